This is an optimization exercise on Yosys and OpenROAD, whose aim is small area, not a production implementation. Where RTL was checked, it was by simulation tests only, not by an equivalence proof against the original. The runs stand in the order in which they began. Some may have run side by side, so a run need not build on the results above it, and the first need not be the original design. The series may have gaps, and a smaller design here may also do less where the tests do not look. No functional check of the RTL was part of runs 8 and 9. The flow treats the clock pin as an ideal source, which a real chip does not have.

**flow/config.mk**
```make
export PLATFORM = sky130hd
export DESIGN_NAME = Finale
export DESIGN_NICKNAME = Finale
export VERILOG_FILES = /design/flow/design.v
export SDC_FILE = /design/flow/constraint.sdc
export NUM_CORES = 4
export LEC_CHECK = 0
export CAP_MARGIN = 20
export CORE_MARGIN = 2
export CORE_UTILIZATION = 40
export SLEW_MARGIN = 20
```
**flow/constraint.sdc**
```tcl
create_clock -name core_clock -period 12.0 [get_ports {CLOCK_50}]
set_input_delay 2.4000 -clock core_clock [delete_from_list [all_inputs] [get_ports {CLOCK_50}]]
set_output_delay 2.4000 -clock core_clock [all_outputs]
set_load 0.01 [all_outputs]
```
**flow/design.v**
```verilog
module Finale
	(	CLOCK_50,						 
		resetn,							 
		SW_colour,						 
		ps2_key_data,					 
		ps2_key_pressed,				 
		vga_x,							 
		vga_y,
		vga_colour,
		vga_plot,
		HEX0, HEX1, HEX2, HEX3, HEX4, HEX5
	);
	input			CLOCK_50;				 
	input			resetn;
	input	[2:0]	SW_colour;
	input	[7:0]	ps2_key_data;
	input			ps2_key_pressed;
	output	[7:0]	vga_x;
	output	[6:0]	vga_y;
	output	[2:0]	vga_colour;
	output			vga_plot;
	output [6:0]HEX0, HEX1, HEX2, HEX3, HEX4, HEX5;
	reg [7:0] last_data_received;
	wire [2:0] colour, colourset;
	wire [7:0] x;
	wire [6:0] y;
	wire writeEn;
	assign colourset = SW_colour;
	assign vga_x = x;
	assign vga_y = y;
	assign vga_colour = colour;
	assign vga_plot = writeEn;
	wire [9:0] count;
	wire [13:0] clear_count;
	wire [9:0]seg_count;
	wire donebox, boxpos1, boxpos2, boxpos3, boxpos4, plot, countEn, clear_en, doneshift, shift_en, check_en, correct, colourred, donecheck, donegame, checkgame, colourgreen, seg_en, doneseg, segpos1,segpos2,segpos3,segpos4,segpos5,segpos6,segpos7, restart0, randorestart, restart1;
	wire count_en, clearred_en;
	wire timer_en;
	wire [6:0] deltax;
	wire [14:0]progress_count;
	wire doneprogress, progress_en, progresspos;
	wire [14:0]redcount;
	wire clearred;
	wire [29:0]animate_count;
	wire animate_en;
	wire increment_en;
	wire [11:0]score;
	wire [26:0]q;
	wire [11:0]counterout;
	wire enable;
	wire inputkey1, inputkey2, inputkey3, inputkey4;
	assign inputkey1 = 1'b0;
	assign inputkey2 = 1'b0;
	assign inputkey3 = 1'b0;
	assign inputkey4 = ~resetn;
	assign writeEn = plot;
	reg gamemode;
	always @(posedge CLOCK_50) begin
	if (resetn == 0) begin
		last_data_received <= 8'h00;
	end
	else if (ps2_key_pressed == 1'b1)
		last_data_received <= ps2_key_data;
	if (resetn == 0)
		gamemode<=0;
	else if (ps2_key_data == 8'h05)
		gamemode<=0;
	else if (ps2_key_data == 8'h06)
		gamemode<=1;
	end
	datapath dp(CLOCK_50, resetn, x, y, count_en, count, clear_en, clear_count, colourset, colour, donebox, boxpos1, boxpos2, boxpos3, boxpos4, shift_en, doneshift, correct, check_en, colourred, inputkey1, inputkey2, inputkey3, inputkey4, donecheck, checkgame, colourgreen, donegame, seg_en, segpos1,segpos2,segpos3,segpos4,segpos5,segpos6,segpos7, deltax, doneseg, seg_count, restart0, randorestart, last_data_received, progress_count, doneprogress, progress_en, progresspos, redcount, clearred_en, animate_count, animate_en, gamemode, increment_en, score, restart1);  
   control con(CLOCK_50, resetn, plot, count_en, count, clear_en, clear_count, inputkey1, inputkey2, inputkey3, inputkey4, donebox, boxpos1, boxpos2, boxpos3, boxpos4, shift_en, check_en, colourred, doneshift, correct, donecheck, timer_en, donegame, checkgame, colourgreen, counterout, doneseg, seg_count, seg_en, segpos1,segpos2,segpos3,segpos4,segpos5,segpos6,segpos7,deltax, restart0, randorestart, last_data_received, ps2_key_pressed, progress_count, doneprogress, progress_en, progresspos, redcount, clearred_en, animate_count, animate_en, gamemode, increment_en, restart1, score);  
	counterRateDivider dcount(CLOCK_50,resetn,q,gamemode);
	assign enable = (q == 0)?1:0;
	countern ucount(CLOCK_50, resetn, enable, counterout,~restart0, ~restart1, timer_en, gamemode, last_data_received);
	seg7 display0(counterout[3:0], HEX0);
	seg7 display1(counterout[7:4], HEX1);
	seg7 display2(counterout[11:8], HEX2);
	seg7 display3(score[3:0], HEX3);
	seg7 display4(score[7:4], HEX4);
	seg7 display5(score[11:8], HEX5);
endmodule
module counterRateDivider(clock, resetn, q, gamemode);
	input clock, resetn;
	output reg [26:0] q;
	input gamemode;
	always @(posedge clock)
		begin
			if (resetn == 0)
				q <= 0;
			else if (q == 0 && gamemode == 0)
				q <= 27'd2047;
			else if (q == 0 && gamemode == 1)
				q <= 27'd23999;
			else
				q <= q - 1;
		end
endmodule
module countern(clock, resetn, enable, q, reset0, reset1, timer_en, gamemode, key);
	parameter n=12;
	input clock, resetn, enable, reset0, reset1, timer_en, gamemode;
	input [7:0]key;
	output reg [n-1:0] q;
	always @(posedge clock)
		begin
			if (resetn == 0) begin
				q <= 0;
			end
			else begin
			if (!reset0 && gamemode == 0) begin
				q[3:0] <= 4'b1001;
				q[7:4] <= 4'b1001;
				q[11:8] <= 4'b1001;
			end
			if (key == 8'h06) begin
				q[3:0] <= 4'b0000;
				q[7:4] <= 4'b0011;
				q[11:8] <= 4'b0000;
			end
			else if (!reset1 && gamemode == 1) begin
				q[3:0] <= 4'b0000;
				q[7:4] <= 4'b0011;
				q[11:8] <= 4'b0000;
			end
			else if (enable && timer_en) begin
				q <= q - 1;
				if (q[3:0] == 4'b0) begin
					q[3:0] <=4'b1001;
					q[7:4] <= q[7:4] - 1;
					if(q[7:4]==4'b0) begin
						q[7:4]<=4'b1001;
						q[11:8]<= q[11:8] - 1;
						if(q[11:8]==4'b0) begin
							q[11:8]<=4'b0000;
							q[7:4]<=4'b0000;
							q[3:0]<=4'b0000;
						end
					end
				end
			end
			end
		end
endmodule
module datapath(
   input clk,
   input resetn,
   output reg [7:0] data_x,  
	output reg [6:0] data_y,
   input count_en,
   output reg [9:0] count,
	input clear_en,
	output reg [13:0]clear_count,
	input [2:0]colourset, 
	output reg [2:0]colour,
	output reg donebox,
	input boxpos1, boxpos2, boxpos3, boxpos4,
	input shift_en,
	output reg doneshift,
	output reg correct,
	input check_en, colourred,
	input inputkey1, inputkey2, inputkey3, inputkey4,
	output reg donecheck,
	input checkgame, colourgreen,
	output reg donegame,
	input seg_en, segpos1,segpos2,segpos3,segpos4,segpos5,segpos6,segpos7,
	input [6:0]deltax,
	output reg doneseg,
	output reg [9:0]seg_count,
	input restart, randorestart,
	input [7:0]ps2_key_data,
	output reg [14:0]progress_count, 
	output reg doneprogress,
	input progress_en, progresspos,
	output reg [14:0]redcount,
	input clearred_en,
	output reg [29:0]animate_count, 
	input animate_en,
	input gamemode,
	input increment_en,
	output reg [11:0] score,
	input restart1
   );
	reg [7:0]x;
	reg [6:0]y;
	reg [121:0] queue;
	reg [7:0] progpos;
	always @ (posedge clk)begin
		if(resetn==0 || restart1 || ps2_key_data == 8'h06 || ps2_key_data == 8'h05)begin
			score <= 0;
		end
		else if(increment_en && gamemode==1)begin
			score <= score + 1'b1;
		end
		else if (score[3:0]>4'b1001) begin
				score[3:0] <=4'b0;
				score[7:4] <= score[7:4] + 1;
				if(score[7:4]==4'b1001) begin
					score[7:4]<=4'b0;
					score[11:8]<= score[11:8] + 1;
					if(score[11:8]==4'b1001) begin
						score[11:8]<=4'b1001;
						score[7:4]<=4'b1001;
						score[3:0]<=4'b1001;
					end
				end
		end
	end
	always @ (negedge clk) begin
		if(resetn==0 || restart) begin
			queue<=122'b11010010110001011000111101001010011101001000100011010010010101100010110110000001110011010110001001001110110001000101110011;
			doneshift <= 0;
		end
		else if(shift_en == 1 && gamemode == 0) begin
			queue<= {1'b0, queue[121:1]};
			doneshift <= 1;
		end
		else if(shift_en == 1 && gamemode == 1) begin
			queue<= {queue[0], queue[121:1]};
			doneshift <= 1;
		end
		else if(randorestart) begin
			queue<= {queue[0], queue[121:1]};
		end
	end
	 always@(posedge clk) begin
		if(!resetn || restart) begin
			x<= 0;
			y<=0;
			progpos<=0;
			donebox<=1'b0;
			doneseg<=1'b0;
			doneprogress<=1'b0;
		end
		else if (boxpos1) begin
			y<=7'b1011001;
			if (queue[1:0] == 2'b00)
				x<=8'b00010010;
			else if (queue[1:0] == 2'b01)
				x<=8'b00110001;
			else if (queue[1:0] == 2'b10)
				x<=8'b01010001;
			else if (queue[1:0] == 2'b11)
				x<=8'b01110000;
			donebox<=1'b1;
		end
		else if (boxpos2) begin
			y<=7'b0111011;
			if (queue[3:2] == 2'b00)
				x<=8'b00010010;
			else if (queue[3:2] == 2'b01)
				x<=8'b00110001;
			else if (queue[3:2] == 2'b10)
				x<=8'b01010001;
			else if (queue[3:2] == 2'b11)
				x<=8'b01110000;
			donebox<=1'b1;
		end
		else if (boxpos3) begin
			y<=7'b0011101;
			if (queue[5:4] == 2'b00)
				x<=8'b00010010;
			else if (queue[5:4] == 2'b01)
				x<=8'b00110001;
			else if (queue[5:4] == 2'b10)
				x<=8'b01010001;
			else if (queue[5:4] == 2'b11)
				x<=8'b01110000;
			donebox<=1'b1;
		end
		else if (boxpos4) begin
			y<=7'b0;
			if (queue[7:6] == 2'b00)
				x<=8'b00010010;
			else if (queue[7:6] == 2'b01)
				x<=8'b00110001;
			else if (queue[7:6] == 2'b10)
				x<=8'b01010001;
			else if (queue[7:6] == 2'b11)
				x<=8'b01110000;
			donebox<=1'b1;
		end
		else if (segpos1 && seg_en==0) begin
			x<=8'd25 + deltax;
			y<=7'd30;
			doneseg<=1'b1;
		end
		else if (segpos2 && seg_en==0) begin
			x<=8'd46 + deltax;
			y<=7'd30;
			doneseg<=1'b1;
		end
		else if (segpos3 && seg_en==0) begin
			x<=8'd46 + deltax;
			y<=7'd60;
			doneseg<=1'b1;
		end
		else if (segpos4 && seg_en==0) begin
			x<=8'd25 + deltax;
			y<=7'd81;
			doneseg<=1'b1;
		end
		else if (segpos5 && seg_en==0) begin
			x<=8'd25 + deltax;
			y<=7'd60;
			doneseg<=1'b1;
		end
		else if (segpos6 && seg_en==0) begin
			x<=8'd25 + deltax;
			y<=7'd30;
			doneseg<=1'b1;
		end
		else if (segpos7 && seg_en==0) begin
			x<=8'd25 + deltax;
			y<=7'd55;
			doneseg<=1'b1;
		end
		else if (progresspos == 1) begin
			x<=0;
			y<=7'd119 - progpos;
			progpos <= progpos + 2'd2;
			doneprogress<=1'b1;
		end
		else if (clear_en) begin
			x <= 8'b00010001;
		end
	 end
	 always @(posedge clk)begin
		if(!resetn || restart) begin
			correct<= 0;
			donecheck<=0;
		end
		else if(check_en)begin
			if (queue[1:0] == 2'b00 && ps2_key_data == 8'h15) begin
				correct <= 1'b1;
				donecheck <= 1'b1;
				end
			else if (queue[1:0] == 2'b01 && ps2_key_data == 8'h1d) begin
				correct <= 1'b1;
				donecheck <= 1'b1;
				end
			else if (queue[1:0] == 2'b10 && ps2_key_data == 8'h24) begin
				correct <= 1'b1;
				donecheck <= 1'b1;
				end
			else if (queue[1:0] == 2'b11 && ps2_key_data == 8'h2d) begin
				correct <= 1'b1;
				donecheck <= 1'b1;
				end
			else begin
				correct <= 1'b0;
				donecheck <= 1'b1;
			end
		end
	 end
	 always @(posedge clk) begin
		if(count_en) begin
			count <= count + 1;
		end
		else begin
			count <=0;
		end
	end
	always @(posedge clk) begin
		if(clear_en) begin
			clear_count <= clear_count + 1;
		end
		else
			clear_count <= 0;
	end
	always @(posedge clk) begin
		if(clearred_en) begin
			redcount <= redcount + 1;
		end
		else
			redcount <= 0;
	end
	always @(posedge clk) begin
		if(seg_en) begin
			seg_count <= seg_count + 1;
		end
		else begin
			seg_count <=0;
		end
	end
	always @(posedge clk) begin
		if(progress_en) begin
			progress_count <= progress_count + 1;
		end
		else begin
			progress_count <=0;
		end
	end
	always @(posedge clk) begin
		if(animate_en) begin
			animate_count <= animate_count + 1;
		end
		else begin
			animate_count <=0;
		end
	end
	 always @(*) begin
			if(!resetn || restart) begin
				data_x<=8'b00000000;
				data_y<=7'b0000000;
			end
			else if(count_en) begin
				data_x <= x + {3'b0,count[4:0]};
				data_y <= y + {2'b0, count[9:5]};
			end
			else if(seg_en) begin
				if(segpos2 || segpos3 || segpos5 || segpos6) begin
					data_x <= x + {3'b0, seg_count[9:5]};
					data_y <= y + {2'b0, seg_count[4:0]};
				end
				else begin
					data_x <= x + {3'b0, seg_count[4:0]};
					data_y <= y + {2'b0, seg_count[9:5]};
				end
			end
			else if(progress_en)begin
				data_x <= x + progress_count[7:0];
				data_y <= y + progress_count[14:8];
			end
			else if(clear_en) begin
				data_x <= x + {1'b0, clear_count[6:0]};
				data_y <= clear_count[13:7];
			end
			else if(clearred_en) begin
				data_x <= x + redcount[7:0];
				data_y <= y + redcount[14:8];
			end
			else begin
				data_x <= 8'b0;
				data_y <= 7'b0;
			end
		end
		always @(negedge clk) begin
			if(!resetn || restart) begin
				donegame <= 1'b0;
			end
			else if(checkgame) begin
				if(queue==100'b0)
					donegame<=1'b1;
				else
					donegame<=1'b0;
			end
		end
		always @(*) begin
			if (colourgreen) 
				colour<=3'b010;
			else if(clear_en)
				colour<=3'b111;
			else if (colourred)
				colour<=3'b100;
			else if (count_en || seg_en)
				colour<=colourset;
			else
				colour<=3'b000;
		end
endmodule
module control(
    input clk,
    input resetn,
    output reg plot,
    output reg count_en,
	 input [9:0]count,
    output reg clear_en,
	 input [13:0]clear_count,
    input inputkey1, inputkey2, inputkey3, inputkey4, donebox,
	 output reg boxpos1, boxpos2, boxpos3, boxpos4,
	 output reg shift_en, check_en, colourred,
	 input doneshift, correct, donecheck,
	 output reg timer_en,
	 input donegame,
	 output reg checkgame, colourgreen,
	 input [11:0]counterout,
	 input doneseg,
	 input [9:0]seg_count,
	 output reg seg_en, segpos1,segpos2,segpos3,segpos4,segpos5,segpos6,segpos7,
	 output reg [6:0] deltax,
	 output reg restart0, randorestart,
	 input [7:0]ps2_key_data,
	 input ps2_key_pressed,
	 input [14:0]progress_count,
	 input doneprogress,
	 output reg progress_en,
	 output reg progresspos,
	 input [14:0]redcount,
	 output reg clearred_en,
	 input [29:0]animate_count,
	 output reg animate_en,
	 input gamemode,
	 output reg increment_en,
	 output reg restart1,
	 input [11:0]score
    );
    reg [6:0] current_state, next_state; 
    localparam  
					 START	= 7'd0,
					 UNSTART = 7'd1,
					 CLEAR   = 7'd2,
					 BOXPOS1	= 7'd3,
					 DRAW1   = 7'd4,
					 BOXPOS2	= 7'd5,
					 DRAW2   = 7'd6,
					 BOXPOS3	= 7'd7,
					 DRAW3   = 7'd8,
					 BOXPOS4	= 7'd9,
					 DRAW4   = 7'd10,
                WAIT    = 7'd11,
					 UNWAIT  = 7'd12,
					 CHECK	= 7'd13,
					 DONECHECK = 7'd14,
					 INCORRECTPOS = 7'd15,
					 DRAWRED	=	7'd16,
					 GAMEOVER = 7'd17,
					 GREENSCREEN = 7'd18,
					 STOP		=	7'd19,
				    UNSTOP	= 	7'd20,
					 SHIFT1  = 7'd21,
					 SHIFT2  = 7'd22,
					 SEGPOS1_1 = 7'd23,
					 SEGDRAW1_1 = 7'd24,
					 SEGPOS2_1 = 7'd25,
					 SEGDRAW2_1 = 7'd26,
					 SEGPOS3_1 = 7'd27,
					 SEGDRAW3_1 = 7'd28,
					 SEGPOS4_1 = 7'd29,
					 SEGDRAW4_1 = 7'd30,
					 SEGPOS5_1 = 7'd31,
					 SEGDRAW5_1 = 7'd32,
					 SEGPOS6_1 = 7'd33,
					 SEGDRAW6_1 = 7'd34,
					 SEGPOS7_1 = 7'd35,
					 SEGDRAW7_1 = 7'd36,
					 SEGPOS1_2 = 7'd37,
					 SEGDRAW1_2 = 7'd38,
					 SEGPOS2_2 = 7'd39,
					 SEGDRAW2_2 = 7'd40,
					 SEGPOS3_2 = 7'd41,
					 SEGDRAW3_2 = 7'd42,
					 SEGPOS4_2 = 7'd43,
					 SEGDRAW4_2 = 7'd44,
					 SEGPOS5_2 = 7'd45,
					 SEGDRAW5_2 = 7'd46,
					 SEGPOS6_2 = 7'd47,
					 SEGDRAW6_2 = 7'd48,
					 SEGPOS7_2 = 7'd49,
					 SEGDRAW7_2 = 7'd50,
					 SEGPOS1_3 = 7'd51,
					 SEGDRAW1_3 = 7'd52,
					 SEGPOS2_3 = 7'd53,
					 SEGDRAW2_3 = 7'd54,
					 SEGPOS3_3 = 7'd55,
					 SEGDRAW3_3 = 7'd56,
					 SEGPOS4_3 = 7'd57,
					 SEGDRAW4_3 = 7'd58,
					 SEGPOS5_3 = 7'd59,
					 SEGDRAW5_3 = 7'd60,
					 SEGPOS6_3 = 7'd61,
					 SEGDRAW6_3 = 7'd62,
					 SEGPOS7_3 = 7'd63,
					 SEGDRAW7_3 = 7'd64,
					 KEYWAIT = 7'd65,
					 RANDOM = 7'd66,
					 PROGRESSPOS = 7'd67,
					 PROGRESSDRAW = 7'd68,
					 CLEARRED = 7'd69,
					 ANIMATE1 = 7'd70,
					 ANIMATE2 = 7'd71,
					 ANIMATE3 = 7'd72,
					 ANIMATE4 = 7'd73, 
					 ANIMATE5 = 7'd74,
					 ANIMATE6 = 7'd75,
					 ANIMATE7 = 7'd76,
					 ANIMATE8 = 7'd77,
					 ANIMATE9 = 7'd78,
					 ANIMATE10 = 7'd79,
					 ANIMATE11 = 7'd80,
					 ANIMATE12 = 7'd81,
					 ANIMATE13 = 7'd82,
					 ANIMATE14 = 7'd83,
					 ANIMATE15 = 7'd84,
					 ANIMATE16 = 7'd85,
					 ANIMATE17 = 7'd86,
					 ANIMATE18 = 7'd87,
					 ANIMATE19 = 7'd88,
					 ANIMATE20 = 7'd89,
					 ANIMATE21 = 7'd90,
					 TIMERCHECK1 = 7'd91,
					 TIMERCHECK2 = 7'd92,
					 STOP1 = 7'd93;
    always@(*)
    begin: state_table 
            case (current_state)
				START: 
					next_state = (ps2_key_pressed==1) ? UNSTART : START;
				UNSTART: 
					next_state = (ps2_key_pressed==0) ? PROGRESSPOS : UNSTART;
				PROGRESSPOS:
					next_state = doneprogress ? PROGRESSDRAW : PROGRESSPOS;
				PROGRESSDRAW:
					next_state = (progress_count > 15'b000001010100000) ? CLEAR : PROGRESSDRAW;
				CLEAR: 
					next_state = (clear_count > 14'b11110001111111) ? BOXPOS1 : CLEAR;
				BOXPOS1:
					next_state = donebox ? DRAW1 : BOXPOS1;
				DRAW1: 
					next_state = (count > 10'b1111011110) ? BOXPOS2 : DRAW1;
				BOXPOS2:
					next_state = donebox ? DRAW2 : BOXPOS2;
				DRAW2: 
					next_state = (count > 10'b1111011110) ? BOXPOS3 : DRAW2;
				BOXPOS3:
					next_state = donebox ? DRAW3 : BOXPOS3;
				DRAW3: 
					next_state = (count > 10'b1111011110) ? BOXPOS4 : DRAW3;
				BOXPOS4:
					next_state = donebox ? DRAW4 : BOXPOS4;
				DRAW4: 
					next_state = (count > 10'b1111011110) ? WAIT : DRAW4;
				WAIT: 
					next_state = (ps2_key_pressed==1) ? UNWAIT : WAIT;
				UNWAIT:
						next_state = (ps2_key_pressed==0) ? CHECK : UNWAIT;
				CHECK: 
					next_state =  donecheck ? DONECHECK : CHECK;
				DONECHECK:
					if (gamemode==0)
						next_state = correct ? GAMEOVER : INCORRECTPOS;
					else 
						next_state = correct ? TIMERCHECK1 : INCORRECTPOS;
				GAMEOVER:
					next_state = donegame ? GREENSCREEN : KEYWAIT;
				TIMERCHECK1:
					next_state = (counterout <= 12'b0) ? GREENSCREEN : KEYWAIT;
				GREENSCREEN:
					next_state = (clear_count > 14'b11110001111111) ? ANIMATE1 : GREENSCREEN;
				ANIMATE1:
					next_state = (animate_count > 30'd255) ? SEGPOS1_1 : ANIMATE1;
				SEGPOS1_1:
					if (~doneseg)
						next_state = SEGPOS1_1;
					else if (gamemode==0&&(counterout[11:8]==4'd0 || counterout[11:8]==4'd2 || counterout[11:8]==4'd3 || counterout[11:8]==4'd5 || counterout[11:8]==4'd6 || counterout[11:8]==4'd7 || counterout[11:8]==4'd8 || counterout[11:8]==4'd9))
						next_state = SEGDRAW1_1;
                    else if (gamemode==1&&(score[11:8]==4'd0 || score[11:8]==4'd2 || score[11:8]==4'd3 || score[11:8]==4'd5 || score[11:8]==4'd6 || score[11:8]==4'd7 || score[11:8]==4'd8 || score[11:8]==4'd9))
						next_state = SEGDRAW1_1;
					else
						next_state = SEGPOS2_1;
				SEGDRAW1_1:
					next_state = (seg_count > 10'b0101011110) ? ANIMATE2 : SEGDRAW1_1;
				ANIMATE2:
					next_state = (animate_count > 30'd255) ? SEGPOS2_1 : ANIMATE2;
				SEGPOS2_1:
					if (~doneseg)
						next_state = SEGPOS2_1;
					else if (gamemode==0&&(counterout[11:8]==4'd0 || counterout[11:8]==4'd1 || counterout[11:8]==4'd2 || counterout[11:8]==4'd3 || counterout[11:8]==4'd4 || counterout[11:8]==4'd7 || counterout[11:8]==4'd8 || counterout[11:8]==4'd9))
						next_state = SEGDRAW2_1;
                    else if (gamemode==1&&(score[11:8]==4'd0 || score[11:8]==4'd1 || score[11:8]==4'd2 || score[11:8]==4'd3 || score[11:8]==4'd4 || score[11:8]==4'd7 || score[11:8]==4'd8 || score[11:8]==4'd9))
						next_state = SEGDRAW2_1;
					else
						next_state = SEGPOS3_1;				
				SEGDRAW2_1:
					next_state = (seg_count > 10'b0101011110) ? ANIMATE3 : SEGDRAW2_1;
				ANIMATE3:
					next_state = (animate_count > 30'd255) ? SEGPOS3_1 : ANIMATE3;
				SEGPOS3_1:
					if (~doneseg)
						next_state = SEGPOS3_1;
					else if (gamemode==0&&(counterout[11:8]==4'd0 || counterout[11:8]==4'd1 || counterout[11:8]==4'd3 || counterout[11:8]==4'd4 || counterout[11:8]==4'd5 || counterout[11:8]==4'd6 || counterout[11:8]==4'd7 || counterout[11:8]==4'd8 || counterout[11:8]==4'd9))
						next_state = SEGDRAW3_1;
                    else if (gamemode==1&&(score[11:8]==4'd0 || score[11:8]==4'd1 || score[11:8]==4'd3 || score[11:8]==4'd4 || score[11:8]==4'd5 || score[11:8]==4'd6 || score[11:8]==4'd7 || score[11:8]==4'd8 || score[11:8]==4'd9))
						next_state = SEGDRAW3_1;
					else
						next_state = SEGPOS4_1;				
				SEGDRAW3_1:
					next_state = (seg_count > 10'b0101011110) ? ANIMATE4 : SEGDRAW3_1;
				ANIMATE4:
					next_state = (animate_count > 30'd255) ? SEGPOS4_1 : ANIMATE4;
				SEGPOS4_1:
					if (~doneseg)
						next_state = SEGPOS4_1;
					else if (gamemode==0&&(counterout[11:8]==4'd0 || counterout[11:8]==4'd2 || counterout[11:8]==4'd3 || counterout[11:8]==4'd5 || counterout[11:8]==4'd6 || counterout[11:8]==4'd8))
						next_state = SEGDRAW4_1;
                    else if (gamemode==1&&(score[11:8]==4'd0 || score[11:8]==4'd2 || score[11:8]==4'd3 || score[11:8]==4'd5 || score[11:8]==4'd6 || score[11:8]==4'd8))
						next_state = SEGDRAW4_1;
					else
						next_state = SEGPOS5_1;
				SEGDRAW4_1:
					next_state = (seg_count > 10'b0101011110) ? ANIMATE5 : SEGDRAW4_1;
				ANIMATE5:
					next_state = (animate_count > 30'd255) ? SEGPOS5_1 : ANIMATE5;
				SEGPOS5_1:
					if (~doneseg)
						next_state = SEGPOS5_1;
					else if (gamemode==0&&(counterout[11:8]==4'd0 || counterout[11:8]==4'd2 || counterout[11:8]==4'd6 || counterout[11:8]==4'd8))
						next_state = SEGDRAW5_1;
                    else if (gamemode==1&&(score[11:8]==4'd0 || score[11:8]==4'd2 || score[11:8]==4'd6 || score[11:8]==4'd8))
						next_state = SEGDRAW5_1;
					else
						next_state = SEGPOS6_1;
				SEGDRAW5_1:
					next_state = (seg_count > 10'b0101011110) ? ANIMATE6 : SEGDRAW5_1;
				ANIMATE6:
					next_state = (animate_count > 30'd255) ? SEGPOS6_1 : ANIMATE6;
				SEGPOS6_1:
					if (~doneseg)
						next_state = SEGPOS6_1;
					else if (gamemode==0&&(counterout[11:8]==4'd0 || counterout[11:8]==4'd4 || counterout[11:8]==4'd5 || counterout[11:8]==4'd6 || counterout[11:8]==4'd8 || counterout[11:8]==4'd9))
						next_state = SEGDRAW6_1;
                    else if (gamemode==1&&(score[11:8]==4'd0 || score[11:8]==4'd4 || score[11:8]==4'd5 || score[11:8]==4'd6 || score[11:8]==4'd8 || score[11:8]==4'd9))
						next_state = SEGDRAW6_1;
					else
						next_state = SEGPOS7_1;	
				SEGDRAW6_1:
					next_state = (seg_count > 10'b0101011110) ? ANIMATE7 : SEGDRAW6_1;
				ANIMATE7:
					next_state = (animate_count > 30'd255) ? SEGPOS7_1 : ANIMATE7;
				SEGPOS7_1:
					if (~doneseg)
						next_state = SEGPOS7_1;
					else if (gamemode==0&&(counterout[11:8]==4'd2 || counterout[11:8]==4'd3 || counterout[11:8]==4'd4 || counterout[11:8]==4'd5 || counterout[11:8]==4'd6 || counterout[11:8]==4'd8 || counterout[11:8]==4'd9))
						next_state = SEGDRAW7_1;
                    else if (gamemode==1&&(score[11:8]==4'd2 || score[11:8]==4'd3 || score[11:8]==4'd4 || score[11:8]==4'd5 || score[11:8]==4'd6 || score[11:8]==4'd8 || score[11:8]==4'd9))
						next_state = SEGDRAW7_1;
					else
						next_state = ANIMATE8;	
				SEGDRAW7_1:
					next_state = (seg_count > 10'b0101011110) ? ANIMATE8 : SEGDRAW7_1;
				ANIMATE8:
					next_state = (animate_count > 30'd255) ? SEGPOS1_2 : ANIMATE8;
				SEGPOS1_2:
					if (~doneseg)
						next_state = SEGPOS1_2;
					else if (gamemode==0&&(counterout[7:4]==4'd0 || counterout[7:4]==4'd2 || counterout[7:4]==4'd3 || counterout[7:4]==4'd5 || counterout[7:4]==4'd6 || counterout[7:4]==4'd7 || counterout[7:4]==4'd8 || counterout[7:4]==4'd9))
						next_state = SEGDRAW1_2;
                    else if (gamemode==1&&(score[7:4]==4'd0 || score[7:4]==4'd2 || score[7:4]==4'd3 || score[7:4]==4'd5 || score[7:4]==4'd6 || score[7:4]==4'd7 || score[7:4]==4'd8 || score[7:4]==4'd9))
						next_state = SEGDRAW1_2;
					else
						next_state = SEGPOS2_2;				
				SEGDRAW1_2:
					next_state = (seg_count > 10'b0101011110) ? ANIMATE9 : SEGDRAW1_2;
				ANIMATE9:
					next_state = (animate_count > 30'd255) ? SEGPOS2_2 : ANIMATE9;
				SEGPOS2_2:
					if (~doneseg)
						next_state = SEGPOS2_2;
					else if (gamemode==0&&(counterout[7:4]==4'd0 || counterout[7:4]==4'd1 || counterout[7:4]==4'd2 || counterout[7:4]==4'd3 || counterout[7:4]==4'd4 || counterout[7:4]==4'd7 || counterout[7:4]==4'd8 || counterout[7:4]==4'd9))
						next_state = SEGDRAW2_2;
                    else if (gamemode==1&&(score[7:4]==4'd0 || score[7:4]==4'd1 || score[7:4]==4'd2 || score[7:4]==4'd3 || score[7:4]==4'd4 || score[7:4]==4'd7 || score[7:4]==4'd8 || score[7:4]==4'd9))
						next_state = SEGDRAW2_2;
					else
						next_state = SEGPOS3_2;				
				SEGDRAW2_2:
					next_state = (seg_count > 10'b0101011110) ? ANIMATE10 : SEGDRAW2_2;
				ANIMATE10:
					next_state = (animate_count > 30'd255) ? SEGPOS3_2 : ANIMATE10;
				SEGPOS3_2:
					if (~doneseg)
						next_state = SEGPOS3_2;
					else if (gamemode==0&&(counterout[7:4]==4'd0 || counterout[7:4]==4'd1 || counterout[7:4]==4'd3 || counterout[7:4]==4'd4 || counterout[7:4]==4'd5 || counterout[7:4]==4'd6 || counterout[7:4]==4'd7 || counterout[7:4]==4'd8 || counterout[7:4]==4'd9))
						next_state = SEGDRAW3_2;
                    else if (gamemode==1&&(score[7:4]==4'd0 || score[7:4]==4'd1 || score[7:4]==4'd3 || score[7:4]==4'd4 || score[7:4]==4'd5 || score[7:4]==4'd6 || score[7:4]==4'd7 || score[7:4]==4'd8 || score[7:4]==4'd9))
						next_state = SEGDRAW3_2;
					else
						next_state = SEGPOS4_2;				
				SEGDRAW3_2:
					next_state = (seg_count > 10'b0101011110) ? ANIMATE11 : SEGDRAW3_2;
				ANIMATE11:
					next_state = (animate_count > 30'd255) ? SEGPOS4_2 : ANIMATE11;
				SEGPOS4_2:
					if (~doneseg)
						next_state = SEGPOS4_2;
					else if (gamemode==0&&(counterout[7:4]==4'd0 || counterout[7:4]==4'd2 || counterout[7:4]==4'd3 || counterout[7:4]==4'd5 || counterout[7:4]==4'd6 || counterout[7:4]==4'd8))
						next_state = SEGDRAW4_2;
                    else if (gamemode==1&&(score[7:4]==4'd0 || score[7:4]==4'd2 || score[7:4]==4'd3 || score[7:4]==4'd5 || score[7:4]==4'd6 || score[7:4]==4'd8))
						next_state = SEGDRAW4_2;
					else
						next_state = SEGPOS5_2;
				SEGDRAW4_2:
					next_state = (seg_count > 10'b0101011110) ? ANIMATE12 : SEGDRAW4_2;
				ANIMATE12:
					next_state = (animate_count > 30'd255) ? SEGPOS5_2 : ANIMATE12;
				SEGPOS5_2:
					if (~doneseg)
						next_state = SEGPOS5_2;
					else if (gamemode==0&&(counterout[7:4]==4'd0 || counterout[7:4]==4'd2 || counterout[7:4]==4'd6 || counterout[7:4]==4'd8))
						next_state = SEGDRAW5_2;
                    else if (gamemode==1&&(score[7:4]==4'd0 || score[7:4]==4'd2 || score[7:4]==4'd6 || score[7:4]==4'd8))
						next_state = SEGDRAW5_2;
					else
						next_state = SEGPOS6_2;
				SEGDRAW5_2:
					next_state = (seg_count > 10'b0101011110) ? ANIMATE13 : SEGDRAW5_2;
				ANIMATE13:
					next_state = (animate_count > 30'd255) ? SEGPOS6_2 : ANIMATE13;
				SEGPOS6_2:
					if (~doneseg)
						next_state = SEGPOS6_2;
					else if (gamemode==0&&(counterout[7:4]==4'd0 || counterout[7:4]==4'd4 || counterout[7:4]==4'd5 || counterout[7:4]==4'd6 || counterout[7:4]==4'd8 || counterout[7:4]==4'd9))
						next_state = SEGDRAW6_2;
                    else if (gamemode==1&&(score[7:4]==4'd0 || score[7:4]==4'd4 || score[7:4]==4'd5 || score[7:4]==4'd6 || score[7:4]==4'd8 || score[7:4]==4'd9))
						next_state = SEGDRAW6_2;
					else
						next_state = SEGPOS7_2;	
				SEGDRAW6_2:
					next_state = (seg_count > 10'b0101011110) ? ANIMATE14 : SEGDRAW6_2;
				ANIMATE14:
					next_state = (animate_count > 30'd255) ? SEGPOS7_2 : ANIMATE14;
				SEGPOS7_2:
					if (~doneseg)
						next_state = SEGPOS7_2;
					else if (gamemode==0&&(counterout[7:4]==4'd2 || counterout[7:4]==4'd3 || counterout[7:4]==4'd4 || counterout[7:4]==4'd5 || counterout[7:4]==4'd6 || counterout[7:4]==4'd8 || counterout[7:4]==4'd9))
						next_state = SEGDRAW7_2;
                    else if (gamemode==1&&(score[7:4]==4'd2 || score[7:4]==4'd3 || score[7:4]==4'd4 || score[7:4]==4'd5 || score[7:4]==4'd6 || score[7:4]==4'd8 || score[7:4]==4'd9))
						next_state = SEGDRAW7_2;
					else
						next_state = ANIMATE15;	
				SEGDRAW7_2:
					next_state = (seg_count > 10'b0101011110) ? ANIMATE15 : SEGDRAW7_2;
				ANIMATE15:
					next_state = (animate_count > 30'd255) ? SEGPOS1_3 : ANIMATE15;
				SEGPOS1_3:
					if (~doneseg)
						next_state = SEGPOS1_3;
					else if (gamemode==0&&(counterout[3:0]==4'd0 || counterout[3:0]==4'd2 || counterout[3:0]==4'd3 || counterout[3:0]==4'd5 || counterout[3:0]==4'd6 || counterout[3:0]==4'd7 || counterout[3:0]==4'd8 || counterout[3:0]==4'd9))
						next_state = SEGDRAW1_3;
                    else if (gamemode==1&&(score[3:0]==4'd0 || score[3:0]==4'd2 || score[3:0]==4'd3 || score[3:0]==4'd5 || score[3:0]==4'd6 || score[3:0]==4'd7 || score[3:0]==4'd8 || score[3:0]==4'd9))
						next_state = SEGDRAW1_3;
					else
						next_state = SEGPOS2_3;	
				SEGDRAW1_3:
					next_state = (seg_count > 10'b0101011110) ? ANIMATE16 : SEGDRAW1_3;
				ANIMATE16:
					next_state = (animate_count > 30'd255) ? SEGPOS2_3 : ANIMATE16;
				SEGPOS2_3:
					if (~doneseg)
						next_state = SEGPOS2_3;
					else if (gamemode==0&&(counterout[3:0]==4'd0 || counterout[3:0]==4'd1 || counterout[3:0]==4'd2 || counterout[3:0]==4'd3 || counterout[3:0]==4'd4 || counterout[3:0]==4'd7 || counterout[3:0]==4'd8 || counterout[3:0]==4'd9))
						next_state = SEGDRAW2_3;
                    else if (gamemode==1&&(score[3:0]==4'd0 || score[3:0]==4'd1 || score[3:0]==4'd2 || score[3:0]==4'd3 || score[3:0]==4'd4 || score[3:0]==4'd7 || score[3:0]==4'd8 || score[3:0]==4'd9))
						next_state = SEGDRAW2_3;
					else
						next_state = SEGPOS3_3;				
				SEGDRAW2_3:
					next_state = (seg_count > 10'b0101011110) ? ANIMATE17 : SEGDRAW2_3;
				ANIMATE17:
					next_state = (animate_count > 30'd255) ? SEGPOS3_3 : ANIMATE17;
				SEGPOS3_3:
					if (~doneseg)
						next_state = SEGPOS3_3;
					else if (gamemode==0&&(counterout[3:0]==4'd0 || counterout[3:0]==4'd1 || counterout[3:0]==4'd3 || counterout[3:0]==4'd4 || counterout[3:0]==4'd5 || counterout[3:0]==4'd6 || counterout[3:0]==4'd7 || counterout[3:0]==4'd8 || counterout[3:0]==4'd9))
						next_state = SEGDRAW3_3;
                    else if (gamemode==1&&(score[3:0]==4'd0 || score[3:0]==4'd1 || score[3:0]==4'd3 || score[3:0]==4'd4 || score[3:0]==4'd5 || score[3:0]==4'd6 || score[3:0]==4'd7 || score[3:0]==4'd8 || score[3:0]==4'd9))
						next_state = SEGDRAW3_3;
					else
						next_state = SEGPOS4_3;				
				SEGDRAW3_3:
					next_state = (seg_count > 10'b0101011110) ? ANIMATE18 : SEGDRAW3_3;
				ANIMATE18:
					next_state = (animate_count > 30'd255) ? SEGPOS4_3 : ANIMATE18;
				SEGPOS4_3:
					if (~doneseg)
						next_state = SEGPOS4_3;
					else if (gamemode==0&&(counterout[3:0]==4'd0 || counterout[3:0]==4'd2 || counterout[3:0]==4'd3 || counterout[3:0]==4'd5 || counterout[3:0]==4'd6 || counterout[3:0]==4'd8))
						next_state = SEGDRAW4_3;
                    else if (gamemode==1&&(score[3:0]==4'd0 || score[3:0]==4'd2 || score[3:0]==4'd3 || score[3:0]==4'd5 || score[3:0]==4'd6 || score[3:0]==4'd8))
						next_state = SEGDRAW4_3;
					else
						next_state = SEGPOS5_3;
				SEGDRAW4_3:
					next_state = (seg_count > 10'b0101011110) ? ANIMATE19 : SEGDRAW4_3;
				ANIMATE19:
					next_state = (animate_count > 30'd255) ? SEGPOS5_3 : ANIMATE19;
				SEGPOS5_3:
					if (~doneseg)
						next_state = SEGPOS5_3;
					else if (gamemode==0&&(counterout[3:0]==4'd0 || counterout[3:0]==4'd2 || counterout[3:0]==4'd6 || counterout[3:0]==4'd8))
						next_state = SEGDRAW5_3;
                    else if (gamemode==1&&(score[3:0]==4'd0 || score[3:0]==4'd2 || score[3:0]==4'd6 || score[3:0]==4'd8))
						next_state = SEGDRAW5_3;
					else
						next_state = SEGPOS6_3;
				SEGDRAW5_3:
					next_state = (seg_count > 10'b0101011110) ? ANIMATE20 : SEGDRAW5_3;
				ANIMATE20:
					next_state = (animate_count > 30'd255) ? SEGPOS6_3 : ANIMATE20;
				SEGPOS6_3:
					if (~doneseg)
						next_state = SEGPOS6_3;
					else if (gamemode==0&&(counterout[3:0]==4'd0 || counterout[3:0]==4'd4 || counterout[3:0]==4'd5 || counterout[3:0]==4'd6 || counterout[3:0]==4'd8 || counterout[3:0]==4'd9))
						next_state = SEGDRAW6_3;
                    else if (gamemode==1&&(score[3:0]==4'd0 || score[3:0]==4'd4 || score[3:0]==4'd5 || score[3:0]==4'd6 || score[3:0]==4'd8 || score[3:0]==4'd9))
					    next_state = SEGDRAW6_3;
					else
						next_state = SEGPOS7_3;	
				SEGDRAW6_3:
					next_state = (seg_count > 10'b0101011110) ? ANIMATE21 : SEGDRAW6_3;
				ANIMATE21:
					next_state = (animate_count > 30'd255) ? SEGPOS7_3 : ANIMATE21;
				SEGPOS7_3:
					if (~doneseg)
						next_state = SEGPOS7_3;
					else if (gamemode==0&&(counterout[3:0]==4'd2 || counterout[3:0]==4'd3 || counterout[3:0]==4'd4 || counterout[3:0]==4'd5 || counterout[3:0]==4'd6 || counterout[3:0]==4'd8 || counterout[3:0]==4'd9))
						next_state = SEGDRAW7_3;
                    else if (gamemode==1&&(score[3:0]==4'd2 || score[3:0]==4'd3 || score[3:0]==4'd4 || score[3:0]==4'd5 || score[3:0]==4'd6 || score[3:0]==4'd8 || score[3:0]==4'd9))
						next_state = SEGDRAW7_3;
					else
						if (gamemode==0)
							next_state = STOP;
						else
							next_state = STOP1;
				SEGDRAW7_3:
					if (gamemode == 0)
						next_state = (seg_count > 10'b0101011110) ? STOP : SEGDRAW7_3;
					else 
						next_state = (seg_count > 10'b0101011110) ? STOP1 : SEGDRAW7_3;
				STOP1:
					next_state = (ps2_key_data==8'h12 || ps2_key_data==8'h05 || ps2_key_data==8'h06) ? START : STOP1;
				KEYWAIT:
					next_state =  (ps2_key_pressed==1) ? SHIFT1 : KEYWAIT;
				INCORRECTPOS:
				if (gamemode==0)
					next_state = donebox ? DRAWRED : INCORRECTPOS;
				else
					next_state = donebox ? TIMERCHECK2 : INCORRECTPOS;
				TIMERCHECK2:
					next_state = (counterout <= 12'b0) ? GREENSCREEN : DRAWRED;
				DRAWRED:
					next_state = (count > 10'b1111011110) ? STOP : DRAWRED;
				STOP: 
					next_state =  RANDOM;
				RANDOM:
					next_state = (ps2_key_data==8'h12) ? UNSTOP : RANDOM;
				UNSTOP: 
					next_state = (ps2_key_pressed==0) ? CLEARRED : UNSTOP;
				CLEARRED:
					next_state = (redcount > 15'b111100010100000) ? CLEAR : CLEARRED;
				SHIFT1:
					next_state = doneshift ? SHIFT2: SHIFT1;
				SHIFT2:
					next_state = doneshift ? START: SHIFT2;
            default:     next_state = START;
        endcase
    end 
    always @(*)
    begin: enable_signals
        count_en = 1'b0;
		  clear_en = 1'b0;
        boxpos1 = 1'b0;
		  boxpos2 = 1'b0;
		  boxpos3 = 1'b0;
		  boxpos4 = 1'b0;
		  plot = 1'b0;
		  shift_en = 1'b0;
		  check_en = 1'b0;
		  colourred = 1'b0;
		  colourgreen=1'b0;
		  checkgame=1'b0;
		  timer_en=1'b1;
		  segpos1 = 1'b0;
		  segpos2 = 1'b0;
		  segpos3 = 1'b0;
		  segpos4 = 1'b0;
		  segpos5 = 1'b0;
		  segpos6 = 1'b0;
		  segpos7 = 1'b0;
		  seg_en = 1'b0;
		  deltax = 7'b0;
		  restart0= 1'b0;
		  restart1=1'b0;
		  randorestart = 1'b0;
		  progress_en = 1'b0;
		  progresspos = 1'b0;
		  clearred_en = 1'b0;
		  animate_en = 1'b0;
		  increment_en = 1'b0;
        case (current_state)
				START: begin
					if(gamemode==0)begin
						timer_en=1'b0;
					end
				end
				UNSTART: begin
					if(gamemode==0)begin
						timer_en=1'b0;
					end
				end
				PROGRESSPOS: begin
					progresspos = 1'b1;
				end
				PROGRESSDRAW: begin
					progress_en = 1'b1;
					plot=1'b1;
					if(gamemode == 0)
						colourgreen = 1'b1;
					else
						colourred = 1'b1;
				end
            CLEAR: begin
					 clear_en = 1'b1;
					 plot = 1'b1;
            end
				BOXPOS1: begin
					 boxpos1=1'b1;
				end
				DRAW1: begin
					 count_en = 1'b1;
					 plot = 1'b1;
				end
				BOXPOS2: begin
					 boxpos2=1'b1;
				end
				DRAW2: begin
					 count_en = 1'b1;
					 plot = 1'b1;
				end
				BOXPOS3: begin
					 boxpos3=1'b1;
				end
				DRAW3: begin
					 count_en = 1'b1;
					 plot = 1'b1;
				end
				BOXPOS4: begin
					 boxpos4=1'b1;
				end
				DRAW4: begin
					 count_en = 1'b1;
					 plot = 1'b1;
				end
				WAIT: begin
				end
				CHECK: begin
					check_en = 1'b1;
				end
				DONECHECK: begin
				end
				GAMEOVER: begin
					checkgame = 1'b1;
				end
				GREENSCREEN: begin
					clear_en=1'b1;
					plot = 1'b1;
					colourgreen = 1'b1;
					timer_en=1'b0;
				end
				SEGPOS1_1: begin
					segpos1 = 1'b1;
					timer_en=1'b0;
				end
				SEGDRAW1_1: begin
					seg_en = 1'b1;
					plot = 1'b1;
					segpos1 = 1'b1;
					timer_en=1'b0;
				end
				SEGPOS2_1: begin
					segpos2 = 1'b1;
					timer_en=1'b0;
				end
				SEGDRAW2_1: begin
					seg_en = 1'b1;
					plot = 1'b1;
					segpos2 = 1'b1;
					timer_en=1'b0;
				end
				SEGPOS3_1: begin
					segpos3 = 1'b1;
					timer_en=1'b0;
				end
				SEGDRAW3_1: begin
					seg_en = 1'b1;
					plot = 1'b1;
					segpos3 = 1'b1;
					timer_en=1'b0;
				end
				SEGPOS4_1: begin
					segpos4 = 1'b1;
					timer_en=1'b0;
				end
				SEGDRAW4_1: begin
					seg_en = 1'b1;
					plot = 1'b1;
					segpos4 = 1'b1;
					timer_en=1'b0;
				end
				SEGPOS5_1: begin
					segpos5 = 1'b1;
					timer_en=1'b0;
				end
				SEGDRAW5_1: begin
					seg_en = 1'b1;
					plot = 1'b1;
					segpos5 = 1'b1;
					timer_en=1'b0;
				end
				SEGPOS6_1: begin
					segpos6 = 1'b1;
					timer_en=1'b0;
				end
				SEGDRAW6_1: begin
					seg_en = 1'b1;
					plot = 1'b1;
					segpos6 = 1'b1;
					timer_en=1'b0;
				end
				SEGPOS7_1: begin
					segpos7 = 1'b1;
					timer_en=1'b0;
				end
				SEGDRAW7_1: begin
					seg_en = 1'b1;
					plot = 1'b1;
					segpos7 = 1'b1;
					timer_en=1'b0;
				end
				SEGPOS1_2: begin
					segpos1 = 1'b1;
					deltax = 7'd40;
					timer_en=1'b0;
				end
				SEGDRAW1_2: begin
					seg_en = 1'b1;
					plot = 1'b1;
					segpos1 = 1'b1;
					timer_en=1'b0;
				end
				SEGPOS2_2: begin
					segpos2 = 1'b1;
					deltax = 7'd40;
					timer_en=1'b0;
				end
				SEGDRAW2_2: begin
					seg_en = 1'b1;
					plot = 1'b1;
					segpos2 = 1'b1;
					timer_en=1'b0;
				end
				SEGPOS3_2: begin
					segpos3 = 1'b1;
					deltax = 7'd40;
					timer_en=1'b0;
				end
				SEGDRAW3_2: begin
					seg_en = 1'b1;
					plot = 1'b1;
					segpos3 = 1'b1;
					timer_en=1'b0;
				end
				SEGPOS4_2: begin
					segpos4 = 1'b1;
					deltax = 7'd40;
					timer_en=1'b0;
				end
				SEGDRAW4_2: begin
					seg_en = 1'b1;
					plot = 1'b1;
					segpos4 = 1'b1;
					timer_en=1'b0;
				end
				SEGPOS5_2: begin
					segpos5 = 1'b1;
					deltax = 7'd40;
					timer_en=1'b0;
				end
				SEGDRAW5_2: begin
					seg_en = 1'b1;
					plot = 1'b1;
					segpos5 = 1'b1;
					timer_en=1'b0;
				end
				SEGPOS6_2: begin
					segpos6 = 1'b1;
					deltax = 7'd40;
					timer_en=1'b0;
				end
				SEGDRAW6_2: begin
					seg_en = 1'b1;
					plot = 1'b1;
					segpos6 = 1'b1;
					timer_en=1'b0;
				end
				SEGPOS7_2: begin
					segpos7 = 1'b1;
					deltax = 7'd40;
					timer_en=1'b0;
				end
				SEGDRAW7_2: begin
					seg_en = 1'b1;
					plot = 1'b1;
					segpos7 = 1'b1;
					timer_en=1'b0;
				end
				SEGPOS1_3: begin
					segpos1 = 1'b1;
					deltax = 7'd80;
					timer_en=1'b0;
				end
				SEGDRAW1_3: begin
					seg_en = 1'b1;
					plot = 1'b1;
					segpos1 = 1'b1;
					timer_en=1'b0;
				end
				SEGPOS2_3: begin
					segpos2 = 1'b1;
					deltax = 7'd80;
					timer_en=1'b0;
				end
				SEGDRAW2_3: begin
					seg_en = 1'b1;
					plot = 1'b1;
					segpos2 = 1'b1;
					timer_en=1'b0;
				end
				SEGPOS3_3: begin
					segpos3 = 1'b1;
					deltax = 7'd80;
					timer_en=1'b0;
				end
				SEGDRAW3_3: begin
					seg_en = 1'b1;
					plot = 1'b1;
					segpos3 = 1'b1;
					timer_en=1'b0;
				end
				SEGPOS4_3: begin
					segpos4 = 1'b1;
					deltax = 7'd80;
					timer_en=1'b0;
				end
				SEGDRAW4_3: begin
					seg_en = 1'b1;
					plot = 1'b1;
					segpos4 = 1'b1;
					timer_en=1'b0;
				end
				SEGPOS5_3: begin
					segpos5 = 1'b1;
					deltax = 7'd80;
					timer_en=1'b0;
				end
				SEGDRAW5_3: begin
					seg_en = 1'b1;
					plot = 1'b1;
					segpos5 = 1'b1;
					timer_en=1'b0;
				end
				SEGPOS6_3: begin
					segpos6 = 1'b1;
					deltax = 7'd80;
					timer_en=1'b0;
				end
				SEGDRAW6_3: begin
					seg_en = 1'b1;
					plot = 1'b1;
					segpos6 = 1'b1;
					timer_en=1'b0;
				end
				SEGPOS7_3: begin
					segpos7 = 1'b1;
					deltax = 7'd80;
					timer_en=1'b0;
				end
				SEGDRAW7_3: begin
					seg_en = 1'b1;
					plot = 1'b1;
					segpos7 = 1'b1;
					timer_en=1'b0;
				end
				ANIMATE1: begin
					animate_en = 1'b1;
					timer_en = 1'b0;
				end
				ANIMATE2: begin
					animate_en = 1'b1;
					timer_en = 1'b0;
				end
				ANIMATE3: begin
					animate_en = 1'b1;
					timer_en = 1'b0;
				end
				ANIMATE4: begin
					animate_en = 1'b1;
					timer_en = 1'b0;
				end
				ANIMATE5: begin
					animate_en = 1'b1;
					timer_en = 1'b0;
				end
				ANIMATE6: begin
					animate_en = 1'b1;
					timer_en = 1'b0;
				end
				ANIMATE7: begin
					animate_en = 1'b1;
					timer_en = 1'b0;
				end
				ANIMATE8: begin
					animate_en = 1'b1;
					timer_en = 1'b0;
				end
				ANIMATE9: begin
					animate_en = 1'b1;
					timer_en = 1'b0;
				end
				ANIMATE10: begin
					animate_en = 1'b1;
					timer_en = 1'b0;
				end
				ANIMATE11: begin
					animate_en = 1'b1;
					timer_en = 1'b0;
				end
				ANIMATE12: begin
					animate_en = 1'b1;
					timer_en = 1'b0;
				end
				ANIMATE13: begin
					animate_en = 1'b1;
					timer_en = 1'b0;
				end
				ANIMATE14: begin
					animate_en = 1'b1;
					timer_en = 1'b0;
				end
				ANIMATE15: begin
					animate_en = 1'b1;
					timer_en = 1'b0;
				end
				ANIMATE16: begin
					animate_en = 1'b1;
					timer_en = 1'b0;
				end
				ANIMATE17: begin
					animate_en = 1'b1;
					timer_en = 1'b0;
				end
				ANIMATE18: begin
					animate_en = 1'b1;
					timer_en = 1'b0;
				end
				ANIMATE19: begin
					animate_en = 1'b1;
					timer_en = 1'b0;
				end
				ANIMATE20: begin
					animate_en = 1'b1;
					timer_en = 1'b0;
				end
				ANIMATE21: begin
					animate_en = 1'b1;
					timer_en = 1'b0;
				end
				UNWAIT: begin
				end
				INCORRECTPOS: begin
					boxpos1=1'b1;
				end
				DRAWRED: begin
					count_en=1'b1;
					plot = 1'b1;
					colourred = 1'b1;
				end
				STOP: begin
					if(gamemode==0)begin
						restart0=1'b1;
					end
				end
				STOP1: begin
					timer_en=1'b0;
					restart1=1'b1;
				end
				CLEARRED: begin
					plot = 1'b1;
					colourred = 1'b1;
					clearred_en =1'b1;
				end
				RANDOM: begin
					if(gamemode==0)begin
						timer_en = 1'b0;
					end
					randorestart = 1'b1;
				end
				UNSTOP: begin
					timer_en = 1'b0;
					randorestart = 1'b1;
				end
				SHIFT1: begin
					shift_en = 1'b1;
				end
				SHIFT2: begin
					shift_en = 1'b1;
					increment_en = 1'b1;
				end
        endcase
    end
    always@(posedge clk)
    begin: state_FFs
        if(!resetn)
            current_state <= START;
        else
            current_state <= next_state;
    end
endmodule
module seg7(input [3:0]C, output [6:0]HEX);
	assign HEX[0] = ((~C[3] & ~C[2] & ~C[1] & C[0]) | (~C[3] & C[2] & ~C[1]  & ~C[0]) | (C[3] & ~C[2] & C[1] & C[0]) | (C[3] & C[2] & ~C[1] & C[0]));
	assign HEX[1] = ((~C[3] & C[2] & ~C[1] & C[0]) | (~C[3] & C[2] & C[1] & ~C[0]) | (C[3] & ~C[2] & C[1] & C[0]) | (C[3] & C[2] & ~C[1] & ~C[0]) | (C[3] & C[2] & C[1] & ~C[0]) | (C[3] & C[2] & C[1] & C[0]));
	assign HEX[2] = ((~C[3] & ~C[2] & C[1] & ~C[0]) | (C[3] & C[2] & ~C[1] & ~C[0]) | (C[3] & C[2] & C[1] & ~C[0]) | (C[3] & C[2] & C[1] & C[0]));
	assign HEX[3] = ((~C[3] & ~C[2] & ~C[1] & C[0]) | (~C[3] & C[2] & ~C[1] & ~C[0]) | (~C[3] & C[2] & C[1] & C[0]) | (C[3] & ~C[2] & ~C[1] & C[0]) | (C[3] & ~C[2] & C[1] & ~C[0]) | (C[3] & C[2] & C[1] & C[0]));
	assign HEX[4] = ((~C[3] & ~C[2] & ~C[1] & C[0]) | (~C[3] & ~C[2] & C[1] & C[0]) | (~C[3] & C[2] & ~C[1] & ~C[0]) | (~C[3] & C[2] & ~C[1] & C[0]) | (~C[3] & C[2] & C[1] & C[0]) | (C[3] & ~C[2] & ~C[1] & C[0]));
	assign HEX[5] = ((~C[3] & ~C[2] & ~C[1] & C[0]) | (~C[3] & ~C[2] & C[1] & ~C[0]) | (~C[3] & ~C[2] & C[1] & C[0]) | (~C[3] & C[2] & C[1] & C[0]) | (C[3] & C[2] & ~C[1] & C[0]));
	assign HEX[6] = ((~C[3] & ~C[2] & ~C[1] & ~C[0]) | (~C[3] & ~C[2] & ~C[1] & C[0]) | (~C[3] & C[2] & C[1] & C[0]) | (C[3] & C[2] & ~C[1] & ~C[0]));
endmodule
```
**flow/run.sh**
```bash
#!/bin/bash
# synth_recipe.tcl (not shown) runs the flow's synth.tcl, then flattens the netlist and writes it again
# the make line also repeats each setting of config.mk as NAME=value (left out here)
make -C /OpenROAD-flow-scripts/flow DESIGN_CONFIG=/design/flow/config.mk WORK_HOME=/design/flow/orfs CLKGATE_MAP_FILE= SYNTH_SCRIPT=/design/flow/synth_recipe.tcl finish
```
==> metrics.cfg, run 1 <==
[synthesis]
synth_seq_area_share_pct = 29.43
synth_most_common_cell = nand2_1
synth_cell_types = 93
yosysWarnings = 5
ys_ff_latch = 311
synth_top_cells_by_area = dfxtp_1, nand2_1, a21oi_1
synth_flop_cell = dfxtp_1
synthCells = 2891
syn-num-nets = 3006
yosys-top-cells-count = nand2_1, dfxtp_1, nor2_1
synth-edff-count = 0
synthesis.area_um2 = 21150
yosysTopAreaCellShare_pct = 29.43
yosys.area.top_type = dfxtp_1
synthArstFlopShare_pct = 0
synth_area_per_cell_um2 = 7.317

[global_routing]
grtUsageTotal_pct = 27.68
antenna_found_initial = 1
overflow = 0
grt_max_degree = 79
grt_pass1_vias = 21040
grt_pass1_wl_um = 119200

[floorplanning]
placementRows = 84
initial_core_util_pct = 40.34
die_area_um2 = 54740
floorplan.die.width_um = 234.0
core-area_um2 = 52450
die_h_um = 234.0
ios = 75

[clock_network]
cts_buffers = 38
ctsResizeCount = 0
ctsHoldBuffers = 0
htreeDepth = 2
clock-root-buffer = clkbuf_16
clkTransAtPathRegs_ns = 0.06
cts_sinks = 311
clockBufferDepth = 3
tritoncts = yes
post_cts_buffers = 0
clkLatencyLatePin_ns = 0.65

[setup_path]
critical_path.startpoint = resetn
r2r-start = con.current_state[4]$_SDFF_PN0_
cp.required_ns = 6.49
arrival_ns = 4.15
start_kind = input port
crit_path_end_kind = flip-flop
criticalPathCategory = in2reg
critPathMaxFanout = 41
r2r_slack_ns = 2.67

[placement]
dp_hpwl_um = 54370
gp_congestion = 1.042
numPortBuffers = 74

[detailed_routing]
routed_via_density = 6.061
post_drt_wl_per_cell_um = 20.91
first_pass_iters = 7
drt-initial-drc-count = 2440
ant_nets = 0
vias = 22420
drcViolationCount = 0
wirelength_um = 77360

[layout]
multi_input_area_um2 = 13950
fin_nets = 3098
fillCellCount = 5238
drive_gt1_share_pct = 5.781
syn_to_final_growth_pct = 14.81
regArea_um2 = 6232

[timing]
timing.final.hold_violations = 0
rsz0062_at_grt = false
setup_viol = 0
worst_pin_slew_ns = 1.034
fin_setup_tns_ns = 0
fin_worst_skew_ns = 0.07966
slew_headroom_pct = 29.32
finalMaxSlewViolations = 0

[outcome]
status = complete, no violations

[min_path]
hp-start = dp.animate_count[0]$_SDFF_PN0_
hp-class = reg2reg

[run]
drv_cap = 0

==> path summary, 6_finish.rpt <==
path / to / cells after the start
worst min register to register: dp.animate_count[0]$_SDFF_PN0_ / 1
worst max register to register: dp.queue[69]$_SDFFE_NN0P_ / 9
worst min-delay path: dp.animate_count[0]$_SDFF_PN0_ / 1
worst max-delay path: dp.queue[17]$_SDFFE_NN1P_ / 4
==> cells by family (layout without fill, tap and decap cells) <==
logic type      count (synthesis)  count (layout)  share of synthesized area, %
compound gates                740             740                         22.18
xor+xnor                      161             161                         6.666
fa+ha+maj                     101             101                         6.293
buf+inv                       259             378                         4.974
flops                         311             311                         29.43
mux                            24              24                         1.189
other cells                     0               1                             0
simple gates                 1295            1295                         29.27
==> flip-flops by register name, indices dropped and copies added, names as in the netlist, 8 cells and up <==
name,flops
dcount.q,27
dp.animate_count,30
dp.clear_count,14
dp.count,10
dp.progress_count,15
dp.queue,122
dp.redcount,15
dp.score,12
dp.seg_count,10
dp.x,8
last_data_received,8
ucount.q,12
==> cells in the final DEF, fill, tap and decap left out, types with 11 or more instances in the layout <==
cell,Yosys,layout
o2111ai_1,11,11
nor2b_1,49,49
nand4_1,39,39
inv_1,57,181
a31oi_1,41,41
buf_4,7,51
o22ai_1,40,40
a21oi_1,246,245
xor2_1,93,93
clkbuf_16,0,40
nor4_1,61,60
and2_1,15,14
or2_2,11,11
dfxtp_1,311,306
o221ai_1,11,11
nor2_1,300,300
a2111oi_0,11,11
nand2_1,446,445
o21ai_0,149,148
or3_1,25,25
nor3_1,71,68
nand3_1,131,131
a211oi_1,24,24
a32oi_1,12,12
a21boi_0,14,13
clkdlybuf4s50_1,0,74
a311oi_1,13,13
xnor2_1,68,68
a21o_1,28,28
mux2i_1,15,15
nand2b_1,39,39
o31ai_1,11,11
o211ai_1,18,18
a22oi_1,17,17
ha_1,92,92
and3_1,28,28
a221oi_1,11,11
==> layer usage <==
layer  part of all wire, %  vias up  wire [um]  global-route usage [%]
met5                 0.016        -         12                       0
met4                   4.4        2       3423                   12.70
met3                   8.4      218       6487                   6.104
met2                    44     1028      33660                   42.70
met1                    44    10600      33770                   36.80
li1                      -    10570          -                       -
==> area by class of cell <==
class,count,area share (%)
antenna,1,0.01030
multi-input combinational,2321,57.44
sequential,311,25.66
tap,688,3.544
timing repair buffer,125,4.626
clock buffer,47,4.384
clock inverter,144,3.374
inverter,62,0.9582
==> critical path, cell delays in order <==
cell,delay [ns]
clkdlybuf4s50_1,0.48
and2_2,0.69
buf_4,0.43
nand3_1,0.12
==> per-stage QoR <==
| step | setup WS (ns) | cells | util [%] | cell area (um^2) | hold slack, ns |
|---|---|---|---|---|---|
| detailed placement | 1.681 | 3508 | 42.72 | 22400 | 0.4461 |
| finish | 2.349 | 3699 | 46.31 | 24290 | 0.4553 |
| CTS | 2.349 | 3698 | 46.30 | 24280 | 0.4561 |
| global placement | 1.729 | 3508 | 42.72 | 22400 | 0.4286 |
| global route | 2.256 | 3698 | 46.30 | 24280 | 0.4633 |
| floorplan | 2.494 | 2891 | - | 21150 | 0.4176 |
Power of run 1 is not shown: the default activity estimate is doubtful for this run.
==> inputs of run 2 (changes only) <==
==> flow/design.v (replaced) <==
module Finale
	(	CLOCK_50,
		resetn,
		SW_colour,
		ps2_key_data,
		ps2_key_pressed,
		vga_x,
		vga_y,
		vga_colour,
		vga_plot,
		HEX0, HEX1, HEX2, HEX3, HEX4, HEX5
	);
	input			CLOCK_50;
	input			resetn;
	input	[2:0]	SW_colour;
	input	[7:0]	ps2_key_data;
	input			ps2_key_pressed;
	output	[7:0]	vga_x;
	output	[6:0]	vga_y;
	output	[2:0]	vga_colour;
	output			vga_plot;
	output [6:0]HEX0, HEX1, HEX2, HEX3, HEX4, HEX5;
	localparam [121:0] QINIT = 122'b11010010110001011000111101001010011101001000100011010010010101100010110110000001110011010110001001001110110001000101110011;
	localparam [4:0]
		S_START    = 5'd0,
		S_UNSTART  = 5'd1,
		S_PROGPOS  = 5'd2,
		S_PROGDRAW = 5'd3,
		S_CLEAR    = 5'd4,
		S_BOXPOS   = 5'd5,
		S_DRAW     = 5'd6,
		S_WAIT     = 5'd7,
		S_UNWAIT   = 5'd8,
		S_CHECK    = 5'd9,
		S_DONECHK  = 5'd10,
		S_GAMEOVER = 5'd11,
		S_TC1      = 5'd12,
		S_GREEN    = 5'd13,
		S_ANIM     = 5'd14,
		S_SEGPOS   = 5'd15,
		S_SEGDRAW  = 5'd16,
		S_STOP1    = 5'd17,
		S_KEYWAIT  = 5'd18,
		S_INCPOS   = 5'd19,
		S_TC2      = 5'd20,
		S_DRAWRED  = 5'd21,
		S_STOP     = 5'd22,
		S_RANDOM   = 5'd23,
		S_UNSTOP   = 5'd24,
		S_CLEARRED = 5'd25,
		S_SHIFT1   = 5'd26,
		S_SHIFT2   = 5'd27;
	reg [2:0] kc;
	reg gamemode;
	wire gm = gamemode;
	reg [2:0] kin;
	always @(*) begin
		case (ps2_key_data)
			8'h15: kin = 3'd0;
			8'h1d: kin = 3'd1;
			8'h24: kin = 3'd2;
			8'h2d: kin = 3'd3;
			8'h05: kin = 3'd4;
			8'h06: kin = 3'd5;
			8'h12: kin = 3'd6;
			default: kin = 3'd7;
		endcase
	end
	always @(posedge CLOCK_50) begin
		if (!resetn)
			kc <= 3'd7;
		else if (ps2_key_pressed)
			kc <= kin;
		if (!resetn)
			gamemode <= 1'b0;
		else if (kin == 3'd4)
			gamemode <= 1'b0;
		else if (kin == 3'd5)
			gamemode <= 1'b1;
	end
	wire k05 = (kc == 3'd4);
	wire k06 = (kc == 3'd5);
	wire k12 = (kc == 3'd6);
	reg [4:0] st;
	reg [4:0] sd;			 
	wire [2:0] ss = sd[2:0];
	wire [1:0] dd = sd[4:3];
	wire [1:0] bb = sd[1:0];
	reg [14:0] cnt;
	reg [121:0] queue;
	reg [11:0] tmr;
	reg [11:0] score;
	reg [14:0] divq;
	reg [7:0] xr;
	reg [6:0] yr;
	reg [5:0] pp;
	reg donebox, doneseg, doneprog, donecheck, correct;
	wire st_stop = (st == S_STOP);
	wire restart0 = st_stop & ~gm;
	wire restart1 = (st == S_STOP1);
	wire rst_r = ~resetn | restart0;
	wire c990 = &{cnt[9:6], cnt[4:0]};
	wire c350 = &{cnt[8], cnt[6], cnt[4:0]};
	wire c672 = &{cnt[9], cnt[7], cnt[5], cnt[0]};
	wire c15487 = &{cnt[13:10], cnt[7]};
	wire c30880 = &{cnt[14:11], cnt[7], cnt[5], cnt[0]};
	wire c255 = cnt[8];
	reg [3:0] dig;
	always @(*) begin
		case (dd)
			2'd0: dig = gm ? score[11:8] : tmr[11:8];
			2'd1: dig = gm ? score[7:4] : tmr[7:4];
			default: dig = gm ? score[3:0] : tmr[3:0];
		endcase
	end
	reg seg_on;
	always @(*) begin
		case (ss)
			3'd0: seg_on = (dig == 0 || dig == 2 || dig == 3 || dig == 5 || dig == 6 || dig == 7 || dig == 8 || dig == 9);
			3'd1: seg_on = (dig == 0 || dig == 1 || dig == 2 || dig == 3 || dig == 4 || dig == 7 || dig == 8 || dig == 9);
			3'd2: seg_on = (dig == 0 || dig == 1 || dig == 3 || dig == 4 || dig == 5 || dig == 6 || dig == 7 || dig == 8 || dig == 9);
			3'd3: seg_on = (dig == 0 || dig == 2 || dig == 3 || dig == 5 || dig == 6 || dig == 8);
			3'd4: seg_on = (dig == 0 || dig == 2 || dig == 6 || dig == 8);
			3'd5: seg_on = (dig == 0 || dig == 4 || dig == 5 || dig == 6 || dig == 8 || dig == 9);
			default: seg_on = (dig == 2 || dig == 3 || dig == 4 || dig == 5 || dig == 6 || dig == 8 || dig == 9);
		endcase
	end
	wire last_seg = (ss == 3'd6);
	wire last_dig = (dd == 2'd2);
	wire [4:0] sd_next = last_seg ? {dd + 2'd1, 3'd0} : {dd, ss + 3'd1};
	wire tmr_zero = (tmr == 12'd0);
	reg [4:0] nst;
	reg [4:0] nsd;
	always @(*) begin
		nst = st;
		nsd = sd;
		case (st)
			S_START:    if (ps2_key_pressed) nst = S_UNSTART;
			S_UNSTART:  if (!ps2_key_pressed) nst = S_PROGPOS;
			S_PROGPOS:  if (doneprog) nst = S_PROGDRAW;
			S_PROGDRAW: if (c672) nst = S_CLEAR;
			S_CLEAR:    if (c15487) begin nst = S_BOXPOS; nsd = 5'd0; end
			S_BOXPOS:   if (donebox) nst = S_DRAW;
			S_DRAW:     if (c990) begin
							if (bb == 2'd3) nst = S_WAIT;
							else begin nst = S_BOXPOS; nsd = {sd[4:2], bb + 2'd1}; end
						end
			S_WAIT:     if (ps2_key_pressed) nst = S_UNWAIT;
			S_UNWAIT:   if (!ps2_key_pressed) nst = S_CHECK;
			S_CHECK:    if (donecheck) nst = S_DONECHK;
			S_DONECHK:  nst = !correct ? S_INCPOS : (gm ? S_TC1 : S_GAMEOVER);
			S_GAMEOVER: nst = (queue == 122'd0) ? S_GREEN : S_KEYWAIT;
			S_TC1:      nst = tmr_zero ? S_GREEN : S_KEYWAIT;
			S_GREEN:    if (c15487) begin nst = S_ANIM; nsd = 5'd0; end
			S_ANIM:     if (c255) nst = S_SEGPOS;
			S_SEGPOS:   if (doneseg) begin
							if (seg_on) nst = S_SEGDRAW;
							else if (!last_seg) nsd = sd_next;
							else if (!last_dig) begin nst = S_ANIM; nsd = sd_next; end
							else nst = gm ? S_STOP1 : S_STOP;
						end
			S_SEGDRAW:  if (c350) begin
							if (last_seg && last_dig) nst = gm ? S_STOP1 : S_STOP;
							else begin nst = S_ANIM; nsd = sd_next; end
						end
			S_STOP1:    if (k12 || k05 || k06) nst = S_START;
			S_KEYWAIT:  if (ps2_key_pressed) nst = S_SHIFT1;
			S_INCPOS:   if (donebox) nst = gm ? S_TC2 : S_DRAWRED;
			S_TC2:      nst = tmr_zero ? S_GREEN : S_DRAWRED;
			S_DRAWRED:  if (c990) nst = S_STOP;
			S_STOP:     nst = S_RANDOM;
			S_RANDOM:   if (k12) nst = S_UNSTOP;
			S_UNSTOP:   if (!ps2_key_pressed) nst = S_CLEARRED;
			S_CLEARRED: if (c30880) nst = S_CLEAR;
			S_SHIFT1:   nst = S_SHIFT2;
			S_SHIFT2:   nst = S_START;
			default:    nst = S_START;
		endcase
	end
	always @(posedge CLOCK_50) begin
		if (!resetn)
			st <= S_START;
		else
			st <= nst;
		sd <= nsd;
		cnt <= (nst == st) ? cnt + 15'd1 : 15'd0;
	end
	wire shift_en = (st == S_SHIFT1) | (st == S_SHIFT2);
	wire rnd = (st == S_RANDOM) | (st == S_UNSTOP);
	always @(posedge CLOCK_50) begin
		if (rst_r)
			queue <= QINIT;
		else if (shift_en | rnd)
			queue <= {(gm | ~shift_en) & queue[0], queue[121:1]};
	end
	wire boxpos = (st == S_BOXPOS) | (st == S_INCPOS);
	wire [1:0] bsel = (st == S_INCPOS) ? 2'd0 : bb;
	reg [1:0] tcol;
	always @(*) begin
		case (bsel)
			2'd0: tcol = queue[1:0];
			2'd1: tcol = queue[3:2];
			2'd2: tcol = queue[5:4];
			default: tcol = queue[7:6];
		endcase
	end
	reg [7:0] tilex;
	always @(*) begin
		case (tcol)
			2'd0: tilex = 8'd18;
			2'd1: tilex = 8'd49;
			2'd2: tilex = 8'd81;
			default: tilex = 8'd112;
		endcase
	end
	reg [6:0] tiley;
	always @(*) begin
		case (bsel)
			2'd0: tiley = 7'd89;
			2'd1: tiley = 7'd59;
			2'd2: tiley = 7'd29;
			default: tiley = 7'd0;
		endcase
	end
	reg [7:0] segx;
	reg [6:0] segy;
	always @(*) begin
		case (ss)
			3'd0: begin segx = 8'd25; segy = 7'd30; end
			3'd1: begin segx = 8'd46; segy = 7'd30; end
			3'd2: begin segx = 8'd46; segy = 7'd60; end
			3'd3: begin segx = 8'd25; segy = 7'd81; end
			3'd4: begin segx = 8'd25; segy = 7'd60; end
			3'd5: begin segx = 8'd25; segy = 7'd30; end
			default: begin segx = 8'd25; segy = 7'd55; end
		endcase
		case (dd)
			2'd0: segx = segx;
			2'd1: segx = segx + 8'd40;
			default: segx = segx + 8'd80;
		endcase
	end
	always @(posedge CLOCK_50) begin
		if (rst_r) begin
			xr <= 8'd0;
			yr <= 7'd0;
			pp <= 6'd0;
			donebox <= 1'b0;
			doneseg <= 1'b0;
			doneprog <= 1'b0;
		end
		else if (boxpos) begin
			xr <= tilex;
			yr <= tiley;
			donebox <= 1'b1;
		end
		else if (st == S_SEGPOS) begin
			xr <= segx;
			yr <= segy;
			doneseg <= 1'b1;
		end
		else if (st == S_PROGPOS) begin
			xr <= 8'd0;
			yr <= 7'd119 - {pp, 1'b0};
			pp <= pp + 6'd1;
			doneprog <= 1'b1;
		end
		else if (st == S_CLEAR || st == S_GREEN)
			xr <= 8'd17;
	end
	always @(posedge CLOCK_50) begin
		if (rst_r) begin
			correct <= 1'b0;
			donecheck <= 1'b0;
		end
		else if (st == S_CHECK) begin
			correct <= ~kc[2] & (kc[1:0] == queue[1:0]);
			donecheck <= 1'b1;
		end
	end
	always @(posedge CLOCK_50) begin
		if (!resetn || restart1 || k06 || k05)
			score <= 12'd0;
		else if (st == S_SHIFT2 && gm)
			score <= score + 12'd1;
		else if (score[3:0] > 4'd9) begin
			score[3:0] <= 4'd0;
			score[7:4] <= score[7:4] + 4'd1;
			if (score[7:4] == 4'd9) begin
				score[7:4] <= 4'd0;
				score[11:8] <= score[11:8] + 4'd1;
				if (score[11:8] == 4'd9) begin
					score <= 12'h999;
				end
			end
		end
	end
	wire tick = (divq == 15'd0);
	always @(posedge CLOCK_50) begin
		if (!resetn)
			divq <= 15'd0;
		else if (tick)
			divq <= gm ? 15'd23999 : 15'd2047;
		else
			divq <= divq - 15'd1;
	end
	reg timer_en;
	always @(*) begin
		case (st)
			S_START, S_UNSTART, S_RANDOM: timer_en = gm;
			S_GREEN, S_ANIM, S_SEGPOS, S_SEGDRAW, S_STOP1, S_UNSTOP: timer_en = 1'b0;
			default: timer_en = 1'b1;
		endcase
	end
	always @(posedge CLOCK_50) begin
		if (!resetn)
			tmr <= 12'd0;
		else if (k06 || (restart1 && gm))
			tmr <= 12'h030;
		else if (tick && timer_en) begin
			if (tmr[3:0] != 4'd0)
				tmr[3:0] <= tmr[3:0] - 4'd1;
			else if (tmr[7:4] != 4'd0) begin
				tmr[3:0] <= 4'd9;
				tmr[7:4] <= tmr[7:4] - 4'd1;
			end
			else if (tmr[11:8] != 4'd0) begin
				tmr[3:0] <= 4'd9;
				tmr[7:4] <= 4'd9;
				tmr[11:8] <= tmr[11:8] - 4'd1;
			end
			else
				tmr <= 12'd0;
		end
		else if (restart0)
			tmr <= 12'h999;
	end
	wire draw_box = (st == S_DRAW) | (st == S_DRAWRED);
	wire segdraw = (st == S_SEGDRAW);
	wire vert = (ss == 3'd1) | (ss == 3'd2) | (ss == 3'd4) | (ss == 3'd5);
	wire progdraw = (st == S_PROGDRAW);
	wire clr = (st == S_CLEAR) | (st == S_GREEN);
	wire clrred = (st == S_CLEARRED);
	reg [7:0] ax;
	reg [6:0] ay;
	reg usexy;
	always @(*) begin
		ax = 8'd0; ay = 7'd0; usexy = 1'b1;
		if (draw_box || (segdraw && !vert)) begin
			ax = {3'b0, cnt[4:0]}; ay = {2'b0, cnt[9:5]};
		end
		else if (segdraw) begin
			ax = {3'b0, cnt[9:5]}; ay = {2'b0, cnt[4:0]};
		end
		else if (progdraw || clrred) begin
			ax = cnt[7:0]; ay = cnt[14:8];
		end
		else if (clr) begin
			ax = {1'b0, cnt[6:0]}; ay = cnt[13:7]; usexy = 1'b0;
		end
		else usexy = 1'b0;
	end
	wire drawing = draw_box | segdraw | progdraw | clrred | clr;
	wire [7:0] bx = (drawing && resetn) ? xr : 8'd0;
	wire [6:0] by = (usexy && resetn) ? yr : 7'd0;
	wire [7:0] ax2 = resetn ? ax : 8'd0;
	wire [6:0] ay2 = resetn ? ay : 7'd0;
	assign vga_x = bx + ax2;
	assign vga_y = by + ay2;
	assign vga_plot = drawing;
	wire cgreen = (progdraw & ~gm) | (st == S_GREEN);
	wire cred = (progdraw & gm) | (st == S_DRAWRED) | clrred;
	assign vga_colour = cgreen ? 3'b010 : clr ? 3'b111 : cred ? 3'b100 : (draw_box | segdraw) ? SW_colour : 3'b000;
	seg7 display0(tmr[3:0], HEX0);
	seg7 display1(tmr[7:4], HEX1);
	seg7 display2(tmr[11:8], HEX2);
	seg7 display3(score[3:0], HEX3);
	seg7 display4(score[7:4], HEX4);
	seg7 display5(score[11:8], HEX5);
endmodule
module seg7(input [3:0]C, output [6:0]HEX);
	assign HEX[0] = ((~C[3] & ~C[2] & ~C[1] & C[0]) | (~C[3] & C[2] & ~C[1]  & ~C[0]) | (C[3] & ~C[2] & C[1] & C[0]) | (C[3] & C[2] & ~C[1] & C[0]));
	assign HEX[1] = ((~C[3] & C[2] & ~C[1] & C[0]) | (~C[3] & C[2] & C[1] & ~C[0]) | (C[3] & ~C[2] & C[1] & C[0]) | (C[3] & C[2] & ~C[1] & ~C[0]) | (C[3] & C[2] & C[1] & ~C[0]) | (C[3] & C[2] & C[1] & C[0]));
	assign HEX[2] = ((~C[3] & ~C[2] & C[1] & ~C[0]) | (C[3] & C[2] & ~C[1] & ~C[0]) | (C[3] & C[2] & C[1] & ~C[0]) | (C[3] & C[2] & C[1] & C[0]));
	assign HEX[3] = ((~C[3] & ~C[2] & ~C[1] & C[0]) | (~C[3] & C[2] & ~C[1] & ~C[0]) | (~C[3] & C[2] & C[1] & C[0]) | (C[3] & ~C[2] & ~C[1] & C[0]) | (C[3] & ~C[2] & C[1] & ~C[0]) | (C[3] & C[2] & C[1] & C[0]));
	assign HEX[4] = ((~C[3] & ~C[2] & ~C[1] & C[0]) | (~C[3] & ~C[2] & C[1] & C[0]) | (~C[3] & C[2] & ~C[1] & ~C[0]) | (~C[3] & C[2] & ~C[1] & C[0]) | (~C[3] & C[2] & C[1] & C[0]) | (C[3] & ~C[2] & ~C[1] & C[0]));
	assign HEX[5] = ((~C[3] & ~C[2] & ~C[1] & C[0]) | (~C[3] & ~C[2] & C[1] & ~C[0]) | (~C[3] & ~C[2] & C[1] & C[0]) | (~C[3] & C[2] & C[1] & C[0]) | (C[3] & C[2] & ~C[1] & C[0]));
	assign HEX[6] = ((~C[3] & ~C[2] & ~C[1] & ~C[0]) | (~C[3] & ~C[2] & ~C[1] & C[0]) | (~C[3] & C[2] & C[1] & C[0]) | (C[3] & C[2] & ~C[1] & ~C[0]));
endmodule
--- a/flow/config.mk
+++ b/flow/config.mk
@@ -5,6 +5,7 @@
 export SDC_FILE = /design/flow/constraint.sdc
 export NUM_CORES = 4
 export LEC_CHECK = 0
+export ABC_AREA = 1
 export CAP_MARGIN = 20
 export CORE_MARGIN = 2
 export CORE_UTILIZATION = 40
==> metrics.cfg, run 2 <==
[outcome]
status = complete, no violations

[clock_network]
tritoncts = yes
cts_buffers = 25
cts_sinks = 215
clkLatencyLatePin_ns = 0.54
htreeDepth = 1
clkTransAtPathRegs_ns = 0.06
clockBufferDepth = 3
ctsHoldBuffers = 0
ctsResizeCount = 0
clock-root-buffer = clkbuf_16
post_cts_buffers = 0

[setup_path]
criticalPathCategory = in2out
critPathMaxFanout = 27
cp.required_ns = 9.60
arrival_ns = 5.77
r2r_cells = 12
start_kind = input port
crit_path_end_kind = output pin

[synthesis]
synth_seq_area_share_pct = 34.68
synthesis.area_um2 = 12560
synth_cell_types = 54
synth_area_per_cell_um2 = 6.619
synth-edff-count = 5
synthArstFlopShare_pct = 0
yosysTopAreaCellShare_pct = 33.48
yosys-top-cells-count = nand2_1, nor2_1, dfxtp_1
ys_ff_latch = 215
synthCells = 1897
yosysWarnings = 1
syn-num-nets = 1946
synth_flop_cell = dfxtp_1
synth_most_common_cell = nand2_1
synth_top_cells_by_area = dfxtp_1, nand2_1, nor2_1
yosys.area.top_type = dfxtp_1

[floorplanning]
placementRows = 64
ios = 75
die_h_um = 181.2
floorplan.die.width_um = 181.2
core-area_um2 = 30750
initial_core_util_pct = 40.83
die_area_um2 = 32820

[detailed_routing]
first_pass_iters = 7
drcViolationCount = 0
ant_nets = 0
post_drt_wl_per_cell_um = 14.75
vias = 12490
wirelength_um = 34680
routed_via_density = 5.309
drt-initial-drc-count = 992

[placement]
numPortBuffers = 74
gp_congestion = 0.9526
dp_hpwl_um = 25120

[timing]
timing.final.hold_violations = 0
fin_worst_skew_ns = 0.02292
rsz0062_at_grt = false
fmax_ghz = 0.1224
fin_crit_ns = 8.170
finalMaxSlewViolations = 0
fin_setup_tns_ns = 0
setup_viol = 0
slew_headroom_pct = 34.06
min_period_over_period_pct = 68.09
worst_pin_slew_ns = 0.9854

[global_routing]
grt_pass1_wl_um = 57180
grtUsageTotal_pct = 20.59
overflow = 0
grt_max_degree = 103
grt_pass1_vias = 11570
antenna_found_initial = 0

[layout]
fillCellCount = 3174
largest_reg_flops = 122
diodes = 0
final_common_cell = nand2_1
syn_to_final_growth_pct = 15.19
drive_gt1_share_pct = 6.237
fin_nets = 1986
most-common-layout-cells = nand2_1, nor2_1, dfxtp_1
largestRegisters = queue: 122 flops, cnt: 15 flops, divq: 15 flops
largest-register = queue

[run]
drv_cap = 0

[min_path]
min_path_cells = 1
hp-class = reg2reg

[run 2: cell count changes in the layout (fill, tap and decap cells not counted), sizes merged, moves of 40 or more]
cell,delta
a21oi,-166
buf,-44
nor2b,-49
nand2b,-40
nand2,-46
xor2,-68
dfxtp,-101
nor3,-42
ha,-59
xnor2,-61
[run 2: worst paths after layout]
| kind | end | startpoint | slack (ns) |
|---|---|---|---|
| min | divq[0]$_SDFF_PN0_ | divq[0]$_SDFF_PN0_ | 0.43 |
| min reg2reg | divq[0]$_SDFF_PN0_ | divq[0]$_SDFF_PN0_ | 0.43 |
| max | vga_x[7] | resetn | 3.83 |
| max reg2reg | queue[60]$_SDFFE_PP1P_ | st[3]$_SDFF_PN0_ | 8.46 |
[run 2: worst max-delay path: stages]
cell and delay, ns:
clkdlybuf4s50_1 0.45, buf_4 0.27, clkinv_1 0.10, buf_4 0.25, o32ai_1 0.50, ha_1 0.32, nand3_1 0.08, nand2_1 0.08
a21oi_1 0.17, o21bai_1 0.13, nand2_1 0.08, nand2_1 0.05, a21oi_1 0.15, xnor2_1 0.15, clkdlybuf4s50_1 0.58
[run 2: kinds of logic (layout without fill, tap and decap cells)]
group	count (synthesis)	in the layout	synth area share (%)
buffers and inverters	293	352	9.258
xor gates and xnor gates	32	32	2.232
AOI/OAI and AO/OA	339	339	15.53
adders and majority gates	35	35	3.607
DFF	215	215	34.68
and+or+nand+nor	983	983	34.70
[run 2: metrics by stage]
stage	hold WS [ns]	setup WS [ns]	std cells	area, um^2	utilization (%)
after global placement	0.4271	3.891	2306	13540	44.04
after detailed placement	0.4305	3.859	2306	13540	44.04
after CTS	0.4396	3.834	2352	14460	47.03
after floorplan	0.4121	5.280	1897	12560	-
after global routing	0.4558	3.613	2352	14460	47.03
final	0.4346	3.830	2352	14460	47.03
[run 2: metal layers]
metal,share of wire [%],GRT usage (%),wire length [um],vias up
met5,0,0,0,-
met4,2.6,6.049,913,0
met3,5.3,2.802,1843,62
met2,45,33.67,15640,329
met1,47,28.26,16290,5740
li1,-,-,-,6356
[run 2: cell type report]
class	count	area [um^2]	area share [%]
Multi-Input combinational cell	1389	7054	48.78
Sequential cell	215	4354	30.11
Inverter	225	845.8	5.848
Timing Repair Buffer	81	793.3	5.485
Clock buffer	33	705.7	4.879
Tap cell	396	495.5	3.426
Clock inverter	13	214.0	1.479
Power of run 2 is not shown: the default activity estimate is doubtful for this run.
==> inputs of run 3 (changes only) <==
--- a/flow/design.v
+++ b/flow/design.v
@@ -87,18 +87,60 @@
 	wire [1:0] dd = sd[4:3];
 	wire [1:0] bb = sd[1:0];
 	reg [14:0] cnt;
-	reg [121:0] queue;
+	reg fc;					 
 	reg [11:0] tmr;
 	reg [11:0] score;
-	reg [14:0] divq;
-	reg [7:0] xr;
-	reg [6:0] yr;
-	reg [5:0] pp;
+	reg [5:0] ry;			 
+	reg [1:0] tcol;			 
+	reg [1:0] lk;			 
 	reg donebox, doneseg, doneprog, donecheck, correct;
 	wire st_stop = (st == S_STOP);
 	wire restart0 = st_stop & ~gm;
 	wire restart1 = (st == S_STOP1);
 	wire rst_r = ~resetn | restart0;
+	wire shift_en = (st == S_SHIFT1) | (st == S_SHIFT2);
+	wire rnd = (st == S_RANDOM) | (st == S_UNSTOP);
+	wire qop = shift_en | rnd;
+	wire qkill = shift_en & ~gm & ~rst_r;
+	reg [121:0] dead;
+	reg [6:0] p8;
+	reg [7:0] W;
+	wire [7:0] plo;
+	wire [15:0] phi;
+	wire [15:0] khi;
+	genvar g;
+	generate
+		for (g = 0; g < 8; g = g + 1) begin : glo
+			assign plo[g] = (p8[2:0] == g);
+		end
+		for (g = 0; g < 16; g = g + 1) begin : ghi
+			assign phi[g] = (p8[6:3] == g);
+			assign khi[g] = phi[g] & qkill;
+		end
+	endgenerate
+	wire [121:0] E = QINIT & ~dead;
+	reg enew;
+	integer j, k;
+	always @(*) begin
+		enew = 1'b0;
+		for (j = 0; j < 122; j = j + 1)
+			if (QINIT[j]) enew = enew | (E[j] & phi[j >> 3] & plo[j & 7]);
+	end
+	always @(posedge CLOCK_50) begin
+		if (rst_r) begin
+			p8 <= 7'd8;
+			W <= QINIT[7:0];
+		end else if (qop) begin
+			p8 <= (p8 == 7'd121) ? 7'd0 : p8 + 7'd1;
+			W <= {enew, W[7:1]};
+		end
+		for (j = 0; j < 122; j = j + 1)
+			if (QINIT[j]) begin
+				k = (j + 8) % 122;
+				dead[j] <= (~rst_r & dead[j]) | (khi[k >> 3] & plo[k & 7]);
+			end
+	end
+	wire qzero = (E == 122'd0);
 	wire c990 = &{cnt[9:6], cnt[4:0]};
 	wire c350 = &{cnt[8], cnt[6], cnt[4:0]};
 	wire c672 = &{cnt[9], cnt[7], cnt[5], cnt[0]};
@@ -128,7 +170,6 @@
 	wire last_seg = (ss == 3'd6);
 	wire last_dig = (dd == 2'd2);
 	wire [4:0] sd_next = last_seg ? {dd + 2'd1, 3'd0} : {dd, ss + 3'd1};
-	wire tmr_zero = (tmr == 12'd0);
 	reg [4:0] nst;
 	reg [4:0] nsd;
 	always @(*) begin
@@ -149,7 +190,7 @@
 			S_UNWAIT:   if (!ps2_key_pressed) nst = S_CHECK;
 			S_CHECK:    if (donecheck) nst = S_DONECHK;
 			S_DONECHK:  nst = !correct ? S_INCPOS : (gm ? S_TC1 : S_GAMEOVER);
-			S_GAMEOVER: nst = (queue == 122'd0) ? S_GREEN : S_KEYWAIT;
+			S_GAMEOVER: nst = qzero ? S_GREEN : S_KEYWAIT;
 			S_TC1:      nst = tmr_zero ? S_GREEN : S_KEYWAIT;
 			S_GREEN:    if (c15487) begin nst = S_ANIM; nsd = 5'd0; end
 			S_ANIM:     if (c255) nst = S_SEGPOS;
@@ -177,33 +218,54 @@
 			default:    nst = S_START;
 		endcase
 	end
+	wire stay = (nst == st);
 	always @(posedge CLOCK_50) begin
 		if (!resetn)
 			st <= S_START;
 		else
 			st <= nst;
 		sd <= nsd;
-		cnt <= (nst == st) ? cnt + 15'd1 : 15'd0;
-	end
-	wire shift_en = (st == S_SHIFT1) | (st == S_SHIFT2);
-	wire rnd = (st == S_RANDOM) | (st == S_UNSTOP);
-	always @(posedge CLOCK_50) begin
-		if (rst_r)
-			queue <= QINIT;
-		else if (shift_en | rnd)
-			queue <= {(gm | ~shift_en) & queue[0], queue[121:1]};
+		cnt <= stay ? cnt + 15'd1 : 15'd0;
+		fc <= ~stay;
 	end
 	wire boxpos = (st == S_BOXPOS) | (st == S_INCPOS);
 	wire [1:0] bsel = (st == S_INCPOS) ? 2'd0 : bb;
-	reg [1:0] tcol;
+	reg [1:0] wcol;
 	always @(*) begin
 		case (bsel)
-			2'd0: tcol = queue[1:0];
-			2'd1: tcol = queue[3:2];
-			2'd2: tcol = queue[5:4];
-			default: tcol = queue[7:6];
+			2'd0: wcol = W[1:0];
+			2'd1: wcol = W[3:2];
+			2'd2: wcol = W[5:4];
+			default: wcol = W[7:6];
 		endcase
 	end
+	always @(posedge CLOCK_50) begin
+		if (rst_r) begin
+			ry <= 6'd60;
+			lk <= 2'd0;
+			donebox <= 1'b0;
+			doneseg <= 1'b0;
+			doneprog <= 1'b0;
+		end
+		else begin
+			if (boxpos) begin
+				tcol <= wcol;
+				donebox <= 1'b1;
+			end
+			if (st == S_SEGPOS)
+				doneseg <= 1'b1;
+			if (st == S_PROGPOS) begin
+				ry <= ry - 6'd1;
+				doneprog <= 1'b1;
+			end
+			if (st == S_PROGPOS)
+				lk <= 2'd0;
+			else if (st == S_DRAWRED)
+				lk <= 2'd1;
+			else if (st == S_SEGDRAW || st == S_SEGPOS)
+				lk <= 2'd2;
+		end
+	end
 	reg [7:0] tilex;
 	always @(*) begin
 		case (tcol)
@@ -215,7 +277,7 @@
 	end
 	reg [6:0] tiley;
 	always @(*) begin
-		case (bsel)
+		case (bb)
 			2'd0: tiley = 7'd89;
 			2'd1: tiley = 7'd59;
 			2'd2: tiley = 7'd29;
@@ -240,41 +302,15 @@
 			default: segx = segx + 8'd80;
 		endcase
 	end
-	always @(posedge CLOCK_50) begin
-		if (rst_r) begin
-			xr <= 8'd0;
-			yr <= 7'd0;
-			pp <= 6'd0;
-			donebox <= 1'b0;
-			doneseg <= 1'b0;
-			doneprog <= 1'b0;
-		end
-		else if (boxpos) begin
-			xr <= tilex;
-			yr <= tiley;
-			donebox <= 1'b1;
-		end
-		else if (st == S_SEGPOS) begin
-			xr <= segx;
-			yr <= segy;
-			doneseg <= 1'b1;
-		end
-		else if (st == S_PROGPOS) begin
-			xr <= 8'd0;
-			yr <= 7'd119 - {pp, 1'b0};
-			pp <= pp + 6'd1;
-			doneprog <= 1'b1;
-		end
-		else if (st == S_CLEAR || st == S_GREEN)
-			xr <= 8'd17;
-	end
+	wire [7:0] lx = (lk == 2'd1) ? tilex : (lk == 2'd2) ? 8'd105 : 8'd0;
+	wire [6:0] ly = (lk == 2'd1) ? 7'd89 : (lk == 2'd2) ? 7'd55 : 7'd0;
 	always @(posedge CLOCK_50) begin
 		if (rst_r) begin
 			correct <= 1'b0;
 			donecheck <= 1'b0;
 		end
 		else if (st == S_CHECK) begin
-			correct <= ~kc[2] & (kc[1:0] == queue[1:0]);
+			correct <= ~kc[2] & (kc[1:0] == W[1:0]);
 			donecheck <= 1'b1;
 		end
 	end
@@ -295,14 +331,16 @@
 			end
 		end
 	end
-	wire tick = (divq == 15'd0);
+	localparam [14:0] LF_T = 15'h3ab4, LF_R0 = 15'h4fb0, LF_R1 = 15'h5a5a;
+	reg [14:0] lf;
+	wire tick = (lf == LF_T);
 	always @(posedge CLOCK_50) begin
 		if (!resetn)
-			divq <= 15'd0;
+			lf <= LF_T;
 		else if (tick)
-			divq <= gm ? 15'd23999 : 15'd2047;
+			lf <= gm ? LF_R1 : LF_R0;
 		else
-			divq <= divq - 15'd1;
+			lf <= {lf[13:0], lf[14] ^ lf[13]};
 	end
 	reg timer_en;
 	always @(*) begin
@@ -312,30 +350,28 @@
 			default: timer_en = 1'b1;
 		endcase
 	end
+	wire [3:0] t0 = tmr[3:0], t1 = tmr[7:4], t2 = tmr[11:8];
+	wire z0 = (t0 == 4'd0), z1 = (t1 == 4'd0), z2 = (t2 == 4'd0);
+	wire tmr_zero = z0 & z1 & z2;
 	always @(posedge CLOCK_50) begin
 		if (!resetn)
 			tmr <= 12'd0;
 		else if (k06 || (restart1 && gm))
 			tmr <= 12'h030;
 		else if (tick && timer_en) begin
-			if (tmr[3:0] != 4'd0)
-				tmr[3:0] <= tmr[3:0] - 4'd1;
-			else if (tmr[7:4] != 4'd0) begin
-				tmr[3:0] <= 4'd9;
-				tmr[7:4] <= tmr[7:4] - 4'd1;
-			end
-			else if (tmr[11:8] != 4'd0) begin
-				tmr[3:0] <= 4'd9;
-				tmr[7:4] <= 4'd9;
-				tmr[11:8] <= tmr[11:8] - 4'd1;
+			if (!tmr_zero) begin
+				tmr[3:0] <= z0 ? 4'd9 : t0 - 4'd1;
+				if (z0) begin
+					tmr[7:4] <= z1 ? 4'd9 : t1 - 4'd1;
+					if (z1) tmr[11:8] <= t2 - 4'd1;
+				end
 			end
-			else
-				tmr <= 12'd0;
 		end
 		else if (restart0)
 			tmr <= 12'h999;
 	end
-	wire draw_box = (st == S_DRAW) | (st == S_DRAWRED);
+	wire draw_box = (st == S_DRAW);
+	wire draw_red = (st == S_DRAWRED);
 	wire segdraw = (st == S_SEGDRAW);
 	wire vert = (ss == 3'd1) | (ss == 3'd2) | (ss == 3'd4) | (ss == 3'd5);
 	wire progdraw = (st == S_PROGDRAW);
@@ -343,10 +379,11 @@
 	wire clrred = (st == S_CLEARRED);
 	reg [7:0] ax;
 	reg [6:0] ay;
-	reg usexy;
+	reg [7:0] bx;
+	reg [6:0] by;
 	always @(*) begin
-		ax = 8'd0; ay = 7'd0; usexy = 1'b1;
-		if (draw_box || (segdraw && !vert)) begin
+		ax = 8'd0; ay = 7'd0; bx = 8'd0; by = 7'd0;
+		if (draw_box || draw_red || (segdraw && !vert)) begin
 			ax = {3'b0, cnt[4:0]}; ay = {2'b0, cnt[9:5]};
 		end
 		else if (segdraw) begin
@@ -356,21 +393,37 @@
 			ax = cnt[7:0]; ay = cnt[14:8];
 		end
 		else if (clr) begin
-			ax = {1'b0, cnt[6:0]}; ay = cnt[13:7]; usexy = 1'b0;
+			ax = {1'b0, cnt[6:0]}; ay = cnt[13:7];
+		end
+		if (draw_box) begin
+			bx = tilex; by = tiley;
+		end
+		else if (draw_red) begin
+			bx = tilex; by = 7'd89;
+		end
+		else if (segdraw) begin
+			bx = segx; by = segy;
+		end
+		else if (progdraw) begin
+			bx = 8'd0; by = {ry, 1'b1};
+		end
+		else if (clrred) begin
+			bx = lx; by = ly;
+		end
+		else if (clr) begin
+			bx = !fc ? 8'd17 : (st == S_GREEN) ? tilex : lx;
+		end
+		if (!resetn) begin
+			ax = 8'd0; ay = 7'd0; bx = 8'd0; by = 7'd0;
 		end
-		else usexy = 1'b0;
 	end
-	wire drawing = draw_box | segdraw | progdraw | clrred | clr;
-	wire [7:0] bx = (drawing && resetn) ? xr : 8'd0;
-	wire [6:0] by = (usexy && resetn) ? yr : 7'd0;
-	wire [7:0] ax2 = resetn ? ax : 8'd0;
-	wire [6:0] ay2 = resetn ? ay : 7'd0;
-	assign vga_x = bx + ax2;
-	assign vga_y = by + ay2;
+	assign vga_x = bx + ax;
+	assign vga_y = by + ay;
+	wire drawing = draw_box | draw_red | segdraw | progdraw | clrred | clr;
 	assign vga_plot = drawing;
 	wire cgreen = (progdraw & ~gm) | (st == S_GREEN);
-	wire cred = (progdraw & gm) | (st == S_DRAWRED) | clrred;
-	assign vga_colour = cgreen ? 3'b010 : clr ? 3'b111 : cred ? 3'b100 : (draw_box | segdraw) ? SW_colour : 3'b000;
+	wire cred = (progdraw & gm) | draw_red | clrred;
+	assign vga_colour = cgreen ? 3'b010 : clr ? 3'b111 : cred ? 3'b100 : (draw_box | draw_red | segdraw) ? SW_colour : 3'b000;
 	seg7 display0(tmr[3:0], HEX0);
 	seg7 display1(tmr[7:4], HEX1);
 	seg7 display2(tmr[11:8], HEX2);
==> metrics.cfg, run 3 <==
[setup_path]
reg2reg_to = sd[0]$_DFFE_PP_
r2r-start = gamemode$_SDFFE_PP0N_
arrival_ns = 6.13
path_cells = clkdlybuf4s50_1 > inv_1 > buf_4 > o32ai_1 > ha_1 > nand3_1 > nand2_1 > a21oi_1 > o21bai_1 > nand2_1 > nand2_1 > a21oi_1 > xnor2_1 > clkdlybuf4s50_1
path_common_cell = nand2_1
crit_path_end_kind = output pin
slowest_delay_ns = 1.13
cp_slowest_cell = clkdlybuf4s50_1
critPathMaxFanout = 30
crit_family = buffers and inverters
criticalPathCategory = in2out
critical_path.startpoint = resetn
start_kind = input port
cp.required_ns = 9.60
r2r_cells = 13
crit_buf_inv = 4
r2r_slack_ns = 8.44

[timing]
worst_pin_slew_ns = 1.141
min_period_over_period_pct = 71.07
fin_crit_ns = 8.528
timing.final.hold_violations = 0
finalMaxSlewViolations = 0
setup_viol = 0
slew_headroom_pct = 23.32
fmax_ghz = 0.1173
fin_setup_tns_ns = 0
rsz0062_at_grt = false
fin_worst_skew_ns = 0.01846

[synthesis]
synth_seq_area_share_pct = 29.10
syn-num-nets = 1767
synth_flop_cell = dfxtp_1
synth_area_per_cell_um2 = 6.429
yosysTopAreaCellShare_pct = 27.18
synth_top_family_by_area = simple AND/OR/NAND/NOR gates
synthCells = 1707
synth-simple-area-share_pct = 32.37
yosys.area.top_type = dfxtp_1
yosys-top-cells-count = nand2_1, inv_1, nor2_1
synth_most_common_cell = nand2_1
synth_xor_area_share_pct = 1.915
synthesis.area_um2 = 10970
synth-edff-count = 7
synth_top_cells_by_area = dfxtp_1, nand2_1, inv_1
yosys.area_share.adder_pct = 5.381
synth_compound_area_share_pct = 19.72
synthMuxAreaShare_pct = 0
synthArstFlopShare_pct = 0
ys_ff_latch = 156
yosysWarnings = 66
synth_cell_types = 61

[min_path]
hp-class = reg2reg
hp-start = lf[1]$_SDFF_PN0_
min_path_cells = 2
hold_end = lf[2]$_SDFF_PN1_

[clock_network]
clock-root-buffer = clkbuf_16
clkTransAtPathRegs_ns = 0.07
ctsResizeCount = 0
post_cts_buffers = 0
cts_sinks = 156
htreeDepth = 4
tritoncts = yes
clkLatencyLatePin_ns = 0.45
cts_buffers = 17
clockBufferDepth = 2
ctsHoldBuffers = 0

[run]
drv_cap = 0

[detailed_routing]
first_pass_iters = 6
post_drt_wl_per_cell_um = 16.51
vias = 11730
routed_via_density = 5.526
drcViolationCount = 0
drt-initial-drc-count = 1259
wirelength_um = 35040
ant_nets = 0

[layout]
diodes = 0
fin_nets = 1828
syn_to_final_growth_pct = 14.56
final_common_cell = nand2_1
largest_reg_flops = 57
most-common-layout-cells = nand2_1, inv_1, nor2_1
largest-register = dead
drive_gt1_share_pct = 5.952
largestRegisters = dead: 57 flops, cnt: 15 flops, lf: 15 flops

[floorplanning]
placementRows = 60
ios = 75
die_h_um = 169.6
floorplan.die.width_um = 169.6
initial_core_util_pct = 40.72
core-area_um2 = 26950
die_area_um2 = 28780

[global_routing]
overflow = 0
antenna_found_initial = 0
grt_pass1_vias = 10870
grt_pass1_wl_um = 56080
grtUsageTotal_pct = 24.34
grt_max_degree = 42

[placement]
gp_congestion = 0.9779
numPortBuffers = 74
dp_hpwl_um = 27080

[outcome]
status = complete, no violations

## run 3: how the worst max path moves through the flow
| stage | slack [ns] | endpoint | depth (start not counted) |
|---|---|---|---|
| 2_1_floorplan | 4.95 | vga_x[6] | 12 |
| 3_3_place_gp | 3.62 | vga_x[7] | 14 |
| 3_5_place_dp | 3.53 | vga_x[7] | 14 |
| 4_1_cts | 3.51 | vga_x[7] | 14 |
| 5_1_grt | 3.21 | vga_x[7] | 14 |
| 6_report | 3.47 | vga_x[7] | 14 |
## run 3: routing by layer
metal | share of wire (%) | vias up | GRT usage, %
met1 | 46 | 5412 | 33.30
met2 | 44 | 421 | 38.42
met3 | 6.9 | 71 | 4.268
met5 | 0 | - | 0
met4 | 3.0 | 0 | 8.919
li1 | - | 5822 | -
## run 3: cell type report
type,instances,area (um^2)
clock inverter,15,168.9
multi-input combinational,1231,6518
fill,2798,14380
tap,341,426.7
clock buffer,17,425.4
timing repair buffer,79,778.2
inverter,283,1062
sequential,156,3193
## run 3: cell families after synthesis
logic type	after synthesis
simple gates	795
flops	156
xor+xnor	24
fa+ha+maj	46
compound gates	366
buf+inv	320
## run 3: stage by stage
step                      utilization [%]  hold WS (ns)  cells  setup WS, ns  cell area (um^2)
after floorplan                         -        0.4043   1707         4.953             10970
after global placement              44.44        0.4391   2090         3.623             11980
after detailed placement            44.44        0.4378   2090         3.533             11980
after CTS                           46.65        0.4539   2122         3.507             12570
after global routing                46.65        0.4787   2122         3.208             12570
final                               46.65        0.4576   2122         3.472             12570
## run 3: worst min-delay path, stage by stage, from the launching register on
cell     delay [ns]
dfxtp_1        0.31
inv_1          0.06
nand2_1        0.06
Power of run 3 is not shown: the default activity estimate is doubtful for this run.
==> inputs of run 4 (changes only) <==
--- a/flow/config.mk
+++ b/flow/config.mk
@@ -6,7 +6,10 @@
 export NUM_CORES = 4
 export LEC_CHECK = 0
 export ABC_AREA = 1
-export CAP_MARGIN = 20
+export CAP_MARGIN = 0
 export CORE_MARGIN = 2
 export CORE_UTILIZATION = 40
-export SLEW_MARGIN = 20
+export CTS_BUF_LIST = sky130_fd_sc_hd__clkbuf_8
+export CTS_CLUSTER_DIAMETER = 60
+export CTS_CLUSTER_SIZE = 16
+export SLEW_MARGIN = 0
==> metrics.cfg, run 4 <==
[detailed_routing]
drcViolationCount = 0
drt-initial-drc-count = 1223
first_pass_iters = 6
wirelength_um = 34990
ant_nets = 0
post_drt_wl_per_cell_um = 16.49
vias = 11720
routed_via_density = 5.521

[setup_path]
crit_path_end_kind = output pin
r2r_cells = 13
cp_slowest_cell = clkdlybuf4s50_1
r2r_slack_ns = 8.41
arrival_ns = 6.12
critical_path.startpoint = resetn
critPathMaxFanout = 30
cp.required_ns = 9.60
slowest_delay_ns = 1.12
r2r-start = gamemode$_SDFFE_PP0N_
reg2reg_to = sd[0]$_DFFE_PP_
crit_family = buffers and inverters
worst-path-stages = 14
path_common_cell = nand2_1
criticalPathCategory = in2out
crit_buf_inv = 4
path_cells = clkdlybuf4s50_1 > inv_1 > buf_4 > o32ai_1 > ha_1 > nand3_1 > nand2_1 > a21oi_1 > o21bai_1 > nand2_1 > nand2_1 > a21oi_1 > xnor2_1 > clkdlybuf4s50_1
crit_end = vga_x[7]
start_kind = input port

[timing]
min_period_over_period_pct = 71.03
fmax_ghz = 0.1173
whs_ns = 0.4614
timing.final.hold_violations = 0
finalMaxSlewViolations = 0
fin_worst_skew_ns = 0.02708
fin_setup_tns_ns = 0
setup_viol = 0
worst_pin_slew_ns = 1.080
rsz0062_at_grt = false
slew_headroom_pct = 27.44
fin_crit_ns = 8.523

[placement]
numPortBuffers = 74
place_inst = 2090
dp_hpwl_um = 27080
gp_congestion = 0.9779

[min_path]
hp-class = reg2reg

[synthesis]
synthesis.area_um2 = 10970
synth_seq_area_share_pct = 29.10
synth_flop_cell = dfxtp_1
synth_most_common_cell = nand2_1
synth-edff-count = 7
synthArstFlopShare_pct = 0
syn-num-nets = 1767
yosysWarnings = 66
synth_area_per_cell_um2 = 6.429
yosys.area.top_type = dfxtp_1
ys_ff_latch = 156
yosys-top-cells-count = nand2_1, inv_1, nor2_1
synth_cell_types = 61
synth_top_cells_by_area = dfxtp_1, nand2_1, inv_1
yosysTopAreaCellShare_pct = 27.18
synthCells = 1707

[layout]
fin_cells = 2122
syn_to_final_growth_pct = 12.81
drive_gt1_share_pct = 5.952
final_common_cell = nand2_1
fin_nets = 1828
utilization_pct = 45.94
most-common-layout-cells = nand2_1, inv_1, nor2_1
largest_reg_flops = 57
largestRegisters = dead: 57 flops, cnt: 15 flops, lf: 15 flops
regArea_um2 = 3193
fillCellCount = 2818
multi_input_area_um2 = 6518
largest-register = dead
diodes = 0

[clock_network]
tritoncts = yes
cts_sinks = 156
ctsHoldBuffers = 0
clockBufferDepth = 2
clock-root-buffer = clkbuf_8
post_cts_buffers = 0
clkTransAtPathRegs_ns = 0.09
htreeDepth = 4
ctsResizeCount = 0
cts_buffers = 17
clkLatencyLatePin_ns = 0.49

[outcome]
status = complete, no violations

[global_routing]
antenna_found_initial = 0
grt_pass1_vias = 10850
grt_max_degree = 42
overflow = 0
grtUsageTotal_pct = 24.29
grt_pass1_wl_um = 56080

[floorplanning]
placementRows = 60
floorplan.die.width_um = 169.6
ios = 75
core-area_um2 = 26950
initial_core_util_pct = 40.72
die_h_um = 169.6
die_area_um2 = 28780

[run]
drv_cap = 0

-- run 4: cell counts after synthesis --
Identical to the previous run, type by type.
-- run 4: logic make-up (layout without fill, tap and decap cells) --
kind of cell | after synthesis | in the layout | share of synthesized area (%)
and+or+nand+nor | 795 | 795 | 32.37
AOI/OAI and AO/OA | 366 | 366 | 19.72
buffers and inverters | 320 | 394 | 11.52
DFF | 156 | 156 | 29.10
adders and majority gates | 46 | 46 | 5.381
xor gates and xnor gates | 24 | 24 | 1.915
-- run 4: metrics by stage --
step | cell area, um^2 | setup slack, ns
global placement | 11980 | 3.623
global route | 12380 | 3.208
CTS | 12380 | 3.507
detailed placement | 11980 | 3.533
floorplan | 10970 | 4.953
finish | 12380 | 3.477
-- run 4: worst register-to-register path, delay by kind of cell, from the launching register on --
kind	cells	cell delay (ns)
AND/OR/NAND/NOR	10	1.60
AO/OA/AOI/OAI	2	0.27
buffers and inverters	1	0.42
flip-flops	1	1.00
-- run 4: area by class of cell --
cell class / instances / area share, %
flip-flops and latches: 156 / 25.79
well taps: 341 / 3.446
multi-input cells: 1231 / 52.64
repair buffers: 79 / 6.286
clock buffers: 17 / 1.890
clock inverters: 15 / 1.364
inverters: 283 / 8.580
-- run 4: layer usage --
| metal | global-route usage, % | part of all wire (%) | vias up |
|---|---|---|---|
| met5 | 0 | 0 | - |
| met4 | 8.361 | 2.8 | 0 |
| met3 | 3.335 | 6.4 | 71 |
| met2 | 38.69 | 45 | 409 |
| met1 | 33.74 | 46 | 5413 |
| li1 | - | - | 5822 |
-- run 4: worst min path at each step --
stage / start / end / slack [ns] / cells past startpoint
2_1_floorplan: lf[1]$_SDFF_PN0_ / lf[2]$_SDFF_PN1_ / 0.40 / 2
3_3_place_gp: lf[3]$_SDFF_PN0_ / lf[4]$_SDFF_PP1_ / 0.44 / 2
3_5_place_dp: lf[1]$_SDFF_PN0_ / lf[2]$_SDFF_PN1_ / 0.44 / 2
4_1_cts: lf[1]$_SDFF_PN0_ / lf[2]$_SDFF_PN1_ / 0.46 / 2
5_1_grt: lf[1]$_SDFF_PN0_ / lf[2]$_SDFF_PN1_ / 0.49 / 2
6_report: lf[1]$_SDFF_PN0_ / lf[2]$_SDFF_PN1_ / 0.46 / 2
Power of run 4 is not shown: the default activity estimate is doubtful for this run.
==> inputs of run 5 (changes only) <==
--- a/flow/design.v
+++ b/flow/design.v
@@ -86,7 +86,8 @@
 	wire [2:0] ss = sd[2:0];
 	wire [1:0] dd = sd[4:3];
 	wire [1:0] bb = sd[1:0];
-	reg [14:0] cnt;
+	reg [7:0] cx;			 
+	reg [6:0] cy;			 
 	reg fc;					 
 	reg [11:0] tmr;
 	reg [11:0] score;
@@ -141,12 +142,12 @@
 			end
 	end
 	wire qzero = (E == 122'd0);
-	wire c990 = &{cnt[9:6], cnt[4:0]};
-	wire c350 = &{cnt[8], cnt[6], cnt[4:0]};
-	wire c672 = &{cnt[9], cnt[7], cnt[5], cnt[0]};
-	wire c15487 = &{cnt[13:10], cnt[7]};
-	wire c30880 = &{cnt[14:11], cnt[7], cnt[5], cnt[0]};
-	wire c255 = cnt[8];
+	wire c990 = &{cy[4:1], cx[4:0]};			 
+	wire c350 = &{cy[3], cy[1], cx[4:0]};		 
+	wire c672 = &{cy[1], cx[7], cx[5], cx[0]};	 
+	wire c15487 = &{cy[6:3], cy[0]};			 
+	wire c30880 = &{cy[6:3], cx[7], cx[5], cx[0]};	 
+	wire c255 = cy[0];						 
 	reg [3:0] dig;
 	always @(*) begin
 		case (dd)
@@ -155,18 +156,9 @@
 			default: dig = gm ? score[3:0] : tmr[3:0];
 		endcase
 	end
-	reg seg_on;
-	always @(*) begin
-		case (ss)
-			3'd0: seg_on = (dig == 0 || dig == 2 || dig == 3 || dig == 5 || dig == 6 || dig == 7 || dig == 8 || dig == 9);
-			3'd1: seg_on = (dig == 0 || dig == 1 || dig == 2 || dig == 3 || dig == 4 || dig == 7 || dig == 8 || dig == 9);
-			3'd2: seg_on = (dig == 0 || dig == 1 || dig == 3 || dig == 4 || dig == 5 || dig == 6 || dig == 7 || dig == 8 || dig == 9);
-			3'd3: seg_on = (dig == 0 || dig == 2 || dig == 3 || dig == 5 || dig == 6 || dig == 8);
-			3'd4: seg_on = (dig == 0 || dig == 2 || dig == 6 || dig == 8);
-			3'd5: seg_on = (dig == 0 || dig == 4 || dig == 5 || dig == 6 || dig == 8 || dig == 9);
-			default: seg_on = (dig == 2 || dig == 3 || dig == 4 || dig == 5 || dig == 6 || dig == 8 || dig == 9);
-		endcase
-	end
+	wire [6:0] dhex;
+	seg7d segd(dig, dhex);
+	wire seg_on = ~dhex[ss];
 	wire last_seg = (ss == 3'd6);
 	wire last_dig = (dd == 2'd2);
 	wire [4:0] sd_next = last_seg ? {dd + 2'd1, 3'd0} : {dd, ss + 3'd1};
@@ -189,7 +181,8 @@
 			S_WAIT:     if (ps2_key_pressed) nst = S_UNWAIT;
 			S_UNWAIT:   if (!ps2_key_pressed) nst = S_CHECK;
 			S_CHECK:    if (donecheck) nst = S_DONECHK;
-			S_DONECHK:  nst = !correct ? S_INCPOS : (gm ? S_TC1 : S_GAMEOVER);
+			S_DONECHK:  if (!correct) begin nst = S_INCPOS; nsd = 5'd0; end
+						else nst = gm ? S_TC1 : S_GAMEOVER;
 			S_GAMEOVER: nst = qzero ? S_GREEN : S_KEYWAIT;
 			S_TC1:      nst = tmr_zero ? S_GREEN : S_KEYWAIT;
 			S_GREEN:    if (c15487) begin nst = S_ANIM; nsd = 5'd0; end
@@ -219,13 +212,25 @@
 		endcase
 	end
 	wire stay = (nst == st);
+	wire w32 = (st == S_DRAW) | (st == S_DRAWRED) | (st == S_SEGDRAW);
+	wire w128 = (st == S_CLEAR) | (st == S_GREEN);
+	wire wrap = w32 ? &cx[4:0] : w128 ? &cx[6:0] : &cx[7:0];
 	always @(posedge CLOCK_50) begin
 		if (!resetn)
 			st <= S_START;
 		else
 			st <= nst;
 		sd <= nsd;
-		cnt <= stay ? cnt + 15'd1 : 15'd0;
+		if (!stay) begin
+			cx <= 8'd0;
+			cy <= 7'd0;
+		end
+		else if (wrap) begin
+			cx <= 8'd0;
+			cy <= cy + 7'd1;
+		end
+		else
+			cx <= cx + 8'd1;
 		fc <= ~stay;
 	end
 	wire boxpos = (st == S_BOXPOS) | (st == S_INCPOS);
@@ -318,17 +323,18 @@
 		if (!resetn || restart1 || k06 || k05)
 			score <= 12'd0;
 		else if (st == S_SHIFT2 && gm)
-			score <= score + 12'd1;
-		else if (score[3:0] > 4'd9) begin
+			score[3:0] <= score[3:0] + 4'd1;
+		else if (score[3] & score[1]) begin
 			score[3:0] <= 4'd0;
-			score[7:4] <= score[7:4] + 4'd1;
-			if (score[7:4] == 4'd9) begin
+			if (score[7] & score[4]) begin
 				score[7:4] <= 4'd0;
-				score[11:8] <= score[11:8] + 4'd1;
-				if (score[11:8] == 4'd9) begin
+				if (score[11] & score[8])
 					score <= 12'h999;
-				end
+				else
+					score[11:8] <= score[11:8] + 4'd1;
 			end
+			else
+				score[7:4] <= score[7:4] + 4'd1;
 		end
 	end
 	localparam [14:0] LF_T = 15'h3ab4, LF_R0 = 15'h4fb0, LF_R1 = 15'h5a5a;
@@ -373,70 +379,60 @@
 	wire draw_box = (st == S_DRAW);
 	wire draw_red = (st == S_DRAWRED);
 	wire segdraw = (st == S_SEGDRAW);
-	wire vert = (ss == 3'd1) | (ss == 3'd2) | (ss == 3'd4) | (ss == 3'd5);
+	wire vert = segdraw & ((ss == 3'd1) | (ss == 3'd2) | (ss == 3'd4) | (ss == 3'd5));
 	wire progdraw = (st == S_PROGDRAW);
 	wire clr = (st == S_CLEAR) | (st == S_GREEN);
 	wire clrred = (st == S_CLEARRED);
-	reg [7:0] ax;
-	reg [6:0] ay;
+	wire drawing = draw_box | draw_red | segdraw | progdraw | clrred | clr;
+	wire act = drawing & resetn;
+	wire left = clrred | ((st == S_CLEAR) & fc);		 
+	wire sel_tile = draw_box | draw_red | ((st == S_GREEN) & fc) | (left & (lk == 2'd1));
+	wire sel_105 = left & (lk == 2'd2);
+	wire sel_17 = clr & ~fc;
 	reg [7:0] bx;
 	reg [6:0] by;
 	always @(*) begin
-		ax = 8'd0; ay = 7'd0; bx = 8'd0; by = 7'd0;
-		if (draw_box || draw_red || (segdraw && !vert)) begin
-			ax = {3'b0, cnt[4:0]}; ay = {2'b0, cnt[9:5]};
-		end
-		else if (segdraw) begin
-			ax = {3'b0, cnt[9:5]}; ay = {2'b0, cnt[4:0]};
-		end
-		else if (progdraw || clrred) begin
-			ax = cnt[7:0]; ay = cnt[14:8];
-		end
-		else if (clr) begin
-			ax = {1'b0, cnt[6:0]}; ay = cnt[13:7];
-		end
-		if (draw_box) begin
-			bx = tilex; by = tiley;
-		end
-		else if (draw_red) begin
-			bx = tilex; by = 7'd89;
-		end
-		else if (segdraw) begin
-			bx = segx; by = segy;
-		end
-		else if (progdraw) begin
-			bx = 8'd0; by = {ry, 1'b1};
-		end
-		else if (clrred) begin
-			bx = lx; by = ly;
-		end
-		else if (clr) begin
-			bx = !fc ? 8'd17 : (st == S_GREEN) ? tilex : lx;
-		end
-		if (!resetn) begin
-			ax = 8'd0; ay = 7'd0; bx = 8'd0; by = 7'd0;
-		end
-	end
-	assign vga_x = bx + ax;
-	assign vga_y = by + ay;
-	wire drawing = draw_box | draw_red | segdraw | progdraw | clrred | clr;
+		bx = 8'd0;
+		if (sel_tile) bx = tilex;
+		if (segdraw) bx = segx;
+		if (sel_105) bx = 8'd105;
+		if (sel_17) bx = 8'd17;
+		by = 7'd0;
+		if (draw_box | draw_red) by = tiley;
+		if (segdraw) by = segy;
+		if (progdraw) by = {ry, 1'b1};
+		if (clrred) by = ly;
+	end
+	wire [7:0] ax = vert ? {1'b0, cy} : cx;
+	wire [6:0] ay = vert ? cx[6:0] : cy;
+	assign vga_x = (resetn ? bx : 8'd0) + (act ? ax : 8'd0);
+	assign vga_y = (resetn ? by : 7'd0) + (act ? ay : 7'd0);
 	assign vga_plot = drawing;
 	wire cgreen = (progdraw & ~gm) | (st == S_GREEN);
 	wire cred = (progdraw & gm) | draw_red | clrred;
 	assign vga_colour = cgreen ? 3'b010 : clr ? 3'b111 : cred ? 3'b100 : (draw_box | draw_red | segdraw) ? SW_colour : 3'b000;
-	seg7 display0(tmr[3:0], HEX0);
-	seg7 display1(tmr[7:4], HEX1);
-	seg7 display2(tmr[11:8], HEX2);
-	seg7 display3(score[3:0], HEX3);
-	seg7 display4(score[7:4], HEX4);
-	seg7 display5(score[11:8], HEX5);
+	seg7d display0(tmr[3:0], HEX0);
+	seg7d display1(tmr[7:4], HEX1);
+	seg7d display2(tmr[11:8], HEX2);
+	seg7a display3(score[3:0], HEX3);
+	seg7d display4(score[7:4], HEX4);
+	seg7d display5(score[11:8], HEX5);
+endmodule
+module seg7d(input [3:0]C, output [6:0]HEX);
+	assign HEX[0] = (~C[3] & ~C[2] & ~C[1] & C[0]) | (C[2] & ~C[1] & ~C[0]);
+	assign HEX[1] = (C[2] & ~C[1] & C[0]) | (C[2] & C[1] & ~C[0]);
+	assign HEX[2] = (~C[2] & C[1] & ~C[0]);
+	assign HEX[3] = (~C[2] & ~C[1] & C[0]) | (C[2] & ~C[1] & ~C[0]) | (C[2] & C[1] & C[0]);
+	assign HEX[4] = (C[2] & ~C[1]) | (C[0]);
+	assign HEX[5] = (~C[3] & ~C[2] & C[0]) | (~C[2] & C[1]) | (C[1] & C[0]);
+	assign HEX[6] = (~C[3] & ~C[2] & ~C[1]) | (C[2] & C[1] & C[0]);
 endmodule
-module seg7(input [3:0]C, output [6:0]HEX);
-	assign HEX[0] = ((~C[3] & ~C[2] & ~C[1] & C[0]) | (~C[3] & C[2] & ~C[1]  & ~C[0]) | (C[3] & ~C[2] & C[1] & C[0]) | (C[3] & C[2] & ~C[1] & C[0]));
-	assign HEX[1] = ((~C[3] & C[2] & ~C[1] & C[0]) | (~C[3] & C[2] & C[1] & ~C[0]) | (C[3] & ~C[2] & C[1] & C[0]) | (C[3] & C[2] & ~C[1] & ~C[0]) | (C[3] & C[2] & C[1] & ~C[0]) | (C[3] & C[2] & C[1] & C[0]));
-	assign HEX[2] = ((~C[3] & ~C[2] & C[1] & ~C[0]) | (C[3] & C[2] & ~C[1] & ~C[0]) | (C[3] & C[2] & C[1] & ~C[0]) | (C[3] & C[2] & C[1] & C[0]));
-	assign HEX[3] = ((~C[3] & ~C[2] & ~C[1] & C[0]) | (~C[3] & C[2] & ~C[1] & ~C[0]) | (~C[3] & C[2] & C[1] & C[0]) | (C[3] & ~C[2] & ~C[1] & C[0]) | (C[3] & ~C[2] & C[1] & ~C[0]) | (C[3] & C[2] & C[1] & C[0]));
-	assign HEX[4] = ((~C[3] & ~C[2] & ~C[1] & C[0]) | (~C[3] & ~C[2] & C[1] & C[0]) | (~C[3] & C[2] & ~C[1] & ~C[0]) | (~C[3] & C[2] & ~C[1] & C[0]) | (~C[3] & C[2] & C[1] & C[0]) | (C[3] & ~C[2] & ~C[1] & C[0]));
-	assign HEX[5] = ((~C[3] & ~C[2] & ~C[1] & C[0]) | (~C[3] & ~C[2] & C[1] & ~C[0]) | (~C[3] & ~C[2] & C[1] & C[0]) | (~C[3] & C[2] & C[1] & C[0]) | (C[3] & C[2] & ~C[1] & C[0]));
-	assign HEX[6] = ((~C[3] & ~C[2] & ~C[1] & ~C[0]) | (~C[3] & ~C[2] & ~C[1] & C[0]) | (~C[3] & C[2] & C[1] & C[0]) | (C[3] & C[2] & ~C[1] & ~C[0]));
+module seg7a(input [3:0]C, output [6:0]HEX);
+	assign HEX[0] = (~C[3] & ~C[2] & ~C[1] & C[0]) | (C[2] & ~C[1] & ~C[0]);
+	assign HEX[1] = (C[2] & ~C[1] & C[0]) | (C[2] & C[1] & ~C[0]);
+	assign HEX[2] = (~C[3] & ~C[2] & C[1] & ~C[0]);
+	assign HEX[3] = (C[3] & C[1]) | (~C[2] & ~C[1] & C[0]) | (C[2] & ~C[1] & ~C[0]) | (C[2] & C[1] & C[0]);
+	assign HEX[4] = (C[2] & ~C[1]) | (C[0]);
+	assign HEX[5] = (~C[3] & ~C[2] & C[1]) | (~C[3] & ~C[2] & C[0]) | (C[1] & C[0]);
+	assign HEX[6] = (~C[3] & ~C[2] & ~C[1]) | (C[2] & C[1] & C[0]);
 endmodule
--- a/flow/config.mk
+++ b/flow/config.mk
@@ -6,10 +6,10 @@
 export NUM_CORES = 4
 export LEC_CHECK = 0
 export ABC_AREA = 1
-export CAP_MARGIN = 0
+export CAP_MARGIN = 20
 export CORE_MARGIN = 2
 export CORE_UTILIZATION = 40
 export CTS_BUF_LIST = sky130_fd_sc_hd__clkbuf_8
 export CTS_CLUSTER_DIAMETER = 60
 export CTS_CLUSTER_SIZE = 16
-export SLEW_MARGIN = 0
+export SLEW_MARGIN = 20
==> metrics.cfg, run 5 <==
[outcome]
status = complete, no violations

[layout]
most-common-layout-cells = nand2_1, inv_1, nor2_1
fillCellCount = 2670
fin_cells = 2000
final_common_cell = nand2_1
utilization_pct = 46.54
fin_nets = 1720
largestRegisters = dead: 57 flops, lf: 15 flops
largest-register = dead
diodes = 0
drive_gt1_share_pct = 5.389
largest_reg_flops = 57
syn_to_final_growth_pct = 14.00

[timing]
rsz0062_at_grt = false
timing.final.hold_violations = 0
worst_pin_slew_ns = 0.7893
min_period_over_period_pct = 70.67
fin_crit_ns = 8.481
setup_viol = 0
slew_headroom_pct = 46.89
fmax_ghz = 0.1179
fin_ws_ns = 3.519
fin_worst_skew_ns = 0.01791
fin_setup_tns_ns = 0
finalMaxSlewViolations = 0

[detailed_routing]
drcViolationCount = 0
ant_nets = 0
first_pass_iters = 6
routed_via_density = 5.404
drt-initial-drc-count = 1018
vias = 10810
post_drt_wl_per_cell_um = 15.83
wirelength_um = 31650

[synthesis]
synth_cell_types = 57
synth_top_cells_by_area = dfxtp_1, nand2_1, inv_1
synthesis.area_um2 = 10280
yosysTopAreaCellShare_pct = 29.02
yosys.area.top_type = dfxtp_1
synth_seq_area_share_pct = 31.06
ys_ff_latch = 156
syn-num-nets = 1660
synth_most_common_cell = nand2_1
yosysWarnings = 66
yosys-top-cells-count = nand2_1, inv_1, nor2_1
synthArstFlopShare_pct = 0
synthCells = 1597
synth-edff-count = 7
synth_flop_cell = dfxtp_1
synth_area_per_cell_um2 = 6.437

[min_path]
hp-class = reg2reg
min_path_cells = 1

[setup_path]
r2r-start = st[0]$_SDFF_PN0_
criticalPathCategory = in2out
crit_end = vga_y[6]
critical_path.startpoint = resetn
critPathMaxFanout = 14
r2r_slack_ns = 8.49
reg2reg_to = dead[96]$_DFF_P_
arrival_ns = 6.08
cp.required_ns = 9.60
crit_path_end_kind = output pin
r2r_cells = 12
start_kind = input port

[placement]
numPortBuffers = 74
dp_hpwl_um = 24280
gp_congestion = 0.9882
place_inst = 1968
pre_cts_ws_ns = 3.509

[floorplanning]
die_area_um2 = 27000
placementRows = 58
floorplan.die.width_um = 164.3
die_h_um = 164.3
core-area_um2 = 25180
ios = 75
initial_core_util_pct = 40.82

[clock_network]
clkLatencyLatePin_ns = 0.49
clock-root-buffer = clkbuf_8
tritoncts = yes
ctsResizeCount = 0
clockBufferDepth = 2
clkTransAtPathRegs_ns = 0.11
cts_sinks = 156
cts_buffers = 17
htreeDepth = 4
post_cts_buffers = 0
ctsHoldBuffers = 0

[global_routing]
grt_pass1_wl_um = 51390
grtUsageTotal_pct = 23.88
overflow = 0
antenna_found_initial = 0
grt_max_degree = 63
grt_pass1_vias = 9963

[run]
drv_cap = 0

## run 5: cell count changes in the layout (fill, tap and decap cells not counted), moves of 7 or more
cell | before | now
a21oi_1 | 102 | 87
inv_1 | 260 | 215
inv_2 | 18 | 10
nand2_1 | 347 | 360
nand3_1 | 105 | 97
nor2_1 | 203 | 195
nor3_1 | 33 | 40
o211ai_1 | 16 | 5
o21ai_0 | 110 | 128
o22ai_1 | 51 | 31
o311ai_0 | 8 | 0
## run 5: through the flow
stage          instance area, um^2  hold WS [ns]
2_1_floorplan                10280        0.4043
3_3_place_gp                 11310        0.4281
3_5_place_dp                 11310        0.4331
4_1_cts                      11720        0.4550
5_1_grt                      11720        0.4727
6_report                     11720        0.4563
## run 5: cells by family (layout without fill, tap and decap cells)
family,after synthesis,after routing,synth area share [%]
compound gates,322,322,17.84
simple gates,783,783,33.23
buf+inv,265,338,9.871
xor+xnor,21,21,1.789
fa+ha+maj,49,49,6.110
mux,1,1,0.09737
flops,156,156,31.06
## run 5: layout make-up
class                      instances  area [um^2]  area share (%)
timing repair buffer              78        770.7           6.577
clock buffer                      17        234.0           1.997
clock inverter                    15        172.7           1.473
sequential                       156         3193           27.25
multi-input combinational       1176         6080           51.88
inverter                         228        855.8           7.303
tap                              330        412.9           3.523
## run 5: per-layer routing
metal,vias up,routed length (um),track usage [%]
met5,-,0,0
met4,0,638,7.536
met3,45,2101,3.838
met2,347,13960,37.69
met1,5007,14950,33.29
li1,5408,-,-
## run 5: worst min path at each step
stage / to / start / slack (ns)
floorplan: lf[2]$_SDFF_PN1_ / lf[1]$_SDFF_PN0_ / 0.40
global placement: lf[2]$_SDFF_PN1_ / lf[1]$_SDFF_PN0_ / 0.43
detailed placement: lf[2]$_SDFF_PN1_ / lf[1]$_SDFF_PN0_ / 0.43
CTS: score[10]$_SDFFE_PP0P_ / score[10]$_SDFFE_PP0P_ / 0.46
global route: score[10]$_SDFFE_PP0P_ / score[10]$_SDFFE_PP0P_ / 0.47
finish: score[10]$_SDFFE_PP0P_ / score[10]$_SDFFE_PP0P_ / 0.46
## run 5: critical path, stage by stage
cell and delay [ns]:
clkdlybuf4s50_1 0.82, nand2_1 0.46, a211oi_1 0.30, ha_1 0.21
inv_1 0.07, fa_1 0.40, o21ai_0 0.30, nand2_1 0.10
nand2_1 0.07, a21oi_1 0.07, xnor2_1 0.19, xor2_1 0.17
inv_1 0.05, clkdlybuf4s50_1 0.47
Power of run 5 is not shown: the default activity estimate is doubtful for this run.
==> inputs of run 6 (changes only) <==
==> flow/flow/run.sh (new file) <==
#!/bin/bash
# Layout flow: the standard synthesis, then an area-oriented re-mapping of the
# combinational logic (registers kept as they are, by name and cell), a check that the
# re-mapped netlist is equivalent to the standard one, then the standard layout.
set -euo pipefail
W=$(pwd)
R=$W/orfs/results/$FLOW_PLATFORM/Finale/base
LIB=$FLOW_HOME/platforms/$FLOW_PLATFORM/lib/sky130_fd_sc_hd__tt_025C_1v80.lib
YOSYS=$(command -v yosys || echo $FLOW_HOME/../tools/install/yosys/bin/yosys)

bash standard.sh synth > $W/flow_synth.log 2>&1

cp $R/1_2_yosys.v $W/std_netlist.v
sed -e "s#@LIB@#$LIB#g" -e "s#@IN@#$W/std_netlist.v#g" -e "s#@OUT@#$W/resyn_netlist.v#g" \
    -e "s#@SCRIPT@#$W/flow/resyn.abc#g" $W/flow/resyn.ys > $W/resyn.ys
sed -e "s#@LIB@#$LIB#g" -e "s#@GOLD@#$W/std_netlist.v#g" -e "s#@GATE@#$W/resyn_netlist.v#g" \
    $W/flow/equiv.ys > $W/equiv.ys
if $YOSYS -s $W/resyn.ys > $W/flow_resyn.log 2>&1 && $YOSYS -s $W/equiv.ys > $W/flow_equiv.log 2>&1; then
    cp $W/resyn_netlist.v $R/1_2_yosys.v
    echo "using the re-mapped netlist" > $W/flow_choice.log
else
    echo "re-mapping failed or not proven equivalent: using the standard netlist" > $W/flow_choice.log
fi
rm -f $R/1_synth.odb $R/1_synth.sdc
touch $R/1_2_yosys.v $R/1_2_yosys.sdc

BUFFER_PORTS_ARGS="-buffer_cell sky130_fd_sc_hd__buf_1" bash standard.sh finish > $W/flow_layout.log 2>&1
==> flow/flow/equiv.ys (new file) <==
read_liberty -ignore_miss_func @LIB@
setattr -mod -set blackbox 1 sky130_fd_sc_hd__df* sky130_fd_sc_hd__edf* sky130_fd_sc_hd__sdf* sky130_fd_sc_hd__sedf* sky130_fd_sc_hd__dl*
read_verilog @GOLD@
rename Finale gold
read_verilog @GATE@
rename Finale gate
flatten gold gate
rename -hide w:_*
opt_clean
equiv_make gold gate equiv
hierarchy -top equiv
equiv_simple
equiv_status -assert
==> flow/flow/resyn.abc (new file) <==
strash
&get -n
&st
&dch -f
&nf -R 1000
&put
mfs2 -W 6
strash
&get -n
&dch -f
&nf -R 1000
&put
mfs2 -W 6
strash
&get -n
&dch -f
&nf -R 1000
&put
==> flow/flow/resyn.ys (new file) <==
read_liberty -ignore_miss_func @LIB@
setattr -mod -set blackbox 1 sky130_fd_sc_hd__df* sky130_fd_sc_hd__edf* sky130_fd_sc_hd__sdf* sky130_fd_sc_hd__sedf* sky130_fd_sc_hd__dl*
read_verilog @IN@
hierarchy -top Finale
flatten
opt_clean -purge
abc -liberty @LIB@ -dont_use sky130_fd_sc_hd__probe_p_8 -dont_use sky130_fd_sc_hd__probec_p_8 -dont_use sky130_fd_sc_hd__lpflow_* -script @SCRIPT@
opt_clean -purge
hilomap -singleton -hicell sky130_fd_sc_hd__conb_1 HI -locell sky130_fd_sc_hd__conb_1 LO
insbuf -buf sky130_fd_sc_hd__buf_4 A X
splitnets
opt_clean -purge
select -assert-none t:$lut t:$_*
stat -liberty @LIB@
write_verilog -noattr -nohex -nodec @OUT@
==> flow/standard.sh (new file) <==
#!/bin/bash
# synth_recipe.tcl (not shown) runs the flow's synth.tcl, then flattens the netlist and writes it again
# the make line also repeats each setting of config.mk as NAME=value (left out here)
make -C /OpenROAD-flow-scripts/flow DESIGN_CONFIG=/design/flow/config.mk WORK_HOME=/design/flow/orfs CLKGATE_MAP_FILE= SYNTH_SCRIPT=/design/flow/synth_recipe.tcl "${@:-finish}"
removed: flow/run.sh
==> metrics.cfg, run 6 <==
[global_routing]
grt_max_degree = 66
grt_pass1_vias = 8428
antenna_found_initial = 0
overflow = 0
grt_pass1_wl_um = 44550
grtUsageTotal_pct = 24.78

[synthesis]
synthCells = 1147
syn-num-nets = 1161
synthesis.area_um2 = 8606
synth_area_per_cell_um2 = 7.503
yosysWarnings = 66

[setup_path]
criticalPathCategory = in2out
critPathMaxFanout = 28
path_cells = buf_1 > buf_4 > nand2_1 > nor3_1 > xor2_1 > nor2_1 > o21ai_0 > and2_0 > nor2_1 > a21oi_1 > maj3_1 > maj3_1 > xor2_1 > buf_1
start_kind = input port
crit_family = simple AND/OR/NAND/NOR gates
arrival_ns = 5.46
worst-path-stages = 14
cp_slowest_cell = nor3_1
slowest_delay_ns = 0.42
crit_path_end_kind = output pin
r2r_slack_ns = 7.31
crit_buf_inv = 3
cp.required_ns = 9.60
r2r_cells = 16

[clock_network]
htreeDepth = 4
cts_sinks = 156
tritoncts = yes
clockBufferDepth = 2
cts_buffers = 17
ctsHoldBuffers = 0
post_cts_buffers = 0
ctsResizeCount = 0
clkTransAtPathRegs_ns = 0.09
clkLatencyLatePin_ns = 0.47
clock-root-buffer = clkbuf_8

[detailed_routing]
vias = 9089
post_drt_wl_per_cell_um = 18.05
routed_via_density = 5.917
first_pass_iters = 7
drcViolationCount = 0
drt-initial-drc-count = 704
wirelength_um = 27720
ant_nets = 0

[timing]
timing.final.hold_violations = 0
fmax_ghz = 0.1272
fin_ws_ns = 4.141
setup_viol = 0
worst_pin_slew_ns = 0.9514
finalMaxSlewViolations = 0
slew_headroom_pct = 36.34
min_period_over_period_pct = 65.49
whs_ns = 0.4417
fin_crit_ns = 7.859
fin_worst_skew_ns = 0.01534
rsz0062_at_grt = false
fin_setup_tns_ns = 0

[layout]
fillCellCount = 2222
final_common_cell = nor2_1
fin_nets = 1263
multi_input_area_um2 = 5361
diodes = 0
most-common-layout-cells = nor2_1, nand2_1, dfxtp_1
largest_reg_flops = 57
syn_to_final_growth_pct = 12.75
largest-register = dead
largestRegisters = dead: 57 flops, lf: 15 flops
regArea_um2 = 3193
drive_gt1_share_pct = 3.331

[floorplanning]
floorplan.die.width_um = 150.7
core-area_um2 = 21090
placementRows = 53
ios = 75
die_h_um = 150.7
initial_core_util_pct = 40.81
die_area_um2 = 22700

[min_path]
hp-class = reg2reg
min_path_cells = 2

[placement]
numPortBuffers = 74
gp_congestion = 0.9852
dp_hpwl_um = 20540
pre_cts_ws_ns = 4.133

[run]
drv_cap = 0

[outcome]
status = complete, no violations

## run 6: worst paths after layout
path	start	end
max	resetn	vga_x[7]
min	lf[7]$_SDFF_PN1_	lf[8]$_SDFF_PN0_
max reg2reg	sd[4]$_DFFE_PP_	cx[6]$_SDFF_PP0_
min reg2reg	lf[7]$_SDFF_PN1_	lf[8]$_SDFF_PN0_
## run 6: per-layer routing
layer  vias to the layer above  GRT usage (%)  wire length, um
li1                       4440              -                -
met2                       385          40.66            12860
met4                         0          11.03             1125
met1                      4182          31.60            11850
met5                         -              0                0
met3                        82          4.818             1890
## run 6: worst register-to-register path, cell delays in order (launching register included)
cell,delay (ns)
edfxtp_1,0.57
nor2_1,0.44
a21oi_1,0.16
o21ai_0,0.59
xor2_1,0.19
or3_1,0.33
nand3_1,0.09
a21oi_1,0.08
a31oi_1,0.31
and3_1,0.27
a21boi_0,0.28
nor4_1,0.13
xnor2_1,0.15
or3_1,0.54
clkinv_1,0.09
nand2_1,0.18
nor3b_1,0.24
## run 6: metrics by stage
stage / utilization [%] / cells / instance area, um^2
finish: 46.01 / 1536 / 9703
global route: 46.01 / 1536 / 9703
detailed placement: 44.17 / 1505 / 9315
CTS: 46.01 / 1536 / 9703
global placement: 44.15 / 1505 / 9310
floorplan: - / 1147 / 8606
## run 6: final cells by class
class                   instances  share of cell area (%)
flip-flops and latches        156                   32.91
clock buffers                  17                   2.411
clock inverters                14                   1.586
inverters                      19                  0.7350
repair buffers                 83                   3.559
well taps                     275                   3.546
multi-input cells             972                   55.25
Power of run 6 is not shown: the default activity estimate is doubtful for this run.
==> inputs of run 7 (changes only) <==
--- a/flow/design.v
+++ b/flow/design.v
@@ -307,8 +307,6 @@
 			default: segx = segx + 8'd80;
 		endcase
 	end
-	wire [7:0] lx = (lk == 2'd1) ? tilex : (lk == 2'd2) ? 8'd105 : 8'd0;
-	wire [6:0] ly = (lk == 2'd1) ? 7'd89 : (lk == 2'd2) ? 7'd55 : 7'd0;
 	always @(posedge CLOCK_50) begin
 		if (rst_r) begin
 			correct <= 1'b0;
@@ -387,26 +385,26 @@
 	wire act = drawing & resetn;
 	wire left = clrred | ((st == S_CLEAR) & fc);		 
 	wire sel_tile = draw_box | draw_red | ((st == S_GREEN) & fc) | (left & (lk == 2'd1));
-	wire sel_105 = left & (lk == 2'd2);
+	wire sel_seg = segdraw | (left & (lk == 2'd2));
 	wire sel_17 = clr & ~fc;
 	reg [7:0] bx;
 	reg [6:0] by;
 	always @(*) begin
 		bx = 8'd0;
 		if (sel_tile) bx = tilex;
-		if (segdraw) bx = segx;
-		if (sel_105) bx = 8'd105;
+		if (sel_seg) bx = segx;
 		if (sel_17) bx = 8'd17;
 		by = 7'd0;
-		if (draw_box | draw_red) by = tiley;
-		if (segdraw) by = segy;
+		if (draw_box | draw_red | (clrred & (lk == 2'd1))) by = tiley;
+		if (segdraw | (clrred & (lk == 2'd2))) by = segy;
 		if (progdraw) by = {ry, 1'b1};
-		if (clrred) by = ly;
 	end
 	wire [7:0] ax = vert ? {1'b0, cy} : cx;
 	wire [6:0] ay = vert ? cx[6:0] : cy;
-	assign vga_x = (resetn ? bx : 8'd0) + (act ? ax : 8'd0);
-	assign vga_y = (resetn ? by : 7'd0) + (act ? ay : 7'd0);
+	wire [7:0] sx = bx + ax;
+	wire [6:0] sy = by + ay;
+	assign vga_x = act ? sx : 8'd0;
+	assign vga_y = act ? sy : 7'd0;
 	assign vga_plot = drawing;
 	wire cgreen = (progdraw & ~gm) | (st == S_GREEN);
 	wire cred = (progdraw & gm) | draw_red | clrred;
==> metrics.cfg, run 7 <==
[timing]
min_period_over_period_pct = 64.99
finalMaxSlewViolations = 0
setup_viol = 0
fin_worst_skew_ns = 0.01859
rsz0062_at_grt = false
fin_setup_tns_ns = 0
fin_crit_ns = 7.799
slew_headroom_pct = 31.05
timing.final.hold_violations = 0
fmax_ghz = 0.1282
worst_pin_slew_ns = 1.008

[outcome]
status = complete, no violations

[floorplanning]
floorplan.die.width_um = 149.6
die_h_um = 149.6
die_area_um2 = 22380
initial_core_util_pct = 40.60
core-area_um2 = 20890
placementRows = 53
ios = 75

[detailed_routing]
vias = 8974
routed_via_density = 5.862
drt-initial-drc-count = 864
wirelength_um = 27540
ant_nets = 0
post_drt_wl_per_cell_um = 17.99
first_pass_iters = 6
drcViolationCount = 0

[synthesis]
synthCells = 1141
yosysWarnings = 66
synthesis.area_um2 = 8481
syn-num-nets = 1155
synth_area_per_cell_um2 = 7.433

[setup_path]
start_kind = flip-flop
crit_path_end_kind = output pin
arrival_ns = 5.40
cp_slowest_cell = nor2b_1
criticalPathCategory = reg2out
slowest_delay_ns = 0.59
path_cells = nor2b_1 > nand2_1 > nor2_1 > a21oi_1 > o31ai_1 > and2_0 > nor3_1 > nor2_1 > o21ai_0 > o21ai_0 > xnor2_1 > nand2b_1 > o21ai_0 > maj3_1 > xnor2_1 > maj3_1 > xnor2_1 > nor2_1 > buf_1
cp.required_ns = 9.60
r2r-start = sd[4]$_DFFE_PP_
critical_path.startpoint = st[2]$_SDFF_PN0_
critPathMaxFanout = 12

[global_routing]
grtUsageTotal_pct = 24.44
grt_pass1_vias = 7862
antenna_found_initial = 0
grt_max_degree = 67
grt_pass1_wl_um = 43190
overflow = 0

[layout]
diodes = 0
drive_gt1_share_pct = 3.264
final_common_cell = nand2_1
largest_reg_flops = 57
syn_to_final_growth_pct = 13.00
utilization_pct = 45.88
regArea_um2 = 3193
largestRegisters = dead: 57 flops, lf: 15 flops
most-common-layout-cells = nand2_1, nor2_1, dfxtp_1
fin_nets = 1257
fin_cells = 1531
largest-register = dead
fillCellCount = 2241
multi_input_area_um2 = 5218

[min_path]
hp-start = lf[6]$_SDFF_PN0_
hp-class = reg2reg

[clock_network]
ctsHoldBuffers = 0
htreeDepth = 4
post_cts_buffers = 0
cts_buffers = 17
cts_sinks = 156
ctsResizeCount = 0
clkTransAtPathRegs_ns = 0.09
clock-root-buffer = clkbuf_8
clkLatencyLatePin_ns = 0.47
tritoncts = yes
clockBufferDepth = 2

[placement]
gp_congestion = 0.9676
numPortBuffers = 74
place_inst = 1499
dp_hpwl_um = 20300

[run]
drv_cap = 0

## run 7: changes by cell type in the layout (fill, tap and decap cells not counted), moves of 8 or more
cell,delta
o21ai_0,+26
a22o_1,-25
nand2_1,+12
a21oi_1,-11
nor2b_1,-9
and2_0,+8
## run 7: routing by layer
metal	global-route usage, %	wire length (um)	vias up
met5	0	0	-
met4	8.524	532	0
met1	35.05	12990	4173
met3	3.750	2082	42
li1	-	-	4402
met2	37.27	11930	357
## run 7: per-stage QoR
step                setup WS, ns  area, um^2  hold WS, ns
floorplan                  4.953        8481       0.4120
global placement           5.002        9171       0.4260
detailed placement         4.867        9171       0.4341
CTS                        4.332        9583       0.4530
global route               3.816        9583       0.4660
finish                     4.201        9583       0.4500
## run 7: final cells by class
class,instances,share of cell area (%)
multi-input combinational,966,54.45
tap,275,3.591
sequential,156,33.32
inverter,19,0.7442
clock buffer,18,2.585
timing repair buffer,83,3.604
clock inverter,14,1.710
## run 7: worst paths after layout
check	end	slack (ns)	cells past startpoint
min	lf[7]$_SDFF_PN1_	0.45	1
max reg2reg	cx[6]$_SDFF_PP0_	6.74	16
max	vga_y[6]	4.20	19
min reg2reg	lf[7]$_SDFF_PN1_	0.45	1
## run 7: critical path: cells and delay by family (launching register included)
kind	cells	cell delay, ns
fa+ha+maj	2	0.78
buf+inv	1	0.16
compound gates	5	0.90
simple gates	8	2.07
xor+xnor	3	0.45
flops	1	0.57
Power of run 7 is not shown: the default activity estimate is doubtful for this run.
==> inputs of run 8 (changes only) <==
--- a/flow/design.v
+++ b/flow/design.v
@@ -86,6 +86,7 @@
 	wire [2:0] ss = sd[2:0];
 	wire [1:0] dd = sd[4:3];
 	wire [1:0] bb = sd[1:0];
+	wire vseg = (ss == 3'd1) | (ss == 3'd2) | (ss == 3'd4) | (ss == 3'd5);
 	reg [7:0] cx;			 
 	reg [6:0] cy;			 
 	reg fc;					 
@@ -143,7 +144,7 @@
 	end
 	wire qzero = (E == 122'd0);
 	wire c990 = &{cy[4:1], cx[4:0]};			 
-	wire c350 = &{cy[3], cy[1], cx[4:0]};		 
+	wire c350 = vseg ? &{cx[3], cx[1], cy[4:0]} : &{cy[3], cy[1], cx[4:0]};	 
 	wire c672 = &{cy[1], cx[7], cx[5], cx[0]};	 
 	wire c15487 = &{cy[6:3], cy[0]};			 
 	wire c30880 = &{cy[6:3], cx[7], cx[5], cx[0]};	 
@@ -215,6 +216,8 @@
 	wire w32 = (st == S_DRAW) | (st == S_DRAWRED) | (st == S_SEGDRAW);
 	wire w128 = (st == S_CLEAR) | (st == S_GREEN);
 	wire wrap = w32 ? &cx[4:0] : w128 ? &cx[6:0] : &cx[7:0];
+	wire vmode = (st == S_SEGDRAW) & vseg;
+	wire wrapy = &cy[4:0];
 	always @(posedge CLOCK_50) begin
 		if (!resetn)
 			st <= S_START;
@@ -225,6 +228,14 @@
 			cx <= 8'd0;
 			cy <= 7'd0;
 		end
+		else if (vmode) begin
+			if (wrapy) begin
+				cy <= 7'd0;
+				cx <= cx + 8'd1;
+			end
+			else
+				cy <= cy + 7'd1;
+		end
 		else if (wrap) begin
 			cx <= 8'd0;
 			cy <= cy + 7'd1;
@@ -335,7 +346,7 @@
 				score[7:4] <= score[7:4] + 4'd1;
 		end
 	end
-	localparam [14:0] LF_T = 15'h3ab4, LF_R0 = 15'h4fb0, LF_R1 = 15'h5a5a;
+	localparam [14:0] LF_T = 15'h6e58, LF_R0 = 15'h6ada, LF_R1 = 15'h6a5b;
 	reg [14:0] lf;
 	wire tick = (lf == LF_T);
 	always @(posedge CLOCK_50) begin
@@ -377,7 +388,6 @@
 	wire draw_box = (st == S_DRAW);
 	wire draw_red = (st == S_DRAWRED);
 	wire segdraw = (st == S_SEGDRAW);
-	wire vert = segdraw & ((ss == 3'd1) | (ss == 3'd2) | (ss == 3'd4) | (ss == 3'd5));
 	wire progdraw = (st == S_PROGDRAW);
 	wire clr = (st == S_CLEAR) | (st == S_GREEN);
 	wire clrred = (st == S_CLEARRED);
@@ -399,8 +409,8 @@
 		if (segdraw | (clrred & (lk == 2'd2))) by = segy;
 		if (progdraw) by = {ry, 1'b1};
 	end
-	wire [7:0] ax = vert ? {1'b0, cy} : cx;
-	wire [6:0] ay = vert ? cx[6:0] : cy;
+	wire [7:0] ax = cx;
+	wire [6:0] ay = cy;
 	wire [7:0] sx = bx + ax;
 	wire [6:0] sy = by + ay;
 	assign vga_x = act ? sx : 8'd0;
--- a/flow/config.mk
+++ b/flow/config.mk
@@ -10,6 +10,6 @@
 export CORE_MARGIN = 2
 export CORE_UTILIZATION = 40
 export CTS_BUF_LIST = sky130_fd_sc_hd__clkbuf_8
-export CTS_CLUSTER_DIAMETER = 60
-export CTS_CLUSTER_SIZE = 16
+export CTS_CLUSTER_DIAMETER = 100
+export CTS_CLUSTER_SIZE = 30
 export SLEW_MARGIN = 20
==> metrics.cfg, run 8 <==
[timing]
timing.final.hold_violations = 0
worst_pin_slew_ns = 0.9209
fmax_ghz = 0.1313
slew_headroom_pct = 37.96
min_period_over_period_pct = 63.46
finalMaxSlewViolations = 0
fin_crit_ns = 7.615
rsz0062_at_grt = false
fin_setup_tns_ns = 0
fin_worst_skew_ns = 0.01740
setup_viol = 0

[floorplanning]
ios = 75
core-area_um2 = 20890
initial_core_util_pct = 40.40
floorplan.die.width_um = 149.3
placementRows = 53
die_area_um2 = 22280
die_h_um = 149.3

[detailed_routing]
routed_via_density = 5.894
vias = 9006
drcViolationCount = 0
first_pass_iters = 6
drt-initial-drc-count = 735
ant_nets = 0
post_drt_wl_per_cell_um = 18.57
wirelength_um = 28380

[setup_path]
cp_slowest_cell = nor3_1
start_kind = flip-flop
path_common_cell = a21oi_1
path_cells = or2_0 > nor3_1 > a21oi_1 > o21ai_0 > clkinv_1 > nor2_1 > a211oi_1 > nand3b_1 > nand3_1 > and3_1 > a31oi_1 > or2_0 > nand2_1 > maj3_1 > and2_0 > a21oi_1 > a21oi_1 > xnor2_1 > nor2_1 > buf_1
crit_path_end_kind = output pin
slowest_delay_ns = 0.64
criticalPathCategory = reg2out
crit_family = simple AND/OR/NAND/NOR gates
crit_buf_inv = 2
arrival_ns = 5.21
critPathMaxFanout = 12
cp.required_ns = 9.60

[layout]
largest-register = dead
most-common-layout-cells = nor2_1, nand2_1, dfxtp_1
fillCellCount = 2192
largest_reg_flops = 57
largestRegisters = dead: 57 flops, lf: 15 flops
drive_gt1_share_pct = 3.192
syn_to_final_growth_pct = 12.36
final_common_cell = nor2_1
diodes = 0
fin_nets = 1254

[outcome]
status = complete, no violations

[clock_network]
cts_sinks = 156
tritoncts = yes
htreeDepth = 4
clkTransAtPathRegs_ns = 0.10
clkLatencyLatePin_ns = 0.47
clock-root-buffer = clkbuf_8
post_cts_buffers = 0
cts_buffers = 17
ctsResizeCount = 0
clockBufferDepth = 2
ctsHoldBuffers = 0

[min_path]
hp-class = reg2reg

[global_routing]
grt_pass1_wl_um = 43950
overflow = 0
grtUsageTotal_pct = 25.36
grt_max_degree = 67
antenna_found_initial = 0
grt_pass1_vias = 7760

[synthesis]
synth_area_per_cell_um2 = 7.416
yosysWarnings = 66
synthCells = 1138
syn-num-nets = 1152
synthesis.area_um2 = 8439

[placement]
gp_congestion = 0.9800
numPortBuffers = 74
dp_hpwl_um = 21310

[run]
drv_cap = 0

## run 8: path summary, 6_finish.rpt
check        cells past startpoint  slack, ns            endpoint         startpoint
min reg2reg                      2       0.43   lf[12]$_SDFF_PP0_  lf[11]$_SDFF_PP1_
max                             20       4.39            vga_x[7]   st[0]$_SDFF_PN0_
min                              2       0.43   lf[12]$_SDFF_PP0_  lf[11]$_SDFF_PP1_
max reg2reg                     15       7.02  cx[6]$_SDFFE_PP0P_    sd[4]$_DFFE_PP_
## run 8: routing by layer
layer  vias to the layer above  track usage (%)  wire [um]
met3                        61            4.801       1705
met4                         0            9.190        881
met2                       320            40.25      12960
met5                         -                0          0
li1                       4382                -          -
met1                      4243            34.40      12830
## run 8: layout make-up
cell class	instances	area, um^2	area share, %
Sequential cell	156	3193	33.67
Inverter	23	86.33	0.9104
Tap cell	275	344.1	3.628
Clock inverter	15	118.9	1.253
Timing Repair Buffer	83	345.3	3.642
Clock buffer	17	234.0	2.467
Multi-Input combinational cell	959	5161	54.43
## run 8: per-stage QoR
stage | cell area, um^2 | cells | setup slack (ns) | util [%] | hold WS (ns)
2_1_floorplan | 8439 | 1138 | 5.770 | - | 0.4020
5_1_grt | 9483 | 1528 | 3.879 | 45.40 | 0.4553
4_1_cts | 9483 | 1528 | 4.456 | 45.40 | 0.4346
3_3_place_gp | 9130 | 1496 | 5.103 | 43.71 | 0.4135
3_5_place_dp | 9130 | 1496 | 4.987 | 43.71 | 0.4221
6_report | 9483 | 1528 | 4.385 | 45.40 | 0.4290
## run 8: worst min-delay path, cell delays in order (launching register included)
cell	delay, ns
dfxtp_1	0.32
clkinv_1	0.04
nor2_1	0.03
Power of run 8 is not shown: the default activity estimate is doubtful for this run.
==> inputs of run 9 (changes only) <==
--- a/flow/flow/run.sh
+++ b/flow/flow/run.sh
@@ -24,4 +24,7 @@
 rm -f $R/1_synth.odb $R/1_synth.sdc
 touch $R/1_2_yosys.v $R/1_2_yosys.sdc
 
+# clock tree options (without dummy loads), read from flow/cts_args.txt
+CTS_ARGS=$(cat $W/flow/cts_args.txt)
+export CTS_ARGS
 BUFFER_PORTS_ARGS="-buffer_cell sky130_fd_sc_hd__buf_1" bash standard.sh finish > $W/flow_layout.log 2>&1
==> flow/flow/cts_args.txt (new file) <==
-sink_clustering_enable -repair_clock_nets -sink_clustering_size 16 -sink_clustering_max_diameter 60 -buf_list sky130_fd_sc_hd__clkbuf_8 -dont_use_dummy_load
--- a/flow/flow/resyn.ys
+++ b/flow/flow/resyn.ys
@@ -3,6 +3,7 @@
 read_verilog @IN@
 hierarchy -top Finale
 flatten
+rename -hide w:*.*
 opt_clean -purge
 abc -liberty @LIB@ -dont_use sky130_fd_sc_hd__probe_p_8 -dont_use sky130_fd_sc_hd__probec_p_8 -dont_use sky130_fd_sc_hd__lpflow_* -script @SCRIPT@
 opt_clean -purge
==> metrics.cfg, run 9 <==
[outcome]
status = complete, no violations

[synthesis]
syn-num-nets = 1152
synthesis.area_um2 = 8439
yosysWarnings = 66
synth_area_per_cell_um2 = 7.416
synthCells = 1138

[setup_path]
path_common_cell = a21oi_1
critPathMaxFanout = 12
slowest_delay_ns = 0.68
arrival_ns = 5.18
path_cells = or2_0 > nor3_1 > a21oi_1 > o21ai_0 > clkinv_1 > nor2_1 > a211oi_1 > nand3b_1 > nand3_1 > and3_1 > a31oi_1 > or2_0 > nand2_1 > maj3_1 > and2_0 > a21oi_1 > a21oi_1 > xnor2_1 > nor2_1 > buf_1
start_kind = flip-flop
criticalPathCategory = reg2out
cp_slowest_cell = nor3_1
crit_path_end_kind = output pin
cp.required_ns = 9.60

[layout]
drive_gt1_share_pct = 2.262
largestRegisters = dead: 57 flops, lf: 15 flops
largest-register = dead
syn_to_final_growth_pct = 11.00
utilization_pct = 44.85
most-common-layout-cells = nor2_1, nand2_1, dfxtp_1
fillCellCount = 2230
largest_reg_flops = 57
final_common_cell = nor2_1
diodes = 0
fin_nets = 1254

[placement]
numPortBuffers = 74
dp_hpwl_um = 21360
pre_cts_ws_ns = 4.930
gp_congestion = 0.9929

[global_routing]
overflow = 0
antenna_found_initial = 0
grt_max_degree = 66
grtUsageTotal_pct = 25.55
grt_pass1_vias = 7982
grt_pass1_wl_um = 44440

[clock_network]
cts_buffers = 17
ctsHoldBuffers = 0
clockBufferDepth = 2
htreeDepth = 4
clkTransAtPathRegs_ns = 0.09
post_cts_buffers = 0
tritoncts = yes
cts_sinks = 156
clock-root-buffer = clkbuf_8
clkLatencyLatePin_ns = 0.47
ctsResizeCount = 0

[detailed_routing]
wirelength_um = 28430
drcViolationCount = 0
vias = 8923
ant_nets = 0
post_drt_wl_per_cell_um = 18.79
drt-initial-drc-count = 679
routed_via_density = 5.898
first_pass_iters = 7

[timing]
fmax_ghz = 0.1319
min_period_over_period_pct = 63.19
timing.final.hold_violations = 0
worst_pin_slew_ns = 0.9852
fin_ws_ns = 4.418
slew_headroom_pct = 34.03
rsz0062_at_grt = false
fin_crit_ns = 7.582
fin_worst_skew_ns = 0.03529
setup_viol = 0
finalMaxSlewViolations = 0
fin_setup_tns_ns = 0

[floorplanning]
ios = 75
floorplan.die.width_um = 149.3
core-area_um2 = 20890
die_area_um2 = 22280
die_h_um = 149.3
placementRows = 53
initial_core_util_pct = 40.40

[min_path]
hp-class = reg2reg

[run]
drv_cap = 0

==> run 9: cell count changes in the layout (fill, tap and decap cells not counted), moves of 2 or more <==
cell,delta
clkinv_2,-2
inv_1,-2
inv_8,-2
inv_6,-3
clkinvlp_4,-2
inv_4,-2
==> run 9: routing by layer <==
layer  vias up  wire length (um)  GRT usage [%]
li1       4362                 -              -
met1      4131             12530          33.54
met2       352             13230          41.54
met3        78              1663          4.801
met4         0              1008          10.14
met5         -                 0              0
==> run 9: cell type report <==
cell class                      count  area [um^2]  share of cell area [%]
Tap cell                          275        344.1                   3.673
Inverter                           23        86.33                  0.9216
Multi-Input combinational cell    959         5165                   55.14
Sequential cell                   156         3193                   34.09
Timing Repair Buffer               83        345.3                   3.686
Clock buffer                       17        234.0                   2.498
==> run 9: final timing paths <==
kind	slack (ns)	cells after the start	to	start
max	4.42	20	vga_x[7]	st[0]$_SDFF_PN0_
min	0.43	2	lf[5]$_SDFF_PP0_	lf[4]$_SDFF_PP1_
max reg2reg	6.94	15	cx[6]$_SDFFE_PP0P_	sd[4]$_DFFE_PP_
min reg2reg	0.43	2	lf[5]$_SDFF_PP0_	lf[4]$_SDFF_PP1_
==> run 9: metrics by stage <==
step / instances / cell area [um^2] / hold WS, ns
after CTS: 1513 / 9364 / 0.4272
after global placement: 1496 / 9130 / 0.4122
after floorplan: 1138 / 8439 / 0.4020
after detailed placement: 1496 / 9130 / 0.4134
final: 1513 / 9368 / 0.4260
after global routing: 1513 / 9368 / 0.4488
==> run 9: worst max-delay path: cells and delay by family, from the launching register on <==
kind	cells	cell delay [ns]
compound gates	6	1.21
xor+xnor	1	0.12
fa+ha+maj	1	0.38
buf+inv	2	0.33
flops	1	0.44
simple gates	10	2.26
Power of run 9 is not shown: the default activity estimate is doubtful for this run.
==> inputs of run 10 (changes only) <==
--- a/flow/design.v
+++ b/flow/design.v
@@ -106,6 +106,17 @@
 	wire qkill = shift_en & ~gm & ~rst_r;
 	reg [121:0] dead;
 	reg [6:0] p8;
+	function [6:0] lfs(input integer n);
+		integer i;
+		reg [6:0] v;
+		begin
+			v = 7'd1;
+			for (i = 0; i < n; i = i + 1)
+				v = {v[5:0], v[6] ^ v[5]};
+			lfs = v;
+		end
+	endfunction
+	localparam [6:0] P8_0 = lfs(0), P8_8 = lfs(8), P8_LAST = lfs(121);
 	reg [7:0] W;
 	wire [7:0] plo;
 	wire [15:0] phi;
@@ -126,19 +137,22 @@
 	always @(*) begin
 		enew = 1'b0;
 		for (j = 0; j < 122; j = j + 1)
-			if (QINIT[j]) enew = enew | (E[j] & phi[j >> 3] & plo[j & 7]);
+			if (QINIT[j]) begin
+				k = lfs(j);
+				enew = enew | (E[j] & phi[k >> 3] & plo[k & 7]);
+			end
 	end
 	always @(posedge CLOCK_50) begin
 		if (rst_r) begin
-			p8 <= 7'd8;
+			p8 <= P8_8;
 			W <= QINIT[7:0];
 		end else if (qop) begin
-			p8 <= (p8 == 7'd121) ? 7'd0 : p8 + 7'd1;
+			p8 <= (p8 == P8_LAST) ? P8_0 : {p8[5:0], p8[6] ^ p8[5]};
 			W <= {enew, W[7:1]};
 		end
 		for (j = 0; j < 122; j = j + 1)
 			if (QINIT[j]) begin
-				k = (j + 8) % 122;
+				k = lfs((j + 8) % 122);
 				dead[j] <= (~rst_r & dead[j]) | (khi[k >> 3] & plo[k & 7]);
 			end
 	end
==> metrics.cfg, run 10 <==
[setup_path]
arrival_ns = 5.15
start_kind = flip-flop
critPathMaxFanout = 14
cp_slowest_cell = dfxtp_1
r2r_slack_ns = 6.58
slowest_delay_ns = 0.58
cp.required_ns = 9.60
criticalPathCategory = reg2out
crit_path_end_kind = output pin
path_cells = or2_0 > nor2_1 > a21oi_1 > nor3b_1 > a211oi_1 > clkinv_1 > a211oi_1 > o21a_1 > o22ai_1 > and3_1 > a21oi_1 > nor2_1 > a31o_1 > maj3_1 > and2_0 > a21oi_1 > maj3_1 > xor2_1 > nor2_1 > buf_1

[detailed_routing]
drt-initial-drc-count = 840
first_pass_iters = 5
ant_nets = 0
wirelength_um = 28480
routed_via_density = 6.036
drcViolationCount = 0
vias = 8800
post_drt_wl_per_cell_um = 19.53

[layout]
largest-register = dead
final_common_cell = nor2_1
fin_nets = 1204
drive_gt1_share_pct = 2.273
diodes = 0
syn_to_final_growth_pct = 10.95
largest_reg_flops = 57
largestRegisters = dead: 57 flops, lf: 15 flops
utilization_pct = 45.55
most-common-layout-cells = nor2_1, dfxtp_1, nand2_1

[synthesis]
synthCells = 1089
syn-num-nets = 1103
synth_area_per_cell_um2 = 7.677
yosysWarnings = 66
synthesis.area_um2 = 8361

[timing]
fin_crit_ns = 7.548
setup_viol = 0
min_period_over_period_pct = 62.90
fin_setup_tns_ns = 0
fmax_ghz = 0.1325
rsz0062_at_grt = false
worst_pin_slew_ns = 0.9748
fin_worst_skew_ns = 0.05759
timing.final.hold_violations = 0
slew_headroom_pct = 34.42
finalMaxSlewViolations = 0

[clock_network]
cts_sinks = 156
ctsResizeCount = 0
ctsHoldBuffers = 0
htreeDepth = 4
tritoncts = yes
clkTransAtPathRegs_ns = 0.07
clkLatencyLatePin_ns = 0.47
clockBufferDepth = 2
clock-root-buffer = clkbuf_8
post_cts_buffers = 0
cts_buffers = 17

[global_routing]
grtUsageTotal_pct = 25.75
grt_pass1_wl_um = 44440
antenna_found_initial = 0
grt_pass1_vias = 8059
grt_max_degree = 65
overflow = 0

[min_path]
hp-class = reg2reg

[floorplanning]
initial_core_util_pct = 41.05
ios = 75
core-area_um2 = 20360
die_area_um2 = 22070
floorplan.die.width_um = 148.6
placementRows = 52
die_h_um = 148.6

[placement]
dp_hpwl_um = 21600
gp_congestion = 1.047
numPortBuffers = 74

[outcome]
status = complete, no violations

[run]
drv_cap = 0

run 10: path summary, 6_finish.rpt:
| check | start | to | cells after the start |
|---|---|---|---|
| max | st[1]$_SDFF_PN0_ | vga_x[7] | 20 |
| min | lf[8]$_SDFF_PP0_ | lf[9]$_SDFF_PP1_ | 1 |
| max reg2reg | sd[4]$_DFFE_PP_ | cx[6]$_SDFFE_PP0P_ | 18 |
| min reg2reg | lf[8]$_SDFF_PP0_ | lf[9]$_SDFF_PP1_ | 1 |
run 10: worst max-delay path, delay by kind of cell (launching register included):
family          cells  cell delay (ns)
compound gates      8             1.83
simple gates        7             1.22
fa+ha+maj           2             0.60
buf+inv             2             0.34
xor+xnor            1             0.14
flops               1             0.58
run 10: area by class of cell:
cell class / instances / area (um^2)
fill: 2126 / 11090
multi-input combinational: 911 / 5091
sequential: 156 / 3193
timing repair buffer: 82 / 337.8
tap: 270 / 337.8
clock buffer: 17 / 234.0
inverter: 22 / 82.58
run 10: per-stage QoR:
stage	hold slack, ns	cell area [um^2]	std cells	worst slack, ns
after floorplan	0.4048	8361	1089	5.655
after global placement	0.4146	9042	1441	5.076
after detailed placement	0.4214	9042	1441	5.007
after CTS	0.4412	9276	1458	4.492
after global routing	0.4607	9276	1458	3.977
final	0.4396	9276	1458	4.452
run 10: layer usage:
| layer | wire length, um | global-route usage, % | up-vias |
|---|---|---|---|
| met2 | 12110 | 37.75 | 349 |
| met1 | 13360 | 36.98 | 4143 |
| met3 | 2350 | 6.288 | 52 |
| li1 | - | - | 4256 |
| met5 | 0 | 0 | - |
| met4 | 662 | 8.667 | 0 |
Power of run 10 is not shown: the default activity estimate is doubtful for this run.
==> inputs of run 11 (changes only) <==
==> flow/flow/cts_args.txt (replaced) <==
-sink_clustering_enable -repair_clock_nets -sink_clustering_size 40 -sink_clustering_max_diameter 150 -buf_list sky130_fd_sc_hd__clkbuf_16 -dont_use_dummy_load
==> metrics.cfg, run 11 <==
[layout]
largestRegisters = dead: 57 flops, lf: 15 flops
fillCellCount = 2095
drive_gt1_share_pct = 2.273
utilization_pct = 46.49
fin_nets = 1204
regArea_um2 = 3193
diodes = 0
multi_input_area_um2 = 5091
most-common-layout-cells = nor2_1, dfxtp_1, nand2_1
largest_reg_flops = 57
largest-register = dead
syn_to_final_growth_pct = 13.24
final_common_cell = nor2_1

[detailed_routing]
post_drt_wl_per_cell_um = 19.63
wirelength_um = 28630
first_pass_iters = 8
routed_via_density = 6.031
drt-initial-drc-count = 764
drcViolationCount = 0
vias = 8793
ant_nets = 0

[timing]
fin_worst_skew_ns = 0.03536
rsz0062_at_grt = false
whs_ns = 0.4390
timing.final.hold_violations = 0
fin_crit_ns = 7.517
finalMaxSlewViolations = 0
fmax_ghz = 0.1330
slew_headroom_pct = 33.51
setup_viol = 0
worst_pin_slew_ns = 0.9882
min_period_over_period_pct = 62.64
fin_setup_tns_ns = 0

[setup_path]
r2r-start = sd[4]$_DFFE_PP_
critPathMaxFanout = 14
criticalPathCategory = reg2out
crit_path_end_kind = output pin
arrival_ns = 5.12
r2r_cells = 18
cp.required_ns = 9.60
critical_path.startpoint = st[1]$_SDFF_PN0_
start_kind = flip-flop

[min_path]
hp-start = lf[8]$_SDFF_PP0_
min_path_cells = 1
hp-class = reg2reg

[clock_network]
post_cts_buffers = 0
cts_buffers = 17
clkTransAtPathRegs_ns = 0.06
tritoncts = yes
cts_sinks = 156
ctsResizeCount = 0
clkLatencyLatePin_ns = 0.44
ctsHoldBuffers = 0
clockBufferDepth = 2
clock-root-buffer = clkbuf_16
htreeDepth = 4

[run]
drv_cap = 0

[placement]
gp_congestion = 1.047
numPortBuffers = 74
dp_hpwl_um = 21600

[global_routing]
grt_pass1_vias = 8075
grtUsageMet1_pct = 37.03
grtUsageMet2_pct = 38.26
grt_busiest_layer = met2
grt_use_met3_pct = 6.442
grtUsageTotal_pct = 25.98
overflow = 0
grt_max_degree = 65
antenna_found_initial = 0
grt_pass1_wl_um = 44750

[floorplanning]
floorplan.die.width_um = 148.6
die_area_um2 = 22070
initial_core_util_pct = 41.05
ios = 75
placementRows = 52
core-area_um2 = 20360
die_h_um = 148.6

[synthesis]
synthesis.area_um2 = 8361
synth_area_per_cell_um2 = 7.677
yosysWarnings = 66
synthCells = 1089
syn-num-nets = 1103

[outcome]
status = complete, no violations

## run 11: final timing paths
check	end	slack, ns
max	vga_x[7]	4.48
min	lf[9]$_SDFF_PP1_	0.44
max reg2reg	cx[6]$_SDFFE_PP0P_	6.59
min reg2reg	lf[9]$_SDFF_PP1_	0.44
## run 11: layout make-up
type / count / share of cell area, %
repair buffers: 82 / 3.568
flip-flops and latches: 156 / 33.73
multi-input cells: 911 / 53.77
inverters: 22 / 0.8722
clock buffers: 17 / 4.493
well taps: 270 / 3.568
## run 11: critical path, stage by stage (launching register included)
cell and delay (ns):
dfxtp_1 0.57, or2_0 0.43, nor2_1 0.20, a21oi_1 0.26, nor3b_1 0.08, a211oi_1 0.29
clkinv_1 0.20, a211oi_1 0.43, o21a_1 0.19, o22ai_1 0.09, and3_1 0.22, a21oi_1 0.15
nor2_1 0.07, a31o_1 0.22, maj3_1 0.37, and2_0 0.17, a21oi_1 0.20, maj3_1 0.22
xor2_1 0.14, nor2_1 0.05, buf_1 0.14
## run 11: routing by layer
metal	up-vias	share of wire, %
met1	4146	47
met3	55	7.9
met4	0	2.4
met5	-	0
met2	332	43
li1	4260	-
## run 11: stage by stage
stage	worst slack, ns	instances	cell area, um^2
floorplan	5.655	1089	8361
global placement	5.076	1441	9042
detailed placement	5.007	1441	9042
CTS	4.535	1458	9468
global route	4.038	1458	9468
finish	4.483	1458	9468
Power of run 11 is not shown: the default activity estimate is doubtful for this run.
==> inputs of run 12 (changes only) <==
==> flow/flow/cts_args.txt (replaced) <==
-sink_clustering_enable -repair_clock_nets -sink_clustering_size 16 -sink_clustering_max_diameter 60 -buf_list sky130_fd_sc_hd__clkbuf_8 -dont_use_dummy_load
--- a/flow/config.mk
+++ b/flow/config.mk
@@ -8,8 +8,8 @@
 export ABC_AREA = 1
 export CAP_MARGIN = 20
 export CORE_MARGIN = 2
-export CORE_UTILIZATION = 40
+export CORE_UTILIZATION = 65
 export CTS_BUF_LIST = sky130_fd_sc_hd__clkbuf_8
-export CTS_CLUSTER_DIAMETER = 100
-export CTS_CLUSTER_SIZE = 30
+export CTS_CLUSTER_DIAMETER = 60
+export CTS_CLUSTER_SIZE = 16
 export SLEW_MARGIN = 20
==> metrics.cfg, run 12 <==
[setup_path]
crit_end = vga_x[7]
r2r_slack_ns = 6.84
critPathMaxFanout = 14
reg2reg_to = cx[6]$_SDFFE_PP0P_
cp.required_ns = 9.60
criticalPathCategory = reg2out
r2r-start = sd[4]$_DFFE_PP_
critical_path.startpoint = st[1]$_SDFF_PN0_
crit_path_end_kind = output pin
arrival_ns = 5.22
r2r_cells = 19
start_kind = flip-flop

[global_routing]
grt_pass1_vias = 8325
grt_max_degree = 65
grt_pass1_wl_um = 42260
overflow = 0
antenna_found_initial = 0
grtUsageTotal_pct = 37.72

[layout]
multi_input_area_um2 = 5091
fillCellCount = 998
diodes = 0
syn_to_final_growth_pct = 9.398
regArea_um2 = 3193
drive_gt1_share_pct = 2.190
largest_reg_flops = 57
final_common_cell = nor2_1
most-common-layout-cells = nor2_1, dfxtp_1, nand2_1
largestRegisters = dead: 57 flops, lf: 15 flops
largest-register = dead
fin_nets = 1203
design_area_um2 = 9146

[clock_network]
clkTransAtPathRegs_ns = 0.11
ctsResizeCount = 0
htreeDepth = 4
post_cts_buffers = 0
clock-root-buffer = clkbuf_8
clkLatencyLatePin_ns = 0.48
ctsHoldBuffers = 0
cts_buffers = 17
clockBufferDepth = 2
tritoncts = yes
cts_sinks = 156

[timing]
fin_worst_skew_ns = 0.04749
finalMaxSlewViolations = 0
fin_setup_tns_ns = 0
timing.final.hold_violations = 0
slew_headroom_pct = 27.24
fmax_ghz = 0.1312
rsz0062_at_grt = false
worst_pin_slew_ns = 1.081
fin_crit_ns = 7.623
fin_ws_ns = 4.377
setup_viol = 0
min_period_over_period_pct = 63.52

[synthesis]
syn-num-nets = 1103
synth_area_per_cell_um2 = 7.677
synthesis.area_um2 = 8361
yosysWarnings = 66
synthCells = 1089

[floorplanning]
die_h_um = 117.4
core-area_um2 = 12570
ios = 75
floorplan.die.width_um = 117.4
placementRows = 41
die_area_um2 = 13790
initial_core_util_pct = 66.52

[detailed_routing]
drcViolationCount = 0
wirelength_um = 26570
ant_nets = 0
post_drt_wl_per_cell_um = 19.55
routed_via_density = 6.756
first_pass_iters = 6
vias = 9181
drt-initial-drc-count = 1055

[min_path]
hp-class = reg2reg

[run]
drv_cap = 0

[placement]
placed_area_um2 = 8912
dp_hpwl_um = 19310
pre_cts_ws_ns = 4.995
numPortBuffers = 74
gp_congestion = 1.168

[outcome]
status = complete, no violations

run 12: area by class of cell:
cell class              instances  share of cell area (%)
flip-flops and latches        156                   34.91
well taps                     172                   2.353
repair buffers                 81                   3.611
multi-input cells             911                   55.66
inverters                      22                  0.9029
clock buffers                  17                   2.558
run 12: worst min path at each step:
stage	from	endpoint	slack (ns)	cells past startpoint
after CTS	lf[10]$_SDFF_PN1_	lf[11]$_SDFF_PP1_	0.47	1
after floorplan	lf[8]$_SDFF_PP0_	lf[9]$_SDFF_PP1_	0.40	1
after detailed placement	lf[12]$_SDFF_PP0_	lf[13]$_SDFF_PP1_	0.46	1
after global routing	lf[10]$_SDFF_PN1_	lf[11]$_SDFF_PP1_	0.48	1
final	lf[10]$_SDFF_PN1_	lf[11]$_SDFF_PP1_	0.47	1
after global placement	lf[8]$_SDFF_PP0_	lf[9]$_SDFF_PP1_	0.41	1
run 12: metrics by stage:
stage | std cells | util [%] | hold slack, ns
2_1_floorplan | 1089 | - | 0.4048
6_report | 1359 | 72.77 | 0.4655
4_1_cts | 1359 | 72.77 | 0.4713
5_1_grt | 1359 | 72.77 | 0.4768
3_3_place_gp | 1342 | 70.91 | 0.4141
3_5_place_dp | 1342 | 70.91 | 0.4587
run 12: worst max-delay path, cell delays in order (launching register included):
cell      delay [ns]
dfxtp_1         0.55
nand2b_1        0.43
nor2_1          0.22
a21oi_1         0.26
nor3b_1         0.08
a211oi_1        0.26
clkinv_1        0.18
a211oi_1        0.43
o21a_1          0.20
o22ai_1         0.09
and3_1          0.22
a21oi_1         0.17
nor2_1          0.09
a31o_1          0.22
maj3_1          0.37
and2_0          0.17
a21oi_1         0.22
maj3_1          0.23
xor2_1          0.17
nor2_1          0.06
buf_1           0.15
run 12: metal layers:
layer	GRT usage (%)	vias to the layer above	wire length, um
met4	18.30	0	1254
met2	60.64	586	11970
met3	9.387	126	2745
met5	0	-	0
met1	47.47	4212	10600
li1	-	4257	-
Power of run 12 is not shown: the default activity estimate is doubtful for this run.
==> inputs of run 13 (changes only) <==
==> flow/flow/cts_args.txt (replaced) <==
-sink_clustering_enable -repair_clock_nets -sink_clustering_size 40 -sink_clustering_max_diameter 150 -sink_buffer_max_cap_derate 1.0 -buf_list sky130_fd_sc_hd__clkbuf_16 -dont_use_dummy_load
--- a/flow/config.mk
+++ b/flow/config.mk
@@ -8,8 +8,8 @@
 export ABC_AREA = 1
 export CAP_MARGIN = 20
 export CORE_MARGIN = 2
-export CORE_UTILIZATION = 65
+export CORE_UTILIZATION = 40
 export CTS_BUF_LIST = sky130_fd_sc_hd__clkbuf_8
-export CTS_CLUSTER_DIAMETER = 60
-export CTS_CLUSTER_SIZE = 16
+export CTS_CLUSTER_DIAMETER = 100
+export CTS_CLUSTER_SIZE = 30
 export SLEW_MARGIN = 20
==> metrics.cfg, run 13 <==
[clock_network]
cts_sinks = 156
post_cts_buffers = 0
clkLatencyLatePin_ns = 0.44
ctsResizeCount = 0
clkTransAtPathRegs_ns = 0.06
cts_buffers = 17
htreeDepth = 4
clockBufferDepth = 2
ctsHoldBuffers = 0
clock-root-buffer = clkbuf_16
tritoncts = yes

[min_path]
hp-class = reg2reg
min_path_cells = 1
hp-start = lf[8]$_SDFF_PP0_
hold_end = lf[9]$_SDFF_PP1_

[placement]
dp_hpwl_um = 21600
gp_congestion = 1.047
numPortBuffers = 74
pre_cts_ws_ns = 5.007

[layout]
diodes = 0
utilization_pct = 46.49
fin_nets = 1204
drive_gt1_share_pct = 2.273
largestRegisters = dead: 57 flops, lf: 15 flops
multi_input_area_um2 = 5091
final_common_cell = nor2_1
largest_reg_flops = 57
most-common-layout-cells = nor2_1, dfxtp_1, nand2_1
regArea_um2 = 3193
syn_to_final_growth_pct = 13.24
largest-register = dead
fillCellCount = 2095

[global_routing]
grt_max_degree = 65
grtUsageTotal_pct = 25.98
antenna_found_initial = 0
overflow = 0
grt_pass1_vias = 8075
grt_pass1_wl_um = 44750

[setup_path]
arrival_ns = 5.12
r2r_cells = 18
cp_slowest_cell = dfxtp_1
criticalPathCategory = reg2out
crit_path_end_kind = output pin
reg2reg_to = cx[6]$_SDFFE_PP0P_
slowest_delay_ns = 0.57
start_kind = flip-flop
critPathMaxFanout = 14
cp.required_ns = 9.60
path_cells = or2_0 > nor2_1 > a21oi_1 > nor3b_1 > a211oi_1 > clkinv_1 > a211oi_1 > o21a_1 > o22ai_1 > and3_1 > a21oi_1 > nor2_1 > a31o_1 > maj3_1 > and2_0 > a21oi_1 > maj3_1 > xor2_1 > nor2_1 > buf_1
r2r-start = sd[4]$_DFFE_PP_
r2r_slack_ns = 6.59

[floorplanning]
die_h_um = 148.6
placementRows = 52
floorplan.die.width_um = 148.6
die_area_um2 = 22070
initial_core_util_pct = 41.05
ios = 75
core-area_um2 = 20360

[timing]
fin_worst_skew_ns = 0.03536
whs_ns = 0.4390
setup_viol = 0
fin_crit_ns = 7.517
finalMaxSlewViolations = 0
worst_pin_slew_ns = 0.9882
slew_headroom_pct = 33.51
fmax_ghz = 0.1330
fin_setup_tns_ns = 0
timing.final.hold_violations = 0
min_period_over_period_pct = 62.64
fin_ws_ns = 4.483
rsz0062_at_grt = false

[detailed_routing]
post_drt_wl_per_cell_um = 19.63
first_pass_iters = 8
wirelength_um = 28630
routed_via_density = 6.031
drcViolationCount = 0
ant_nets = 0
vias = 8793
drt-initial-drc-count = 764

[synthesis]
synthesis.area_um2 = 8361
syn-num-nets = 1103
synthCells = 1089
yosysWarnings = 66
synth_area_per_cell_um2 = 7.677

[outcome]
status = complete, no violations

[run]
drv_cap = 0

-- run 13: worst max path at each step --
stage,start,end,slack (ns),cells past startpoint
detailed placement,st[1]$_SDFF_PN0_,vga_x[7],5.01,20
floorplan,st[1]$_SDFF_PN0_,vga_x[7],5.66,19
CTS,st[1]$_SDFF_PN0_,vga_x[7],4.54,20
finish,st[1]$_SDFF_PN0_,vga_x[7],4.48,20
global placement,st[1]$_SDFF_PN0_,vga_x[7],5.08,20
global route,st[1]$_SDFF_PN0_,vga_x[7],4.04,20
-- run 13: stage by stage --
| stage | instances | instance area, um^2 |
|---|---|---|
| 6_report | 1458 | 9468 |
| 5_1_grt | 1458 | 9468 |
| 4_1_cts | 1458 | 9468 |
| 3_5_place_dp | 1441 | 9042 |
| 3_3_place_gp | 1441 | 9042 |
| 2_1_floorplan | 1089 | 8361 |
-- run 13: worst max-delay path, delay by kind of cell, from the launching register on --
| family | cells | cell delay [ns] |
|---|---|---|
| AO/OA/AOI/OAI | 8 | 1.83 |
| XOR/XNOR | 1 | 0.14 |
| adder cells (fa/ha/maj) | 2 | 0.59 |
| buffers and inverters | 2 | 0.34 |
| flip-flops | 1 | 0.57 |
| AND/OR/NAND/NOR | 7 | 1.22 |
-- run 13: cell type report --
| class | instances | area share [%] |
|---|---|---|
| tap | 270 | 3.568 |
| sequential | 156 | 33.73 |
| multi-input combinational | 911 | 53.77 |
| clock buffer | 17 | 4.493 |
| timing repair buffer | 82 | 3.568 |
| inverter | 22 | 0.8722 |
-- run 13: metal layers --
metal	wire, um	track usage, %
met1	13460	37.03
met2	12200	38.26
met3	2273	6.442
met4	692	8.905
met5	0	0
Power of run 13 is not shown: the default activity estimate is doubtful for this run.
==> inputs of run 14 (changes only) <==
==> flow/flow/cts_args.txt (replaced) <==
-repair_clock_nets -buf_list sky130_fd_sc_hd__clkbuf_8 -dont_use_dummy_load
==> metrics.cfg, run 14 <==
[detailed_routing]
routed_via_density = 6.036
drt-initial-drc-count = 840
ant_nets = 0
first_pass_iters = 5
vias = 8800
drcViolationCount = 0
wirelength_um = 28480
post_drt_wl_per_cell_um = 19.53

[floorplanning]
die_h_um = 148.6
die_area_um2 = 22070
placementRows = 52
core-area_um2 = 20360
initial_core_util_pct = 41.05
ios = 75
floorplan.die.width_um = 148.6

[clock_network]
clkLatencyLatePin_ns = 0.47
clkTransAtPathRegs_ns = 0.07
ctsHoldBuffers = 0
tritoncts = yes
post_cts_buffers = 0
clock-root-buffer = clkbuf_8
ctsResizeCount = 0
clockBufferDepth = 2
htreeDepth = 4
cts_sinks = 156
cts_buffers = 17

[setup_path]
crit_family = compound AO/OA/AOI/OAI gates
slowest_delay_ns = 0.58
criticalPathCategory = reg2out
start_kind = flip-flop
r2r-start = sd[4]$_DFFE_PP_
crit_buf_inv = 2
path_cells = or2_0 > nor2_1 > a21oi_1 > nor3b_1 > a211oi_1 > clkinv_1 > a211oi_1 > o21a_1 > o22ai_1 > and3_1 > a21oi_1 > nor2_1 > a31o_1 > maj3_1 > and2_0 > a21oi_1 > maj3_1 > xor2_1 > nor2_1 > buf_1
arrival_ns = 5.15
critPathMaxFanout = 14
cp_slowest_cell = dfxtp_1
r2r_slack_ns = 6.58
cp.required_ns = 9.60
r2r_cells = 18
crit_path_end_kind = output pin
reg2reg_to = cx[6]$_SDFFE_PP0P_

[layout]
syn_to_final_growth_pct = 10.95
fillCellCount = 2126
fin_nets = 1204
diodes = 0
final_common_cell = nor2_1
largest-register = dead
most-common-layout-cells = nor2_1, dfxtp_1, nand2_1
largest_reg_flops = 57
drive_gt1_share_pct = 2.273
multi_input_area_um2 = 5091
regArea_um2 = 3193
design_area_um2 = 9276
utilization_pct = 45.55
largestRegisters = dead: 57 flops, lf: 15 flops

[run]
drv_cap = 0

[timing]
worst_pin_slew_ns = 0.9748
slew_headroom_pct = 34.42
rsz0062_at_grt = false
fin_worst_skew_ns = 0.05759
setup_viol = 0
whs_ns = 0.4396
fin_crit_ns = 7.548
timing.final.hold_violations = 0
finalMaxSlewViolations = 0
fin_setup_tns_ns = 0
min_period_over_period_pct = 62.90
fmax_ghz = 0.1325

[synthesis]
synth_area_per_cell_um2 = 7.677
syn-num-nets = 1103
yosysWarnings = 66
synthesis.area_um2 = 8361
synthCells = 1089

[min_path]
hp-start = lf[8]$_SDFF_PP0_
hp-class = reg2reg
hold_end = lf[9]$_SDFF_PP1_
min_path_cells = 1

[global_routing]
grt_busiest_layer = met2
grt_pass1_vias = 8059
overflow = 0
grtUsageMet1_pct = 36.98
grt_max_degree = 65
grt_pass1_wl_um = 44440
antenna_found_initial = 0
grtUsageMet2_pct = 37.75
grt_use_met3_pct = 6.288
grtUsageTotal_pct = 25.75

[outcome]
status = complete, no violations

[placement]
numPortBuffers = 74
dp_hpwl_um = 21600
gp_congestion = 1.047
placed_area_um2 = 9042

[run 14: layout make-up]
type,count,share of cell area (%)
multi-input cells,911,54.88
flip-flops and latches,156,34.42
repair buffers,82,3.642
well taps,270,3.642
clock buffers,17,2.522
inverters,22,0.8902
[run 14: through the flow]
stage	instances	worst slack [ns]
3_5_place_dp	1441	5.007
5_1_grt	1458	3.977
3_3_place_gp	1441	5.076
2_1_floorplan	1089	5.655
6_report	1458	4.452
4_1_cts	1458	4.492
[run 14: worst max-delay path by stage]
stage               depth (start not counted)  endpoint  slack, ns             start
floorplan                                  19  vga_x[7]       5.66  st[1]$_SDFF_PN0_
global placement                           20  vga_x[7]       5.08  st[1]$_SDFF_PN0_
detailed placement                         20  vga_x[7]       5.01  st[1]$_SDFF_PN0_
CTS                                        20  vga_x[7]       4.49  st[1]$_SDFF_PN0_
global route                               20  vga_x[7]       3.98  st[1]$_SDFF_PN0_
finish                                     20  vga_x[7]       4.45  st[1]$_SDFF_PN0_
[run 14: worst reg2reg max path, delay by kind of cell, from the launching register on]
family                    cells  cell delay, ns
AOI/OAI and AO/OA             9            1.80
xor gates and xnor gates      1            0.18
DFF                           1            0.60
and+or+nand+nor               8            2.78
[run 14: layer usage]
metal  vias up  share of wire, %
met5         -                 0
met4         0               2.3
met3        52               8.3
met2       349                43
met1      4143                47
li1       4256                 -
Power of run 14 is not shown: the default activity estimate is doubtful for this run.
==> inputs of run 15 (changes only) <==
==> flow/flow/cts_args.txt (replaced) <==
-sink_clustering_enable -sink_clustering_levels 1 -sink_clustering_size 30 -sink_clustering_max_diameter 200 -repair_clock_nets -buf_list sky130_fd_sc_hd__clkbuf_8 -dont_use_dummy_load
==> metrics.cfg, run 15 <==
[outcome]
status = complete, no violations

[detailed_routing]
drt-initial-drc-count = 840
ant_nets = 0
first_pass_iters = 5
vias = 8800
drcViolationCount = 0
routed_via_density = 6.036
wirelength_um = 28480
post_drt_wl_per_cell_um = 19.53

[placement]
pre_cts_ws_ns = 5.007
gp_congestion = 1.047
numPortBuffers = 74
dp_hpwl_um = 21600
placed_area_um2 = 9042

[layout]
drive_gt1_share_pct = 2.273
syn_to_final_growth_pct = 10.95
largest-register = dead
diodes = 0
largestRegisters = dead: 57 flops, lf: 15 flops
final_common_cell = nor2_1
largest_reg_flops = 57
design_area_um2 = 9276
fin_nets = 1204
most-common-layout-cells = nor2_1, dfxtp_1, nand2_1

[global_routing]
antenna_found_initial = 0
overflow = 0
grt_pass1_wl_um = 44440
grt_pass1_vias = 8059
grt_max_degree = 65
grtUsageTotal_pct = 25.75

[min_path]
hp-class = reg2reg
min_path_cells = 1

[timing]
timing.final.hold_violations = 0
fin_setup_tns_ns = 0
setup_viol = 0
fin_crit_ns = 7.548
min_period_over_period_pct = 62.90
fin_worst_skew_ns = 0.05759
slew_headroom_pct = 34.42
worst_pin_slew_ns = 0.9748
fin_ws_ns = 4.452
rsz0062_at_grt = false
fmax_ghz = 0.1325
finalMaxSlewViolations = 0

[setup_path]
crit_path_end_kind = output pin
r2r_cells = 18
critPathMaxFanout = 14
criticalPathCategory = reg2out
arrival_ns = 5.15
start_kind = flip-flop
cp.required_ns = 9.60

[clock_network]
clkLatencyLatePin_ns = 0.47
ctsHoldBuffers = 0
cts_buffers = 17
ctsResizeCount = 0
cts_sinks = 156
clkTransAtPathRegs_ns = 0.07
clockBufferDepth = 2
tritoncts = yes
clock-root-buffer = clkbuf_8
post_cts_buffers = 0
htreeDepth = 4

[floorplanning]
placementRows = 52
core-area_um2 = 20360
floorplan.die.width_um = 148.6
ios = 75
die_area_um2 = 22070
die_h_um = 148.6
initial_core_util_pct = 41.05

[synthesis]
synthCells = 1089
syn-num-nets = 1103
yosysWarnings = 66
synth_area_per_cell_um2 = 7.677
synthesis.area_um2 = 8361

[run]
drv_cap = 0

run 15: area by class of cell:
type                       instances  area (um^2)
tap                              270        337.8
inverter                          22        82.58
multi-input combinational        911         5091
fill                            2126        11090
clock buffer                      17        234.0
timing repair buffer              82        337.8
sequential                       156         3193
run 15: path summary, 6_finish.rpt:
path / start / slack, ns / endpoint
max: st[1]$_SDFF_PN0_ / 4.45 / vga_x[7]
min: lf[8]$_SDFF_PP0_ / 0.44 / lf[9]$_SDFF_PP1_
max reg2reg: sd[4]$_DFFE_PP_ / 6.58 / cx[6]$_SDFFE_PP0P_
min reg2reg: lf[8]$_SDFF_PP0_ / 0.44 / lf[9]$_SDFF_PP1_
run 15: worst max-delay path, stage by stage (launching register included):
cell	delay (ns)
dfxtp_1	0.58
or2_0	0.43
nor2_1	0.20
a21oi_1	0.26
nor3b_1	0.08
a211oi_1	0.28
clkinv_1	0.20
a211oi_1	0.43
o21a_1	0.19
o22ai_1	0.10
and3_1	0.22
a21oi_1	0.15
nor2_1	0.07
a31o_1	0.22
maj3_1	0.37
and2_0	0.17
a21oi_1	0.20
maj3_1	0.23
xor2_1	0.14
nor2_1	0.05
buf_1	0.14
run 15: metrics by stage:
| stage | std cells | hold slack [ns] | utilization (%) |
|---|---|---|---|
| 2_1_floorplan | 1089 | 0.4048 | - |
| 3_3_place_gp | 1441 | 0.4146 | 44.40 |
| 3_5_place_dp | 1441 | 0.4214 | 44.40 |
| 4_1_cts | 1458 | 0.4412 | 45.55 |
| 5_1_grt | 1458 | 0.4607 | 45.55 |
| 6_report | 1458 | 0.4396 | 45.55 |
run 15: routing by layer:
metal / global-route usage (%) / routed length (um) / up-vias
met5: 0 / 0 / -
met4: 8.667 / 662 / 0
met3: 6.288 / 2350 / 52
met2: 37.75 / 12110 / 349
met1: 36.98 / 13360 / 4143
li1: - / - / 4256
Power of run 15 is not shown: the default activity estimate is doubtful for this run.
==> inputs of run 16 (changes only) <==
==> flow/flow/cts_args.txt (replaced) <==
-sink_clustering_enable -repair_clock_nets -sink_clustering_size 16 -sink_clustering_max_diameter 60 -buf_list sky130_fd_sc_hd__clkbuf_8 -dont_use_dummy_load
==> flow/flow/resyn.abc (replaced) <==
strash
&get -n
&deepsyn -T 120
&put
strash
&get -n
&dch -f
&nf -R 1000
&put
mfs2 -W 6
strash
&get -n
&dch -f
&nf -R 1000
&put
==> metrics.cfg, run 16 <==
[min_path]
hp-class = reg2reg
min_path_cells = 1
hold_end = lf[11]$_SDFF_PP1_
hp-start = lf[10]$_SDFF_PN1_

[synthesis]
syn-num-nets = 1091
synthCells = 1077
synth_area_per_cell_um2 = 7.648
yosysWarnings = 66
synthesis.area_um2 = 8237

[placement]
dp_hpwl_um = 18910
pre_cts_ws_ns = 4.538
placed_area_um2 = 8884
gp_congestion = 0.9860
numPortBuffers = 74

[global_routing]
antenna_found_initial = 0
overflow = 0
grtUsageTotal_pct = 23.49
grt_max_degree = 66
grt_pass1_vias = 7565
grt_pass1_wl_um = 40880

[timing]
rsz0062_at_grt = false
slew_headroom_pct = 43.92
finalMaxSlewViolations = 0
worst_pin_slew_ns = 0.8325
fin_crit_ns = 8.056
timing.final.hold_violations = 0
fin_setup_tns_ns = 0
fin_worst_skew_ns = 0.04063
setup_viol = 0
min_period_over_period_pct = 67.14
fin_ws_ns = 3.944
fmax_ghz = 0.1241

[setup_path]
cp.required_ns = 9.60
reg2reg_to = cx[5]$_SDFFE_PP0P_
arrival_ns = 5.66
critPathMaxFanout = 19
criticalPathCategory = reg2out
critical_path.startpoint = st[1]$_SDFF_PN0_
r2r_slack_ns = 7.40
crit_path_end_kind = output pin
r2r-start = sd[4]$_DFFE_PP_
start_kind = flip-flop
r2r_cells = 17

[detailed_routing]
drt-initial-drc-count = 818
drcViolationCount = 0
vias = 8448
ant_nets = 0
wirelength_um = 25710
first_pass_iters = 6
post_drt_wl_per_cell_um = 17.83
routed_via_density = 5.859

[layout]
syn_to_final_growth_pct = 10.77
most-common-layout-cells = nand2_1, dfxtp_1, nor2_1
largestRegisters = dead: 57 flops, lf: 15 flops
multi_input_area_um2 = 4976
largest-register = dead
fillCellCount = 2116
final_common_cell = nand2_1
largest_reg_flops = 57
fin_nets = 1188
regArea_um2 = 3193
drive_gt1_share_pct = 2.218
design_area_um2 = 9124
diodes = 0

[clock_network]
ctsResizeCount = 0
htreeDepth = 4
ctsHoldBuffers = 0
cts_sinks = 156
clkLatencyLatePin_ns = 0.47
clock-root-buffer = clkbuf_8
tritoncts = yes
cts_buffers = 17
clkTransAtPathRegs_ns = 0.08
clockBufferDepth = 2
post_cts_buffers = 0

[floorplanning]
core-area_um2 = 20230
ios = 75
initial_core_util_pct = 40.71
floorplan.die.width_um = 147.5
die_h_um = 147.5
die_area_um2 = 21750
placementRows = 52

[run]
drv_cap = 0

[outcome]
status = complete, no violations

## run 16: layer usage
metal | global-route usage (%) | part of all wire, %
met1 | 33.64 | 47
met3 | 5.401 | 8.6
met2 | 34.49 | 42
met5 | 0 | 0
met4 | 8.750 | 2.3
## run 16: per-stage QoR
step	cells	util (%)	hold WS, ns
2_1_floorplan	1077	-	0.4113
3_3_place_gp	1425	43.90	0.4173
3_5_place_dp	1425	43.90	0.4255
4_1_cts	1442	45.06	0.4461
5_1_grt	1442	45.09	0.4801
6_report	1442	45.09	0.4438
## run 16: critical path: stages, from the launching register on
cell and delay (ns):
dfxtp_1 0.73, clkinv_1 0.32, nor2_1 0.57, nand2_1 0.23, nand2_1 0.23, or2_0 0.38, nor2_1 0.09, nor2_1 0.17
a21oi_1 0.07, o21ai_0 0.09, nand3_1 0.11, and2_0 0.22, maj3_1 0.38, and2_0 0.18, a21o_1 0.18, maj3_1 0.37
nand2_1 0.09, nand2_1 0.09, maj3_1 0.38, o21bai_1 0.15, a21oi_1 0.05, buf_1 0.13
## run 16: worst max path at each step
stage                     endpoint  slack, ns  cells after the start
after floorplan           vga_x[7]       5.40                     19
after global placement    vga_x[7]       4.72                     21
after detailed placement  vga_x[7]       4.54                     21
after CTS                 vga_x[7]       4.04                     21
after global routing      vga_x[7]       3.54                     21
final                     vga_x[7]       3.94                     21
## run 16: area by class of cell
type	count	share of cell area (%)
clock buffers	17	2.564
inverters	20	0.8228
multi-input cells	901	54.54
flip-flops and latches	156	35.00
well taps	270	3.703
repair buffers	78	3.374
Power of run 16 is not shown: the default activity estimate is doubtful for this run.
==> inputs of run 17 (changes only) <==
--- a/flow/flow/run.sh
+++ b/flow/flow/run.sh
@@ -27,4 +27,5 @@
 # clock tree options (without dummy loads), read from flow/cts_args.txt
 CTS_ARGS=$(cat $W/flow/cts_args.txt)
 export CTS_ARGS
+export PRE_CTS_TCL=$W/flow/pre_cts.tcl
 BUFFER_PORTS_ARGS="-buffer_cell sky130_fd_sc_hd__buf_1" bash standard.sh finish > $W/flow_layout.log 2>&1
==> flow/flow/pre_cts.tcl (new file) <==
set_max_fanout 40 [current_design]
==> metrics.cfg, run 17 <==
[setup_path]
crit_family = simple AND/OR/NAND/NOR gates
cp.required_ns = 9.60
crit_path_end_kind = output pin
path_cells = nor3_1 > and2_0 > or4_1 > nand2_1 > nor2_1 > a21oi_1 > clkinv_1 > a21oi_1 > o21ai_0 > nand2_1 > a21oi_1 > nor2b_1 > a31o_1 > maj3_1 > nand2_1 > a21oi_1 > a31o_1 > a21oi_1 > o21a_1 > buf_1
arrival_ns = 5.06
cp_slowest_cell = dfxtp_1
slowest_delay_ns = 0.76
r2r_cells = 11
path_common_cell = a21oi_1
critPathMaxFanout = 22
criticalPathCategory = reg2out
start_kind = flip-flop
crit_buf_inv = 2
worst-path-stages = 20
r2r_slack_ns = 6.17

[floorplanning]
initial_core_util_pct = 40.54
die_area_um2 = 21600
floorplan.die.width_um = 147.0
ios = 75
die_h_um = 147.0
placementRows = 52
core-area_um2 = 20170

[detailed_routing]
routed_via_density = 5.863
drt-initial-drc-count = 778
ant_nets = 0
wirelength_um = 25580
first_pass_iters = 7
vias = 8496
post_drt_wl_per_cell_um = 17.66
drcViolationCount = 0

[layout]
largest_reg_flops = 57
fin_cells = 1449
most-common-layout-cells = nand2_1, dfxtp_1, nor2_1
drive_gt1_share_pct = 2.036
final_common_cell = nand2_1
largest-register = dead
fin_nets = 1195
syn_to_final_growth_pct = 11.61
diodes = 0
fillCellCount = 2100
largestRegisters = dead: 57 flops, lf: 15 flops

[global_routing]
grt_pass1_vias = 7657
grtUsageTotal_pct = 23.42
grt_max_degree = 64
antenna_found_initial = 0
grt_pass1_wl_um = 40540
overflow = 0

[timing]
worst_pin_slew_ns = 0.9550
finalMaxSlewViolations = 0
slew_headroom_pct = 36.13
rsz0062_at_grt = false
setup_viol = 0
timing.final.hold_violations = 0
fin_crit_ns = 7.459
min_period_over_period_pct = 62.16
fin_worst_skew_ns = 0.03936
fmax_ghz = 0.1341
fin_setup_tns_ns = 0

[synthesis]
synthesis.area_um2 = 8177
yosysWarnings = 66
syn-num-nets = 1094
synth_area_per_cell_um2 = 7.571
synthCells = 1080

[clock_network]
ctsHoldBuffers = 0
clkLatencyLatePin_ns = 0.47
clkTransAtPathRegs_ns = 0.08
post_cts_buffers = 0
tritoncts = yes
ctsResizeCount = 0
cts_buffers = 17
cts_sinks = 156

[run]
drv_cap = 0

[placement]
gp_congestion = 0.9672
numPortBuffers = 74
dp_hpwl_um = 18940
place_inst = 1429

[min_path]
min_path_cells = 1
hp-class = reg2reg

[outcome]
status = complete, no violations

[run 17: path summary, 6_finish.rpt]
| path | from | end |
|---|---|---|
| min | lf[10]$_SDFF_PN1_ | lf[11]$_SDFF_PP1_ |
| min reg2reg | lf[10]$_SDFF_PN1_ | lf[11]$_SDFF_PP1_ |
| max reg2reg | gamemode$_SDFFE_PP0N_ | dead[34]$_DFF_P_ |
| max | st[4]$_SDFF_PN0_ | vga_x[7] |
[run 17: worst register-to-register path: cells and delay by family (launching register included)]
kind / cells / cell delay, ns
AND/OR/NAND/NOR: 4 / 1.17
flip-flops: 1 / 0.76
buffers and inverters: 5 / 3.32
AO/OA/AOI/OAI: 2 / 0.50
[run 17: final cells by class]
class / instances / area (um^2) / area share [%]
Multi-Input combinational cell: 900 / 4908 / 53.78
Sequential cell: 156 / 3193 / 34.99
Timing Repair Buffer: 82 / 362.8 / 3.976
Tap cell: 270 / 337.8 / 3.702
Clock buffer: 17 / 234.0 / 2.564
Inverter: 24 / 90.09 / 0.9871
[run 17: stage by stage]
stage / hold slack [ns] / worst slack (ns) / instance area [um^2] / utilization (%)
2_1_floorplan: 0.4113 / 5.151 / 8177 / -
3_3_place_gp: 0.4244 / 5.138 / 8845 / 43.85
3_5_place_dp: 0.4345 / 5.030 / 8845 / 43.85
4_1_cts: 0.4348 / 4.542 / 9079 / 45.01
5_1_grt: 0.4420 / 4.109 / 9126 / 45.25
6_report: 0.4265 / 4.541 / 9126 / 45.25
[run 17: per-layer routing]
metal,vias up,routed length [um],global-route usage (%)
met3,71,2061,5.714
met2,357,10950,34.34
li1,4144,-,-
met4,0,711,8.894
met5,-,0,0
met1,3924,11860,33.31
Power of run 17 is not shown: the default activity estimate is doubtful for this run.

[re-timing with driven ports]
The results above use ideal ports. As a check the final layouts listed here were re-extracted and re-timed, cells and wires unchanged. Step 1 (the two cells are an assumption about what drives the block):
set clk [get_ports {CLOCK_50}]
set_driving_cell -lib_cell sky130_fd_sc_hd__clkbuf_16 $clk
set_driving_cell -lib_cell sky130_fd_sc_hd__buf_2 [delete_from_list [all_inputs] $clk]
Step 2 also shifts input and output timing later by t, the mid clock arrival at the registers, as if the neighbouring blocks saw the same clock. Three values: ideal ports, drivers, drivers and shift; two values: the first two.
| run | t, ns | setup slack, ns | cell pins on the clock port's net |
|---|---|---|---|
| run 2 | 0.580 | 3.830 / 3.804 / 3.804 | 1 |
| run 3 | 0.482 | 3.472 / 3.447 / 3.447 | 1 |
| run 4 | 0.518 | 3.477 / 3.452 / 3.452 | 1 |
| run 5 | 0.521 | 3.519 / 3.498 / 3.498 | 1 |
| run 6 | 0.498 | 4.141 / 4.119 / 4.119 | 1 |
| run 7 | 0.496 | 4.201 / 4.162 / 4.658 | 1 |
| run 8 | 0.504 | 4.385 / 4.343 / 4.847 | 1 |
| run 9 | 0.494 | 4.418 / 4.378 / 4.872 | 1 |
| run 10 | 0.489 | 4.452 / 4.409 / 4.898 | 1 |
| run 11 | 0.467 | 4.483 / 4.434 / 4.900 | 1 |
| run 12 | 0.495 | 4.377 / 4.337 / 4.832 | 1 |
| run 13 | 0.467 | 4.483 / 4.434 / 4.900 | 1 |
| run 14 | 0.489 | 4.452 / 4.409 / 4.898 | 1 |
| run 15 | 0.489 | 4.452 / 4.409 / 4.898 | 1 |
| run 16 | 0.493 | 3.944 / 3.901 / 4.395 | 1 |
| run 17 | 0.490 | 4.541 / 4.500 / 4.391 | 1 |
After both steps every run listed still meets setup and hold. The setup slack of run 17, which loses most, moves by -0.041 ns with the drivers and by -0.150 ns with both steps.
